Background: an optimization exercise with open tools, aiming at small area. Do not read the settings as production practice.
RTL that was checked went through simulation tests only; none was proved equivalent to the original.
Runs are listed by start time; runs that overlapped did not see each other's results, and the first one shown may already differ from the original design.
The series may have gaps, and a smaller design here may also do less where the tests do not look.
Only the layout flow was run in runs 9, 11 and 15; the RTL was not checked for function there.

==> flow/design.v <==
module PE #(parameter data_width=8)
  (
    input  logic                      i_clk , i_rst,
    input  logic [data_width-1:0]     i_Left , i_Top,
    output logic [data_width-1:0]     o_right, o_down,
    output logic [(2*data_width):0]   o_Cell_Value
  );
  logic [(2*data_width)-1:0] mul;
  always @(posedge i_clk or posedge i_rst) 
    begin
      if(i_rst)
        begin
          o_right         <= 0;
          o_down          <= 0;
          o_Cell_Value    <= 0;
        end
      else 
        begin
          o_Cell_Value <= o_Cell_Value + mul;   
          o_right      <= i_Left;               
          o_down       <= i_Top;                
        end
    end
  assign mul = i_Left * i_Top;            
endmodule
module Systolic_Array #(parameter data_width=8) (
  input  logic                      i_clk     , i_rst,
  input  logic [data_width-1:0]     i_Cell_A1 , i_Cell_A4,i_Cell_A7,
  input  logic [data_width-1:0]     i_Cell_B1 , i_Cell_B2,i_Cell_B3,
  output logic [(data_width*2):0]   o_cell_1  , o_cell_2 , o_cell_3 , o_cell_4 , o_cell_5, o_cell_6 , o_cell_7, o_cell_8, o_cell_9
);
  logic [data_width-1:0] A12 , A23 , A45 , A56 , A78 , A89;
  logic [data_width-1:0] B14 , B47 , B25 , B58 , B36 , B69;
  PE PE1(i_clk,i_rst,i_Cell_A1,i_Cell_B1,A12,B14,o_cell_1);
  PE PE2(i_clk,i_rst,A12,i_Cell_B2,A23,B25,o_cell_2);
  PE PE3(i_clk,i_rst,A23,i_Cell_B3,,B36,o_cell_3);
  PE PE4(i_clk,i_rst,i_Cell_A4,B14,A45,B47,o_cell_4);
  PE PE5(i_clk,i_rst,A45,B25,A56,B58,o_cell_5);
  PE PE6(i_clk,i_rst,A56,B36,,B69,o_cell_6);
  PE PE7(i_clk,i_rst,i_Cell_A7,B47,A78,,o_cell_7);
  PE PE8(i_clk,i_rst,A78,B58,A89,,o_cell_8);
  PE PE9(i_clk,i_rst,A89,B69,,,o_cell_9);
endmodule
==> flow/run.sh <==
#!/bin/bash
# synth_recipe.tcl (not shown) runs the flow's synth.tcl, then flattens the netlist and writes it again
# the make line also repeats each setting of config.mk as NAME=value (left out here)
make -C /OpenROAD-flow-scripts/flow DESIGN_CONFIG=/design/flow/config.mk WORK_HOME=/design/flow/orfs CLKGATE_MAP_FILE= SYNTH_SCRIPT=/design/flow/synth_recipe.tcl finish
==> flow/config.mk <==
export PLATFORM = sky130hd
export DESIGN_NAME = Systolic_Array
export DESIGN_NICKNAME = Systolic_Array
export VERILOG_FILES = /design/flow/design.v
export SDC_FILE = /design/flow/constraint.sdc
export NUM_CORES = 4
export LEC_CHECK = 0
export CAP_MARGIN = 20
export CORE_MARGIN = 2
export CORE_UTILIZATION = 40
export SLEW_MARGIN = 20
==> flow/constraint.sdc <==
create_clock -name core_clock -period 5.2 [get_ports {i_clk}]
set_input_delay 1.0400 -clock core_clock [delete_from_list [all_inputs] [get_ports {i_clk}]]
set_output_delay 1.0400 -clock core_clock [all_outputs]
set_load 0.01 [all_outputs]
==> results of run 1 <==
==> cells in the final DEF, fill, tap and decap left out, types with 6 or more instances in the layout <==
master	instances
clkbuf_1	6
clkbuf_16	37
o21a_1	19
a31oi_1	7
o31a_1	6
ha_1	342
clkdlybuf4s50_1	202
nand2_1	293
nor3_1	15
inv_1	888
and3_1	6
buf_4	191
nand2b_1	12
a21o_1	23
nor2_1	71
o21ai_1	11
o21bai_1	8
dfrtp_1	249
and2_1	322
fa_1	450
xnor2_1	82
o211ai_1	7
a21oi_1	76
o21ai_0	33
nand4_1	9
a211oi_1	6
xor2_1	22
nor2b_1	21
nand3_1	20
==> timing repair <==
action                                  in CTS  in global routing
endpoints found under the setup margin       0                  2
resized for setup                            0                  3
endpoints found under the hold margin        0                  0
buffers inserted                             0                  0
hold buffers                                 0                  0
==> logic make-up (layout without fill, tap and decap cells) <==
logic type      count (synthesis)  in the layout  share of synthesized area
buf+inv                       916           1347                      0.116
mux                             4              4                    0.00135
xor+xnor                      104            104                     0.0307
simple gates                  796            796                      0.138
fa+ha+maj                     792            792                      0.448
compound gates                247            247                     0.0571
flops                         249            249                      0.210
other cells                     0              1                          0
==> metal layers <==
metal  vias to the layer above  GRT usage  routed length (um)
li1                      10100          -                   -
met2                       284      0.333               34100
met3                        86     0.0439                3760
met1                     10400      0.254               31400
met4                         4     0.0425                1390
met5                         -          0                  22
==> stage by stage <==
stage                     setup TNS, ps  cells  utilization
after global routing                  0   4498        0.485
after detailed placement          -7120   4436        0.469
after CTS                             0   4498        0.485
final                                 0   4499        0.485
after global placement            -6790   4436        0.469
after floorplan                       0   3108            -
==> state kept, by name (all words and copies together) (netlist names), 17 cells and up <==
register          cells
PE3.o_Cell_Value     17
PE1.o_Cell_Value     17
PE2.o_Cell_Value     17
PE6.o_Cell_Value     17
PE8.o_Cell_Value     17
PE9.o_Cell_Value     17
PE7.o_Cell_Value     17
PE4.o_Cell_Value     17
PE5.o_Cell_Value     17
==> final cells by class <==
| class | instances | area [um^2] |
|---|---|---|
| clock buffer | 48 | 1020 |
| clock inverter | 14 | 184 |
| timing repair buffer | 396 | 3520 |
| multi-input combinational | 1943 | 20000 |
| inverter | 889 | 3340 |
| antenna | 1 | 2.50 |
| fill | 6965 | 37700 |
| sequential | 249 | 6230 |
| tap | 959 | 1200 |
==> worst min path at each step <==
| stage | endpoint | slack (ps) | cells after the start |
|---|---|---|---|
| finish | PE4.o_Cell_Value[0] | 510 | 1 |
| floorplan | PE2.o_right[5] | 350 | 0 |
| CTS | PE4.o_Cell_Value[0] | 520 | 1 |
| detailed placement | PE4.o_Cell_Value[0] | 500 | 1 |
| global route | PE3.o_Cell_Value[0] | 540 | 1 |
| global placement | PE5.o_Cell_Value[0] | 490 | 1 |
==> Yosys cell counts, types with 3 or more instances <==
| cell type | instances | area, um^2 |
|---|---|---|
| a2111oi_0 | 3 | 26.3 |
| a211oi_1 | 6 | 45.0 |
| a21boi_1 | 3 | 22.5 |
| a21o_1 | 23 | 173 |
| a21oi_1 | 76 | 380 |
| a221oi_1 | 4 | 35.0 |
| a31oi_1 | 7 | 43.8 |
| a31oi_4 | 5 | 106 |
| a41oi_1 | 4 | 35.0 |
| and2_1 | 322 | 2010 |
| and3_1 | 6 | 37.5 |
| clkbuf_1 | 27 | 101 |
| dfrtp_1 | 249 | 6230 |
| fa_1 | 450 | 9010 |
| ha_1 | 342 | 4280 |
| inv_1 | 889 | 3340 |
| mux2i_1 | 4 | 40.0 |
| nand2_1 | 293 | 1100 |
| nand2b_1 | 12 | 75.1 |
| nand3_1 | 20 | 100 |
| nand3b_1 | 4 | 30.0 |
| nand4_1 | 9 | 56.3 |
| nor2_1 | 71 | 267 |
| nor2b_1 | 21 | 131 |
| nor3_1 | 15 | 75.1 |
| nor3b_1 | 4 | 30.0 |
| nor4_1 | 4 | 25.0 |
| o2111ai_1 | 3 | 26.3 |
| o211ai_1 | 7 | 52.6 |
| o21a_1 | 19 | 143 |
| o21ai_0 | 33 | 165 |
| o21ai_1 | 11 | 55.1 |
| o21bai_1 | 8 | 60.1 |
| o221ai_1 | 3 | 26.3 |
| o311ai_1 | 4 | 35.0 |
| o31a_1 | 6 | 52.6 |
| o31ai_1 | 4 | 30.0 |
| o41ai_1 | 3 | 26.3 |
| or4_4 | 5 | 56.3 |
| xnor2_1 | 82 | 718 |
| xor2_1 | 22 | 193 |
==> summary.txt, run 1 <==
Root Buffer=clkbuf_16; fin nets=around 4.4k; final setup fails=0; RSZ-0062 raised after global routing=no; drt via density=around 4.6; Total GRT Usage=0.195; initial antenna violation count=4; CP startpoint=i_Cell_B3[2]; fmax=between 150 and 200 MHz; die area=between 70000 and 80000 um^2; CP Capture Type=flop; drc violations=0; worst-path maximum fanout=7; Worst setup SP type=input pin; DP Wirelength=between 50000 and 60000 um; Slowest-stage cell, CP=clkdlybuf4s50_1; Setup Skew=between 20 and 25 ps; fin. max-slew vios=0; pin count of the biggest net entering global routing=a little over 90; Required @ worst endpoint=5610 ps; drt wl/cell=about 16 um; Max transition margin=0.514; Synth Flop Type=dfrtp_1; Starting Density=0.406; Synth Warn #=1; share of cells above drive strength 1=0.0760; final hold viol count=0; Rows=99; Port Buffer Count=202; height of the die=roughly 280 um; Num Clock Sinks=approximately 250; crit-path cells=clkdlybuf4s50_1 -> nand2_1 -> fa_1 -> fa_1 -> inv_1 -> fa_1 -> inv_1 -> fa_1 -> inv_1 -> ha_1 -> o21a_1 -> o31a_1 -> or4_4 -> a31oi_4 -> o31ai_1 -> xor2_1; crit-path max cell delay=between 600 and 700 ps; Mapped Avg Cell Area=roughly 9.6 um^2; vias in the first global route=between 20k and 25k; Buf/Inv on CP=4; Max Root-Sink Buffers=3; origin of the worst min-delay path=PE4.o_Cell_Value[0]; Final Cycle Share=0.969; I/O pins=around 200; worst hold slack=around 500 ps; final WL=approximately 71000 um; Synth cell types=a little over 60; first-pass GRT wire length=~120000 um; max-cap viol count=0; pre-CTS setup slack=-421 ps; # H-tree levels=2; crit path DAT=roughly 5500 ps; CP dominant cell by count=fa_1; placed cell areas=roughly 34000 um^2; R2R setup slack=about 500 ps; FF+latch count, synth=roughly 250; min setup slack post-route=around 160 ps; Worst Reg-to-Reg Cells=15; worst slew pin tran=just over 700 ps; routed vias=20.9k; status=finished clean; Syn Nets=between 3k and 4k; crit path capture=PE3.o_Cell_Value[15]; Mapped Area=29700 um^2; EDFF count, synth=0; Hold Path Class=flop to flop; CTS clk-pin slew, worst paths=around 60 ps; post-route ant nets=0; Clk Latency, worst-skew pair=approximately 560 ps; Area Growth Syn to Fin=19.7%; CTS tree=yes; Seq/Total Area, Yosys=0.210; CTS buffer count=35; GR Overflow Total=0; CP Class=input pin to flop; Top Family by Delay on Critical Path=adder cells; post-synthesis instance total=between 3k and 4k; Starting DRT DRC Count=slightly above 700; Critical R2R Capture=PE8.o_Cell_Value[13]; Crit path depth=16; router iterations before antenna repair=5; GP Congestion=around 0.85; DIE WIDTH=~280 um; ys async rst share=1.00; design area=roughly 36000 um^2; reg2reg start=PE7.o_right[6]; core box area=~73000 um^2; minimum clock period=5040 ps
Power of run 1 is not shown: the default activity estimate is doubtful for this run.
==> run 2: changes to the inputs <==
==> flow/design.v (replaced) <==
module SA_FA (input A, B, CIN, output SUM, COUT);
  assign SUM  = A ^ B ^ CIN;
  assign COUT = (A & B) | (A & CIN) | (B & CIN);
endmodule
module SA_HA (input A, B, output SUM, COUT);
  assign SUM  = A ^ B;
  assign COUT = A & B;
endmodule
module SA_NOR2 (input A, B, output Y);
  assign Y = ~(A | B);
endmodule
module SA_NAND2 (input A, B, output Y);
  assign Y = ~(A & B);
endmodule
module SA_AOI21 (input A1, A2, B1, output Y);
  assign Y = ~((A1 & A2) | B1);
endmodule
module SA_OAI21 (input A1, A2, B1, output Y);
  assign Y = ~((A1 | A2) & B1);
endmodule
module SA_XOR2 (input A, B, output X);
  assign X = A ^ B;
endmodule
module SA_XNOR2 (input A, B, output Y);
  assign Y = ~(A ^ B);
endmodule
module SA_NOR2B (input A, B_N, output Y);
  assign Y = ~(A | ~B_N);
endmodule
module SA_INV (input A, output Y);
  assign Y = ~A;
endmodule
module PE (
    input  logic        i_clk, i_rst,
    input  logic [7:0]  i_Left_n, i_Top_n,
    output logic [7:0]  o_right_n, o_down_n,
    output logic [16:0] o_Cell_Value
  );
  wire [7:0] an = i_Left_n;
  wire [7:0] bn = i_Top_n;
  wire [16:0] acc = o_Cell_Value;
  wire pp1;
  SA_NOR2 u2 (.A(an[0]), .B(bn[0]), .Y(pp1));
  wire pp3;
  SA_NOR2 u4 (.A(an[0]), .B(bn[1]), .Y(pp3));
  wire pp5;
  SA_NOR2 u6 (.A(an[0]), .B(bn[2]), .Y(pp5));
  wire pp7;
  SA_NOR2 u8 (.A(an[0]), .B(bn[3]), .Y(pp7));
  wire pp9;
  SA_NOR2 u10 (.A(an[0]), .B(bn[4]), .Y(pp9));
  wire pp11;
  SA_NOR2 u12 (.A(an[0]), .B(bn[5]), .Y(pp11));
  wire pp13;
  SA_NOR2 u14 (.A(an[0]), .B(bn[6]), .Y(pp13));
  wire pp15;
  SA_NOR2 u16 (.A(an[0]), .B(bn[7]), .Y(pp15));
  wire pp17;
  SA_NOR2 u18 (.A(an[1]), .B(bn[0]), .Y(pp17));
  wire pp19;
  SA_NOR2 u20 (.A(an[1]), .B(bn[1]), .Y(pp19));
  wire pp21;
  SA_NOR2 u22 (.A(an[1]), .B(bn[2]), .Y(pp21));
  wire pp23;
  SA_NOR2 u24 (.A(an[1]), .B(bn[3]), .Y(pp23));
  wire pp25;
  SA_NOR2 u26 (.A(an[1]), .B(bn[4]), .Y(pp25));
  wire pp27;
  SA_NOR2 u28 (.A(an[1]), .B(bn[5]), .Y(pp27));
  wire pp29;
  SA_NOR2 u30 (.A(an[1]), .B(bn[6]), .Y(pp29));
  wire pp31;
  SA_NOR2 u32 (.A(an[1]), .B(bn[7]), .Y(pp31));
  wire pp33;
  SA_NOR2 u34 (.A(an[2]), .B(bn[0]), .Y(pp33));
  wire pp35;
  SA_NOR2 u36 (.A(an[2]), .B(bn[1]), .Y(pp35));
  wire pp37;
  SA_NOR2 u38 (.A(an[2]), .B(bn[2]), .Y(pp37));
  wire pp39;
  SA_NOR2 u40 (.A(an[2]), .B(bn[3]), .Y(pp39));
  wire pp41;
  SA_NOR2 u42 (.A(an[2]), .B(bn[4]), .Y(pp41));
  wire pp43;
  SA_NOR2 u44 (.A(an[2]), .B(bn[5]), .Y(pp43));
  wire pp45;
  SA_NOR2 u46 (.A(an[2]), .B(bn[6]), .Y(pp45));
  wire pp47;
  SA_NOR2 u48 (.A(an[2]), .B(bn[7]), .Y(pp47));
  wire pp49;
  SA_NOR2 u50 (.A(an[3]), .B(bn[0]), .Y(pp49));
  wire pp51;
  SA_NOR2 u52 (.A(an[3]), .B(bn[1]), .Y(pp51));
  wire pp53;
  SA_NOR2 u54 (.A(an[3]), .B(bn[2]), .Y(pp53));
  wire pp55;
  SA_NOR2 u56 (.A(an[3]), .B(bn[3]), .Y(pp55));
  wire pp57;
  SA_NOR2 u58 (.A(an[3]), .B(bn[4]), .Y(pp57));
  wire pp59;
  SA_NOR2 u60 (.A(an[3]), .B(bn[5]), .Y(pp59));
  wire pp61;
  SA_NOR2 u62 (.A(an[3]), .B(bn[6]), .Y(pp61));
  wire pp63;
  SA_NOR2 u64 (.A(an[3]), .B(bn[7]), .Y(pp63));
  wire pp65;
  SA_NOR2 u66 (.A(an[4]), .B(bn[0]), .Y(pp65));
  wire pp67;
  SA_NOR2 u68 (.A(an[4]), .B(bn[1]), .Y(pp67));
  wire pp69;
  SA_NOR2 u70 (.A(an[4]), .B(bn[2]), .Y(pp69));
  wire pp71;
  SA_NOR2 u72 (.A(an[4]), .B(bn[3]), .Y(pp71));
  wire pp73;
  SA_NOR2 u74 (.A(an[4]), .B(bn[4]), .Y(pp73));
  wire pp75;
  SA_NOR2 u76 (.A(an[4]), .B(bn[5]), .Y(pp75));
  wire pp77;
  SA_NOR2 u78 (.A(an[4]), .B(bn[6]), .Y(pp77));
  wire pp79;
  SA_NOR2 u80 (.A(an[4]), .B(bn[7]), .Y(pp79));
  wire pp81;
  SA_NOR2 u82 (.A(an[5]), .B(bn[0]), .Y(pp81));
  wire pp83;
  SA_NOR2 u84 (.A(an[5]), .B(bn[1]), .Y(pp83));
  wire pp85;
  SA_NOR2 u86 (.A(an[5]), .B(bn[2]), .Y(pp85));
  wire pp87;
  SA_NOR2 u88 (.A(an[5]), .B(bn[3]), .Y(pp87));
  wire pp89;
  SA_NOR2 u90 (.A(an[5]), .B(bn[4]), .Y(pp89));
  wire pp91;
  SA_NOR2 u92 (.A(an[5]), .B(bn[5]), .Y(pp91));
  wire pp93;
  SA_NOR2 u94 (.A(an[5]), .B(bn[6]), .Y(pp93));
  wire pp95;
  SA_NOR2 u96 (.A(an[5]), .B(bn[7]), .Y(pp95));
  wire pp97;
  SA_NOR2 u98 (.A(an[6]), .B(bn[0]), .Y(pp97));
  wire pp99;
  SA_NOR2 u100 (.A(an[6]), .B(bn[1]), .Y(pp99));
  wire pp101;
  SA_NOR2 u102 (.A(an[6]), .B(bn[2]), .Y(pp101));
  wire pp103;
  SA_NOR2 u104 (.A(an[6]), .B(bn[3]), .Y(pp103));
  wire pp105;
  SA_NOR2 u106 (.A(an[6]), .B(bn[4]), .Y(pp105));
  wire pp107;
  SA_NOR2 u108 (.A(an[6]), .B(bn[5]), .Y(pp107));
  wire pp109;
  SA_NOR2 u110 (.A(an[6]), .B(bn[6]), .Y(pp109));
  wire pp111;
  SA_NOR2 u112 (.A(an[6]), .B(bn[7]), .Y(pp111));
  wire pp113;
  SA_NOR2 u114 (.A(an[7]), .B(bn[0]), .Y(pp113));
  wire pp115;
  SA_NOR2 u116 (.A(an[7]), .B(bn[1]), .Y(pp115));
  wire pp117;
  SA_NOR2 u118 (.A(an[7]), .B(bn[2]), .Y(pp117));
  wire pp119;
  SA_NOR2 u120 (.A(an[7]), .B(bn[3]), .Y(pp119));
  wire pp121;
  SA_NOR2 u122 (.A(an[7]), .B(bn[4]), .Y(pp121));
  wire pp123;
  SA_NOR2 u124 (.A(an[7]), .B(bn[5]), .Y(pp123));
  wire pp125;
  SA_NOR2 u126 (.A(an[7]), .B(bn[6]), .Y(pp125));
  wire pp127;
  SA_NOR2 u128 (.A(an[7]), .B(bn[7]), .Y(pp127));
  wire s129;
  wire c130;
  SA_HA u131 (.A(acc[0]), .B(pp1), .SUM(s129), .COUT(c130));
  wire s132;
  wire c133;
  SA_FA u134 (.A(acc[1]), .B(pp3), .CIN(pp17), .SUM(s132), .COUT(c133));
  wire s135;
  wire c136;
  SA_HA u137 (.A(c130), .B(s132), .SUM(s135), .COUT(c136));
  wire s138;
  wire c139;
  SA_FA u140 (.A(acc[2]), .B(pp5), .CIN(pp19), .SUM(s138), .COUT(c139));
  wire s141;
  wire c142;
  SA_FA u143 (.A(pp33), .B(c133), .CIN(s138), .SUM(s141), .COUT(c142));
  wire s144;
  wire c145;
  SA_HA u146 (.A(c136), .B(s141), .SUM(s144), .COUT(c145));
  wire s147;
  wire c148;
  SA_FA u149 (.A(acc[3]), .B(pp7), .CIN(pp21), .SUM(s147), .COUT(c148));
  wire s150;
  wire c151;
  SA_FA u152 (.A(pp35), .B(pp49), .CIN(c139), .SUM(s150), .COUT(c151));
  wire s153;
  wire c154;
  SA_FA u155 (.A(s147), .B(c142), .CIN(s150), .SUM(s153), .COUT(c154));
  wire s156;
  wire c157;
  SA_HA u158 (.A(c145), .B(s153), .SUM(s156), .COUT(c157));
  wire s159;
  wire c160;
  SA_FA u161 (.A(acc[4]), .B(pp9), .CIN(pp23), .SUM(s159), .COUT(c160));
  wire s162;
  wire c163;
  SA_FA u164 (.A(pp37), .B(pp51), .CIN(pp65), .SUM(s162), .COUT(c163));
  wire s165;
  wire c166;
  SA_FA u167 (.A(c148), .B(s159), .CIN(s162), .SUM(s165), .COUT(c166));
  wire s168;
  wire c169;
  SA_HA u170 (.A(c151), .B(s165), .SUM(s168), .COUT(c169));
  wire s171;
  wire k172;
  wire p173;
  wire g174;
  SA_HA u175 (.A(c154), .B(s168), .SUM(p173), .COUT(g174));
  SA_AOI21 u176 (.A1(p173), .A2(c157), .B1(g174), .Y(k172));
  SA_XOR2 u177 (.A(p173), .B(c157), .X(s171));
  wire s178;
  wire c179;
  SA_FA u180 (.A(acc[5]), .B(pp11), .CIN(pp25), .SUM(s178), .COUT(c179));
  wire s181;
  wire c182;
  SA_FA u183 (.A(pp39), .B(pp53), .CIN(pp67), .SUM(s181), .COUT(c182));
  wire s184;
  wire c185;
  SA_FA u186 (.A(pp81), .B(c160), .CIN(c163), .SUM(s184), .COUT(c185));
  wire s187;
  wire c188;
  SA_FA u189 (.A(s178), .B(s181), .CIN(c166), .SUM(s187), .COUT(c188));
  wire s190;
  wire c191;
  SA_HA u192 (.A(s184), .B(c169), .SUM(s190), .COUT(c191));
  wire s193;
  wire k194;
  wire kl195;
  wire ng196;
  wire p197;
  SA_NOR2 u198 (.A(s187), .B(s190), .Y(kl195));
  SA_NAND2 u199 (.A(s187), .B(s190), .Y(ng196));
  SA_NOR2B u200 (.A(kl195), .B_N(ng196), .Y(p197));
  SA_AOI21 u201 (.A1(ng196), .A2(k172), .B1(kl195), .Y(k194));
  SA_XNOR2 u202 (.A(p197), .B(k172), .Y(s193));
  wire s203;
  wire c204;
  SA_FA u205 (.A(acc[6]), .B(pp13), .CIN(pp27), .SUM(s203), .COUT(c204));
  wire s206;
  wire c207;
  SA_FA u208 (.A(pp41), .B(pp55), .CIN(pp69), .SUM(s206), .COUT(c207));
  wire s209;
  wire c210;
  SA_FA u211 (.A(pp83), .B(pp97), .CIN(c179), .SUM(s209), .COUT(c210));
  wire s212;
  wire c213;
  SA_FA u214 (.A(c182), .B(s203), .CIN(s206), .SUM(s212), .COUT(c213));
  wire s215;
  wire c216;
  SA_FA u217 (.A(c185), .B(s209), .CIN(s212), .SUM(s215), .COUT(c216));
  wire s218;
  wire c219;
  SA_HA u220 (.A(c191), .B(c188), .SUM(s218), .COUT(c219));
  wire s221;
  wire k222;
  wire p223;
  wire g224;
  SA_HA u225 (.A(s215), .B(s218), .SUM(p223), .COUT(g224));
  SA_AOI21 u226 (.A1(p223), .A2(k194), .B1(g224), .Y(k222));
  SA_XOR2 u227 (.A(p223), .B(k194), .X(s221));
  wire s228;
  wire c229;
  SA_FA u230 (.A(acc[7]), .B(pp15), .CIN(pp29), .SUM(s228), .COUT(c229));
  wire s231;
  wire c232;
  SA_FA u233 (.A(pp43), .B(pp57), .CIN(pp71), .SUM(s231), .COUT(c232));
  wire s234;
  wire c235;
  SA_FA u236 (.A(pp85), .B(pp99), .CIN(pp113), .SUM(s234), .COUT(c235));
  wire s237;
  wire c238;
  SA_FA u239 (.A(c204), .B(c207), .CIN(s228), .SUM(s237), .COUT(c238));
  wire s240;
  wire c241;
  SA_FA u242 (.A(s231), .B(s234), .CIN(c210), .SUM(s240), .COUT(c241));
  wire s243;
  wire c244;
  SA_FA u245 (.A(c213), .B(s237), .CIN(s240), .SUM(s243), .COUT(c244));
  wire s246;
  wire c247;
  SA_HA u248 (.A(c216), .B(c219), .SUM(s246), .COUT(c247));
  wire s249;
  wire k250;
  wire kl251;
  wire ng252;
  wire p253;
  SA_NOR2 u254 (.A(s243), .B(s246), .Y(kl251));
  SA_NAND2 u255 (.A(s243), .B(s246), .Y(ng252));
  SA_NOR2B u256 (.A(kl251), .B_N(ng252), .Y(p253));
  SA_AOI21 u257 (.A1(ng252), .A2(k222), .B1(kl251), .Y(k250));
  SA_XNOR2 u258 (.A(p253), .B(k222), .Y(s249));
  wire s259;
  wire c260;
  SA_FA u261 (.A(acc[8]), .B(pp31), .CIN(pp45), .SUM(s259), .COUT(c260));
  wire s262;
  wire c263;
  SA_FA u264 (.A(pp59), .B(pp73), .CIN(pp87), .SUM(s262), .COUT(c263));
  wire s265;
  wire c266;
  SA_FA u267 (.A(pp101), .B(pp115), .CIN(c229), .SUM(s265), .COUT(c266));
  wire s268;
  wire c269;
  SA_FA u270 (.A(c232), .B(c235), .CIN(s259), .SUM(s268), .COUT(c269));
  wire s271;
  wire c272;
  SA_FA u273 (.A(s262), .B(c238), .CIN(s265), .SUM(s271), .COUT(c272));
  wire s274;
  wire c275;
  SA_FA u276 (.A(s268), .B(c241), .CIN(s271), .SUM(s274), .COUT(c275));
  wire s277;
  wire c278;
  SA_HA u279 (.A(c247), .B(c244), .SUM(s277), .COUT(c278));
  wire s280;
  wire k281;
  wire p282;
  wire g283;
  SA_HA u284 (.A(s274), .B(s277), .SUM(p282), .COUT(g283));
  SA_AOI21 u285 (.A1(p282), .A2(k250), .B1(g283), .Y(k281));
  SA_XOR2 u286 (.A(p282), .B(k250), .X(s280));
  wire s287;
  wire c288;
  SA_FA u289 (.A(acc[9]), .B(pp47), .CIN(pp61), .SUM(s287), .COUT(c288));
  wire s290;
  wire c291;
  SA_FA u292 (.A(pp75), .B(pp89), .CIN(pp103), .SUM(s290), .COUT(c291));
  wire s293;
  wire c294;
  SA_FA u295 (.A(pp117), .B(c260), .CIN(c263), .SUM(s293), .COUT(c294));
  wire s296;
  wire c297;
  SA_FA u298 (.A(s287), .B(s290), .CIN(c266), .SUM(s296), .COUT(c297));
  wire s299;
  wire c300;
  SA_FA u301 (.A(c269), .B(s293), .CIN(c272), .SUM(s299), .COUT(c300));
  wire s302;
  wire c303;
  SA_FA u304 (.A(s296), .B(c275), .CIN(s299), .SUM(s302), .COUT(c303));
  wire s305;
  wire k306;
  wire kl307;
  wire ng308;
  wire p309;
  SA_NOR2 u310 (.A(c278), .B(s302), .Y(kl307));
  SA_NAND2 u311 (.A(c278), .B(s302), .Y(ng308));
  SA_NOR2B u312 (.A(kl307), .B_N(ng308), .Y(p309));
  SA_AOI21 u313 (.A1(ng308), .A2(k281), .B1(kl307), .Y(k306));
  SA_XNOR2 u314 (.A(p309), .B(k281), .Y(s305));
  wire s315;
  wire c316;
  SA_FA u317 (.A(acc[10]), .B(pp63), .CIN(pp77), .SUM(s315), .COUT(c316));
  wire s318;
  wire c319;
  SA_FA u320 (.A(pp91), .B(pp105), .CIN(pp119), .SUM(s318), .COUT(c319));
  wire s321;
  wire c322;
  SA_FA u323 (.A(c288), .B(c291), .CIN(s315), .SUM(s321), .COUT(c322));
  wire s324;
  wire c325;
  SA_FA u326 (.A(s318), .B(c294), .CIN(s321), .SUM(s324), .COUT(c325));
  wire s327;
  wire c328;
  SA_FA u329 (.A(c297), .B(s324), .CIN(c300), .SUM(s327), .COUT(c328));
  wire s330;
  wire k331;
  wire p332;
  wire g333;
  SA_HA u334 (.A(c303), .B(s327), .SUM(p332), .COUT(g333));
  SA_AOI21 u335 (.A1(p332), .A2(k306), .B1(g333), .Y(k331));
  SA_XOR2 u336 (.A(p332), .B(k306), .X(s330));
  wire s337;
  wire c338;
  SA_FA u339 (.A(acc[11]), .B(pp79), .CIN(pp93), .SUM(s337), .COUT(c338));
  wire s340;
  wire c341;
  SA_FA u342 (.A(pp107), .B(pp121), .CIN(c316), .SUM(s340), .COUT(c341));
  wire s343;
  wire c344;
  SA_FA u345 (.A(c319), .B(s337), .CIN(c322), .SUM(s343), .COUT(c344));
  wire s346;
  wire c347;
  SA_FA u348 (.A(s340), .B(c325), .CIN(s343), .SUM(s346), .COUT(c347));
  wire s349;
  wire k350;
  wire kl351;
  wire ng352;
  wire p353;
  SA_NOR2 u354 (.A(c328), .B(s346), .Y(kl351));
  SA_NAND2 u355 (.A(c328), .B(s346), .Y(ng352));
  SA_NOR2B u356 (.A(kl351), .B_N(ng352), .Y(p353));
  SA_AOI21 u357 (.A1(ng352), .A2(k331), .B1(kl351), .Y(k350));
  SA_XNOR2 u358 (.A(p353), .B(k331), .Y(s349));
  wire s359;
  wire c360;
  SA_FA u361 (.A(acc[12]), .B(pp95), .CIN(pp109), .SUM(s359), .COUT(c360));
  wire s362;
  wire c363;
  SA_FA u364 (.A(pp123), .B(c338), .CIN(s359), .SUM(s362), .COUT(c363));
  wire s365;
  wire c366;
  SA_FA u367 (.A(c341), .B(s362), .CIN(c344), .SUM(s365), .COUT(c366));
  wire s368;
  wire k369;
  wire p370;
  wire g371;
  SA_HA u372 (.A(c347), .B(s365), .SUM(p370), .COUT(g371));
  SA_AOI21 u373 (.A1(p370), .A2(k350), .B1(g371), .Y(k369));
  SA_XOR2 u374 (.A(p370), .B(k350), .X(s368));
  wire s375;
  wire c376;
  SA_FA u377 (.A(acc[13]), .B(pp111), .CIN(pp125), .SUM(s375), .COUT(c376));
  wire s378;
  wire c379;
  SA_FA u380 (.A(c360), .B(s375), .CIN(c363), .SUM(s378), .COUT(c379));
  wire s381;
  wire k382;
  wire kl383;
  wire ng384;
  wire p385;
  SA_NOR2 u386 (.A(c366), .B(s378), .Y(kl383));
  SA_NAND2 u387 (.A(c366), .B(s378), .Y(ng384));
  SA_NOR2B u388 (.A(kl383), .B_N(ng384), .Y(p385));
  SA_AOI21 u389 (.A1(ng384), .A2(k369), .B1(kl383), .Y(k382));
  SA_XNOR2 u390 (.A(p385), .B(k369), .Y(s381));
  wire s391;
  wire c392;
  SA_FA u393 (.A(acc[14]), .B(pp127), .CIN(c376), .SUM(s391), .COUT(c392));
  wire s394;
  wire k395;
  wire p396;
  wire g397;
  SA_HA u398 (.A(c379), .B(s391), .SUM(p396), .COUT(g397));
  SA_AOI21 u399 (.A1(p396), .A2(k382), .B1(g397), .Y(k395));
  SA_XOR2 u400 (.A(p396), .B(k382), .X(s394));
  wire s401;
  wire k402;
  wire kl403;
  wire ng404;
  wire p405;
  SA_NOR2 u406 (.A(acc[15]), .B(c392), .Y(kl403));
  SA_NAND2 u407 (.A(acc[15]), .B(c392), .Y(ng404));
  SA_NOR2B u408 (.A(kl403), .B_N(ng404), .Y(p405));
  SA_AOI21 u409 (.A1(ng404), .A2(k395), .B1(kl403), .Y(k402));
  SA_XNOR2 u410 (.A(p405), .B(k395), .Y(s401));
  wire s411;
  SA_XOR2 u412 (.A(acc[16]), .B(k402), .X(s411));
  wire [16:0] nxt = {s411, s401, s394, s381, s368, s349, s330, s305, s280, s249, s221, s193, s171, s156, s144, s135, s129};
  always @(posedge i_clk or posedge i_rst)
    if (i_rst) begin
      o_right_n    <= 8'hff;
      o_down_n     <= 8'hff;
      o_Cell_Value <= 17'd0;
    end else begin
      o_right_n    <= i_Left_n;
      o_down_n     <= i_Top_n;
      o_Cell_Value <= nxt;
    end
endmodule
module Systolic_Array #(parameter data_width=8) (
  input  logic                      i_clk     , i_rst,
  input  logic [data_width-1:0]     i_Cell_A1 , i_Cell_A4,i_Cell_A7,
  input  logic [data_width-1:0]     i_Cell_B1 , i_Cell_B2,i_Cell_B3,
  output logic [(data_width*2):0]   o_cell_1  , o_cell_2 , o_cell_3 , o_cell_4 , o_cell_5, o_cell_6 , o_cell_7, o_cell_8, o_cell_9
);
  wire [7:0] A1n, A4n, A7n, B1n, B2n, B3n;
  genvar k;
  for (k = 0; k < 8; k = k + 1) begin : inv
    SA_INV ia1 (.A(i_Cell_A1[k]), .Y(A1n[k]));
    SA_INV ia4 (.A(i_Cell_A4[k]), .Y(A4n[k]));
    SA_INV ia7 (.A(i_Cell_A7[k]), .Y(A7n[k]));
    SA_INV ib1 (.A(i_Cell_B1[k]), .Y(B1n[k]));
    SA_INV ib2 (.A(i_Cell_B2[k]), .Y(B2n[k]));
    SA_INV ib3 (.A(i_Cell_B3[k]), .Y(B3n[k]));
  end
  wire [7:0] A12, A23, A45, A56, A78, A89;
  wire [7:0] B14, B47, B25, B58, B36, B69;
  PE PE1 (i_clk, i_rst, A1n, B1n, A12, B14, o_cell_1);
  PE PE2 (i_clk, i_rst, A12, B2n, A23, B25, o_cell_2);
  PE PE3 (i_clk, i_rst, A23, B3n,    , B36, o_cell_3);
  PE PE4 (i_clk, i_rst, A4n, B14, A45, B47, o_cell_4);
  PE PE5 (i_clk, i_rst, A45, B25, A56, B58, o_cell_5);
  PE PE6 (i_clk, i_rst, A56, B36,    , B69, o_cell_6);
  PE PE7 (i_clk, i_rst, A7n, B47, A78,    , o_cell_7);
  PE PE8 (i_clk, i_rst, A78, B58, A89,    , o_cell_8);
  PE PE9 (i_clk, i_rst, A89, B69,    ,    , o_cell_9);
endmodule
==> flow/flow/run.sh (new file) <==
#!/bin/bash
# Layout flow: the standard ORFS flow, with two changes:
#  - synthesis maps the design's SA_* gate modules one-to-one onto library cells
#    (flow/gatemap.tcl, run as ORFS's SYNTH_CANONICALIZE_TCL hook);
#  - ports are buffered with sky130_fd_sc_hd__buf_1.
# Each ORFS step writes its full log under orfs/logs/; make's own output goes to flow_make.log.
set -euo pipefail
W=$(pwd)
bash standard.sh \
  "SYNTH_CANONICALIZE_TCL=$W/flow/gatemap.tcl" \
  "BUFFER_PORTS_ARGS=-buffer_cell sky130_fd_sc_hd__buf_1" \
  finish > "$W/flow_make.log" 2>&1
==> flow/flow/gatemap.tcl (new file) <==
# Map the design's gate modules (SA_*) one-to-one onto library cells of the same function.
foreach {m c} {
  SA_FA    sky130_fd_sc_hd__fa_1
  SA_HA    sky130_fd_sc_hd__ha_1
  SA_NOR2  sky130_fd_sc_hd__nor2_1
  SA_NAND2 sky130_fd_sc_hd__nand2_1
  SA_AOI21 sky130_fd_sc_hd__a21oi_1
  SA_OAI21 sky130_fd_sc_hd__o21ai_0
  SA_XOR2  sky130_fd_sc_hd__xor2_1
  SA_XNOR2 sky130_fd_sc_hd__xnor2_1
  SA_NOR2B sky130_fd_sc_hd__nor2b_1
  SA_INV   sky130_fd_sc_hd__inv_1
} {
  chtype -map $m $c
  delete $m
}
hierarchy -check -top $::env(DESIGN_NAME)
==> flow/standard.sh (new file) <==
#!/bin/bash
# synth_recipe.tcl (not shown) runs the flow's synth.tcl, then flattens the netlist and writes it again
# the make line also repeats each setting of config.mk as NAME=value (left out here)
make -C /OpenROAD-flow-scripts/flow DESIGN_CONFIG=/design/flow/config.mk WORK_HOME=/design/flow/orfs CLKGATE_MAP_FILE= SYNTH_SCRIPT=/design/flow/synth_recipe.tcl "${@:-finish}"
--- a/flow/config.mk
+++ b/flow/config.mk
@@ -9,3 +9,3 @@
 export CORE_MARGIN = 2
-export CORE_UTILIZATION = 40
+export CORE_UTILIZATION = 55
 export SLEW_MARGIN = 20
removed: flow/run.sh
==> run 2 against run 1 <==
Compared with the run above: first-iteration DRC count decreased by 13%; still clean; non-clock buffer count decreased by 47; cell count shrank 38%; wire length down 28%; register-to-register slack worse by 140 ps; synthesized cell count down 40%; worst setup slack better by 190 ps; via count shrank 29%; global-route usage increased by 7.0 points; design area decreased by 28%; count of clock-buffer cells in the layout decreased by 11; critical path depth increased by 2.
==> summary.txt, run 2 <==
Compound-Gate Fraction of Synth Area=0.0247 (-0.0324); # H-tree levels=1 (-1); CTS clk-pin slew, worst paths=60 ps (about the same); drt wl/cell=18.3 um (+16%); status=finished clean; Synth area leader=fa_1; I/O pins=203 (unchanged); initial antenna violation count=0 (-4); footprint of the multi-input gates=15400 um^2 (-23%); mux cell area share after synthesis=0 (-0.00135); post-synthesis instance total=1855 (-40%); Max Root-Sink Buffers=3 (unchanged); most common cell after layout, fill and taps aside=nor2_1; final setup fails=0 (unchanged); # hold bufs at CTS=0 (unchanged); total area of sequential cells=6350 um^2 (+1.9%); busiest grt layer=met2; drc violations=0 (unchanged); Synth Flop Type=dfrtp_1; Setup Skew=22.5 ps (-2.22 ps); ys async rst share=1.00 (unchanged); Synth Warn #=2 (+1); vias in the first global route=17.0k (-25%); synth top area cells=fa_1 42%, dfrtp_1 17%, dfstp_2 12%; pin count of the biggest net entering global routing=131 (+44%); Max transition margin=0.529 (+0.0145); Fill cells=3233 (-54%); Total GRT Usage=0.266 (+0.0704); first-pass GRT wire length=86300 um (-28%); CTS buffer count=30 (-14%); Area Growth Syn to Fin=17.0%; die area=41400 um^2 (-46%); CTS tree=yes; FF+latch count, synth=249 (unchanged); CP Class=flop to flop; Hold Path Class=flop to flop; fmax=206 MHz (+4.0%); global-route met1 utilization=0.364 (+0.110); CP Capture Type=flop; height of the die=203 um (-26%); max-cap viol count=0 (unchanged); worst slew pin tran=707 ps (-20.2 ps); Global Route met3 Usage=0.0404 (-0.00351); pre-CTS setup slack=-185 ps (+236 ps); Rows=73 (-26%); Mapped Avg Cell Area=11.8 um^2 (+23%); minimum clock period=4840 ps (-193 ps); share of the synthesized area in the top cell type=0.420 (+0.116); routed vias=14.8k (-29%); Worst setup SP type=flop; global-route met2 utilization=0.447 (+0.115); RSZ-0062 raised after global routing=no; fin nets=2880 (-34%); drt via density=5.32 (+15%); post-route ant nets=0 (unchanged); Seq/Total Area, Yosys=0.290 (+0.0804); final WL=50900 um (-28%); core box area=39500 um^2 (-46%); GP Congestion=0.910 (+6.9%); xor and xnor area share after synthesis=0.0468 (+0.0161); fin. max-slew vios=0 (unchanged); commonest non-fill, non-tap cells in the layout=630 x nor2_1, 459 x fa_1, 202 x buf_1; share of cells above drive strength 1=0.136 (+0.0603); GR Overflow Total=0 (unchanged); Num Clock Sinks=249 (unchanged); post-synthesis simple-gate area fraction=0.133 (-0.00488); Port Buffer Count=202 (unchanged); EDFF count, synth=0 (unchanged); worst-path maximum fanout=9 (+2); Root Buffer=clkbuf_16; adder-cell share of the synthesized area=0.497 (+0.0495); Final Cycle Share=0.931 (-0.0372); Syn Nets=2499 (-37%); Mapped Area=21900 um^2 (-26%); DP Wirelength=40800 um (-31%); Required @ worst endpoint=5660 ps (+50 ps); Starting Density=0.555 (+0.149); crit path DAT=5300 ps (-150 ps); cell with the most instances after synthesis=nor2_1; Clk Latency, worst-skew pair=580 ps (+20 ps); router iterations before antenna repair=5 (unchanged); Synth cell types=11 (-82%); min setup slack post-route=357 ps (+193 ps); final hold viol count=0 (unchanged); DIE WIDTH=203 um (-26%); Cells after DPL=2729 (-38%); non-filler cells, final=2785 (-38%); n_diodes=0 (-1); largest family of logic cells by synthesized area=adder cells; Starting DRT DRC Count=631 (-13%); top cells by count, synth=630 x nor2_1, 459 x fa_1, 153 x dfrtp_1, 135 x ha_1, 108 x a21oi_1
-- run 2: repair_timing --
action	in CTS	in global routing
resized for setup	0	12
setup buffers	0	0
setup endpoints to repair	0	5
-- run 2: through the flow --
step,utilization,setup TNS [ps],area (um^2),hold WS [ps]
after floorplan,-,0,21900,396
after global placement,0.619,-222,24400,413
after detailed placement,0.619,-1070,24400,410
after CTS,0.648,0,25600,405
after global routing,0.649,0,25600,417
final,0.649,0,25600,403
-- run 2: final timing paths --
check / start / to / slack [ps] / cells past startpoint
setup reg to reg: PE4.o_right_n[0] / PE5.o_Cell_Value[16] / 360 / 18
hold reg to reg: PE2.o_down_n[2] / PE5.o_down_n[2] / 400 / 0
max in group asynchronous: i_rst / PE2.o_Cell_Value[13] / 3960 / 3
setup / recovery: PE4.o_right_n[0] / PE5.o_Cell_Value[16] / 360 / 18
hold / removal: PE2.o_down_n[2] / PE5.o_down_n[2] / 400 / 0
min in group asynchronous: i_rst / PE9.o_Cell_Value[7] / 630 / 3
-- run 2: routing by layer --
layer | share of wire | wire [um] | vias up
li1 | - | - | 6594
met1 | 0.41 | 20900 | 7656
met2 | 0.50 | 25600 | 461
met3 | 0.062 | 3140 | 92
met4 | 0.025 | 1250 | 0
met5 | 0 | 0 | -
-- run 2: layout make-up --
| cell class | count | area share |
|---|---|---|
| multi-input combinational | 1557 | 0.601 |
| sequential | 249 | 0.248 |
| timing repair buffer | 349 | 0.0737 |
| clock buffer | 37 | 0.0320 |
| tap | 525 | 0.0257 |
| clock inverter | 19 | 0.0120 |
| inverter | 49 | 0.00733 |
-- run 2: cell families (layout without fill, tap and decap cells) --
family | after synthesis | count (layout)
XOR/XNOR | 117 | 117
AND/OR/NAND/NOR | 738 | 738
buffers and inverters | 49 | 454
flip-flops | 249 | 249
adder cells (fa/ha/maj) | 594 | 594
AO/OA/AOI/OAI | 108 | 108
-- run 2: critical path: stages, from the launching register on --
cell and delay [ps]:
dfstp_2 650, nor2_1 100, fa_1 470, fa_1 420, fa_1 420, ha_1 330
a21oi_1 230, a21oi_1 160, a21oi_2 230, a21oi_2 110, a21oi_2 200, a21oi_1 130
a21oi_1 250, a21oi_1 140, a21oi_1 240, a21oi_1 140, a21oi_1 230, a21oi_1 110
xor2_1 150
Power of run 2 is not shown: the default activity estimate is doubtful for this run.
==> run 3: changes to the inputs <==
--- a/flow/config.mk
+++ b/flow/config.mk
@@ -9,3 +9,5 @@
 export CORE_MARGIN = 2
-export CORE_UTILIZATION = 55
+export CORE_UTILIZATION = 65
+export CTS_BUF_LIST = sky130_fd_sc_hd__clkbuf_4
+export GPL_TIMING_DRIVEN = 0
 export SLEW_MARGIN = 20
==> run 3 against run 2 <==
Compared with the run above: still clean; utilization increased by 8.4 points; design area is 4.5% lower; flip-flop and latch count unchanged; largest cell class unchanged; highest routed layer unchanged.
==> summary.txt, run 3 <==
status=finished clean; most common cell after layout, fill and taps aside=nor2_1; crit-path cells=buf_1 -> inv_1 -> nor2_1 -> fa_1 -> fa_1 -> fa_1 -> ha_1 -> a21oi_1 -> a21oi_1 -> a21oi_1 -> a21oi_1 -> a21oi_2 -> a21oi_1 -> a21oi_1 -> a21oi_1 -> a21oi_1 -> a21oi_2 -> a21oi_2 -> a21oi_1 -> xor2_1; CP Capture Type=flop; Worst setup SP type=input pin; CTS clk-pin slew, worst paths=70 ps (about the same); minimum clock period=4920 ps (+81.0 ps); Hold Path Class=input pin to async pin; Max transition margin=0.697 (+0.168); R2R setup slack=330 ps (-30 ps); pre-CTS setup slack=-622 ps (-437 ps); crit-path max cell delay=490 ps (-160 ps); Mapped Avg Cell Area=11.8 um^2 (unchanged); height of the die=187 um (-7.9%); Num Clock Sinks=249 (unchanged); DIE WIDTH=187 um (-7.9%); Max Root-Sink Buffers=3 (unchanged); Port Buffer Count=202 (unchanged); Synth Flop Type=dfrtp_1; Synth Warn #=2 (unchanged); # hold bufs at CTS=0 (unchanged); worst-path maximum fanout=9 (unchanged); die area=35200 um^2 (-15%); GP Congestion=0.904 (-0.72%); share of the synthesized area in the top cell type=0.420 (unchanged); fin. max-slew vios=0 (unchanged); reg2reg start=PE4.o_down_n[2]; GR Overflow Total=0 (unchanged); ys async rst share=1.00 (unchanged); fin nets=2785 (-3.3%); final WL=48600 um (-4.5%); Final Cycle Share=0.947 (+0.0156); Synth area leader=fa_1; fmax=203 MHz (-1.6%); crit path DAT=5570 ps (+270 ps); I/O pins=203 (unchanged); initial antenna violation count=2 (+2); Area Growth Syn to Fin=11.7%; vias in the first global route=17.0k (+0.43%); Buf/Inv on CP=2 (+2); Seq/Total Area, Yosys=0.290 (unchanged); Required @ worst endpoint=5840 ps (+180 ps); Rows=67 (-8.2%); CTS tree=yes; Total GRT Usage=0.305 (+0.0388); core box area=33400 um^2 (-15%); max-cap viol count=0 (unchanged); Starting Density=0.656 (+0.101); Root Buffer=clkbuf_4; Top Family by Delay on Critical Path=compound AO/OA/AOI/OAI gates; post-synthesis instance total=1855 (unchanged); synth top area cells=fa_1 42%, dfrtp_1 17%, dfstp_2 12%; Setup Skew=41.2 ps (+18.8 ps); Mapped Area=21900 um^2 (unchanged); commonest non-fill, non-tap cells in the layout=630 x nor2_1, 459 x fa_1, 202 x buf_1; Syn Nets=2499 (unchanged); FF+latch count, synth=249 (unchanged); final setup fails=0 (unchanged); CP Class=input pin to flop; final hold viol count=0 (unchanged); min setup slack post-route=275 ps (-81.0 ps); CP dominant cell by count=a21oi_1; Critical R2R Capture=PE7.o_Cell_Value[16]; post-route ant nets=0 (unchanged); first-pass GRT wire length=84000 um (-2.7%); # H-tree levels=3 (+2); Clk Latency, worst-skew pair=780 ps (+200 ps); Starting DRT DRC Count=710 (+13%); EDFF count, synth=0 (unchanged); Synth cell types=11 (unchanged); Total Neg Setup Slack=0 ps (unchanged); CTS buffer count=72 (+140%); cell with the most instances after synthesis=nor2_1; drt wl/cell=18.3 um (+0.40%); Worst Reg-to-Reg Cells=18 (unchanged); share of cells above drive strength 1=0.118 (-0.0179); pin count of the biggest net entering global routing=38 (-71%); Slowest-stage cell, CP=fa_1; drt via density=5.55 (+4.4%); DP Wirelength=37600 um (-7.9%); drc violations=0 (unchanged); worst slew pin tran=454 ps (-253 ps); router iterations before antenna repair=5 (unchanged); top cells by count, synth=630 x nor2_1, 459 x fa_1, 153 x dfrtp_1, 135 x ha_1, 108 x a21oi_1; routed vias=14.7k (-0.70%); Fill cells=2446 (-24%)
-- run 3: cell counts after synthesis --
No cell type changed its count.
-- run 3: metal layers --
layer	global-route usage	up-vias	share of wire
met5	0	-	0
li1	-	6448	-
met2	0.493	475	0.50
met4	0.123	0	0.038
met3	0.0647	120	0.062
met1	0.410	7656	0.40
-- run 3: worst max path at each step --
stage                           startpoint                    to  cells after the start
after detailed placement      i_Cell_A4[0]  PE4.o_Cell_Value[16]                     20
after floorplan               i_Cell_A1[2]  PE1.o_Cell_Value[16]                     19
final                         i_Cell_A4[0]  PE4.o_Cell_Value[16]                     20
after global placement               i_rst   PE8.o_Cell_Value[8]                      2
after global routing       PE1.o_down_n[1]  PE4.o_Cell_Value[16]                     18
after CTS                 PE8.o_right_n[0]  PE9.o_Cell_Value[16]                     18
-- run 3: layout make-up --
cell class | count | area (um^2) | share of cell area
inverter | 49 | 191 | 0.00783
clock inverter | 19 | 126 | 0.00517
multi-input combinational | 1557 | 15400 | 0.632
tap | 448 | 561 | 0.0229
sequential | 249 | 6350 | 0.260
timing repair buffer | 212 | 933 | 0.0382
clock buffer | 111 | 833 | 0.0341
antenna | 3 | 7.51 | 0.000307
-- run 3: cells by family (layout without fill, tap and decap cells) --
logic type,Yosys count,after routing,share of synthesized area
AOI/OAI and AO/OA,108,108,0.0247
DFF,249,249,0.290
other,0,3,0
adders and majority gates,594,594,0.497
xor gates and xnor gates,117,117,0.0468
buffers and inverters,49,391,0.00840
and+or+nand+nor,738,738,0.133
-- run 3: what timing repair did --
item / CTS / global route
resized for setup: 0 / 37
setup endpoints to repair: 0 / 13
endpoints found under the hold margin: 0 / 0
buffers inserted: 0 / 2
-- run 3: through the flow --
stage	util	cell area, um^2	hold WS (ps)	instances
final	0.733	24500	283	2648
after global routing	0.733	24500	275	2648
after CTS	0.729	24300	238	2643
after detailed placement	0.700	23400	430	2513
after global placement	0.696	23200	429	2505
after floorplan	-	21900	396	1855
Power of run 3 is not shown: the default activity estimate is doubtful for this run.
==> run 4: changes to the inputs <==
--- a/flow/config.mk
+++ b/flow/config.mk
@@ -10,4 +10,3 @@
 export CORE_UTILIZATION = 65
-export CTS_BUF_LIST = sky130_fd_sc_hd__clkbuf_4
-export GPL_TIMING_DRIVEN = 0
+export CTS_BUF_LIST = sky130_fd_sc_hd__clkbuf_2 sky130_fd_sc_hd__clkbuf_4 sky130_fd_sc_hd__clkbuf_8
 export SLEW_MARGIN = 20
==> run 4 against run 3 <==
Compared with the run above: still clean; clock skew shrank 15 ps; worst setup slack gained 46 ps; via count grew 1.6%; die area is the same; non-clock buffer count grew 121; worst hold slack gained 130 ps; critical path depth shrank 2; first-iteration DRC count grew 13%; sequential share of layout area shrank 0.91 points; cell count grew 2.8%.
==> summary.txt, run 4 <==
status=finished clean; share of the synthesized area in the top cell type=0.420 (unchanged); cell with the most instances after synthesis=nor2_1; minimum clock period=4880 ps (-45.9 ps); Worst Reg-to-Reg Cells=18 (unchanged); Seq/Total Area, Yosys=0.290 (unchanged); DP Wirelength=39700 um (+5.7%); FF+latch count, synth=249 (unchanged); router iterations before antenna repair=6 (+1); most common cell after layout, fill and taps aside=nor2_1; Global Route met3 Usage=0.0645 (-0.000188); height of the die=187 um (unchanged); CTS tree=yes; synth top area cells=fa_1 42%, dfrtp_1 17%, dfstp_2 12%; # hold bufs at CTS=0 (unchanged); Critical R2R Capture=PE5.o_Cell_Value[16]; Synth area leader=fa_1; final setup fails=0 (unchanged); post-route ant nets=0 (unchanged); routed vias=14.9k (+1.6%); Num Clock Sinks=249 (unchanged); initial antenna violation count=0 (-2); first-pass GRT wire length=84800 um (+0.85%); pin count of the biggest net entering global routing=166 (+340%); commonest non-fill, non-tap cells in the layout=630 x nor2_1, 459 x fa_1, 202 x buf_1; max-cap viol count=0 (unchanged); Synth cell types=11 (unchanged); post-synthesis instance total=1855 (unchanged); worst-path maximum fanout=9 (unchanged); Starting Density=0.656 (unchanged); Max Root-Sink Buffers=3 (unchanged); GR Overflow Total=0 (unchanged); GP Congestion=0.943 (+4.4%); drt via density=5.49 (-1.1%); Area Growth Syn to Fin=15.8%; global-route met1 utilization=0.411 (+0.00101); Root Buffer=clkbuf_8; CTS buffer count=46 (-36%); share of cells above drive strength 1=0.144 (+0.0260); final hold viol count=0 (unchanged); # H-tree levels=2 (-1); Starting DRT DRC Count=802 (+13%); fin nets=2880 (+3.4%); Rows=67 (unchanged); drt wl/cell=18.1 um (-1.4%); die area=35200 um^2 (unchanged); Syn Nets=2499 (unchanged); Worst setup SP type=flop; min setup slack post-route=321 ps (+45.9 ps); CTS clk-pin slew, worst paths=60 ps (about the same); fin. max-slew vios=0 (unchanged); Port Buffer Count=202 (unchanged); Hold Path Class=flop to flop; vias in the first global route=17.2k (+0.79%); ys async rst share=1.00 (unchanged); top cells by count, synth=630 x nor2_1, 459 x fa_1, 153 x dfrtp_1, 135 x ha_1, 108 x a21oi_1; Mapped Avg Cell Area=11.8 um^2 (unchanged); Max transition margin=0.404 (-0.293); Total GRT Usage=0.307 (+0.00247); post-CTS setup buffer count=0 (unchanged); Setup Skew=26.5 ps (-14.7 ps); Hold EP=PE8.o_right_n[2]; I/O pins=203 (unchanged); worst slew pin tran=894 ps (+440 ps); Synth Flop Type=dfrtp_1; busiest grt layer=met2; n_diodes=0 (-3); global-route met2 utilization=0.512 (+0.0190); origin of the worst min-delay path=PE7.o_right_n[2]; CP Capture Type=flop; Mapped Area=21900 um^2 (unchanged); CP Class=flop to flop; Total Neg Setup Slack=0 ps (unchanged); Synth Warn #=2 (unchanged); EDFF count, synth=0 (unchanged); worst hold stages=0; CP startpoint=PE4.o_right_n[0]; drc violations=0 (unchanged); Final Cycle Share=0.938 (-0.00883); pre-CTS setup slack=-250 ps (+372 ps); DIE WIDTH=187 um (unchanged); final WL=49200 um (+1.3%); fmax=205 MHz (+0.94%); reg2reg start=PE4.o_right_n[0]; Clk Latency, worst-skew pair=600 ps (-180 ps); Required @ worst endpoint=5660 ps (-180 ps); R2R setup slack=320 ps (about the same); RSZ-0062 raised after global routing=no; fin util=0.760 (+0.0266); core box area=33400 um^2 (unchanged); crit path DAT=5340 ps (-230 ps)
==> run 4: cell counts after synthesis <==
Identical to the previous run, type by type.
==> run 4: how the worst max path moves through the flow <==
stage	endpoint
after global placement	PE4.o_Cell_Value[16]
after detailed placement	PE4.o_Cell_Value[16]
after floorplan	PE1.o_Cell_Value[16]
after CTS	PE9.o_Cell_Value[16]
final	PE5.o_Cell_Value[16]
after global routing	PE5.o_Cell_Value[16]
==> run 4: cells by family after synthesis <==
group	share of synthesized area
and+or+nand+nor	0.133
adders and majority gates	0.497
DFF	0.290
xor gates and xnor gates	0.0468
AOI/OAI and AO/OA	0.0247
buffers and inverters	0.00840
==> run 4: critical path, stage by stage (launching register included) <==
cell and delay, ps:
dfstp_2 640, nor2_1 100, fa_1 440, fa_1 440, fa_1 410, ha_1 330
a21oi_1 220, a21oi_1 140, a21oi_1 270, a21oi_1 150, a21oi_1 230, a21oi_1 130
a21oi_1 270, a21oi_1 170, a21oi_2 200, a21oi_1 120, a21oi_1 220, a21oi_1 110
xor2_1 140
==> run 4: per-layer routing <==
metal | share of wire | vias up | routed length [um]
met5 | 0 | - | 0
met4 | 0.029 | 0 | 1410
met3 | 0.072 | 106 | 3550
met2 | 0.50 | 530 | 24800
met1 | 0.40 | 7704 | 19500
li1 | - | 6598 | -
==> run 4: repair_timing <==
| item | CTS | global route |
|---|---|---|
| endpoints found under the hold margin | 0 | 0 |
| gates resized for setup | 0 | 15 |
| endpoints found under the setup margin | 0 | 7 |
==> run 4: cell type report <==
| type | count | area, um^2 |
|---|---|---|
| clock inverter | 20 | 258 |
| clock buffer | 65 | 826 |
| inverter | 49 | 188 |
| fill | 2325 | 8020 |
| multi-input combinational | 1557 | 15400 |
| sequential | 249 | 6350 |
| timing repair buffer | 333 | 1750 |
| tap | 448 | 561 |
==> run 4: per-stage QoR <==
step                      hold slack, ps  area [um^2]  cells
after global routing                 416        25300   2721
after detailed placement             409        24200   2636
final                                418        25300   2721
after global placement               411        24200   2636
after floorplan                      396        21900   1855
after CTS                            417        25300   2721
Power of run 4 is not shown: the default activity estimate is doubtful for this run.
==> run 5: changes to the inputs <==
==> flow/flow/run.sh (replaced) <==
#!/bin/bash
# Layout flow: the standard ORFS flow, with these changes:
#  - synthesis maps the design's SA_* gate modules one-to-one onto library cells
#    (flow/gatemap.tcl, run as ORFS's SYNTH_CANONICALIZE_TCL hook);
#  - ports are buffered with sky130_fd_sc_hd__buf_1;
#  - clock tree: clkbuf_8 buffers, larger sink clusters, no dummy loads.
# Each ORFS step writes its full log under orfs/logs/; make's own output goes to flow_make.log.
set -euo pipefail
W=$(pwd)
bash standard.sh \
  "SYNTH_CANONICALIZE_TCL=$W/flow/gatemap.tcl" \
  "BUFFER_PORTS_ARGS=-buffer_cell sky130_fd_sc_hd__buf_1" \
  "CTS_ARGS=-sink_clustering_enable -repair_clock_nets -buf_list sky130_fd_sc_hd__clkbuf_8 -sink_clustering_size 15 -sink_clustering_max_diameter 60 -dont_use_dummy_load" \
  finish > "$W/flow_make.log" 2>&1
--- a/flow/config.mk
+++ b/flow/config.mk
@@ -9,4 +9,4 @@
 export CORE_MARGIN = 2
-export CORE_UTILIZATION = 65
-export CTS_BUF_LIST = sky130_fd_sc_hd__clkbuf_2 sky130_fd_sc_hd__clkbuf_4 sky130_fd_sc_hd__clkbuf_8
+export CORE_UTILIZATION = 70
+export GPL_TIMING_DRIVEN = 0
 export SLEW_MARGIN = 20
==> run 5 against run 4 <==
Compared with the run above: register-to-register slack lost 30 ps; sequential share of layout area grew 1.6 points; largest cell class unchanged; still clean on timing, DRC and antenna; global-route usage grew 0.58 points.
==> summary.txt, run 5 <==
Root Buffer=clkbuf_8; Final Cycle Share=0.944 (+0.00541); core box area=30700 um^2 (-8.1%); worst slew pin tran=418 ps (-476 ps); Required @ worst endpoint=5670 ps (about the same); Synth Warn #=2 (unchanged); minimum clock period=4910 ps (+28.1 ps); share of the synthesized area in the top cell type=0.420 (unchanged); placed cell areas=23300 um^2 (-3.7%); fin nets=2742 (-4.8%); Area Growth Syn to Fin=8.99%; GP Congestion=0.888 (-5.8%); final hold viol count=0 (unchanged); Setup Skew=47.2 ps (+20.6 ps); first-pass GRT wire length=81600 um (-3.7%); Total GRT Usage=0.313 (+0.00578); Mapped Avg Cell Area=11.8 um^2 (unchanged); CTS tree=yes; # hold bufs at CTS=0 (unchanged); top cells by count, synth=630 x nor2_1, 459 x fa_1, 153 x dfrtp_1, 135 x ha_1, 108 x a21oi_1; worst hold stages=0 (unchanged); crit path DAT=5380 ps (+40 ps); status=finished clean; R2R setup slack=290 ps (-30 ps); Port Buffer Count=202 (unchanged); CP Capture Type=flop; height of the die=181 um (-3.6%); most common cell after layout, fill and taps aside=nor2_1; fin. max-slew vios=0 (unchanged); final WL=47700 um (-3.0%); initial antenna violation count=0 (unchanged); DP Wirelength=38000 um (-4.5%); Syn Nets=2499 (unchanged); # H-tree levels=1 (-1); Hold Path Class=flop to flop; Max Root-Sink Buffers=3 (unchanged); n_diodes=0 (unchanged); routed vias=14.5k (-2.9%); Starting DRT DRC Count=898 (+12%); synth top area cells=fa_1 42%, dfrtp_1 17%, dfstp_2 12%; Starting Density=0.714 (+0.0576); Fill cells=2028 (-13%); die area=32700 um^2 (-7.0%); ys async rst share=1.00 (unchanged); drt wl/cell=19.1 um (+5.9%); vias in the first global route=16.6k (-3.4%); worst-path maximum fanout=8 (-1); design area=23900 um^2 (-5.9%); Clk Latency, worst-skew pair=610 ps (about the same); cell with the most instances after synthesis=nor2_1; Mapped Area=21900 um^2 (unchanged); I/O pins=203 (unchanged); post-synthesis instance total=1855 (unchanged); Worst setup SP type=flop; final setup fails=0 (unchanged); Seq/Total Area, Yosys=0.290 (unchanged); max-cap viol count=0 (unchanged); CP Class=flop to flop; Synth Flop Type=dfrtp_1; drc violations=0 (unchanged); Rows=64 (-4.5%); router iterations before antenna repair=5 (-1); drt via density=5.82 (+6.1%); Worst Reg-to-Reg Cells=18 (unchanged); FF+latch count, synth=249 (unchanged); Max transition margin=0.721 (+0.317); pin count of the biggest net entering global routing=36 (-78%); Num Clock Sinks=249 (unchanged); commonest non-fill, non-tap cells in the layout=630 x nor2_1, 459 x fa_1, 202 x buf_1; share of cells above drive strength 1=0.0949 (-0.0494); GR Overflow Total=0 (unchanged); Synth area leader=fa_1; EDFF count, synth=0 (unchanged); DIE WIDTH=181 um (-3.6%); post-route ant nets=0 (unchanged); Synth cell types=11 (unchanged); CTS buffer count=29 (-37%); CTS clk-pin slew, worst paths=90 ps (+30 ps); fmax=204 MHz (-0.57%)
-- run 5: critical path: stages, from the launching register on --
cell and delay, ps:
dfstp_2 640, nor2_1 90, fa_1 480, fa_1 420, fa_1 420, ha_1 360, a21oi_2 230, a21oi_1 130
a21oi_1 250, a21oi_1 140, a21oi_1 230, a21oi_1 140, a21oi_2 270, a21oi_2 110, a21oi_2 190, a21oi_1 120
a21oi_1 250, a21oi_1 130, xor2_1 160
-- run 5: stage by stage --
stage / std cells / utilization / hold slack, ps / setup TNS (ps) / worst slack (ps)
detailed placement: 2461 / 0.760 / 424 / -5450 / -622
global placement: 2453 / 0.755 / 422 / -83730 / -556
floorplan: 1855 / - / 396 / 0 / 137
finish: 2492 / 0.778 / 402 / 0 / 293
global route: 2492 / 0.778 / 393 / -18.4 / -11.5
CTS: 2490 / 0.773 / 369 / 0 / 16.6
-- run 5: per-layer routing --
metal	vias up	global-route usage	routed length (um)
li1	6282	-	-
met1	7545	0.425	18600
met2	565	0.527	24500
met3	117	0.0536	3180
met4	0	0.0958	1460
met5	-	0	0
-- run 5: logic make-up after synthesis --
family	share of synthesized area
fa+ha+maj	0.497
flops	0.290
compound gates	0.0247
xor+xnor	0.0468
buf+inv	0.00840
simple gates	0.133
-- run 5: what timing repair did --
item	CTS	global route
endpoints found under the setup margin	0	16
gates resized for setup	0	63
setup buffers	0	2
-- run 5: area by class of cell --
cell class                 instances  area (um^2)  area share
clock buffer                      29          399      0.0167
multi-input combinational       1557        15500       0.649
timing repair buffer             212          941      0.0395
inverter                          49          191     0.00803
tap                              396          495      0.0208
sequential                       249         6350       0.266
-- run 5: path summary, 6_finish.rpt --
check	start	to
min in group asynchronous	i_rst	PE3.o_Cell_Value[6]
max in group asynchronous	i_rst	PE7.o_right_n[0]
worst min register to register	PE4.o_right_n[3]	PE5.o_right_n[3]
worst max register to register	PE6.o_down_n[2]	PE9.o_Cell_Value[16]
worst max-delay path	PE6.o_down_n[2]	PE9.o_Cell_Value[16]
worst min-delay path	PE4.o_right_n[3]	PE5.o_right_n[3]
Power of run 5 is not shown: the default activity estimate is doubtful for this run.
==> run 6: changes to the inputs <==
==> flow/flow/run.sh (replaced) <==
#!/bin/bash
# Layout flow: the standard ORFS flow, with these changes:
#  - synthesis maps the design's SA_* gate modules one-to-one onto library cells
#    (flow/gatemap.tcl, run as ORFS's SYNTH_CANONICALIZE_TCL hook);
#  - ports are buffered with sky130_fd_sc_hd__buf_1;
#  - clock tree: clkbuf_4 buffers, larger sink clusters, no dummy loads.
# Each ORFS step writes its full log under orfs/logs/; make's own output goes to flow_make.log.
set -euo pipefail
W=$(pwd)
bash standard.sh \
  "SYNTH_CANONICALIZE_TCL=$W/flow/gatemap.tcl" \
  "BUFFER_PORTS_ARGS=-buffer_cell sky130_fd_sc_hd__buf_1" \
  "CTS_ARGS=-sink_clustering_enable -repair_clock_nets -buf_list sky130_fd_sc_hd__clkbuf_4 -sink_clustering_size 10 -sink_clustering_max_diameter 50 -dont_use_dummy_load" \
  finish > "$W/flow_make.log" 2>&1
==> run 6 against run 5 <==
Compared with the run above: utilization decreased by 0.20 points; highest routed layer unchanged; die area unchanged; non-clock buffer count increased by 10; register-to-register slack improved by 30 ps; worst setup slack got worse by 47 ps; via count increased by 0.49%; design area decreased by 0.26%; sequential share of layout area increased by 0.070 points; first-iteration DRC count decreased by 0.33%; area after synthesis unchanged.
==> summary.txt, run 6 <==
status=finished clean; vias in the first global route=16.7k (+0.71%); EDFF count, synth=0 (unchanged); fin. max-slew vios=0 (unchanged); GP Congestion=0.888 (unchanged); ys async rst share=1.00 (unchanged); most common cell after layout, fill and taps aside=nor2_1; Critical R2R Capture=PE5.o_Cell_Value[16]; post-synthesis simple-gate area fraction=0.133 (unchanged); router iterations before antenna repair=6 (+1); post-route ant nets=0 (unchanged); Port Buffer Count=202 (unchanged); top cells by count, synth=630 x nor2_1, 459 x fa_1, 153 x dfrtp_1, 135 x ha_1, 108 x a21oi_1; final setup fails=0 (unchanged); FF+latch count, synth=249 (unchanged); I/O pins=203 (unchanged); Worst Reg-to-Reg Cells=18 (unchanged); Synth cell types=11 (unchanged); height of the die=181 um (unchanged); min setup slack post-route=246 ps (-47.1 ps); # H-tree levels=2 (+1); fin nets=2761 (+0.69%); GR Overflow Total=0 (unchanged); Starting Density=0.714 (unchanged); Rows=64 (unchanged); DIE WIDTH=181 um (unchanged); CTS clk-pin slew, worst paths=90 ps (about the same); adder-cell share of the synthesized area=0.497 (unchanged); pin count of the biggest net entering global routing=36 (unchanged); Setup Skew=64.6 ps (+17.4 ps); CTS tree=yes; R2R setup slack=320 ps (+30 ps); crit path DAT=5480 ps (+100 ps); Compound-Gate Fraction of Synth Area=0.0247 (unchanged); CP startpoint=i_Cell_B1[2]; Root Buffer=clkbuf_4; Syn Nets=2499 (unchanged); cell with the most instances after synthesis=nor2_1; mux cell area share after synthesis=0 (unchanged); Worst setup SP type=input pin; Total GRT Usage=0.315 (+0.00178); Area Growth Syn to Fin=8.70%; drt wl/cell=19.1 um (-0.25%); Num Clock Sinks=249 (unchanged); drt via density=5.80 (-0.31%); die area=32700 um^2 (unchanged); Required @ worst endpoint=5730 ps (+60 ps); Hold Path Class=input pin to async pin; minimum clock period=4950 ps (+47.1 ps); # hold bufs at CTS=0 (unchanged); worst-path maximum fanout=9 (+1); reg2reg start=PE2.o_down_n[2]; Mapped Area=21900 um^2 (unchanged); commonest non-fill, non-tap cells in the layout=630 x nor2_1, 459 x fa_1, 202 x buf_1; Synth Flop Type=dfrtp_1; share of the synthesized area in the top cell type=0.420 (unchanged); Max transition margin=0.712 (-0.00897); DP Wirelength=38000 um (unchanged); core box area=30700 um^2 (unchanged); Mapped Avg Cell Area=11.8 um^2 (unchanged); Starting DRT DRC Count=895 (-0.33%); worst slew pin tran=431 ps (+13.9 ps); CP Class=input pin to flop; share of cells above drive strength 1=0.0965 (+0.00151); Seq/Total Area, Yosys=0.290 (unchanged); final WL=48000 um (+0.55%); CP Capture Type=flop; pre-CTS setup slack=-622 ps (unchanged); Clk Latency, worst-skew pair=680 ps (+70 ps); Max Root-Sink Buffers=3 (unchanged); routed vias=14.6k (+0.49%); Synth area leader=fa_1; Final Cycle Share=0.953 (+0.00907); Fill cells=2054 (+1.3%); synth top area cells=fa_1 42%, dfrtp_1 17%, dfstp_2 12%; first-pass GRT wire length=81700 um (+0.13%); CTS buffer count=38 (+31%); largest family of logic cells by synthesized area=adder cells; post-synthesis instance total=1855 (unchanged); xor and xnor area share after synthesis=0.0468 (unchanged); crit path capture=PE1.o_Cell_Value[16]; drc violations=0 (unchanged); RSZ-0062 raised after global routing=no; Synth Warn #=2 (unchanged); fmax=202 MHz (-0.95%); final hold viol count=0 (unchanged); initial antenna violation count=1 (+1); max-cap viol count=0 (unchanged)
-- run 6: cell counts after synthesis --
No cell type changed its count.
-- run 6: cell families (layout without fill, tap and decap cells) --
family                     after synthesis  in the layout
and+or+nand+nor                        738            738
adders and majority gates              594            594
DFF                                    249            249
xor gates and xnor gates               117            117
AOI/OAI and AO/OA                      108            108
buffers and inverters                   49            309
other                                    0              1
-- run 6: cell type report --
| class | count | area (um^2) | area share |
|---|---|---|---|
| sequential | 249 | 6350 | 0.267 |
| inverter | 49 | 191 | 0.00805 |
| antenna | 1 | 2.50 | 0.000105 |
| multi-input combinational | 1557 | 15400 | 0.649 |
| clock buffer | 38 | 285 | 0.0120 |
| tap | 396 | 495 | 0.0208 |
| timing repair buffer | 222 | 1020 | 0.0427 |
-- run 6: worst min-delay path by stage --
stage	startpoint	to	slack, ps	depth (start not counted)
2_1_floorplan	PE1.o_down_n[0]	PE4.o_down_n[0]	400	0
3_3_place_gp	PE3.o_down_n[0]	PE6.o_down_n[0]	420	0
3_5_place_dp	PE3.o_down_n[0]	PE6.o_down_n[0]	420	0
4_1_cts	i_rst	PE3.o_Cell_Value[8]	330	2
5_1_grt	i_rst	PE3.o_Cell_Value[5]	360	2
6_report	i_rst	PE3.o_Cell_Value[8]	370	2
-- run 6: per-stage QoR --
stage / area [um^2] / setup TNS (ps) / util / hold WS, ps / instances
floorplan: 21900 / 0 / - / 396 / 1855
global placement: 23100 / -83730 / 0.755 / 422 / 2453
detailed placement: 23300 / -5450 / 0.760 / 424 / 2461
CTS: 23600 / 0 / 0.769 / 334 / 2499
global route: 23800 / 0 / 0.776 / 361 / 2512
finish: 23800 / 0 / 0.776 / 365 / 2512
-- run 6: repair_timing --
item	in CTS	in global routing
endpoints found under the hold margin	0	0
setup buffers	0	12
gates resized for setup	0	49
setup endpoints to repair	0	14
-- run 6: routing by layer --
layer	track usage	share of wire	vias up
li1	-	-	6336
met1	0.422	0.39	7589
met2	0.532	0.51	543
met3	0.0570	0.065	112
met4	0.0984	0.030	0
met5	0	0	-
-- run 6: critical path, cell delays in order --
cell	delay [ps]
buf_1	80
inv_2	170
nor2_1	100
fa_1	570
fa_1	450
ha_1	210
ha_1	180
ha_1	200
ha_1	190
ha_1	290
ha_1	310
a21oi_1	240
a21oi_1	150
a21oi_1	270
a21oi_1	140
a21oi_1	240
a21oi_1	150
a21oi_1	230
a21oi_1	110
xor2_1	150
Power of run 6 is not shown: the default activity estimate is doubtful for this run.
==> run 7: changes to the inputs <==
==> flow/flow/run.sh (replaced) <==
#!/bin/bash
# Layout flow: the standard ORFS flow (standard.sh), with these changes:
#  - synthesis maps the design's SA_* gate modules one-to-one onto library cells
#    (flow/gatemap.tcl, run as ORFS's SYNTH_CANONICALIZE_TCL hook);
#  - ports are buffered with sky130_fd_sc_hd__buf_1;
#  - clock tree: clkbuf_4 buffers, sink clusters of up to CLUSTER sinks, no dummy loads;
#  - the largest buffers and inverters are added to the platform's don't-use list, so that
#    repair builds the reset tree from smaller buffers.
# Each ORFS step writes its full log under orfs/logs/; make's own output goes to flow_make.log.
set -euo pipefail
W=$(pwd)
CLUSTER=10
DIAMETER=50
PLAT_DU=$(make -s -C "$FLOW_HOME" DESIGN_CONFIG="$W/config.mk" WORK_HOME="$W/orfs" print-DONT_USE_CELLS | sed -n 's/^DONT_USE_CELLS: //p')
EXTRA_DU="sky130_fd_sc_hd__buf_8 sky130_fd_sc_hd__buf_12 sky130_fd_sc_hd__buf_16 sky130_fd_sc_hd__bufbuf_8 sky130_fd_sc_hd__bufbuf_16 sky130_fd_sc_hd__bufinv_8 sky130_fd_sc_hd__bufinv_16 sky130_fd_sc_hd__inv_12 sky130_fd_sc_hd__inv_16 sky130_fd_sc_hd__clkinv_16 sky130_fd_sc_hd__clkbuf_16"
bash standard.sh \
  "SYNTH_CANONICALIZE_TCL=$W/flow/gatemap.tcl" \
  "BUFFER_PORTS_ARGS=-buffer_cell sky130_fd_sc_hd__buf_1" \
  "CTS_ARGS=-sink_clustering_enable -repair_clock_nets -buf_list sky130_fd_sc_hd__clkbuf_4 -sink_clustering_size $CLUSTER -sink_clustering_max_diameter $DIAMETER -dont_use_dummy_load" \
  "DONT_USE_CELLS=$PLAT_DU $EXTRA_DU" \
  finish > "$W/flow_make.log" 2>&1
--- a/flow/config.mk
+++ b/flow/config.mk
@@ -9,3 +9,3 @@
 export CORE_MARGIN = 2
-export CORE_UTILIZATION = 70
+export CORE_UTILIZATION = 78
 export GPL_TIMING_DRIVEN = 0
==> run 7 against run 6 <==
Compared with the run above: largest cell class unchanged; cell count shrank 0.68%; sequential share of layout area grew 0.13 points; die area shrank 10%; via count grew 4.2%; utilization grew 7.9 points; synthesized cell count is the same.
==> summary.txt, run 7 <==
status=finished clean; Area Growth Syn to Fin=8.17%; Synth cell types=11 (unchanged); top cells by count, synth=630 x nor2_1, 459 x fa_1, 153 x dfrtp_1, 135 x ha_1, 108 x a21oi_1; Rows=61 (-4.7%); Final Cycle Share=0.960 (+0.00691); Clk Latency, worst-skew pair=680 ps (about the same); Seq/Total Area, Yosys=0.290 (unchanged); worst slew pin tran=663 ps (+232 ps); drt via density=6.09 (+4.9%); I/O pins=203 (unchanged); final hold viol count=0 (unchanged); cell with the most instances after synthesis=nor2_1; Worst Reg-to-Reg Cells=18 (unchanged); die area=29400 um^2 (-10%); worst hold slack=417 ps (+52.3 ps); vias in the first global route=17.0k (+1.9%); post-route ant nets=0 (unchanged); # hold bufs at CTS=0 (unchanged); initial antenna violation count=2 (+1); origin of the worst min-delay path=PE2.o_down_n[0]; R2R setup slack=210 ps (-110 ps); max-cap viol count=0 (unchanged); Synth area leader=fa_1; fin nets=2762 (+0.036%); Starting Density=0.790 (+0.0763); minimum clock period=4990 ps (+35.9 ps); Hold Path Class=flop to flop; Total GRT Usage=0.358 (+0.0438); CP Capture Type=flop; FF+latch count, synth=249 (unchanged); synth top area cells=fa_1 42%, dfrtp_1 17%, dfstp_2 12%; router iterations before antenna repair=6 (unchanged); Mapped Avg Cell Area=11.8 um^2 (unchanged); final WL=49600 um (+3.3%); Fill cells=1481 (-28%); CP Class=flop to flop; commonest non-fill, non-tap cells in the layout=630 x nor2_1, 459 x fa_1, 202 x buf_1; Syn Nets=2499 (unchanged); final setup fails=0 (unchanged); total area of sequential cells=6350 um^2 (unchanged); Required @ worst endpoint=5780 ps (+50 ps); core box area=27700 um^2 (-9.7%); post-synthesis instance total=1855 (unchanged); CTS buffer count=38 (unchanged); fmax=200 MHz (-0.72%); Mapped Area=21900 um^2 (unchanged); first-pass GRT wire length=81400 um (-0.40%); worst hold stages=0; drt wl/cell=19.9 um (+4.0%); Root Buffer=clkbuf_4; global-route met1 utilization=0.464 (+0.0414); ys async rst share=1.00 (unchanged); Hold EP=PE5.o_down_n[0]; # H-tree levels=2 (unchanged); Worst setup SP type=flop; Setup Skew=58.0 ps (-6.59 ps); CTS tree=yes; Synth Warn #=2 (unchanged); Global Route met3 Usage=0.0647 (+0.00761); global-route met2 utilization=0.606 (+0.0749); crit path DAT=5570 ps (+90 ps); most common cell after layout, fill and taps aside=nor2_1; share of the synthesized area in the top cell type=0.420 (unchanged); GR Overflow Total=0 (unchanged); EDFF count, synth=0 (unchanged); Starting DRT DRC Count=1082 (+21%); height of the die=172 um (-5.1%); footprint of the multi-input gates=15500 um^2 (about the same); CTS clk-pin slew, worst paths=110 ps (+20 ps); routed vias=15.2k (+4.2%); Num Clock Sinks=249 (unchanged); Port Buffer Count=202 (unchanged); reg2reg start=PE3.o_down_n[3]; DIE WIDTH=172 um (-5.1%); Synth Flop Type=dfrtp_1; drc violations=0 (unchanged); busiest grt layer=met2; share of cells above drive strength 1=0.0992 (+0.00279); GP Congestion=0.954 (+7.3%); fin. max-slew vios=0 (unchanged); Critical R2R Capture=PE6.o_Cell_Value[16]; Max Root-Sink Buffers=3 (unchanged); pin count of the biggest net entering global routing=38 (+5.6%); Max transition margin=0.557 (-0.155); DP Wirelength=38400 um (+1.1%); worst-path maximum fanout=9 (unchanged)
## run 7: cell count changes in the layout (fill, tap and decap cells not counted)
cell | previous run | this run
buf_2 | 0 | 14
buf_4 | 12 | 0
a21oi_1 | 82 | 78
a21oi_2 | 26 | 30
inv_1 | 25 | 24
buf_12 | 7 | 0
inv_2 | 22 | 23
buf_6 | 0 | 7
buf_16 | 1 | 0
## run 7: worst max-delay path by stage
stage                          from                   end  slack (ps)
finish              PE3.o_down_n[3]  PE6.o_Cell_Value[16]         210
global route        PE3.o_down_n[2]  PE6.o_Cell_Value[16]         -70
CTS                    i_Cell_A4[0]  PE4.o_Cell_Value[16]          20
detailed placement     i_Cell_A4[0]  PE4.o_Cell_Value[16]        -700
global placement              i_rst  PE7.o_Cell_Value[11]        -460
floorplan              i_Cell_A1[2]  PE1.o_Cell_Value[16]         140
## run 7: worst max-delay path: stages, from the launching register on
cell	delay, ps
dfstp_2	670
nor2_1	120
fa_1	460
fa_1	510
ha_1	200
ha_1	180
ha_1	200
ha_1	190
ha_1	310
ha_1	330
a21oi_1	100
a21oi_1	290
a21oi_2	130
a21oi_1	290
a21oi_1	160
a21oi_1	270
a21oi_1	150
a21oi_1	200
xor2_1	160
## run 7: cell type report
| type | instances | area share |
|---|---|---|
| flip-flops and latches | 249 | 0.268 |
| inverters | 49 | 0.00809 |
| clock buffers | 38 | 0.0121 |
| repair buffers | 223 | 0.0383 |
| diodes | 1 | 0.000106 |
| multi-input cells | 1557 | 0.653 |
| well taps | 378 | 0.0200 |
## run 7: cell families (layout without fill, tap and decap cells)
family	after synthesis	count (layout)	share of synthesized area
AOI/OAI and AO/OA	108	108	0.0247
other	0	1	0
and+or+nand+nor	738	738	0.133
adders and majority gates	594	594	0.497
xor gates and xnor gates	117	117	0.0468
DFF	249	249	0.290
buffers and inverters	49	310	0.00840
## run 7: repair_timing
action	in CTS	in global routing
gates resized for setup	0	54
setup buffers	0	14
setup endpoints to repair	0	14
## run 7: per-layer routing
| layer | part of all wire | vias to the layer above |
|---|---|---|
| met3 | 0.076 | 194 |
| met5 | 0 | - |
| met2 | 0.51 | 777 |
| met1 | 0.36 | 7878 |
| li1 | - | 6338 |
| met4 | 0.046 | 0 |
## run 7: per-stage QoR
step | area, um^2 | util | worst slack, ps | instances | TNS [ps]
finish | 23700 | 0.854 | 210 | 2495 | 0
global route | 23700 | 0.854 | -72.5 | 2495 | -150
CTS | 23500 | 0.848 | 18.3 | 2480 | 0
detailed placement | 23200 | 0.837 | -697 | 2442 | -5800
global placement | 23100 | 0.834 | -464 | 2435 | -69810
floorplan | 21900 | - | 137 | 1855 | 0
Power of run 7 is not shown: the default activity estimate is doubtful for this run.
==> run 8: changes to the inputs <==
--- a/flow/config.mk
+++ b/flow/config.mk
@@ -9,3 +9,3 @@
 export CORE_MARGIN = 2
-export CORE_UTILIZATION = 78
+export CORE_UTILIZATION = 85
 export GPL_TIMING_DRIVEN = 0
==> run 8 against run 7 <==
Compared with the run above: the run now fails in global routing; synthesized cell count did not move; area after synthesis did not move.
==> summary.txt, run 8 <==
status=did not finish; Failed at=global routing; Run Error=[ERROR GRT-0228] Horizontal edge usage exceeds the maximum allowed. (11, 15) usage=65535 limit=3200; Syn Nets=2499 (unchanged); FF+latch count, synth=249 (unchanged); Synth area leader=fa_1; worst ep type=register input; Synth Flop Type=dfrtp_1; GRT worst endpoint=PE6.o_Cell_Value[16]$_DFF_PP0_/D; Synth cell types=11 (unchanged); share of the synthesized area in the top cell type=0.420 (unchanged); top cells by count, synth=630 x nor2_1, 459 x fa_1, 153 x dfrtp_1, 135 x ha_1, 108 x a21oi_1; pin count of the biggest net entering global routing=39; # H-tree levels=2 (unchanged); initial antenna violation count=10; height of the die=164 um (-4.1%); placed cell areas=23100 um^2 (-0.26%); Mapped Area=21900 um^2 (unchanged); EDFF count, synth=0 (unchanged); I/O pins=203 (unchanged); Rows=58 (-4.9%); ys async rst share=1.00 (unchanged); DIE WIDTH=164 um (-4.1%); Synth Warn #=2 (unchanged); Mapped Avg Cell Area=11.8 um^2 (unchanged); Max Root-Sink Buffers=3 (unchanged); Seq/Total Area, Yosys=0.290 (unchanged); Starting Density=0.867 (+0.0767); CTS buffer count=36 (-5.3%); synth top area cells=fa_1 42%, dfrtp_1 17%, dfstp_2 12%; pre-CTS setup slack=-728 ps (-30.5 ps); Root Buffer=clkbuf_4; Num Clock Sinks=249 (unchanged); cell with the most instances after synthesis=nor2_1; GP Congestion=0.931 (-2.4%); Port Buffer Count=202 (unchanged); post-synthesis instance total=1855 (unchanged); DP Wirelength=44700 um (+16%)
run 8: worst max path at each step:
| stage | startpoint | end | cells past startpoint |
|---|---|---|---|
| after floorplan | i_Cell_A1[2] | PE1.o_Cell_Value[16] | 19 |
| after global placement | i_rst | PE8.o_Cell_Value[6] | 2 |
| after detailed placement | i_Cell_B2[1] | PE2.o_Cell_Value[16] | 20 |
| after CTS | i_Cell_B1[1] | PE1.o_Cell_Value[16] | 20 |
run 8: logic make-up after synthesis:
kind of cell,synth area share
compound gates,0.0247
xor+xnor,0.0468
fa+ha+maj,0.497
buf+inv,0.00840
flops,0.290
simple gates,0.133
run 8: metrics by stage:
step           instances  hold slack (ps)   util
2_1_floorplan       1855              396      -
3_3_place_gp        2387              423  0.913
3_5_place_dp        2394              427  0.916
4_1_cts             2433              323  0.930
run 8: timing repair:
item	in CTS
setup endpoints to repair	7
hold buffers	0
resized for setup	17
setup buffers	3
gates cloned	0
==> run 9: changes to the inputs <==
==> flow/design.v (replaced) <==
module SA_FA (input A, B, CIN, output SUM, COUT);
  assign SUM  = A ^ B ^ CIN;
  assign COUT = (A & B) | (A & CIN) | (B & CIN);
endmodule
module SA_HA (input A, B, output SUM, COUT);
  assign SUM  = A ^ B;
  assign COUT = A & B;
endmodule
module SA_NOR2 (input A, B, output Y);
  assign Y = ~(A | B);
endmodule
module SA_NAND2 (input A, B, output Y);
  assign Y = ~(A & B);
endmodule
module SA_AOI21 (input A1, A2, B1, output Y);
  assign Y = ~((A1 & A2) | B1);
endmodule
module SA_OAI21 (input A1, A2, B1, output Y);
  assign Y = ~((A1 | A2) & B1);
endmodule
module SA_XOR2 (input A, B, output X);
  assign X = A ^ B;
endmodule
module SA_XNOR2 (input A, B, output Y);
  assign Y = ~(A ^ B);
endmodule
module SA_NOR2B (input A, B_N, output Y);
  assign Y = ~(A | ~B_N);
endmodule
module SA_INV (input A, output Y);
  assign Y = ~A;
endmodule
module PE (
    input  logic        i_clk, i_rst,
    input  logic [7:0]  i_Left_n, i_Top_n,
    output logic [7:0]  o_right_n, o_down_n,
    output logic [16:0] o_Cell_Value
  );
  wire [7:0] an = i_Left_n;
  wire [7:0] bn = i_Top_n;
  wire [16:0] acc = o_Cell_Value;
  wire pp1;
  SA_NOR2 u2 (.A(an[0]), .B(bn[0]), .Y(pp1));
  wire pp3;
  SA_NOR2 u4 (.A(an[0]), .B(bn[1]), .Y(pp3));
  wire pp5;
  SA_NOR2 u6 (.A(an[0]), .B(bn[2]), .Y(pp5));
  wire pp7;
  SA_NOR2 u8 (.A(an[0]), .B(bn[3]), .Y(pp7));
  wire pp9;
  SA_NOR2 u10 (.A(an[0]), .B(bn[4]), .Y(pp9));
  wire pp11;
  SA_NOR2 u12 (.A(an[0]), .B(bn[5]), .Y(pp11));
  wire pp13;
  SA_NOR2 u14 (.A(an[0]), .B(bn[6]), .Y(pp13));
  wire pp15;
  SA_NOR2 u16 (.A(an[0]), .B(bn[7]), .Y(pp15));
  wire pp17;
  SA_NOR2 u18 (.A(an[1]), .B(bn[0]), .Y(pp17));
  wire pp19;
  SA_NOR2 u20 (.A(an[1]), .B(bn[1]), .Y(pp19));
  wire pp21;
  SA_NOR2 u22 (.A(an[1]), .B(bn[2]), .Y(pp21));
  wire pp23;
  SA_NOR2 u24 (.A(an[1]), .B(bn[3]), .Y(pp23));
  wire pp25;
  SA_NOR2 u26 (.A(an[1]), .B(bn[4]), .Y(pp25));
  wire pp27;
  SA_NOR2 u28 (.A(an[1]), .B(bn[5]), .Y(pp27));
  wire pp29;
  SA_NOR2 u30 (.A(an[1]), .B(bn[6]), .Y(pp29));
  wire pp31;
  SA_NOR2 u32 (.A(an[1]), .B(bn[7]), .Y(pp31));
  wire pp33;
  SA_NOR2 u34 (.A(an[2]), .B(bn[0]), .Y(pp33));
  wire pp35;
  SA_NOR2 u36 (.A(an[2]), .B(bn[1]), .Y(pp35));
  wire pp37;
  SA_NOR2 u38 (.A(an[2]), .B(bn[2]), .Y(pp37));
  wire pp39;
  SA_NOR2 u40 (.A(an[2]), .B(bn[3]), .Y(pp39));
  wire pp41;
  SA_NOR2 u42 (.A(an[2]), .B(bn[4]), .Y(pp41));
  wire pp43;
  SA_NOR2 u44 (.A(an[2]), .B(bn[5]), .Y(pp43));
  wire pp45;
  SA_NOR2 u46 (.A(an[2]), .B(bn[6]), .Y(pp45));
  wire pp47;
  SA_NOR2 u48 (.A(an[2]), .B(bn[7]), .Y(pp47));
  wire pp49;
  SA_NOR2 u50 (.A(an[3]), .B(bn[0]), .Y(pp49));
  wire pp51;
  SA_NOR2 u52 (.A(an[3]), .B(bn[1]), .Y(pp51));
  wire pp53;
  SA_NOR2 u54 (.A(an[3]), .B(bn[2]), .Y(pp53));
  wire pp55;
  SA_NOR2 u56 (.A(an[3]), .B(bn[3]), .Y(pp55));
  wire pp57;
  SA_NOR2 u58 (.A(an[3]), .B(bn[4]), .Y(pp57));
  wire pp59;
  SA_NOR2 u60 (.A(an[3]), .B(bn[5]), .Y(pp59));
  wire pp61;
  SA_NOR2 u62 (.A(an[3]), .B(bn[6]), .Y(pp61));
  wire pp63;
  SA_NOR2 u64 (.A(an[3]), .B(bn[7]), .Y(pp63));
  wire pp65;
  SA_NOR2 u66 (.A(an[4]), .B(bn[0]), .Y(pp65));
  wire pp67;
  SA_NOR2 u68 (.A(an[4]), .B(bn[1]), .Y(pp67));
  wire pp69;
  SA_NOR2 u70 (.A(an[4]), .B(bn[2]), .Y(pp69));
  wire pp71;
  SA_NOR2 u72 (.A(an[4]), .B(bn[3]), .Y(pp71));
  wire pp73;
  SA_NOR2 u74 (.A(an[4]), .B(bn[4]), .Y(pp73));
  wire pp75;
  SA_NOR2 u76 (.A(an[4]), .B(bn[5]), .Y(pp75));
  wire pp77;
  SA_NOR2 u78 (.A(an[4]), .B(bn[6]), .Y(pp77));
  wire pp79;
  SA_NOR2 u80 (.A(an[4]), .B(bn[7]), .Y(pp79));
  wire pp81;
  SA_NOR2 u82 (.A(an[5]), .B(bn[0]), .Y(pp81));
  wire pp83;
  SA_NOR2 u84 (.A(an[5]), .B(bn[1]), .Y(pp83));
  wire pp85;
  SA_NOR2 u86 (.A(an[5]), .B(bn[2]), .Y(pp85));
  wire pp87;
  SA_NOR2 u88 (.A(an[5]), .B(bn[3]), .Y(pp87));
  wire pp89;
  SA_NOR2 u90 (.A(an[5]), .B(bn[4]), .Y(pp89));
  wire pp91;
  SA_NOR2 u92 (.A(an[5]), .B(bn[5]), .Y(pp91));
  wire pp93;
  SA_NOR2 u94 (.A(an[5]), .B(bn[6]), .Y(pp93));
  wire pp95;
  SA_NOR2 u96 (.A(an[5]), .B(bn[7]), .Y(pp95));
  wire pp97;
  SA_NOR2 u98 (.A(an[6]), .B(bn[0]), .Y(pp97));
  wire pp99;
  SA_NOR2 u100 (.A(an[6]), .B(bn[1]), .Y(pp99));
  wire pp101;
  SA_NOR2 u102 (.A(an[6]), .B(bn[2]), .Y(pp101));
  wire pp103;
  SA_NOR2 u104 (.A(an[6]), .B(bn[3]), .Y(pp103));
  wire pp105;
  SA_NOR2 u106 (.A(an[6]), .B(bn[4]), .Y(pp105));
  wire pp107;
  SA_NOR2 u108 (.A(an[6]), .B(bn[5]), .Y(pp107));
  wire pp109;
  SA_NOR2 u110 (.A(an[6]), .B(bn[6]), .Y(pp109));
  wire pp111;
  SA_NOR2 u112 (.A(an[6]), .B(bn[7]), .Y(pp111));
  wire pp113;
  SA_NOR2 u114 (.A(an[7]), .B(bn[0]), .Y(pp113));
  wire pp115;
  SA_NOR2 u116 (.A(an[7]), .B(bn[1]), .Y(pp115));
  wire pp117;
  SA_NOR2 u118 (.A(an[7]), .B(bn[2]), .Y(pp117));
  wire pp119;
  SA_NOR2 u120 (.A(an[7]), .B(bn[3]), .Y(pp119));
  wire pp121;
  SA_NOR2 u122 (.A(an[7]), .B(bn[4]), .Y(pp121));
  wire pp123;
  SA_NOR2 u124 (.A(an[7]), .B(bn[5]), .Y(pp123));
  wire pp125;
  SA_NOR2 u126 (.A(an[7]), .B(bn[6]), .Y(pp125));
  wire pp127;
  SA_NOR2 u128 (.A(an[7]), .B(bn[7]), .Y(pp127));
  wire s129;
  wire c130;
  SA_HA u131 (.A(acc[0]), .B(pp1), .SUM(s129), .COUT(c130));
  wire s132;
  wire c133;
  SA_FA u134 (.A(acc[1]), .B(pp3), .CIN(pp17), .SUM(s132), .COUT(c133));
  wire s135;
  wire c136;
  SA_HA u137 (.A(c130), .B(s132), .SUM(s135), .COUT(c136));
  wire s138;
  wire c139;
  SA_FA u140 (.A(acc[2]), .B(pp5), .CIN(pp19), .SUM(s138), .COUT(c139));
  wire s141;
  wire c142;
  SA_FA u143 (.A(pp33), .B(c133), .CIN(s138), .SUM(s141), .COUT(c142));
  wire s144;
  wire c145;
  SA_HA u146 (.A(c136), .B(s141), .SUM(s144), .COUT(c145));
  wire s147;
  wire c148;
  SA_FA u149 (.A(acc[3]), .B(pp7), .CIN(pp21), .SUM(s147), .COUT(c148));
  wire s150;
  wire c151;
  SA_FA u152 (.A(pp35), .B(pp49), .CIN(c139), .SUM(s150), .COUT(c151));
  wire s153;
  wire c154;
  SA_FA u155 (.A(s147), .B(s150), .CIN(c142), .SUM(s153), .COUT(c154));
  wire s156;
  wire c157;
  SA_HA u158 (.A(c145), .B(s153), .SUM(s156), .COUT(c157));
  wire s159;
  wire c160;
  SA_FA u161 (.A(acc[4]), .B(pp9), .CIN(pp23), .SUM(s159), .COUT(c160));
  wire s162;
  wire c163;
  SA_FA u164 (.A(pp37), .B(pp51), .CIN(pp65), .SUM(s162), .COUT(c163));
  wire s165;
  wire c166;
  SA_FA u167 (.A(c148), .B(s159), .CIN(s162), .SUM(s165), .COUT(c166));
  wire s168;
  wire c169;
  SA_FA u170 (.A(c151), .B(s165), .CIN(c154), .SUM(s168), .COUT(c169));
  wire s171;
  wire c172;
  SA_HA u173 (.A(c157), .B(s168), .SUM(s171), .COUT(c172));
  wire s174;
  wire c175;
  SA_FA u176 (.A(acc[5]), .B(pp11), .CIN(pp25), .SUM(s174), .COUT(c175));
  wire s177;
  wire c178;
  SA_FA u179 (.A(pp39), .B(pp53), .CIN(pp67), .SUM(s177), .COUT(c178));
  wire s180;
  wire c181;
  SA_FA u182 (.A(pp81), .B(c160), .CIN(c163), .SUM(s180), .COUT(c181));
  wire s183;
  wire c184;
  SA_FA u185 (.A(s174), .B(s177), .CIN(s180), .SUM(s183), .COUT(c184));
  wire s186;
  wire c187;
  SA_FA u188 (.A(c166), .B(s183), .CIN(c169), .SUM(s186), .COUT(c187));
  wire s189;
  wire c190;
  SA_HA u191 (.A(c172), .B(s186), .SUM(s189), .COUT(c190));
  wire s192;
  wire c193;
  SA_FA u194 (.A(acc[6]), .B(pp13), .CIN(pp27), .SUM(s192), .COUT(c193));
  wire s195;
  wire c196;
  SA_FA u197 (.A(pp41), .B(pp55), .CIN(pp69), .SUM(s195), .COUT(c196));
  wire s198;
  wire c199;
  SA_FA u200 (.A(pp83), .B(pp97), .CIN(c175), .SUM(s198), .COUT(c199));
  wire s201;
  wire c202;
  SA_FA u203 (.A(c178), .B(s192), .CIN(s195), .SUM(s201), .COUT(c202));
  wire s204;
  wire c205;
  SA_FA u206 (.A(c181), .B(s198), .CIN(s201), .SUM(s204), .COUT(c205));
  wire s207;
  wire c208;
  SA_HA u209 (.A(c184), .B(s204), .SUM(s207), .COUT(c208));
  wire s210;
  wire k211;
  wire p212;
  wire g213;
  SA_HA u214 (.A(c187), .B(s207), .SUM(p212), .COUT(g213));
  SA_AOI21 u215 (.A1(p212), .A2(c190), .B1(g213), .Y(k211));
  SA_XOR2 u216 (.A(p212), .B(c190), .X(s210));
  wire s217;
  wire c218;
  SA_FA u219 (.A(acc[7]), .B(pp15), .CIN(pp29), .SUM(s217), .COUT(c218));
  wire s220;
  wire c221;
  SA_FA u222 (.A(pp43), .B(pp57), .CIN(pp71), .SUM(s220), .COUT(c221));
  wire s223;
  wire c224;
  SA_FA u225 (.A(pp85), .B(pp99), .CIN(pp113), .SUM(s223), .COUT(c224));
  wire s226;
  wire c227;
  SA_FA u228 (.A(c193), .B(c196), .CIN(s217), .SUM(s226), .COUT(c227));
  wire s229;
  wire c230;
  SA_FA u231 (.A(s220), .B(s223), .CIN(c199), .SUM(s229), .COUT(c230));
  wire s232;
  wire c233;
  SA_FA u234 (.A(c202), .B(s226), .CIN(s229), .SUM(s232), .COUT(c233));
  wire s235;
  wire c236;
  SA_HA u237 (.A(c205), .B(c208), .SUM(s235), .COUT(c236));
  wire s238;
  wire k239;
  wire ng240;
  wire np241;
  SA_NAND2 u242 (.A(s232), .B(s235), .Y(ng240));
  SA_XNOR2 u243 (.A(s232), .B(s235), .Y(np241));
  SA_OAI21 u244 (.A1(np241), .A2(k211), .B1(ng240), .Y(k239));
  SA_XOR2 u245 (.A(np241), .B(k211), .X(s238));
  wire s246;
  wire c247;
  SA_FA u248 (.A(acc[8]), .B(pp31), .CIN(pp45), .SUM(s246), .COUT(c247));
  wire s249;
  wire c250;
  SA_FA u251 (.A(pp59), .B(pp73), .CIN(pp87), .SUM(s249), .COUT(c250));
  wire s252;
  wire c253;
  SA_FA u254 (.A(pp101), .B(pp115), .CIN(c218), .SUM(s252), .COUT(c253));
  wire s255;
  wire c256;
  SA_FA u257 (.A(c221), .B(c224), .CIN(s246), .SUM(s255), .COUT(c256));
  wire s258;
  wire c259;
  SA_FA u260 (.A(s249), .B(s252), .CIN(c227), .SUM(s258), .COUT(c259));
  wire s261;
  wire c262;
  SA_FA u263 (.A(s255), .B(c230), .CIN(s258), .SUM(s261), .COUT(c262));
  wire s264;
  wire c265;
  SA_HA u266 (.A(c233), .B(c236), .SUM(s264), .COUT(c265));
  wire s267;
  wire k268;
  wire p269;
  wire g270;
  SA_HA u271 (.A(s261), .B(s264), .SUM(p269), .COUT(g270));
  SA_AOI21 u272 (.A1(p269), .A2(k239), .B1(g270), .Y(k268));
  SA_XOR2 u273 (.A(p269), .B(k239), .X(s267));
  wire s274;
  wire c275;
  SA_FA u276 (.A(acc[9]), .B(pp47), .CIN(pp61), .SUM(s274), .COUT(c275));
  wire s277;
  wire c278;
  SA_FA u279 (.A(pp75), .B(pp89), .CIN(pp103), .SUM(s277), .COUT(c278));
  wire s280;
  wire c281;
  SA_FA u282 (.A(pp117), .B(c247), .CIN(c250), .SUM(s280), .COUT(c281));
  wire s283;
  wire c284;
  SA_FA u285 (.A(s274), .B(s277), .CIN(c253), .SUM(s283), .COUT(c284));
  wire s286;
  wire c287;
  SA_FA u288 (.A(s280), .B(c256), .CIN(s283), .SUM(s286), .COUT(c287));
  wire s289;
  wire c290;
  SA_FA u291 (.A(c259), .B(s286), .CIN(c262), .SUM(s289), .COUT(c290));
  wire s292;
  wire k293;
  wire ng294;
  wire np295;
  SA_NAND2 u296 (.A(c265), .B(s289), .Y(ng294));
  SA_XNOR2 u297 (.A(c265), .B(s289), .Y(np295));
  SA_OAI21 u298 (.A1(np295), .A2(k268), .B1(ng294), .Y(k293));
  SA_XOR2 u299 (.A(np295), .B(k268), .X(s292));
  wire s300;
  wire c301;
  SA_FA u302 (.A(acc[10]), .B(pp63), .CIN(pp77), .SUM(s300), .COUT(c301));
  wire s303;
  wire c304;
  SA_FA u305 (.A(pp91), .B(pp105), .CIN(pp119), .SUM(s303), .COUT(c304));
  wire s306;
  wire c307;
  SA_FA u308 (.A(c275), .B(c278), .CIN(s300), .SUM(s306), .COUT(c307));
  wire s309;
  wire c310;
  SA_FA u311 (.A(s303), .B(c281), .CIN(s306), .SUM(s309), .COUT(c310));
  wire s312;
  wire c313;
  SA_FA u314 (.A(c284), .B(s309), .CIN(c287), .SUM(s312), .COUT(c313));
  wire s315;
  wire k316;
  wire p317;
  wire g318;
  SA_HA u319 (.A(c290), .B(s312), .SUM(p317), .COUT(g318));
  SA_AOI21 u320 (.A1(p317), .A2(k293), .B1(g318), .Y(k316));
  SA_XOR2 u321 (.A(p317), .B(k293), .X(s315));
  wire s322;
  wire c323;
  SA_FA u324 (.A(acc[11]), .B(pp79), .CIN(pp93), .SUM(s322), .COUT(c323));
  wire s325;
  wire c326;
  SA_FA u327 (.A(pp107), .B(pp121), .CIN(c301), .SUM(s325), .COUT(c326));
  wire s328;
  wire c329;
  SA_FA u330 (.A(c304), .B(s322), .CIN(s325), .SUM(s328), .COUT(c329));
  wire s331;
  wire c332;
  SA_FA u333 (.A(c307), .B(s328), .CIN(c310), .SUM(s331), .COUT(c332));
  wire s334;
  wire k335;
  wire ng336;
  wire np337;
  SA_NAND2 u338 (.A(c313), .B(s331), .Y(ng336));
  SA_XNOR2 u339 (.A(c313), .B(s331), .Y(np337));
  SA_OAI21 u340 (.A1(np337), .A2(k316), .B1(ng336), .Y(k335));
  SA_XOR2 u341 (.A(np337), .B(k316), .X(s334));
  wire s342;
  wire c343;
  SA_FA u344 (.A(acc[12]), .B(pp95), .CIN(pp109), .SUM(s342), .COUT(c343));
  wire s345;
  wire c346;
  SA_FA u347 (.A(pp123), .B(c323), .CIN(s342), .SUM(s345), .COUT(c346));
  wire s348;
  wire c349;
  SA_FA u350 (.A(c326), .B(s345), .CIN(c329), .SUM(s348), .COUT(c349));
  wire s351;
  wire k352;
  wire p353;
  wire g354;
  SA_HA u355 (.A(c332), .B(s348), .SUM(p353), .COUT(g354));
  SA_AOI21 u356 (.A1(p353), .A2(k335), .B1(g354), .Y(k352));
  SA_XOR2 u357 (.A(p353), .B(k335), .X(s351));
  wire s358;
  wire c359;
  SA_FA u360 (.A(acc[13]), .B(pp111), .CIN(pp125), .SUM(s358), .COUT(c359));
  wire s361;
  wire c362;
  SA_FA u363 (.A(c343), .B(s358), .CIN(c346), .SUM(s361), .COUT(c362));
  wire s364;
  wire k365;
  wire ng366;
  wire np367;
  SA_NAND2 u368 (.A(c349), .B(s361), .Y(ng366));
  SA_XNOR2 u369 (.A(c349), .B(s361), .Y(np367));
  SA_OAI21 u370 (.A1(np367), .A2(k352), .B1(ng366), .Y(k365));
  SA_XOR2 u371 (.A(np367), .B(k352), .X(s364));
  wire s372;
  wire c373;
  SA_FA u374 (.A(acc[14]), .B(pp127), .CIN(c359), .SUM(s372), .COUT(c373));
  wire s375;
  wire k376;
  wire p377;
  wire g378;
  SA_HA u379 (.A(c362), .B(s372), .SUM(p377), .COUT(g378));
  SA_AOI21 u380 (.A1(p377), .A2(k365), .B1(g378), .Y(k376));
  SA_XOR2 u381 (.A(p377), .B(k365), .X(s375));
  wire s382;
  wire k383;
  wire ng384;
  wire np385;
  SA_NAND2 u386 (.A(acc[15]), .B(c373), .Y(ng384));
  SA_XNOR2 u387 (.A(acc[15]), .B(c373), .Y(np385));
  SA_OAI21 u388 (.A1(np385), .A2(k376), .B1(ng384), .Y(k383));
  SA_XOR2 u389 (.A(np385), .B(k376), .X(s382));
  wire s390;
  SA_XOR2 u391 (.A(acc[16]), .B(k383), .X(s390));
  wire [16:0] nxt = {s390, s382, s375, s364, s351, s334, s315, s292, s267, s238, s210, s189, s171, s156, s144, s135, s129};
  always @(posedge i_clk or posedge i_rst)
    if (i_rst) begin
      o_right_n    <= 8'hff;
      o_down_n     <= 8'hff;
      o_Cell_Value <= 17'd0;
    end else begin
      o_right_n    <= i_Left_n;
      o_down_n     <= i_Top_n;
      o_Cell_Value <= nxt;
    end
endmodule
module Systolic_Array #(parameter data_width=8) (
  input  logic                      i_clk     , i_rst,
  input  logic [data_width-1:0]     i_Cell_A1 , i_Cell_A4,i_Cell_A7,
  input  logic [data_width-1:0]     i_Cell_B1 , i_Cell_B2,i_Cell_B3,
  output logic [(data_width*2):0]   o_cell_1  , o_cell_2 , o_cell_3 , o_cell_4 , o_cell_5, o_cell_6 , o_cell_7, o_cell_8, o_cell_9
);
  wire [7:0] A1n, A4n, A7n, B1n, B2n, B3n;
  genvar k;
  for (k = 0; k < 8; k = k + 1) begin : inv
    SA_INV ia1 (.A(i_Cell_A1[k]), .Y(A1n[k]));
    SA_INV ia4 (.A(i_Cell_A4[k]), .Y(A4n[k]));
    SA_INV ia7 (.A(i_Cell_A7[k]), .Y(A7n[k]));
    SA_INV ib1 (.A(i_Cell_B1[k]), .Y(B1n[k]));
    SA_INV ib2 (.A(i_Cell_B2[k]), .Y(B2n[k]));
    SA_INV ib3 (.A(i_Cell_B3[k]), .Y(B3n[k]));
  end
  wire [7:0] A12, A23, A45, A56, A78, A89;
  wire [7:0] B14, B47, B25, B58, B36, B69;
  PE PE1 (i_clk, i_rst, A1n, B1n, A12, B14, o_cell_1);
  PE PE2 (i_clk, i_rst, A12, B2n, A23, B25, o_cell_2);
  PE PE3 (i_clk, i_rst, A23, B3n,    , B36, o_cell_3);
  PE PE4 (i_clk, i_rst, A4n, B14, A45, B47, o_cell_4);
  PE PE5 (i_clk, i_rst, A45, B25, A56, B58, o_cell_5);
  PE PE6 (i_clk, i_rst, A56, B36,    , B69, o_cell_6);
  PE PE7 (i_clk, i_rst, A7n, B47, A78,    , o_cell_7);
  PE PE8 (i_clk, i_rst, A78, B58, A89,    , o_cell_8);
  PE PE9 (i_clk, i_rst, A89, B69,    ,    , o_cell_9);
endmodule
--- a/flow/flow/run.sh
+++ b/flow/flow/run.sh
@@ -11,3 +11,3 @@
 W=$(pwd)
-CLUSTER=10
+CLUSTER=9
 DIAMETER=50
--- a/flow/flow/gatemap.tcl
+++ b/flow/flow/gatemap.tcl
@@ -7,3 +7,3 @@
   SA_AOI21 sky130_fd_sc_hd__a21oi_1
-  SA_OAI21 sky130_fd_sc_hd__o21ai_0
+  SA_OAI21 sky130_fd_sc_hd__o21ai_1
   SA_XOR2  sky130_fd_sc_hd__xor2_1
--- a/flow/config.mk
+++ b/flow/config.mk
@@ -9,3 +9,3 @@
 export CORE_MARGIN = 2
-export CORE_UTILIZATION = 85
+export CORE_UTILIZATION = 78
 export GPL_TIMING_DRIVEN = 0
==> run 9 against run 8 <==
Compared with the run above: now clean on timing, DRC and antenna; area after synthesis shrank 0.82%; synthesized cell count fell by 5.3%.
==> summary.txt, run 9 <==
CP Class=input pin to flop; commonest non-fill, non-tap cells in the layout=575 x nor2_1, 477 x fa_1, 202 x buf_1; crit path DAT=between 5000 and 6000 ps; Area Growth Syn to Fin=9.25%; Crit path depth=20; GR Overflow Total=0; non-filler cells, final=between 2k and 2.5k; Starting Density=0.788 (-0.0788); EDFF count, synth=0 (unchanged); # H-tree levels=2 (unchanged); Final Cycle Share=0.973; router iterations before antenna repair=7; final hold viol count=0; CTS tree=yes; CP Capture Type=flop; FF+latch count, synth=249 (unchanged); pre-CTS setup slack=-639 ps (+89.2 ps); Num Clock Sinks=249 (unchanged); synth top area cells=fa_1 44%, dfrtp_1 18%, dfstp_2 12%; Clk Latency, worst-skew pair=just under 700 ps; ys async rst share=1.00 (unchanged); Starting DRT DRC Count=about 1.1k; cell with the most instances after synthesis=nor2_1; Mapped Avg Cell Area=12.4 um^2 (+4.8%); fin nets=2691; drc violations=0; max-cap viol count=0; Hold Path Class=flop to flop; total area of sequential cells=6350 um^2; fin. max-slew vios=0; Worst Reg-to-Reg Cells=18; Max Root-Sink Buffers=3 (unchanged); share of cells above drive strength 1=0.123; Cells after DPL=2344 (-2.1%); worst slew pin tran=about 640 ps; DP Wirelength=38200 um (-14%); Top Family by Delay on Critical Path=adder cells; crit-path max cell delay=between 400 and 500 ps; GP Congestion=0.930 (-0.13%); vias in the first global route=roughly 17k; placed cell areas=23100 um^2 (about the same); worst hold stages=0; Synth Warn #=2 (unchanged); pin count of the biggest net entering global routing=35; post-route ant nets=0; status=finished clean; CTS clk-pin slew, worst paths=approximately 110 ps; fin util=0.861; footprint of the multi-input gates=~15000 um^2; # hold bufs at CTS=0 (unchanged); Worst setup SP type=input pin; fmax=roughly 200 MHz; height of the die=171 um (+3.9%); Rows=61 (+5.2%); drt wl/cell=between 20 and 25 um; Synth cell types=11 (unchanged); minimum clock period=between 5000 and 6000 ps; core box area=~28000 um^2; Max transition margin=0.574; final WL=roughly 50000 um; drt via density=approximately 6.1; routed vias=~15k; Mapped Area=21700 um^2 (-0.82%); most common cell after layout, fill and taps aside=nor2_1; I/O pins=203 (unchanged); Fill cells=around 1.4k; Seq/Total Area, Yosys=0.293 (+0.00241); post-synthesis instance total=1756 (-5.3%); crit-path cells=buf_1 -> inv_1 -> nor2_1 -> fa_1 -> fa_1 -> fa_1 -> fa_1 -> fa_1 -> ha_1 -> a21oi_2 -> o21ai_1 -> a21oi_2 -> o21ai_2 -> a21oi_2 -> o21ai_2 -> a21oi_2 -> o21ai_1 -> a21oi_2 -> o21ai_1 -> xor2_1; die area=between 20000 and 30000 um^2; Required @ worst endpoint=5750 ps; share of the synthesized area in the top cell type=0.440 (+0.0201); Total GRT Usage=0.363; initial antenna violation count=1; worst-path maximum fanout=9; final setup fails=0; Syn Nets=2409 (-3.6%); Port Buffer Count=202 (unchanged); Synth Flop Type=dfrtp_1; Slowest-stage cell, CP=fa_1; Root Buffer=clkbuf_4; min setup slack post-route=approximately 140 ps; design area=~24000 um^2; top cells by count, synth=576 x nor2_1, 477 x fa_1, 153 x dfrtp_1, 126 x ha_1, 99 x xor2_1; Setup Skew=approximately 63 ps; Buf/Inv on CP=2; first-pass GRT wire length=80700 um; DIE WIDTH=171 um (+3.9%); Synth area leader=fa_1; CTS buffer count=38 (+5.6%)
## run 9: cell type report
type / count / share of cell area
multi-input combinational: 1458 / 0.650
sequential: 249 / 0.268
timing repair buffer: 242 / 0.0426
tap: 378 / 0.0199
clock buffer: 38 / 0.0120
inverter: 49 / 0.00792
antenna: 1 / 0.000106
## run 9: path summary, 6_finish.rpt
| check | start | endpoint | slack, ps |
|---|---|---|---|
| setup / recovery | i_Cell_B3[0] | PE3.o_Cell_Value[16] | 140 |
| hold / removal | PE3.o_down_n[1] | PE6.o_down_n[1] | 410 |
| max in group asynchronous | i_rst | PE3.o_down_n[4] | 3110 |
| setup reg to reg | PE5.o_right_n[1] | PE6.o_Cell_Value[16] | 150 |
| hold reg to reg | PE3.o_down_n[1] | PE6.o_down_n[1] | 410 |
| min in group asynchronous | i_rst | PE4.o_Cell_Value[10] | 430 |
## run 9: logic make-up (layout without fill, tap and decap cells)
group | count (synthesis) | after routing | share of synthesized area
AO/OA/AOI/OAI | 90 | 90 | 0.0208
XOR/XNOR | 144 | 144 | 0.0581
adder cells (fa/ha/maj) | 603 | 603 | 0.513
buffers and inverters | 49 | 329 | 0.00847
flip-flops | 249 | 249 | 0.293
other | 0 | 1 | 0
AND/OR/NAND/NOR | 621 | 621 | 0.107
## run 9: worst reg2reg max path, cell delays in order, from the launching register on
cell     delay [ps]
dfstp_2         640
nor2_1           90
fa_1            380
fa_1            470
fa_1            430
fa_1            400
fa_1            370
ha_1            340
a21oi_2         180
o21ai_1         120
a21oi_2         200
o21ai_1         130
a21oi_2         220
o21ai_1         140
a21oi_2         240
o21ai_2         100
a21oi_2         200
o21ai_1         110
xor2_1          160
## run 9: timing repair
action	in CTS	in global routing
gates resized for setup	12	35
cloned	0	0
setup endpoints to repair	7	18
pin swaps	0	2
setup buffers	4	28
## run 9: routing by layer
layer  GRT usage  routed length [um]  vias to the layer above
met5           0                   0                        -
met4       0.164                1940                        0
met3      0.0817                4310                      167
met2       0.602               25700                      820
met1       0.466               17900                     7601
li1            -                   -                     6031
## run 9: per-stage QoR
step,hold slack [ps],TNS [ps]
4_1_cts,398,0
3_3_place_gp,426,-74300
3_5_place_dp,421,-7970
5_1_grt,418,-31.6
2_1_floorplan,396,0
6_report,408,0
Power of run 9 is not shown: the default activity estimate is doubtful for this run.
==> run 10: changes to the inputs <==
--- a/flow/design.v
+++ b/flow/design.v
@@ -210,225 +210,234 @@
   wire c169;
-  SA_FA u170 (.A(c151), .B(s165), .CIN(c154), .SUM(s168), .COUT(c169));
+  SA_HA u170 (.A(c151), .B(s165), .SUM(s168), .COUT(c169));
   wire s171;
-  wire c172;
-  SA_HA u173 (.A(c157), .B(s168), .SUM(s171), .COUT(c172));
-  wire s174;
-  wire c175;
-  SA_FA u176 (.A(acc[5]), .B(pp11), .CIN(pp25), .SUM(s174), .COUT(c175));
-  wire s177;
-  wire c178;
-  SA_FA u179 (.A(pp39), .B(pp53), .CIN(pp67), .SUM(s177), .COUT(c178));
-  wire s180;
-  wire c181;
-  SA_FA u182 (.A(pp81), .B(c160), .CIN(c163), .SUM(s180), .COUT(c181));
-  wire s183;
-  wire c184;
-  SA_FA u185 (.A(s174), .B(s177), .CIN(s180), .SUM(s183), .COUT(c184));
-  wire s186;
-  wire c187;
-  SA_FA u188 (.A(c166), .B(s183), .CIN(c169), .SUM(s186), .COUT(c187));
-  wire s189;
-  wire c190;
-  SA_HA u191 (.A(c172), .B(s186), .SUM(s189), .COUT(c190));
-  wire s192;
-  wire c193;
-  SA_FA u194 (.A(acc[6]), .B(pp13), .CIN(pp27), .SUM(s192), .COUT(c193));
-  wire s195;
-  wire c196;
-  SA_FA u197 (.A(pp41), .B(pp55), .CIN(pp69), .SUM(s195), .COUT(c196));
-  wire s198;
-  wire c199;
-  SA_FA u200 (.A(pp83), .B(pp97), .CIN(c175), .SUM(s198), .COUT(c199));
+  wire k172;
+  wire p173;
+  wire g174;
+  SA_HA u175 (.A(c154), .B(s168), .SUM(p173), .COUT(g174));
+  SA_AOI21 u176 (.A1(p173), .A2(c157), .B1(g174), .Y(k172));
+  SA_XOR2 u177 (.A(p173), .B(c157), .X(s171));
+  wire s178;
+  wire c179;
+  SA_FA u180 (.A(acc[5]), .B(pp11), .CIN(pp25), .SUM(s178), .COUT(c179));
+  wire s181;
+  wire c182;
+  SA_FA u183 (.A(pp39), .B(pp53), .CIN(pp67), .SUM(s181), .COUT(c182));
+  wire s184;
+  wire c185;
+  SA_FA u186 (.A(pp81), .B(c160), .CIN(c163), .SUM(s184), .COUT(c185));
+  wire s187;
+  wire c188;
+  SA_FA u189 (.A(s178), .B(s181), .CIN(s184), .SUM(s187), .COUT(c188));
+  wire s190;
+  wire c191;
+  SA_HA u192 (.A(c166), .B(c169), .SUM(s190), .COUT(c191));
+  wire s193;
+  wire k194;
+  wire ng195;
+  wire np196;
+  SA_NAND2 u197 (.A(s187), .B(s190), .Y(ng195));
+  SA_XNOR2 u198 (.A(s187), .B(s190), .Y(np196));
+  SA_OAI21 u199 (.A1(np196), .A2(k172), .B1(ng195), .Y(k194));
+  SA_XOR2 u200 (.A(np196), .B(k172), .X(s193));
   wire s201;
   wire c202;
-  SA_FA u203 (.A(c178), .B(s192), .CIN(s195), .SUM(s201), .COUT(c202));
+  SA_FA u203 (.A(acc[6]), .B(pp13), .CIN(pp27), .SUM(s201), .COUT(c202));
   wire s204;
   wire c205;
-  SA_FA u206 (.A(c181), .B(s198), .CIN(s201), .SUM(s204), .COUT(c205));
+  SA_FA u206 (.A(pp41), .B(pp55), .CIN(pp69), .SUM(s204), .COUT(c205));
   wire s207;
   wire c208;
-  SA_HA u209 (.A(c184), .B(s204), .SUM(s207), .COUT(c208));
+  SA_FA u209 (.A(pp83), .B(pp97), .CIN(c179), .SUM(s207), .COUT(c208));
   wire s210;
-  wire k211;
-  wire p212;
-  wire g213;
-  SA_HA u214 (.A(c187), .B(s207), .SUM(p212), .COUT(g213));
-  SA_AOI21 u215 (.A1(p212), .A2(c190), .B1(g213), .Y(k211));
-  SA_XOR2 u216 (.A(p212), .B(c190), .X(s210));
-  wire s217;
-  wire c218;
-  SA_FA u219 (.A(acc[7]), .B(pp15), .CIN(pp29), .SUM(s217), .COUT(c218));
-  wire s220;
-  wire c221;
-  SA_FA u222 (.A(pp43), .B(pp57), .CIN(pp71), .SUM(s220), .COUT(c221));
-  wire s223;
-  wire c224;
-  SA_FA u225 (.A(pp85), .B(pp99), .CIN(pp113), .SUM(s223), .COUT(c224));
+  wire c211;
+  SA_FA u212 (.A(c182), .B(s201), .CIN(s204), .SUM(s210), .COUT(c211));
+  wire s213;
+  wire c214;
+  SA_FA u215 (.A(c185), .B(s207), .CIN(s210), .SUM(s213), .COUT(c214));
+  wire s216;
+  wire c217;
+  SA_HA u218 (.A(c188), .B(c191), .SUM(s216), .COUT(c217));
+  wire s219;
+  wire k220;
+  wire p221;
+  wire g222;
+  SA_HA u223 (.A(s213), .B(s216), .SUM(p221), .COUT(g222));
+  SA_AOI21 u224 (.A1(p221), .A2(k194), .B1(g222), .Y(k220));
+  SA_XOR2 u225 (.A(p221), .B(k194), .X(s219));
   wire s226;
   wire c227;
-  SA_FA u228 (.A(c193), .B(c196), .CIN(s217), .SUM(s226), .COUT(c227));
+  SA_FA u228 (.A(acc[7]), .B(pp15), .CIN(pp29), .SUM(s226), .COUT(c227));
   wire s229;
   wire c230;
-  SA_FA u231 (.A(s220), .B(s223), .CIN(c199), .SUM(s229), .COUT(c230));
+  SA_FA u231 (.A(pp43), .B(pp57), .CIN(pp71), .SUM(s229), .COUT(c230));
   wire s232;
   wire c233;
-  SA_FA u234 (.A(c202), .B(s226), .CIN(s229), .SUM(s232), .COUT(c233));
+  SA_FA u234 (.A(pp85), .B(pp99), .CIN(pp113), .SUM(s232), .COUT(c233));
   wire s235;
   wire c236;
-  SA_HA u237 (.A(c205), .B(c208), .SUM(s235), .COUT(c236));
+  SA_FA u237 (.A(c202), .B(c205), .CIN(s226), .SUM(s235), .COUT(c236));
   wire s238;
-  wire k239;
-  wire ng240;
-  wire np241;
-  SA_NAND2 u242 (.A(s232), .B(s235), .Y(ng240));
-  SA_XNOR2 u243 (.A(s232), .B(s235), .Y(np241));
-  SA_OAI21 u244 (.A1(np241), .A2(k211), .B1(ng240), .Y(k239));
-  SA_XOR2 u245 (.A(np241), .B(k211), .X(s238));
-  wire s246;
-  wire c247;
-  SA_FA u248 (.A(acc[8]), .B(pp31), .CIN(pp45), .SUM(s246), .COUT(c247));
-  wire s249;
-  wire c250;
-  SA_FA u251 (.A(pp59), .B(pp73), .CIN(pp87), .SUM(s249), .COUT(c250));
-  wire s252;
-  wire c253;
-  SA_FA u254 (.A(pp101), .B(pp115), .CIN(c218), .SUM(s252), .COUT(c253));
+  wire c239;
+  SA_FA u240 (.A(s229), .B(s232), .CIN(c208), .SUM(s238), .COUT(c239));
+  wire s241;
+  wire c242;
+  SA_FA u243 (.A(c211), .B(s235), .CIN(s238), .SUM(s241), .COUT(c242));
+  wire s244;
+  wire c245;
+  SA_HA u246 (.A(c214), .B(c217), .SUM(s244), .COUT(c245));
+  wire s247;
+  wire k248;
+  wire ng249;
+  wire np250;
+  SA_NAND2 u251 (.A(s241), .B(s244), .Y(ng249));
+  SA_XNOR2 u252 (.A(s241), .B(s244), .Y(np250));
+  SA_OAI21 u253 (.A1(np250), .A2(k220), .B1(ng249), .Y(k248));
+  SA_XOR2 u254 (.A(np250), .B(k220), .X(s247));
   wire s255;
   wire c256;
-  SA_FA u257 (.A(c221), .B(c224), .CIN(s246), .SUM(s255), .COUT(c256));
+  SA_FA u257 (.A(acc[8]), .B(pp31), .CIN(pp45), .SUM(s255), .COUT(c256));
   wire s258;
   wire c259;
-  SA_FA u260 (.A(s249), .B(s252), .CIN(c227), .SUM(s258), .COUT(c259));
+  SA_FA u260 (.A(pp59), .B(pp73), .CIN(pp87), .SUM(s258), .COUT(c259));
   wire s261;
   wire c262;
-  SA_FA u263 (.A(s255), .B(c230), .CIN(s258), .SUM(s261), .COUT(c262));
+  SA_FA u263 (.A(pp101), .B(pp115), .CIN(c227), .SUM(s261), .COUT(c262));
   wire s264;
   wire c265;
-  SA_HA u266 (.A(c233), .B(c236), .SUM(s264), .COUT(c265));
+  SA_FA u266 (.A(c230), .B(c233), .CIN(s255), .SUM(s264), .COUT(c265));
   wire s267;
-  wire k268;
-  wire p269;
-  wire g270;
-  SA_HA u271 (.A(s261), .B(s264), .SUM(p269), .COUT(g270));
-  SA_AOI21 u272 (.A1(p269), .A2(k239), .B1(g270), .Y(k268));
-  SA_XOR2 u273 (.A(p269), .B(k239), .X(s267));
-  wire s274;
-  wire c275;
-  SA_FA u276 (.A(acc[9]), .B(pp47), .CIN(pp61), .SUM(s274), .COUT(c275));
-  wire s277;
-  wire c278;
-  SA_FA u279 (.A(pp75), .B(pp89), .CIN(pp103), .SUM(s277), .COUT(c278));
-  wire s280;
-  wire c281;
-  SA_FA u282 (.A(pp117), .B(c247), .CIN(c250), .SUM(s280), .COUT(c281));
+  wire c268;
+  SA_FA u269 (.A(s258), .B(s261), .CIN(c236), .SUM(s267), .COUT(c268));
+  wire s270;
+  wire c271;
+  SA_FA u272 (.A(s264), .B(c239), .CIN(s267), .SUM(s270), .COUT(c271));
+  wire s273;
+  wire c274;
+  SA_HA u275 (.A(c242), .B(c245), .SUM(s273), .COUT(c274));
+  wire s276;
+  wire k277;
+  wire p278;
+  wire g279;
+  SA_HA u280 (.A(s270), .B(s273), .SUM(p278), .COUT(g279));
+  SA_AOI21 u281 (.A1(p278), .A2(k248), .B1(g279), .Y(k277));
+  SA_XOR2 u282 (.A(p278), .B(k248), .X(s276));
   wire s283;
   wire c284;
-  SA_FA u285 (.A(s274), .B(s277), .CIN(c253), .SUM(s283), .COUT(c284));
+  SA_FA u285 (.A(acc[9]), .B(pp47), .CIN(pp61), .SUM(s283), .COUT(c284));
   wire s286;
   wire c287;
-  SA_FA u288 (.A(s280), .B(c256), .CIN(s283), .SUM(s286), .COUT(c287));
+  SA_FA u288 (.A(pp75), .B(pp89), .CIN(pp103), .SUM(s286), .COUT(c287));
   wire s289;
   wire c290;
-  SA_FA u291 (.A(c259), .B(s286), .CIN(c262), .SUM(s289), .COUT(c290));
+  SA_FA u291 (.A(pp117), .B(c256), .CIN(c259), .SUM(s289), .COUT(c290));
   wire s292;
-  wire k293;
-  wire ng294;
-  wire np295;
-  SA_NAND2 u296 (.A(c265), .B(s289), .Y(ng294));
-  SA_XNOR2 u297 (.A(c265), .B(s289), .Y(np295));
-  SA_OAI21 u298 (.A1(np295), .A2(k268), .B1(ng294), .Y(k293));
-  SA_XOR2 u299 (.A(np295), .B(k268), .X(s292));
-  wire s300;
-  wire c301;
-  SA_FA u302 (.A(acc[10]), .B(pp63), .CIN(pp77), .SUM(s300), .COUT(c301));
-  wire s303;
-  wire c304;
-  SA_FA u305 (.A(pp91), .B(pp105), .CIN(pp119), .SUM(s303), .COUT(c304));
-  wire s306;
-  wire c307;
-  SA_FA u308 (.A(c275), .B(c278), .CIN(s300), .SUM(s306), .COUT(c307));
+  wire c293;
+  SA_FA u294 (.A(s283), .B(s286), .CIN(c262), .SUM(s292), .COUT(c293));
+  wire s295;
+  wire c296;
+  SA_FA u297 (.A(s289), .B(c265), .CIN(s292), .SUM(s295), .COUT(c296));
+  wire s298;
+  wire c299;
+  SA_FA u300 (.A(c268), .B(s295), .CIN(c271), .SUM(s298), .COUT(c299));
+  wire s301;
+  wire k302;
+  wire ng303;
+  wire np304;
+  SA_NAND2 u305 (.A(c274), .B(s298), .Y(ng303));
+  SA_XNOR2 u306 (.A(c274), .B(s298), .Y(np304));
+  SA_OAI21 u307 (.A1(np304), .A2(k277), .B1(ng303), .Y(k302));
+  SA_XOR2 u308 (.A(np304), .B(k277), .X(s301));
   wire s309;
   wire c310;
-  SA_FA u311 (.A(s303), .B(c281), .CIN(s306), .SUM(s309), .COUT(c310));
+  SA_FA u311 (.A(acc[10]), .B(pp63), .CIN(pp77), .SUM(s309), .COUT(c310));
   wire s312;
   wire c313;
-  SA_FA u314 (.A(c284), .B(s309), .CIN(c287), .SUM(s312), .COUT(c313));
+  SA_FA u314 (.A(pp91), .B(pp105), .CIN(pp119), .SUM(s312), .COUT(c313));
   wire s315;
-  wire k316;
-  wire p317;
-  wire g318;
-  SA_HA u319 (.A(c290), .B(s312), .SUM(p317), .COUT(g318));
-  SA_AOI21 u320 (.A1(p317), .A2(k293), .B1(g318), .Y(k316));
-  SA_XOR2 u321 (.A(p317), .B(k293), .X(s315));
-  wire s322;
-  wire c323;
-  SA_FA u324 (.A(acc[11]), .B(pp79), .CIN(pp93), .SUM(s322), .COUT(c323));
-  wire s325;
-  wire c326;
-  SA_FA u327 (.A(pp107), .B(pp121), .CIN(c301), .SUM(s325), .COUT(c326));
-  wire s328;
-  wire c329;
-  SA_FA u330 (.A(c304), .B(s322), .CIN(s325), .SUM(s328), .COUT(c329));
+  wire c316;
+  SA_FA u317 (.A(c284), .B(c287), .CIN(s309), .SUM(s315), .COUT(c316));
+  wire s318;
+  wire c319;
+  SA_FA u320 (.A(s312), .B(c290), .CIN(s315), .SUM(s318), .COUT(c319));
+  wire s321;
+  wire c322;
+  SA_FA u323 (.A(c293), .B(s318), .CIN(c296), .SUM(s321), .COUT(c322));
+  wire s324;
+  wire k325;
+  wire p326;
+  wire g327;
+  SA_HA u328 (.A(c299), .B(s321), .SUM(p326), .COUT(g327));
+  SA_AOI21 u329 (.A1(p326), .A2(k302), .B1(g327), .Y(k325));
+  SA_XOR2 u330 (.A(p326), .B(k302), .X(s324));
   wire s331;
   wire c332;
-  SA_FA u333 (.A(c307), .B(s328), .CIN(c310), .SUM(s331), .COUT(c332));
+  SA_FA u333 (.A(acc[11]), .B(pp79), .CIN(pp93), .SUM(s331), .COUT(c332));
   wire s334;
-  wire k335;
-  wire ng336;
-  wire np337;
-  SA_NAND2 u338 (.A(c313), .B(s331), .Y(ng336));
-  SA_XNOR2 u339 (.A(c313), .B(s331), .Y(np337));
-  SA_OAI21 u340 (.A1(np337), .A2(k316), .B1(ng336), .Y(k335));
-  SA_XOR2 u341 (.A(np337), .B(k316), .X(s334));
-  wire s342;
-  wire c343;
-  SA_FA u344 (.A(acc[12]), .B(pp95), .CIN(pp109), .SUM(s342), .COUT(c343));
-  wire s345;
-  wire c346;
-  SA_FA u347 (.A(pp123), .B(c323), .CIN(s342), .SUM(s345), .COUT(c346));
-  wire s348;
-  wire c349;
-  SA_FA u350 (.A(c326), .B(s345), .CIN(c329), .SUM(s348), .COUT(c349));
+  wire c335;
+  SA_FA u336 (.A(pp107), .B(pp121), .CIN(c310), .SUM(s334), .COUT(c335));
+  wire s337;
+  wire c338;
+  SA_FA u339 (.A(c313), .B(s331), .CIN(s334), .SUM(s337), .COUT(c338));
+  wire s340;
+  wire c341;
+  SA_FA u342 (.A(c316), .B(s337), .CIN(c319), .SUM(s340), .COUT(c341));
+  wire s343;
+  wire k344;
+  wire ng345;
+  wire np346;
+  SA_NAND2 u347 (.A(c322), .B(s340), .Y(ng345));
+  SA_XNOR2 u348 (.A(c322), .B(s340), .Y(np346));
+  SA_OAI21 u349 (.A1(np346), .A2(k325), .B1(ng345), .Y(k344));
+  SA_XOR2 u350 (.A(np346), .B(k325), .X(s343));
   wire s351;
-  wire k352;
-  wire p353;
-  wire g354;
-  SA_HA u355 (.A(c332), .B(s348), .SUM(p353), .COUT(g354));
-  SA_AOI21 u356 (.A1(p353), .A2(k335), .B1(g354), .Y(k352));
-  SA_XOR2 u357 (.A(p353), .B(k335), .X(s351));
-  wire s358;
-  wire c359;
-  SA_FA u360 (.A(acc[13]), .B(pp111), .CIN(pp125), .SUM(s358), .COUT(c359));
-  wire s361;
-  wire c362;
-  SA_FA u363 (.A(c343), .B(s358), .CIN(c346), .SUM(s361), .COUT(c362));
-  wire s364;
-  wire k365;
-  wire ng366;
-  wire np367;
-  SA_NAND2 u368 (.A(c349), .B(s361), .Y(ng366));
-  SA_XNOR2 u369 (.A(c349), .B(s361), .Y(np367));
-  SA_OAI21 u370 (.A1(np367), .A2(k352), .B1(ng366), .Y(k365));
-  SA_XOR2 u371 (.A(np367), .B(k352), .X(s364));
-  wire s372;
-  wire c373;
-  SA_FA u374 (.A(acc[14]), .B(pp127), .CIN(c359), .SUM(s372), .COUT(c373));
-  wire s375;
-  wire k376;
-  wire p377;
-  wire g378;
-  SA_HA u379 (.A(c362), .B(s372), .SUM(p377), .COUT(g378));
-  SA_AOI21 u380 (.A1(p377), .A2(k365), .B1(g378), .Y(k376));
-  SA_XOR2 u381 (.A(p377), .B(k365), .X(s375));
-  wire s382;
-  wire k383;
-  wire ng384;
-  wire np385;
-  SA_NAND2 u386 (.A(acc[15]), .B(c373), .Y(ng384));
-  SA_XNOR2 u387 (.A(acc[15]), .B(c373), .Y(np385));
-  SA_OAI21 u388 (.A1(np385), .A2(k376), .B1(ng384), .Y(k383));
-  SA_XOR2 u389 (.A(np385), .B(k376), .X(s382));
-  wire s390;
-  SA_XOR2 u391 (.A(acc[16]), .B(k383), .X(s390));
-  wire [16:0] nxt = {s390, s382, s375, s364, s351, s334, s315, s292, s267, s238, s210, s189, s171, s156, s144, s135, s129};
+  wire c352;
+  SA_FA u353 (.A(acc[12]), .B(pp95), .CIN(pp109), .SUM(s351), .COUT(c352));
+  wire s354;
+  wire c355;
+  SA_FA u356 (.A(pp123), .B(c332), .CIN(s351), .SUM(s354), .COUT(c355));
+  wire s357;
+  wire c358;
+  SA_FA u359 (.A(c335), .B(s354), .CIN(c338), .SUM(s357), .COUT(c358));
+  wire s360;
+  wire k361;
+  wire p362;
+  wire g363;
+  SA_HA u364 (.A(c341), .B(s357), .SUM(p362), .COUT(g363));
+  SA_AOI21 u365 (.A1(p362), .A2(k344), .B1(g363), .Y(k361));
+  SA_XOR2 u366 (.A(p362), .B(k344), .X(s360));
+  wire s367;
+  wire c368;
+  SA_FA u369 (.A(acc[13]), .B(pp111), .CIN(pp125), .SUM(s367), .COUT(c368));
+  wire s370;
+  wire c371;
+  SA_FA u372 (.A(c352), .B(s367), .CIN(c355), .SUM(s370), .COUT(c371));
+  wire s373;
+  wire k374;
+  wire ng375;
+  wire np376;
+  SA_NAND2 u377 (.A(c358), .B(s370), .Y(ng375));
+  SA_XNOR2 u378 (.A(c358), .B(s370), .Y(np376));
+  SA_OAI21 u379 (.A1(np376), .A2(k361), .B1(ng375), .Y(k374));
+  SA_XOR2 u380 (.A(np376), .B(k361), .X(s373));
+  wire s381;
+  wire c382;
+  SA_FA u383 (.A(acc[14]), .B(pp127), .CIN(c368), .SUM(s381), .COUT(c382));
+  wire s384;
+  wire k385;
+  wire p386;
+  wire g387;
+  SA_HA u388 (.A(c371), .B(s381), .SUM(p386), .COUT(g387));
+  SA_AOI21 u389 (.A1(p386), .A2(k374), .B1(g387), .Y(k385));
+  SA_XOR2 u390 (.A(p386), .B(k374), .X(s384));
+  wire s391;
+  wire k392;
+  wire ng393;
+  wire np394;
+  SA_NAND2 u395 (.A(acc[15]), .B(c382), .Y(ng393));
+  SA_XNOR2 u396 (.A(acc[15]), .B(c382), .Y(np394));
+  SA_OAI21 u397 (.A1(np394), .A2(k385), .B1(ng393), .Y(k392));
+  SA_XOR2 u398 (.A(np394), .B(k385), .X(s391));
+  wire s399;
+  SA_XOR2 u400 (.A(acc[16]), .B(k392), .X(s399));
+  wire [16:0] nxt = {s399, s391, s384, s373, s360, s343, s324, s301, s276, s247, s219, s193, s171, s156, s144, s135, s129};
   always @(posedge i_clk or posedge i_rst)
==> run 10 against run 9 <==
Compared with the run above: still clean on timing, DRC and antenna; first-iteration DRC count fell by 11%; non-clock buffer count shrank 27; count of clock-buffer cells in the layout unchanged; synthesized cell count increased by 2.6%; global-route usage about the same; worst setup slack better by 85 ps; sequential share of layout area grew 0.22 points; largest cell class unchanged.
==> summary.txt, run 10 <==
status=finished clean; share of the synthesized area in the top cell type=0.421 (-0.0188); initial antenna violation count=1 (unchanged); Critical R2R Capture=PE5.o_Cell_Value[16]; fin nets=2700 (+0.33%); # hold bufs at CTS=0 (unchanged); pin count of the biggest net entering global routing=36 (+2.9%); Starting Density=0.790 (+0.00190); Root Buffer=clkbuf_4; reg2reg start=PE4.o_right_n[0]; post-route ant nets=0 (unchanged); Area Growth Syn to Fin=7.78%; adder-cell share of the synthesized area=0.499 (-0.0140); router iterations before antenna repair=6 (-1); Fill cells=1517 (+8.0%); final hold viol count=0 (unchanged); Synth area leader=fa_1; GP Congestion=0.924 (-0.62%); Setup Skew=39.0 ps (-23.8 ps); vias in the first global route=16.8k (+0.53%); R2R setup slack=270 ps (+120 ps); Syn Nets=2445 (+1.5%); Required @ worst endpoint=5750 ps (about the same); core box area=27600 um^2 (+0.28%); Synth Flop Type=dfrtp_1; Synth cell types=11 (unchanged); Starting DRT DRC Count=1020 (-11%); die area=29300 um^2 (+0.51%); first-pass GRT wire length=81300 um (+0.74%); crit path DAT=5520 ps (-90 ps); routed vias=14.7k (+0.38%); worst slew pin tran=462 ps (-176 ps); CP Capture Type=flop; Total GRT Usage=0.363 (about the same); non-filler cells, final=2433 (+0.75%); Synth Warn #=2 (unchanged); Hold Path Class=input pin to async pin; largest family of logic cells by synthesized area=adder cells; post-synthesis instance total=1801 (+2.6%); Compound-Gate Fraction of Synth Area=0.0248 (+0.00402); final setup fails=0 (unchanged); CTS buffer count=38 (unchanged); Max transition margin=0.692 (+0.118); post-synthesis simple-gate area fraction=0.108 (+0.000994); most common cell after layout, fill and taps aside=nor2_1; CTS clk-pin slew, worst paths=110 ps (about the same); top cells by count, synth=576 x nor2_1, 459 x fa_1, 153 x dfrtp_1, 135 x ha_1, 117 x xor2_1; xor and xnor area share after synthesis=0.0687 (+0.0105); # H-tree levels=2 (unchanged); minimum clock period=4970 ps (-85.0 ps); Max Root-Sink Buffers=3 (unchanged); total area of sequential cells=6350 um^2 (unchanged); fmax=201 MHz (+1.7%); I/O pins=203 (unchanged); max-cap viol count=0 (unchanged); drt wl/cell=20.3 um (-1.6%); Worst setup SP type=input pin; commonest non-fill, non-tap cells in the layout=576 x nor2_1, 459 x fa_1, 202 x buf_1; Rows=61 (unchanged); Mapped Avg Cell Area=12.1 um^2 (-2.0%); Final Cycle Share=0.956 (-0.0164); Mapped Area=21800 um^2 (+0.52%); worst-path maximum fanout=9 (unchanged); DIE WIDTH=171 um (+0.25%); EDFF count, synth=0 (unchanged); CTS tree=yes; Num Clock Sinks=249 (unchanged); crit path capture=PE1.o_Cell_Value[16]; height of the die=171 um (+0.25%); CP Class=input pin to flop; fin. max-slew vios=0 (unchanged); CP startpoint=i_Cell_B1[6]; Port Buffer Count=202 (unchanged); FF+latch count, synth=249 (unchanged); share of cells above drive strength 1=0.0920 (-0.0308); Seq/Total Area, Yosys=0.291 (-0.00151); drc violations=0 (unchanged); ys async rst share=1.00 (unchanged); synth top area cells=fa_1 42%, dfrtp_1 18%, dfstp_2 12%; GR Overflow Total=0 (unchanged); mux cell area share after synthesis=0 (unchanged); cell with the most instances after synthesis=nor2_1; final WL=49400 um (-0.84%); Worst Reg-to-Reg Cells=18 (unchanged); footprint of the multi-input gates=15300 um^2 (-0.41%); DP Wirelength=38800 um (+1.6%); drt via density=6.03 (-0.37%); Cells after DPL=2389 (+1.9%); Clk Latency, worst-skew pair=670 ps (-20 ps)
## run 10: cell types whose count changed after synthesis, sizes merged
| cell | previous run | this run |
|---|---|---|
| xor2 | 99 | 117 |
| a21oi | 45 | 54 |
| nand2 | 45 | 54 |
| o21ai | 45 | 54 |
| xnor2 | 45 | 54 |
| fa | 477 | 459 |
| ha | 126 | 135 |
## run 10: metal layers
| metal | vias to the layer above | GRT usage | routed length, um |
|---|---|---|---|
| met4 | 0 | 0.168 | 2200 |
| met2 | 698 | 0.598 | 25400 |
| met1 | 7631 | 0.473 | 18200 |
| met5 | - | 0 | 0 |
| li1 | 6154 | - | - |
| met3 | 191 | 0.0757 | 3640 |
## run 10: layout make-up
class                           count  area share
Multi-Input combinational cell   1503       0.652
Antenna cell                        1    0.000106
Clock buffer                       38      0.0121
Tap cell                          378      0.0201
Sequential cell                   249       0.270
Inverter                           49     0.00814
Timing Repair Buffer              215      0.0371
## run 10: cells by family (layout without fill, tap and decap cells)
kind of cell,count (synthesis),in the layout
adders and majority gates,594,594
DFF,249,249
xor gates and xnor gates,171,171
other,0,1
AOI/OAI and AO/OA,108,108
and+or+nand+nor,630,630
buffers and inverters,49,302
## run 10: how the worst min path moves through the flow
| stage | from | to | slack [ps] | cells after the start |
|---|---|---|---|---|
| 6_report | i_rst | PE3.o_Cell_Value[7] | 340 | 2 |
| 5_1_grt | i_rst | PE3.o_Cell_Value[7] | 360 | 2 |
| 4_1_cts | i_rst | PE3.o_Cell_Value[7] | 330 | 2 |
| 3_5_place_dp | PE1.o_down_n[7] | PE4.o_down_n[7] | 430 | 0 |
| 3_3_place_gp | PE1.o_down_n[0] | PE4.o_down_n[0] | 430 | 0 |
| 2_1_floorplan | PE1.o_down_n[0] | PE4.o_down_n[0] | 400 | 0 |
## run 10: what timing repair did
action | in CTS | in global routing
setup buffers | 0 | 5
resized for setup | 0 | 41
hold endpoints to repair | 0 | 0
setup endpoints to repair | 0 | 15
## run 10: worst max-delay path, cell delays in order
cell and delay (ps):
buf_1 70, inv_1 260, nor2_1 110, fa_1 440, fa_1 480, fa_1 490
fa_1 400, fa_1 500, xnor2_1 250, o21ai_1 140, a21oi_1 270, o21ai_1 140
a21oi_1 280, o21ai_1 140, a21oi_1 240, o21ai_1 120, xor2_1 150
## run 10: through the flow
stage,hold WS (ps),TNS [ps],worst slack [ps],utilization,instance area (um^2)
floorplan,396,0,186,-,21800
global placement,427,-71590,-481,0.834,23100
detailed placement,429,-5840,-569,0.838,23100
CTS,334,0,127,0.848,23400
global route,359,-34.7,-18.9,0.851,23500
finish,344,0,227,0.851,23500
Power of run 10 is not shown: the default activity estimate is doubtful for this run.
==> run 11: changes to the inputs <==
==> flow/design.v (replaced) <==
module SA_FA (input A, B, CIN, output SUM, COUT);
  assign SUM  = A ^ B ^ CIN;
  assign COUT = (A & B) | (A & CIN) | (B & CIN);
endmodule
module SA_HA (input A, B, output SUM, COUT);
  assign SUM  = A ^ B;
  assign COUT = A & B;
endmodule
module SA_NOR2 (input A, B, output Y);
  assign Y = ~(A | B);
endmodule
module SA_NAND2 (input A, B, output Y);
  assign Y = ~(A & B);
endmodule
module SA_AOI21 (input A1, A2, B1, output Y);
  assign Y = ~((A1 & A2) | B1);
endmodule
module SA_OAI21 (input A1, A2, B1, output Y);
  assign Y = ~((A1 | A2) & B1);
endmodule
module SA_XOR2 (input A, B, output X);
  assign X = A ^ B;
endmodule
module SA_XNOR2 (input A, B, output Y);
  assign Y = ~(A ^ B);
endmodule
module SA_NOR2B (input A, B_N, output Y);
  assign Y = ~(A | ~B_N);
endmodule
module SA_INV (input A, output Y);
  assign Y = ~A;
endmodule
module PE (
    input  logic        i_clk, i_rst,
    input  logic [7:0]  i_Left_n, i_Top_n,
    output logic [7:0]  o_right_n, o_down_n,
    output logic [16:0] o_Cell_Value
  );
  wire [7:0] an = i_Left_n;
  wire [7:0] bn = i_Top_n;
  wire [16:0] acc = o_Cell_Value;
  wire pp1;
  SA_NOR2 u2 (.A(an[0]), .B(bn[0]), .Y(pp1));
  wire pp3;
  SA_NOR2 u4 (.A(an[0]), .B(bn[1]), .Y(pp3));
  wire pp5;
  SA_NOR2 u6 (.A(an[0]), .B(bn[2]), .Y(pp5));
  wire pp7;
  SA_NOR2 u8 (.A(an[0]), .B(bn[3]), .Y(pp7));
  wire pp9;
  SA_NOR2 u10 (.A(an[0]), .B(bn[4]), .Y(pp9));
  wire pp11;
  SA_NOR2 u12 (.A(an[0]), .B(bn[5]), .Y(pp11));
  wire pp13;
  SA_NOR2 u14 (.A(an[0]), .B(bn[6]), .Y(pp13));
  wire pp15;
  SA_NOR2 u16 (.A(an[0]), .B(bn[7]), .Y(pp15));
  wire pp17;
  SA_NOR2 u18 (.A(an[1]), .B(bn[0]), .Y(pp17));
  wire pp19;
  SA_NOR2 u20 (.A(an[1]), .B(bn[1]), .Y(pp19));
  wire pp21;
  SA_NOR2 u22 (.A(an[1]), .B(bn[2]), .Y(pp21));
  wire pp23;
  SA_NOR2 u24 (.A(an[1]), .B(bn[3]), .Y(pp23));
  wire pp25;
  SA_NOR2 u26 (.A(an[1]), .B(bn[4]), .Y(pp25));
  wire pp27;
  SA_NOR2 u28 (.A(an[1]), .B(bn[5]), .Y(pp27));
  wire pp29;
  SA_NOR2 u30 (.A(an[1]), .B(bn[6]), .Y(pp29));
  wire pp31;
  SA_NOR2 u32 (.A(an[1]), .B(bn[7]), .Y(pp31));
  wire pp33;
  SA_NOR2 u34 (.A(an[2]), .B(bn[0]), .Y(pp33));
  wire pp35;
  SA_NOR2 u36 (.A(an[2]), .B(bn[1]), .Y(pp35));
  wire pp37;
  SA_NOR2 u38 (.A(an[2]), .B(bn[2]), .Y(pp37));
  wire pp39;
  SA_NOR2 u40 (.A(an[2]), .B(bn[3]), .Y(pp39));
  wire pp41;
  SA_NOR2 u42 (.A(an[2]), .B(bn[4]), .Y(pp41));
  wire pp43;
  SA_NOR2 u44 (.A(an[2]), .B(bn[5]), .Y(pp43));
  wire pp45;
  SA_NOR2 u46 (.A(an[2]), .B(bn[6]), .Y(pp45));
  wire pp47;
  SA_NOR2 u48 (.A(an[2]), .B(bn[7]), .Y(pp47));
  wire pp49;
  SA_NOR2 u50 (.A(an[3]), .B(bn[0]), .Y(pp49));
  wire pp51;
  SA_NOR2 u52 (.A(an[3]), .B(bn[1]), .Y(pp51));
  wire pp53;
  SA_NOR2 u54 (.A(an[3]), .B(bn[2]), .Y(pp53));
  wire pp55;
  SA_NOR2 u56 (.A(an[3]), .B(bn[3]), .Y(pp55));
  wire pp57;
  SA_NOR2 u58 (.A(an[3]), .B(bn[4]), .Y(pp57));
  wire pp59;
  SA_NOR2 u60 (.A(an[3]), .B(bn[5]), .Y(pp59));
  wire pp61;
  SA_NOR2 u62 (.A(an[3]), .B(bn[6]), .Y(pp61));
  wire pp63;
  SA_NOR2 u64 (.A(an[3]), .B(bn[7]), .Y(pp63));
  wire pp65;
  SA_NOR2 u66 (.A(an[4]), .B(bn[0]), .Y(pp65));
  wire pp67;
  SA_NOR2 u68 (.A(an[4]), .B(bn[1]), .Y(pp67));
  wire pp69;
  SA_NOR2 u70 (.A(an[4]), .B(bn[2]), .Y(pp69));
  wire pp71;
  SA_NOR2 u72 (.A(an[4]), .B(bn[3]), .Y(pp71));
  wire pp73;
  SA_NOR2 u74 (.A(an[4]), .B(bn[4]), .Y(pp73));
  wire pp75;
  SA_NOR2 u76 (.A(an[4]), .B(bn[5]), .Y(pp75));
  wire pp77;
  SA_NOR2 u78 (.A(an[4]), .B(bn[6]), .Y(pp77));
  wire pp79;
  SA_NOR2 u80 (.A(an[4]), .B(bn[7]), .Y(pp79));
  wire pp81;
  SA_NOR2 u82 (.A(an[5]), .B(bn[0]), .Y(pp81));
  wire pp83;
  SA_NOR2 u84 (.A(an[5]), .B(bn[1]), .Y(pp83));
  wire pp85;
  SA_NOR2 u86 (.A(an[5]), .B(bn[2]), .Y(pp85));
  wire pp87;
  SA_NOR2 u88 (.A(an[5]), .B(bn[3]), .Y(pp87));
  wire pp89;
  SA_NOR2 u90 (.A(an[5]), .B(bn[4]), .Y(pp89));
  wire pp91;
  SA_NOR2 u92 (.A(an[5]), .B(bn[5]), .Y(pp91));
  wire pp93;
  SA_NOR2 u94 (.A(an[5]), .B(bn[6]), .Y(pp93));
  wire pp95;
  SA_NOR2 u96 (.A(an[5]), .B(bn[7]), .Y(pp95));
  wire pp97;
  SA_NOR2 u98 (.A(an[6]), .B(bn[0]), .Y(pp97));
  wire pp99;
  SA_NOR2 u100 (.A(an[6]), .B(bn[1]), .Y(pp99));
  wire pp101;
  SA_NOR2 u102 (.A(an[6]), .B(bn[2]), .Y(pp101));
  wire pp103;
  SA_NOR2 u104 (.A(an[6]), .B(bn[3]), .Y(pp103));
  wire pp105;
  SA_NOR2 u106 (.A(an[6]), .B(bn[4]), .Y(pp105));
  wire pp107;
  SA_NOR2 u108 (.A(an[6]), .B(bn[5]), .Y(pp107));
  wire pp109;
  SA_NOR2 u110 (.A(an[6]), .B(bn[6]), .Y(pp109));
  wire pp111;
  SA_NOR2 u112 (.A(an[6]), .B(bn[7]), .Y(pp111));
  wire pp113;
  SA_NOR2 u114 (.A(an[7]), .B(bn[0]), .Y(pp113));
  wire pp115;
  SA_NOR2 u116 (.A(an[7]), .B(bn[1]), .Y(pp115));
  wire pp117;
  SA_NOR2 u118 (.A(an[7]), .B(bn[2]), .Y(pp117));
  wire pp119;
  SA_NOR2 u120 (.A(an[7]), .B(bn[3]), .Y(pp119));
  wire pp121;
  SA_NOR2 u122 (.A(an[7]), .B(bn[4]), .Y(pp121));
  wire pp123;
  SA_NOR2 u124 (.A(an[7]), .B(bn[5]), .Y(pp123));
  wire pp125;
  SA_NOR2 u126 (.A(an[7]), .B(bn[6]), .Y(pp125));
  wire pp127;
  SA_NOR2 u128 (.A(an[7]), .B(bn[7]), .Y(pp127));
  wire s129;
  wire c130;
  SA_HA u131 (.A(acc[0]), .B(pp1), .SUM(s129), .COUT(c130));
  wire s132;
  wire c133;
  SA_FA u134 (.A(acc[1]), .B(pp3), .CIN(pp17), .SUM(s132), .COUT(c133));
  wire s135;
  wire c136;
  SA_HA u137 (.A(c130), .B(s132), .SUM(s135), .COUT(c136));
  wire s138;
  wire c139;
  SA_FA u140 (.A(acc[2]), .B(pp5), .CIN(pp19), .SUM(s138), .COUT(c139));
  wire s141;
  wire c142;
  SA_FA u143 (.A(pp33), .B(c133), .CIN(s138), .SUM(s141), .COUT(c142));
  wire s144;
  wire c145;
  SA_HA u146 (.A(c136), .B(s141), .SUM(s144), .COUT(c145));
  wire s147;
  wire c148;
  SA_FA u149 (.A(acc[3]), .B(pp7), .CIN(pp21), .SUM(s147), .COUT(c148));
  wire s150;
  wire c151;
  SA_FA u152 (.A(pp35), .B(pp49), .CIN(c139), .SUM(s150), .COUT(c151));
  wire s153;
  wire c154;
  SA_HA u155 (.A(s147), .B(s150), .SUM(s153), .COUT(c154));
  wire s156;
  wire k157;
  wire p158;
  wire g159;
  SA_HA u160 (.A(c142), .B(s153), .SUM(p158), .COUT(g159));
  SA_AOI21 u161 (.A1(p158), .A2(c145), .B1(g159), .Y(k157));
  SA_XOR2 u162 (.A(p158), .B(c145), .X(s156));
  wire s163;
  wire c164;
  SA_FA u165 (.A(acc[4]), .B(pp9), .CIN(pp23), .SUM(s163), .COUT(c164));
  wire s166;
  wire c167;
  SA_FA u168 (.A(pp37), .B(pp51), .CIN(pp65), .SUM(s166), .COUT(c167));
  wire s169;
  wire c170;
  SA_FA u171 (.A(c148), .B(s163), .CIN(s166), .SUM(s169), .COUT(c170));
  wire s172;
  wire c173;
  SA_HA u174 (.A(c151), .B(s169), .SUM(s172), .COUT(c173));
  wire s175;
  wire k176;
  wire ng177;
  wire np178;
  SA_NAND2 u179 (.A(c154), .B(s172), .Y(ng177));
  SA_XNOR2 u180 (.A(c154), .B(s172), .Y(np178));
  SA_OAI21 u181 (.A1(np178), .A2(k157), .B1(ng177), .Y(k176));
  SA_XOR2 u182 (.A(np178), .B(k157), .X(s175));
  wire s183;
  wire c184;
  SA_FA u185 (.A(acc[5]), .B(pp11), .CIN(pp25), .SUM(s183), .COUT(c184));
  wire s186;
  wire c187;
  SA_FA u188 (.A(pp39), .B(pp53), .CIN(pp67), .SUM(s186), .COUT(c187));
  wire s189;
  wire c190;
  SA_FA u191 (.A(pp81), .B(c164), .CIN(c167), .SUM(s189), .COUT(c190));
  wire s192;
  wire c193;
  SA_FA u194 (.A(s183), .B(s186), .CIN(s189), .SUM(s192), .COUT(c193));
  wire s195;
  wire c196;
  SA_HA u197 (.A(c170), .B(c173), .SUM(s195), .COUT(c196));
  wire s198;
  wire k199;
  wire p200;
  wire g201;
  SA_HA u202 (.A(s192), .B(s195), .SUM(p200), .COUT(g201));
  SA_AOI21 u203 (.A1(p200), .A2(k176), .B1(g201), .Y(k199));
  SA_XOR2 u204 (.A(p200), .B(k176), .X(s198));
  wire s205;
  wire c206;
  SA_FA u207 (.A(acc[6]), .B(pp13), .CIN(pp27), .SUM(s205), .COUT(c206));
  wire s208;
  wire c209;
  SA_FA u210 (.A(pp41), .B(pp55), .CIN(pp69), .SUM(s208), .COUT(c209));
  wire s211;
  wire c212;
  SA_FA u213 (.A(pp83), .B(pp97), .CIN(c184), .SUM(s211), .COUT(c212));
  wire s214;
  wire c215;
  SA_FA u216 (.A(c187), .B(s205), .CIN(s208), .SUM(s214), .COUT(c215));
  wire s217;
  wire c218;
  SA_FA u219 (.A(c190), .B(s211), .CIN(s214), .SUM(s217), .COUT(c218));
  wire s220;
  wire c221;
  SA_HA u222 (.A(c193), .B(c196), .SUM(s220), .COUT(c221));
  wire s223;
  wire k224;
  wire ng225;
  wire np226;
  SA_NAND2 u227 (.A(s217), .B(s220), .Y(ng225));
  SA_XNOR2 u228 (.A(s217), .B(s220), .Y(np226));
  SA_OAI21 u229 (.A1(np226), .A2(k199), .B1(ng225), .Y(k224));
  SA_XOR2 u230 (.A(np226), .B(k199), .X(s223));
  wire s231;
  wire c232;
  SA_FA u233 (.A(acc[7]), .B(pp15), .CIN(pp29), .SUM(s231), .COUT(c232));
  wire s234;
  wire c235;
  SA_FA u236 (.A(pp43), .B(pp57), .CIN(pp71), .SUM(s234), .COUT(c235));
  wire s237;
  wire c238;
  SA_FA u239 (.A(pp85), .B(pp99), .CIN(pp113), .SUM(s237), .COUT(c238));
  wire s240;
  wire c241;
  SA_FA u242 (.A(c206), .B(c209), .CIN(s231), .SUM(s240), .COUT(c241));
  wire s243;
  wire c244;
  SA_FA u245 (.A(s234), .B(s237), .CIN(c212), .SUM(s243), .COUT(c244));
  wire s246;
  wire c247;
  SA_FA u248 (.A(c215), .B(s240), .CIN(s243), .SUM(s246), .COUT(c247));
  wire s249;
  wire c250;
  SA_HA u251 (.A(c218), .B(c221), .SUM(s249), .COUT(c250));
  wire s252;
  wire k253;
  wire p254;
  wire g255;
  SA_HA u256 (.A(s246), .B(s249), .SUM(p254), .COUT(g255));
  SA_AOI21 u257 (.A1(p254), .A2(k224), .B1(g255), .Y(k253));
  SA_XOR2 u258 (.A(p254), .B(k224), .X(s252));
  wire s259;
  wire c260;
  SA_FA u261 (.A(acc[8]), .B(pp31), .CIN(pp45), .SUM(s259), .COUT(c260));
  wire s262;
  wire c263;
  SA_FA u264 (.A(pp59), .B(pp73), .CIN(pp87), .SUM(s262), .COUT(c263));
  wire s265;
  wire c266;
  SA_FA u267 (.A(pp101), .B(pp115), .CIN(c232), .SUM(s265), .COUT(c266));
  wire s268;
  wire c269;
  SA_FA u270 (.A(c235), .B(c238), .CIN(s259), .SUM(s268), .COUT(c269));
  wire s271;
  wire c272;
  SA_FA u273 (.A(s262), .B(s265), .CIN(c241), .SUM(s271), .COUT(c272));
  wire s274;
  wire c275;
  SA_FA u276 (.A(s268), .B(c244), .CIN(s271), .SUM(s274), .COUT(c275));
  wire s277;
  wire c278;
  SA_HA u279 (.A(c247), .B(c250), .SUM(s277), .COUT(c278));
  wire s280;
  wire k281;
  wire ng282;
  wire np283;
  SA_NAND2 u284 (.A(s274), .B(s277), .Y(ng282));
  SA_XNOR2 u285 (.A(s274), .B(s277), .Y(np283));
  SA_OAI21 u286 (.A1(np283), .A2(k253), .B1(ng282), .Y(k281));
  SA_XOR2 u287 (.A(np283), .B(k253), .X(s280));
  wire s288;
  wire c289;
  SA_FA u290 (.A(acc[9]), .B(pp47), .CIN(pp61), .SUM(s288), .COUT(c289));
  wire s291;
  wire c292;
  SA_FA u293 (.A(pp75), .B(pp89), .CIN(pp103), .SUM(s291), .COUT(c292));
  wire s294;
  wire c295;
  SA_FA u296 (.A(pp117), .B(c260), .CIN(c263), .SUM(s294), .COUT(c295));
  wire s297;
  wire c298;
  SA_FA u299 (.A(s288), .B(s291), .CIN(c266), .SUM(s297), .COUT(c298));
  wire s300;
  wire c301;
  SA_FA u302 (.A(s294), .B(c269), .CIN(s297), .SUM(s300), .COUT(c301));
  wire s303;
  wire c304;
  SA_FA u305 (.A(c272), .B(s300), .CIN(c275), .SUM(s303), .COUT(c304));
  wire s306;
  wire k307;
  wire p308;
  wire g309;
  SA_HA u310 (.A(c278), .B(s303), .SUM(p308), .COUT(g309));
  SA_AOI21 u311 (.A1(p308), .A2(k281), .B1(g309), .Y(k307));
  SA_XOR2 u312 (.A(p308), .B(k281), .X(s306));
  wire s313;
  wire c314;
  SA_FA u315 (.A(acc[10]), .B(pp63), .CIN(pp77), .SUM(s313), .COUT(c314));
  wire s316;
  wire c317;
  SA_FA u318 (.A(pp91), .B(pp105), .CIN(pp119), .SUM(s316), .COUT(c317));
  wire s319;
  wire c320;
  SA_FA u321 (.A(c289), .B(c292), .CIN(s313), .SUM(s319), .COUT(c320));
  wire s322;
  wire c323;
  SA_FA u324 (.A(s316), .B(c295), .CIN(s319), .SUM(s322), .COUT(c323));
  wire s325;
  wire c326;
  SA_FA u327 (.A(c298), .B(s322), .CIN(c301), .SUM(s325), .COUT(c326));
  wire s328;
  wire k329;
  wire ng330;
  wire np331;
  SA_NAND2 u332 (.A(c304), .B(s325), .Y(ng330));
  SA_XNOR2 u333 (.A(c304), .B(s325), .Y(np331));
  SA_OAI21 u334 (.A1(np331), .A2(k307), .B1(ng330), .Y(k329));
  SA_XOR2 u335 (.A(np331), .B(k307), .X(s328));
  wire s336;
  wire c337;
  SA_FA u338 (.A(acc[11]), .B(pp79), .CIN(pp93), .SUM(s336), .COUT(c337));
  wire s339;
  wire c340;
  SA_FA u341 (.A(pp107), .B(pp121), .CIN(c314), .SUM(s339), .COUT(c340));
  wire s342;
  wire c343;
  SA_FA u344 (.A(c317), .B(s336), .CIN(s339), .SUM(s342), .COUT(c343));
  wire s345;
  wire c346;
  SA_FA u347 (.A(c320), .B(s342), .CIN(c323), .SUM(s345), .COUT(c346));
  wire s348;
  wire k349;
  wire p350;
  wire g351;
  SA_HA u352 (.A(c326), .B(s345), .SUM(p350), .COUT(g351));
  SA_AOI21 u353 (.A1(p350), .A2(k329), .B1(g351), .Y(k349));
  SA_XOR2 u354 (.A(p350), .B(k329), .X(s348));
  wire s355;
  wire c356;
  SA_FA u357 (.A(acc[12]), .B(pp95), .CIN(pp109), .SUM(s355), .COUT(c356));
  wire s358;
  wire c359;
  SA_FA u360 (.A(pp123), .B(c337), .CIN(s355), .SUM(s358), .COUT(c359));
  wire s361;
  wire c362;
  SA_FA u363 (.A(c340), .B(s358), .CIN(c343), .SUM(s361), .COUT(c362));
  wire s364;
  wire k365;
  wire ng366;
  wire np367;
  SA_NAND2 u368 (.A(c346), .B(s361), .Y(ng366));
  SA_XNOR2 u369 (.A(c346), .B(s361), .Y(np367));
  SA_OAI21 u370 (.A1(np367), .A2(k349), .B1(ng366), .Y(k365));
  SA_XOR2 u371 (.A(np367), .B(k349), .X(s364));
  wire s372;
  wire c373;
  SA_FA u374 (.A(acc[13]), .B(pp111), .CIN(pp125), .SUM(s372), .COUT(c373));
  wire s375;
  wire c376;
  SA_FA u377 (.A(c356), .B(s372), .CIN(c359), .SUM(s375), .COUT(c376));
  wire s378;
  wire k379;
  wire p380;
  wire g381;
  SA_HA u382 (.A(c362), .B(s375), .SUM(p380), .COUT(g381));
  SA_AOI21 u383 (.A1(p380), .A2(k365), .B1(g381), .Y(k379));
  SA_XOR2 u384 (.A(p380), .B(k365), .X(s378));
  wire s385;
  wire c386;
  SA_FA u387 (.A(acc[14]), .B(pp127), .CIN(c373), .SUM(s385), .COUT(c386));
  wire s388;
  wire k389;
  wire ng390;
  wire np391;
  SA_NAND2 u392 (.A(c376), .B(s385), .Y(ng390));
  SA_XNOR2 u393 (.A(c376), .B(s385), .Y(np391));
  SA_OAI21 u394 (.A1(np391), .A2(k379), .B1(ng390), .Y(k389));
  SA_XOR2 u395 (.A(np391), .B(k379), .X(s388));
  wire s396;
  wire k397;
  wire p398;
  wire g399;
  SA_HA u400 (.A(acc[15]), .B(c386), .SUM(p398), .COUT(g399));
  SA_AOI21 u401 (.A1(p398), .A2(k389), .B1(g399), .Y(k397));
  SA_XOR2 u402 (.A(p398), .B(k389), .X(s396));
  wire s403;
  SA_XNOR2 u404 (.A(acc[16]), .B(k397), .Y(s403));
  wire [16:0] nxt = {s403, s396, s388, s378, s364, s348, s328, s306, s280, s252, s223, s198, s175, s156, s144, s135, s129};
  always @(posedge i_clk or posedge i_rst)
    if (i_rst) begin
      o_right_n    <= 8'hff;
      o_down_n     <= 8'hff;
      o_Cell_Value <= 17'd0;
    end else begin
      o_right_n    <= i_Left_n;
      o_down_n     <= i_Top_n;
      o_Cell_Value <= nxt;
    end
endmodule
module Systolic_Array #(parameter data_width=8) (
  input  logic                      i_clk     , i_rst,
  input  logic [data_width-1:0]     i_Cell_A1 , i_Cell_A4,i_Cell_A7,
  input  logic [data_width-1:0]     i_Cell_B1 , i_Cell_B2,i_Cell_B3,
  output logic [(data_width*2):0]   o_cell_1  , o_cell_2 , o_cell_3 , o_cell_4 , o_cell_5, o_cell_6 , o_cell_7, o_cell_8, o_cell_9
);
  wire [7:0] A1n, A4n, A7n, B1n, B2n, B3n;
  genvar k;
  for (k = 0; k < 8; k = k + 1) begin : inv
    SA_INV ia1 (.A(i_Cell_A1[k]), .Y(A1n[k]));
    SA_INV ia4 (.A(i_Cell_A4[k]), .Y(A4n[k]));
    SA_INV ia7 (.A(i_Cell_A7[k]), .Y(A7n[k]));
    SA_INV ib1 (.A(i_Cell_B1[k]), .Y(B1n[k]));
    SA_INV ib2 (.A(i_Cell_B2[k]), .Y(B2n[k]));
    SA_INV ib3 (.A(i_Cell_B3[k]), .Y(B3n[k]));
  end
  wire [7:0] A12, A23, A45, A56, A78, A89;
  wire [7:0] B14, B47, B25, B58, B36, B69;
  PE PE1 (i_clk, i_rst, A1n, B1n, A12, B14, o_cell_1);
  PE PE2 (i_clk, i_rst, A12, B2n, A23, B25, o_cell_2);
  PE PE3 (i_clk, i_rst, A23, B3n,    , B36, o_cell_3);
  PE PE4 (i_clk, i_rst, A4n, B14, A45, B47, o_cell_4);
  PE PE5 (i_clk, i_rst, A45, B25, A56, B58, o_cell_5);
  PE PE6 (i_clk, i_rst, A56, B36,    , B69, o_cell_6);
  PE PE7 (i_clk, i_rst, A7n, B47, A78,    , o_cell_7);
  PE PE8 (i_clk, i_rst, A78, B58, A89,    , o_cell_8);
  PE PE9 (i_clk, i_rst, A89, B69,    ,    , o_cell_9);
endmodule
==> run 11 against run 10 <==
Compared with the run above: wire length is 1.2% lower; flip-flop and latch count unchanged; worst hold slack better by 45 ps; die area is 0.25% higher; worst setup slack got worse by 34 ps.
==> summary.txt, run 11 <==
fin. max-slew vios=0 (unchanged); DP Wirelength=38900 um (about the same); initial antenna violation count=1 (unchanged); Required @ worst endpoint=5710 ps (-40 ps); Area Growth Syn to Fin=7.87% (about the same); GR Overflow Total=0 (unchanged); Total GRT Usage=0.358 (-0.00530); Mapped Area=21900 um^2 (+0.26%); Seq/Total Area, Yosys=0.290 (-0.000749); minimum clock period=5010 ps (+33.6 ps); fmax=200 MHz (-0.67%); share of cells above drive strength 1=0.0857 (-0.00627); pre-CTS setup slack=-611 ps (-42.3 ps); die area=29400 um^2 (+0.25%); cell with the most instances after synthesis=nor2_1; Hold Path Class=input pin to async pin; most common cell after layout, fill and taps aside=nor2_1; Worst setup SP type=flop; DIE WIDTH=171 um (+0.13%); GP Congestion=0.917 (-0.78%); Synth Flop Type=dfrtp_1; CTS clk-pin slew, worst paths=100 ps (about the same); Clk Latency, worst-skew pair=680 ps (about the same); Root Buffer=clkbuf_4; EDFF count, synth=0 (unchanged); final WL=48800 um (-1.2%); post-route ant nets=0 (unchanged); Final Cycle Share=0.963 (+0.00646); final setup fails=0 (unchanged); # hold bufs at CTS=0 (unchanged); final hold viol count=0 (unchanged); Synth Warn #=2 (unchanged); drt wl/cell=19.9 um (-2.1%); post-synthesis instance total=1819 (+1.0%); Max transition margin=0.651 (-0.0404); FF+latch count, synth=249 (unchanged); Starting Density=0.789 (about the same); height of the die=171 um (+0.13%); Synth area leader=fa_1; core box area=27700 um^2 (+0.28%); reg2reg start=PE7.o_right_n[0]; vias in the first global route=16.7k (-0.53%); synth top area cells=fa_1 41%, dfrtp_1 18%, dfstp_2 12%; Max Root-Sink Buffers=3 (unchanged); Mapped Avg Cell Area=12.0 um^2 (-0.73%); # H-tree levels=2 (unchanged); CP Class=flop to flop; Critical R2R Capture=PE8.o_Cell_Value[16]; Num Clock Sinks=249 (unchanged); commonest non-fill, non-tap cells in the layout=576 x nor2_1, 450 x fa_1, 202 x buf_1; drc violations=0 (unchanged); worst slew pin tran=522 ps (+60.4 ps); CP Capture Type=flop; Synth cell types=11 (unchanged); I/O pins=203 (unchanged); pin count of the biggest net entering global routing=38 (+5.6%); Starting DRT DRC Count=891 (-13%); CTS tree=yes; max-cap viol count=0 (unchanged); Rows=61 (unchanged); worst-path maximum fanout=9 (unchanged); routed vias=14.8k (+0.78%); status=finished clean; Setup Skew=65.2 ps (+26.2 ps); top cells by count, synth=576 x nor2_1, 450 x fa_1, 153 x dfrtp_1, 144 x ha_1, 117 x xor2_1; first-pass GRT wire length=80800 um (-0.63%); ys async rst share=1.00 (unchanged); router iterations before antenna repair=6 (unchanged); R2R setup slack=190 ps (-80 ps); share of the synthesized area in the top cell type=0.412 (-0.00932); crit path DAT=5510 ps (about the same); Worst Reg-to-Reg Cells=15 (-3); Port Buffer Count=202 (unchanged); drt via density=6.02 (-0.12%); min setup slack post-route=194 ps (-33.6 ps); Syn Nets=2463 (+0.74%); fin nets=2722 (+0.81%); CTS buffer count=39 (+2.6%)
run 11: cell types whose count changed in the layout (fill, tap and decap cells not counted), moves of 3 or more:
cell     before  now
a21oi_1      39   47
inv_1        22   38
xnor2_1      54   63
buf_2         5    8
fa_1        459  450
ha_1        135  144
inv_2        25   10
run 11: cell type report:
cell class | count | area (um^2)
sequential | 249 | 6350
inverter | 49 | 188
tap | 378 | 473
fill | 1503 | 4110
clock buffer | 39 | 293
multi-input combinational | 1521 | 15400
timing repair buffer | 218 | 888
antenna | 1 | 2.50
run 11: kinds of logic (layout without fill, tap and decap cells):
family,after synthesis,after routing,share of synthesized area
compound gates,117,117,0.0268
xor+xnor,180,180,0.0721
fa+ha+maj,594,594,0.494
buf+inv,49,306,0.00841
flops,249,249,0.290
other cells,0,1,0
simple gates,630,630,0.108
run 11: repair_timing:
| action | 4_1_cts | 5_1_grt |
|---|---|---|
| gates resized for setup | 0 | 26 |
| setup endpoints to repair | 0 | 12 |
| setup buffers | 0 | 8 |
| hold endpoints to repair | 0 | 0 |
run 11: metrics by stage:
stage | cells | area (um^2) | hold WS, ps | TNS, ps | utilization
3_3_place_gp | 2399 | 23100 | 428 | -72900 | 0.834
3_5_place_dp | 2407 | 23200 | 426 | -5210 | 0.837
2_1_floorplan | 1819 | 21900 | 396 | 0 | -
4_1_cts | 2446 | 23500 | 378 | 0 | 0.848
5_1_grt | 2455 | 23600 | 413 | -68.8 | 0.852
6_report | 2455 | 23600 | 389 | 0 | 0.852
run 11: routing by layer:
| metal | routed length (um) | global-route usage |
|---|---|---|
| met5 | 0 | 0 |
| met4 | 2080 | 0.147 |
| met3 | 3890 | 0.0775 |
| met2 | 25100 | 0.604 |
| met1 | 17700 | 0.457 |
run 11: worst max-delay path by stage:
| stage | startpoint | endpoint | slack, ps | cells after the start |
|---|---|---|---|---|
| final | PE7.o_right_n[0] | PE8.o_Cell_Value[16] | 190 | 15 |
| after global placement | i_rst | PE4.o_Cell_Value[14] | -490 | 2 |
| after detailed placement | i_Cell_B2[2] | PE2.o_Cell_Value[16] | -610 | 21 |
| after CTS | i_Cell_B2[2] | PE2.o_Cell_Value[16] | 80 | 21 |
| after global routing | i_Cell_B3[3] | PE3.o_Cell_Value[16] | -60 | 20 |
| after floorplan | i_Cell_A1[0] | PE1.o_Cell_Value[16] | 140 | 16 |
run 11: worst max-delay path: stages, from the launching register on:
cell and delay (ps):
dfstp_2 640, nor2_1 100, fa_1 420, fa_1 410
fa_1 520, fa_1 450, fa_1 480, ha_1 330
a21oi_1 110, o21ai_1 340, a21oi_2 120, o21ai_1 240
a21oi_1 150, o21ai_1 320, a21oi_1 140, xnor2_1 140
Power of run 11 is not shown: the default activity estimate is doubtful for this run.
==> run 12: changes to the inputs <==
==> flow/design.v: back to that of run 10 <==
--- a/flow/config.mk
+++ b/flow/config.mk
@@ -9,3 +9,3 @@
 export CORE_MARGIN = 2
-export CORE_UTILIZATION = 78
+export CORE_UTILIZATION = 81
 export GPL_TIMING_DRIVEN = 0
==> run 12 against run 11 <==
Compared with the run above: still clean; non-clock buffer count decreased by 9; area after synthesis decreased by 0.26%; via count is 1.1% higher; flip-flop and latch count stayed put; count of clock-buffer cells in the layout is 1 lower; wire length rose by 2.9%; synthesized cell count decreased by 0.99%.
==> summary.txt, run 12 <==
Top Family by Delay on Critical Path=adder cells; share of the synthesized area in the top cell type=0.421 (+0.00932); EDFF count, synth=0 (unchanged); worst-path maximum fanout=9 (unchanged); post-route ant nets=0 (unchanged); fin nets=2694 (-1.0%); max-cap viol count=0 (unchanged); CP dominant cell by count=o21ai_1; Mapped Avg Cell Area=12.1 um^2 (+0.74%); fmax=202 MHz (+0.99%); crit-path max cell delay=570 ps (-70 ps); die area=28300 um^2 (-3.9%); drt via density=6.26 (+3.9%); reg2reg start=PE3.o_down_n[2]; Synth area leader=fa_1; GP Congestion=0.919 (+0.27%); met2 wire len=26000 um (+3.4%); ys async rst share=1.00 (unchanged); routed length on met3=3990 um (+2.5%); Synth cell types=11 (unchanged); Buf/Inv on CP=2 (+2); post-CTS setup buffer count=0 (unchanged); CP startpoint=i_Cell_A7[2]; Mapped Area=21800 um^2 (-0.26%); router iterations before antenna repair=6 (unchanged); Clk Latency, worst-skew pair=680 ps (about the same); CTS tree=yes; Total GRT Usage=0.387 (+0.0291); GR Overflow Total=0 (unchanged); Seq/Total Area, Yosys=0.291 (+0.000749); wl on met1=17900 um (+1.1%); share of cells above drive strength 1=0.0913 (+0.00557); cell with the most instances after synthesis=nor2_1; Area Growth Syn to Fin=7.47%; DIE WIDTH=168 um (-1.9%); # H-tree levels=2 (unchanged); pin count of the biggest net entering global routing=38 (unchanged); height of the die=168 um (-1.9%); Setup Skew=63.1 ps (-2.07 ps); Num Clock Sinks=249 (unchanged); top cells by count, synth=576 x nor2_1, 459 x fa_1, 153 x dfrtp_1, 135 x ha_1, 117 x xor2_1; Rows=60 (-1.6%); Final Cycle Share=0.953 (-0.00939); initial antenna violation count=1 (unchanged); Starting Density=0.816 (+0.0268); I/O pins=203 (unchanged); CP Capture Type=flop; crit-path cells=buf_1 -> inv_1 -> nor2_1 -> fa_1 -> fa_1 -> ha_1 -> ha_1 -> ha_1 -> ha_1 -> a21oi_2 -> o21ai_1 -> a21oi_1 -> o21ai_1 -> a21oi_2 -> o21ai_1 -> a21oi_2 -> o21ai_1 -> a21oi_2 -> o21ai_1 -> xor2_1; Required @ worst endpoint=5780 ps (+70 ps); worst hold slack=372 ps (-17.3 ps); first-pass GRT wire length=84700 um (+4.8%); commonest non-fill, non-tap cells in the layout=576 x nor2_1, 459 x fa_1, 202 x buf_1; drt wl/cell=21.0 um (+5.7%); DP Wirelength=39500 um (+1.7%); worst slew pin tran=445 ps (-76.9 ps); routed vias=15.0k (+1.1%); Root Buffer=clkbuf_4; CTS buffer count=38 (-2.6%); mux cell area share after synthesis=0 (unchanged); Synth Flop Type=dfrtp_1; CP Class=input pin to flop; Hold Path Class=input pin to async pin; Slowest-stage cell, CP=fa_1; Syn Nets=2445 (-0.73%); synth top area cells=fa_1 42%, dfrtp_1 18%, dfstp_2 12%; minimum clock period=4960 ps (-48.8 ps); crit path DAT=5530 ps (+20 ps); FF+latch count, synth=249 (unchanged); Worst setup SP type=input pin; Port Buffer Count=202 (unchanged); core box area=26700 um^2 (-3.5%); vias in the first global route=17.3k (+3.3%); adder-cell share of the synthesized area=0.499 (+0.00437); final WL=50200 um (+2.9%); largest family of logic cells by synthesized area=adder cells; min setup slack post-route=243 ps (+48.8 ps); Synth Warn #=2 (unchanged); post-synthesis simple-gate area fraction=0.108 (+0.000279); placed cell areas=23100 um^2 (-0.49%); design area=23400 um^2 (-0.62%); pre-CTS setup slack=-626 ps (-14.4 ps); final hold viol count=0 (unchanged); most common cell after layout, fill and taps aside=nor2_1; Max Root-Sink Buffers=3 (unchanged); top sig layer=met4; status=finished clean; Max transition margin=0.703 (+0.0514); post-synthesis instance total=1801 (-0.99%); Starting DRT DRC Count=1136 (+27%); CTS clk-pin slew, worst paths=110 ps (about the same); final setup fails=0 (unchanged); xor and xnor area share after synthesis=0.0687 (-0.00343); drc violations=0 (unchanged); Compound-Gate Fraction of Synth Area=0.0248 (-0.00200); fin. max-slew vios=0 (unchanged)
## run 12: changes by cell type after synthesis
cell     delta
a21oi_1     -9
fa_1        +9
ha_1        -9
xnor2_1     -9
## run 12: repair_timing
action	CTS	global route
hold buffers	0	0
gates resized for setup	0	45
setup endpoints to repair	0	16
## run 12: worst paths after layout
check / to / cells after the start / slack [ps]
setup / recovery: PE7.o_Cell_Value[16] / 20 / 240
hold / removal: PE3.o_Cell_Value[6] / 2 / 370
setup reg to reg: PE6.o_Cell_Value[16] / 18 / 250
hold reg to reg: PE4.o_down_n[0] / 0 / 390
max in group asynchronous: PE4.o_down_n[3] / 4 / 3750
min in group core_clock: PE4.o_down_n[0] / 0 / 390
## run 12: final cells by class
class / count / area [um^2]
clock buffers: 38 / 285
repair buffers: 209 / 837
flip-flops and latches: 249 / 6350
inverters: 49 / 188
fillers: 1301 / 3280
diodes: 1 / 2.50
well taps: 341 / 427
multi-input cells: 1503 / 15400
## run 12: per-layer routing
layer | vias up | global-route usage
met3 | 215 | 0.0689
li1 | 6128 | -
met1 | 7790 | 0.509
met4 | 0 | 0.171
met2 | 821 | 0.649
met5 | - | 0
## run 12: kinds of logic after synthesis
family	after synthesis
simple gates	630
fa+ha+maj	594
flops	249
xor+xnor	171
compound gates	108
buf+inv	49
## run 12: per-stage QoR
step                       util  setup TNS [ps]  std cells
after floorplan               -               0       1801
after global placement    0.861          -69140       2344
after detailed placement  0.864           -5890       2351
after CTS                 0.874               0       2389
after global routing      0.877           -10.6       2390
final                     0.877               0       2390
Power of run 12 is not shown: the default activity estimate is doubtful for this run.
==> run 13: changes to the inputs <==
--- a/flow/design.v
+++ b/flow/design.v
@@ -258,186 +258,180 @@
   wire c217;
-  SA_HA u218 (.A(c188), .B(c191), .SUM(s216), .COUT(c217));
+  SA_FA u218 (.A(c188), .B(c191), .CIN(s213), .SUM(s216), .COUT(c217));
   wire s219;
   wire k220;
-  wire p221;
-  wire g222;
-  SA_HA u223 (.A(s213), .B(s216), .SUM(p221), .COUT(g222));
-  SA_AOI21 u224 (.A1(p221), .A2(k194), .B1(g222), .Y(k220));
-  SA_XOR2 u225 (.A(p221), .B(k194), .X(s219));
+  SA_XOR2 u221 (.A(s216), .B(k194), .X(s219));
+  SA_NAND2 u222 (.A(s216), .B(k194), .Y(k220));
+  wire s223;
+  wire c224;
+  SA_FA u225 (.A(acc[7]), .B(pp15), .CIN(pp29), .SUM(s223), .COUT(c224));
   wire s226;
   wire c227;
-  SA_FA u228 (.A(acc[7]), .B(pp15), .CIN(pp29), .SUM(s226), .COUT(c227));
+  SA_FA u228 (.A(pp43), .B(pp57), .CIN(pp71), .SUM(s226), .COUT(c227));
   wire s229;
   wire c230;
-  SA_FA u231 (.A(pp43), .B(pp57), .CIN(pp71), .SUM(s229), .COUT(c230));
+  SA_FA u231 (.A(pp85), .B(pp99), .CIN(pp113), .SUM(s229), .COUT(c230));
   wire s232;
   wire c233;
-  SA_FA u234 (.A(pp85), .B(pp99), .CIN(pp113), .SUM(s232), .COUT(c233));
+  SA_FA u234 (.A(c202), .B(c205), .CIN(s223), .SUM(s232), .COUT(c233));
   wire s235;
   wire c236;
-  SA_FA u237 (.A(c202), .B(c205), .CIN(s226), .SUM(s235), .COUT(c236));
+  SA_FA u237 (.A(s226), .B(s229), .CIN(c208), .SUM(s235), .COUT(c236));
   wire s238;
   wire c239;
-  SA_FA u240 (.A(s229), .B(s232), .CIN(c208), .SUM(s238), .COUT(c239));
+  SA_FA u240 (.A(c211), .B(s232), .CIN(s235), .SUM(s238), .COUT(c239));
   wire s241;
   wire c242;
-  SA_FA u243 (.A(c211), .B(s235), .CIN(s238), .SUM(s241), .COUT(c242));
+  SA_HA u243 (.A(c214), .B(s238), .SUM(s241), .COUT(c242));
   wire s244;
-  wire c245;
-  SA_HA u246 (.A(c214), .B(c217), .SUM(s244), .COUT(c245));
-  wire s247;
-  wire k248;
-  wire ng249;
-  wire np250;
-  SA_NAND2 u251 (.A(s241), .B(s244), .Y(ng249));
-  SA_XNOR2 u252 (.A(s241), .B(s244), .Y(np250));
-  SA_OAI21 u253 (.A1(np250), .A2(k220), .B1(ng249), .Y(k248));
-  SA_XOR2 u254 (.A(np250), .B(k220), .X(s247));
+  wire k245;
+  wire ng246;
+  wire np247;
+  SA_NAND2 u248 (.A(c217), .B(s241), .Y(ng246));
+  SA_XNOR2 u249 (.A(c217), .B(s241), .Y(np247));
+  SA_OAI21 u250 (.A1(np247), .A2(k220), .B1(ng246), .Y(k245));
+  SA_XOR2 u251 (.A(np247), .B(k220), .X(s244));
+  wire s252;
+  wire c253;
+  SA_FA u254 (.A(acc[8]), .B(pp31), .CIN(pp45), .SUM(s252), .COUT(c253));
   wire s255;
   wire c256;
-  SA_FA u257 (.A(acc[8]), .B(pp31), .CIN(pp45), .SUM(s255), .COUT(c256));
+  SA_FA u257 (.A(pp59), .B(pp73), .CIN(pp87), .SUM(s255), .COUT(c256));
   wire s258;
   wire c259;
-  SA_FA u260 (.A(pp59), .B(pp73), .CIN(pp87), .SUM(s258), .COUT(c259));
+  SA_FA u260 (.A(pp101), .B(pp115), .CIN(c224), .SUM(s258), .COUT(c259));
   wire s261;
   wire c262;
-  SA_FA u263 (.A(pp101), .B(pp115), .CIN(c227), .SUM(s261), .COUT(c262));
+  SA_FA u263 (.A(c227), .B(c230), .CIN(s252), .SUM(s261), .COUT(c262));
   wire s264;
   wire c265;
-  SA_FA u266 (.A(c230), .B(c233), .CIN(s255), .SUM(s264), .COUT(c265));
+  SA_FA u266 (.A(s255), .B(s258), .CIN(c233), .SUM(s264), .COUT(c265));
   wire s267;
   wire c268;
-  SA_FA u269 (.A(s258), .B(s261), .CIN(c236), .SUM(s267), .COUT(c268));
+  SA_FA u269 (.A(s261), .B(c236), .CIN(s264), .SUM(s267), .COUT(c268));
   wire s270;
   wire c271;
-  SA_FA u272 (.A(s264), .B(c239), .CIN(s267), .SUM(s270), .COUT(c271));
+  SA_FA u272 (.A(c239), .B(s267), .CIN(c242), .SUM(s270), .COUT(c271));
   wire s273;
-  wire c274;
-  SA_HA u275 (.A(c242), .B(c245), .SUM(s273), .COUT(c274));
-  wire s276;
-  wire k277;
-  wire p278;
-  wire g279;
-  SA_HA u280 (.A(s270), .B(s273), .SUM(p278), .COUT(g279));
-  SA_AOI21 u281 (.A1(p278), .A2(k248), .B1(g279), .Y(k277));
-  SA_XOR2 u282 (.A(p278), .B(k248), .X(s276));
+  wire k274;
+  SA_XOR2 u275 (.A(s270), .B(k245), .X(s273));
+  SA_NAND2 u276 (.A(s270), .B(k245), .Y(k274));
+  wire s277;
+  wire c278;
+  SA_FA u279 (.A(acc[9]), .B(pp47), .CIN(pp61), .SUM(s277), .COUT(c278));
+  wire s280;
+  wire c281;
+  SA_FA u282 (.A(pp75), .B(pp89), .CIN(pp103), .SUM(s280), .COUT(c281));
   wire s283;
   wire c284;
-  SA_FA u285 (.A(acc[9]), .B(pp47), .CIN(pp61), .SUM(s283), .COUT(c284));
+  SA_FA u285 (.A(pp117), .B(c253), .CIN(c256), .SUM(s283), .COUT(c284));
   wire s286;
   wire c287;
-  SA_FA u288 (.A(pp75), .B(pp89), .CIN(pp103), .SUM(s286), .COUT(c287));
+  SA_FA u288 (.A(s277), .B(s280), .CIN(c259), .SUM(s286), .COUT(c287));
   wire s289;
   wire c290;
-  SA_FA u291 (.A(pp117), .B(c256), .CIN(c259), .SUM(s289), .COUT(c290));
+  SA_FA u291 (.A(s283), .B(c262), .CIN(s286), .SUM(s289), .COUT(c290));
   wire s292;
   wire c293;
-  SA_FA u294 (.A(s283), .B(s286), .CIN(c262), .SUM(s292), .COUT(c293));
+  SA_FA u294 (.A(c265), .B(s289), .CIN(c268), .SUM(s292), .COUT(c293));
   wire s295;
-  wire c296;
-  SA_FA u297 (.A(s289), .B(c265), .CIN(s292), .SUM(s295), .COUT(c296));
-  wire s298;
-  wire c299;
-  SA_FA u300 (.A(c268), .B(s295), .CIN(c271), .SUM(s298), .COUT(c299));
-  wire s301;
-  wire k302;
-  wire ng303;
-  wire np304;
-  SA_NAND2 u305 (.A(c274), .B(s298), .Y(ng303));
-  SA_XNOR2 u306 (.A(c274), .B(s298), .Y(np304));
-  SA_OAI21 u307 (.A1(np304), .A2(k277), .B1(ng303), .Y(k302));
-  SA_XOR2 u308 (.A(np304), .B(k277), .X(s301));
+  wire k296;
+  wire ng297;
+  wire np298;
+  SA_NAND2 u299 (.A(c271), .B(s292), .Y(ng297));
+  SA_XNOR2 u300 (.A(c271), .B(s292), .Y(np298));
+  SA_OAI21 u301 (.A1(np298), .A2(k274), .B1(ng297), .Y(k296));
+  SA_XOR2 u302 (.A(np298), .B(k274), .X(s295));
+  wire s303;
+  wire c304;
+  SA_FA u305 (.A(acc[10]), .B(pp63), .CIN(pp77), .SUM(s303), .COUT(c304));
+  wire s306;
+  wire c307;
+  SA_FA u308 (.A(pp91), .B(pp105), .CIN(pp119), .SUM(s306), .COUT(c307));
   wire s309;
   wire c310;
-  SA_FA u311 (.A(acc[10]), .B(pp63), .CIN(pp77), .SUM(s309), .COUT(c310));
+  SA_FA u311 (.A(c278), .B(c281), .CIN(s303), .SUM(s309), .COUT(c310));
   wire s312;
   wire c313;
-  SA_FA u314 (.A(pp91), .B(pp105), .CIN(pp119), .SUM(s312), .COUT(c313));
+  SA_FA u314 (.A(s306), .B(c284), .CIN(s309), .SUM(s312), .COUT(c313));
   wire s315;
   wire c316;
-  SA_FA u317 (.A(c284), .B(c287), .CIN(s309), .SUM(s315), .COUT(c316));
+  SA_FA u317 (.A(c287), .B(s312), .CIN(c290), .SUM(s315), .COUT(c316));
   wire s318;
-  wire c319;
-  SA_FA u320 (.A(s312), .B(c290), .CIN(s315), .SUM(s318), .COUT(c319));
-  wire s321;
-  wire c322;
-  SA_FA u323 (.A(c293), .B(s318), .CIN(c296), .SUM(s321), .COUT(c322));
-  wire s324;
-  wire k325;
-  wire p326;
-  wire g327;
-  SA_HA u328 (.A(c299), .B(s321), .SUM(p326), .COUT(g327));
-  SA_AOI21 u329 (.A1(p326), .A2(k302), .B1(g327), .Y(k325));
-  SA_XOR2 u330 (.A(p326), .B(k302), .X(s324));
+  wire k319;
+  wire p320;
+  wire g321;
+  SA_HA u322 (.A(c293), .B(s315), .SUM(p320), .COUT(g321));
+  SA_AOI21 u323 (.A1(p320), .A2(k296), .B1(g321), .Y(k319));
+  SA_XOR2 u324 (.A(p320), .B(k296), .X(s318));
+  wire s325;
+  wire c326;
+  SA_FA u327 (.A(acc[11]), .B(pp79), .CIN(pp93), .SUM(s325), .COUT(c326));
+  wire s328;
+  wire c329;
+  SA_FA u330 (.A(pp107), .B(pp121), .CIN(c304), .SUM(s328), .COUT(c329));
   wire s331;
   wire c332;
-  SA_FA u333 (.A(acc[11]), .B(pp79), .CIN(pp93), .SUM(s331), .COUT(c332));
+  SA_FA u333 (.A(c307), .B(s325), .CIN(s328), .SUM(s331), .COUT(c332));
   wire s334;
   wire c335;
-  SA_FA u336 (.A(pp107), .B(pp121), .CIN(c310), .SUM(s334), .COUT(c335));
+  SA_FA u336 (.A(c310), .B(s331), .CIN(c313), .SUM(s334), .COUT(c335));
   wire s337;
-  wire c338;
-  SA_FA u339 (.A(c313), .B(s331), .CIN(s334), .SUM(s337), .COUT(c338));
-  wire s340;
-  wire c341;
-  SA_FA u342 (.A(c316), .B(s337), .CIN(c319), .SUM(s340), .COUT(c341));
-  wire s343;
-  wire k344;
-  wire ng345;
-  wire np346;
-  SA_NAND2 u347 (.A(c322), .B(s340), .Y(ng345));
-  SA_XNOR2 u348 (.A(c322), .B(s340), .Y(np346));
-  SA_OAI21 u349 (.A1(np346), .A2(k325), .B1(ng345), .Y(k344));
-  SA_XOR2 u350 (.A(np346), .B(k325), .X(s343));
+  wire k338;
+  wire ng339;
+  wire np340;
+  SA_NAND2 u341 (.A(c316), .B(s334), .Y(ng339));
+  SA_XNOR2 u342 (.A(c316), .B(s334), .Y(np340));
+  SA_OAI21 u343 (.A1(np340), .A2(k319), .B1(ng339), .Y(k338));
+  SA_XOR2 u344 (.A(np340), .B(k319), .X(s337));
+  wire s345;
+  wire c346;
+  SA_FA u347 (.A(acc[12]), .B(pp95), .CIN(pp109), .SUM(s345), .COUT(c346));
+  wire s348;
+  wire c349;
+  SA_FA u350 (.A(pp123), .B(c326), .CIN(s345), .SUM(s348), .COUT(c349));
   wire s351;
   wire c352;
-  SA_FA u353 (.A(acc[12]), .B(pp95), .CIN(pp109), .SUM(s351), .COUT(c352));
+  SA_FA u353 (.A(c329), .B(s348), .CIN(c332), .SUM(s351), .COUT(c352));
   wire s354;
-  wire c355;
-  SA_FA u356 (.A(pp123), .B(c332), .CIN(s351), .SUM(s354), .COUT(c355));
-  wire s357;
-  wire c358;
-  SA_FA u359 (.A(c335), .B(s354), .CIN(c338), .SUM(s357), .COUT(c358));
-  wire s360;
-  wire k361;
-  wire p362;
-  wire g363;
-  SA_HA u364 (.A(c341), .B(s357), .SUM(p362), .COUT(g363));
-  SA_AOI21 u365 (.A1(p362), .A2(k344), .B1(g363), .Y(k361));
-  SA_XOR2 u366 (.A(p362), .B(k344), .X(s360));
+  wire k355;
+  wire p356;
+  wire g357;
+  SA_HA u358 (.A(c335), .B(s351), .SUM(p356), .COUT(g357));
+  SA_AOI21 u359 (.A1(p356), .A2(k338), .B1(g357), .Y(k355));
+  SA_XOR2 u360 (.A(p356), .B(k338), .X(s354));
+  wire s361;
+  wire c362;
+  SA_FA u363 (.A(acc[13]), .B(pp111), .CIN(pp125), .SUM(s361), .COUT(c362));
+  wire s364;
+  wire c365;
+  SA_FA u366 (.A(c346), .B(s361), .CIN(c349), .SUM(s364), .COUT(c365));
   wire s367;
-  wire c368;
-  SA_FA u369 (.A(acc[13]), .B(pp111), .CIN(pp125), .SUM(s367), .COUT(c368));
-  wire s370;
-  wire c371;
-  SA_FA u372 (.A(c352), .B(s367), .CIN(c355), .SUM(s370), .COUT(c371));
-  wire s373;
-  wire k374;
-  wire ng375;
-  wire np376;
-  SA_NAND2 u377 (.A(c358), .B(s370), .Y(ng375));
-  SA_XNOR2 u378 (.A(c358), .B(s370), .Y(np376));
-  SA_OAI21 u379 (.A1(np376), .A2(k361), .B1(ng375), .Y(k374));
-  SA_XOR2 u380 (.A(np376), .B(k361), .X(s373));
-  wire s381;
-  wire c382;
-  SA_FA u383 (.A(acc[14]), .B(pp127), .CIN(c368), .SUM(s381), .COUT(c382));
-  wire s384;
-  wire k385;
-  wire p386;
-  wire g387;
-  SA_HA u388 (.A(c371), .B(s381), .SUM(p386), .COUT(g387));
-  SA_AOI21 u389 (.A1(p386), .A2(k374), .B1(g387), .Y(k385));
-  SA_XOR2 u390 (.A(p386), .B(k374), .X(s384));
-  wire s391;
-  wire k392;
-  wire ng393;
-  wire np394;
-  SA_NAND2 u395 (.A(acc[15]), .B(c382), .Y(ng393));
-  SA_XNOR2 u396 (.A(acc[15]), .B(c382), .Y(np394));
-  SA_OAI21 u397 (.A1(np394), .A2(k385), .B1(ng393), .Y(k392));
-  SA_XOR2 u398 (.A(np394), .B(k385), .X(s391));
-  wire s399;
-  SA_XOR2 u400 (.A(acc[16]), .B(k392), .X(s399));
-  wire [16:0] nxt = {s399, s391, s384, s373, s360, s343, s324, s301, s276, s247, s219, s193, s171, s156, s144, s135, s129};
+  wire k368;
+  wire ng369;
+  wire np370;
+  SA_NAND2 u371 (.A(c352), .B(s364), .Y(ng369));
+  SA_XNOR2 u372 (.A(c352), .B(s364), .Y(np370));
+  SA_OAI21 u373 (.A1(np370), .A2(k355), .B1(ng369), .Y(k368));
+  SA_XOR2 u374 (.A(np370), .B(k355), .X(s367));
+  wire s375;
+  wire c376;
+  SA_FA u377 (.A(acc[14]), .B(pp127), .CIN(c362), .SUM(s375), .COUT(c376));
+  wire s378;
+  wire k379;
+  wire p380;
+  wire g381;
+  SA_HA u382 (.A(c365), .B(s375), .SUM(p380), .COUT(g381));
+  SA_AOI21 u383 (.A1(p380), .A2(k368), .B1(g381), .Y(k379));
+  SA_XOR2 u384 (.A(p380), .B(k368), .X(s378));
+  wire s385;
+  wire k386;
+  wire ng387;
+  wire np388;
+  SA_NAND2 u389 (.A(acc[15]), .B(c376), .Y(ng387));
+  SA_XNOR2 u390 (.A(acc[15]), .B(c376), .Y(np388));
+  SA_OAI21 u391 (.A1(np388), .A2(k379), .B1(ng387), .Y(k386));
+  SA_XOR2 u392 (.A(np388), .B(k379), .X(s385));
+  wire s393;
+  SA_XOR2 u394 (.A(acc[16]), .B(k386), .X(s393));
+  wire [16:0] nxt = {s393, s385, s378, s367, s354, s337, s318, s295, s273, s244, s219, s193, s171, s156, s144, s135, s129};
   always @(posedge i_clk or posedge i_rst)
--- a/flow/flow/run.sh
+++ b/flow/flow/run.sh
@@ -11,3 +11,3 @@
 W=$(pwd)
-CLUSTER=9
+CLUSTER=8
 DIAMETER=50
--- a/flow/config.mk
+++ b/flow/config.mk
@@ -9,3 +9,3 @@
 export CORE_MARGIN = 2
-export CORE_UTILIZATION = 81
+export CORE_UTILIZATION = 80
 export GPL_TIMING_DRIVEN = 0
==> run 13 against run 12 <==
Compared with the run above: wire length is 0.64% lower; design area is 0.16% lower; largest cell class unchanged; sequential share of layout area hardly changed; clock skew is 46 ps higher; still clean on timing, DRC and antenna; global-route usage is 0.62 points lower.
==> summary.txt, run 13 <==
Worst Reg-to-Reg Cells=16 (-2); Synth area leader=fa_1; CP Capture Type=flop; final hold viol count=0 (unchanged); DP Wirelength=38800 um (-1.9%); status=finished clean; Buf/Inv on CP=0 (-2); die area=28500 um^2 (+0.71%); Total GRT Usage=0.380 (-0.00620); # H-tree levels=2 (unchanged); first-pass GRT wire length=83200 um (-1.7%); FF+latch count, synth=249 (unchanged); CTS clk-pin slew, worst paths=100 ps (about the same); Starting Density=0.810 (-0.00649); Max Root-Sink Buffers=3 (unchanged); GR Overflow Total=0 (unchanged); Seq/Total Area, Yosys=0.293 (+0.00151); # hold bufs at CTS=0 (unchanged); Crit path depth=16 (-20%); fin nets=2672 (-0.82%); worst-path maximum fanout=8 (-1); EDFF count, synth=0 (unchanged); crit-path cells=nor2_1 -> fa_1 -> fa_1 -> fa_1 -> fa_1 -> ha_1 -> fa_1 -> xnor2_1 -> o21ai_1 -> a21oi_1 -> o21ai_2 -> a21oi_2 -> o21ai_1 -> a21oi_1 -> o21ai_1 -> xor2_1; CP dominant cell by count=fa_1; Required @ worst endpoint=5730 ps (-50 ps); core box area=26800 um^2 (+0.28%); worst hold stages=0; post-route ant nets=0 (unchanged); Port Buffer Count=202 (unchanged); CTS tree=yes; synth top area cells=fa_1 44%, dfrtp_1 18%, dfstp_2 12%; share of the synthesized area in the top cell type=0.440 (+0.0188); fin util=0.873 (-0.00386); GP Congestion=0.919 (about the same); initial antenna violation count=1 (unchanged); commonest non-fill, non-tap cells in the layout=576 x nor2_1, 477 x fa_1, 202 x buf_1; Synth cell types=11 (unchanged); drc violations=0 (unchanged); Max transition margin=0.518 (-0.184); Syn Nets=2409 (-1.5%); CP Class=flop to flop; origin of the worst min-delay path=PE1.o_down_n[0]; crit-path max cell delay=660 ps (+90 ps); reg2reg start=PE5.o_down_n[5]; Top Family by Delay on Critical Path=adder cells; Hold Path Class=flop to flop; max-cap viol count=0 (unchanged); Setup Skew=109 ps (+46.3 ps); top cells by count, synth=576 x nor2_1, 477 x fa_1, 153 x dfrtp_1, 117 x xor2_1, 99 x ha_1; Mapped Avg Cell Area=12.2 um^2 (+0.49%); Rows=60 (unchanged); drt wl/cell=20.9 um (-0.47%); final setup fails=0 (unchanged); drt via density=6.18 (-1.3%); R2R setup slack=140 ps (-110 ps); fin. max-slew vios=0 (unchanged); router iterations before antenna repair=6 (unchanged); share of cells above drive strength 1=0.0944 (+0.00311); crit path capture=PE8.o_Cell_Value[16]; height of the die=169 um (+0.35%); Clk Latency, worst-skew pair=710 ps (+30 ps); Mapped Area=21700 um^2 (-0.52%); final WL=49900 um (-0.64%); Synth Flop Type=dfrtp_1; routed vias=14.7k (-1.4%); ys async rst share=1.00 (unchanged); pin count of the biggest net entering global routing=38 (unchanged); CP startpoint=PE5.o_down_n[5]; crit path DAT=5580 ps (+50 ps); most common cell after layout, fill and taps aside=nor2_1; Starting DRT DRC Count=1218 (+7.2%); post-synthesis instance total=1783 (-1.0%); I/O pins=203 (unchanged); cell with the most instances after synthesis=nor2_1; Area Growth Syn to Fin=7.86%; Num Clock Sinks=249 (unchanged); Critical R2R Capture=PE8.o_Cell_Value[16]; DIE WIDTH=169 um (+0.35%); Root Buffer=clkbuf_4; vias in the first global route=17.0k (-1.5%); CTS buffer count=40 (+5.3%); worst slew pin tran=721 ps (+276 ps); fmax=198 MHz (-1.9%); Slowest-stage cell, CP=dfstp_2; Synth Warn #=2 (unchanged); Final Cycle Share=0.972 (+0.0189); minimum clock period=5060 ps (+98.3 ps); Worst setup SP type=flop
[run 13: cell types whose count changed after synthesis]
cell | before | now
a21oi_1 | 54 | 36
fa_1 | 459 | 477
ha_1 | 135 | 99
nand2_1 | 54 | 72
[run 13: layout make-up]
class | count | area [um^2]
inverters | 49 | 191
repair buffers | 221 | 905
multi-input cells | 1485 | 15200
clock buffers | 40 | 300
fillers | 1334 | 3390
flip-flops and latches | 249 | 6350
diodes | 1 | 2.50
well taps | 341 | 427
[run 13: worst min-delay path by stage]
stage                  endpoint
6_report        PE4.o_down_n[0]
5_1_grt         PE4.o_down_n[0]
4_1_cts         PE4.o_down_n[0]
3_5_place_dp   PE8.o_right_n[2]
3_3_place_gp    PE6.o_down_n[0]
2_1_floorplan   PE4.o_down_n[0]
[run 13: logic make-up (layout without fill, tap and decap cells)]
| kind of cell | Yosys count | count (layout) | synth area share |
|---|---|---|---|
| adders and majority gates | 576 | 576 | 0.497 |
| DFF | 249 | 249 | 0.293 |
| other | 0 | 1 | 0 |
| AOI/OAI and AO/OA | 90 | 90 | 0.0208 |
| xor gates and xnor gates | 171 | 171 | 0.0690 |
| and+or+nand+nor | 648 | 648 | 0.112 |
| buffers and inverters | 49 | 310 | 0.00847 |
[run 13: repair_timing]
action                                  CTS  global route
gates resized for setup                   0            37
setup buffers                             0            12
endpoints found under the setup margin    0            13
[run 13: through the flow]
step,worst slack (ps),TNS [ps],area (um^2),cells,hold slack (ps)
global route,-22.7,-43.7,23400,2386,392
global placement,-456,-68060,22900,2326,426
floorplan,102,0,21700,1783,396
finish,144,0,23400,2386,374
detailed placement,-577,-5250,23000,2333,427
CTS,94.5,0,23300,2373,381
[run 13: layer usage]
| layer | up-vias | part of all wire | wire, um | track usage |
|---|---|---|---|---|
| li1 | 6044 | - | - | - |
| met1 | 7713 | 0.36 | 18100 | 0.496 |
| met2 | 778 | 0.51 | 25500 | 0.633 |
| met3 | 205 | 0.077 | 3830 | 0.0744 |
| met4 | 0 | 0.049 | 2440 | 0.178 |
| met5 | - | 0 | 0 | 0 |
Power of run 13 is not shown: the default activity estimate is doubtful for this run.
==> run 14: changes to the inputs <==
--- a/flow/flow/run.sh
+++ b/flow/flow/run.sh
@@ -11,3 +11,3 @@
 W=$(pwd)
-CLUSTER=8
+CLUSTER=9
 DIAMETER=50
--- a/flow/config.mk
+++ b/flow/config.mk
@@ -9,3 +9,3 @@
 export CORE_MARGIN = 2
-export CORE_UTILIZATION = 80
+export CORE_UTILIZATION = 78
 export GPL_TIMING_DRIVEN = 0
==> run 14 against run 13 <==
Compared with the run above: first-iteration DRC count decreased by 18%; worst hold slack improved by 48 ps; non-clock buffer count decreased by 10; via count decreased by 2.6%; wire length decreased by 4.8%; global-route usage decreased by 2.1 points; worst setup slack improved by 27 ps; design area decreased by 0.28%; area after synthesis unchanged; fmax increased by 0.54%; synthesized cell count unchanged; critical path type unchanged; largest cell class unchanged; highest routed layer unchanged.
==> summary.txt, run 14 <==
crit path DAT=5560 ps (-20 ps); fin. max-slew vios=0 (unchanged); Slowest-stage cell, CP=dfstp_2; cell with the most instances after synthesis=nor2_1; CTS clk-pin slew, worst paths=100 ps (about the same); DIE WIDTH=171 um (+1.2%); top cells by count, synth=576 x nor2_1, 477 x fa_1, 153 x dfrtp_1, 117 x xor2_1, 99 x ha_1; Synth area leader=fa_1; CP Capture Type=flop; CP Class=flop to flop; Starting DRT DRC Count=997 (-18%); Required @ worst endpoint=5730 ps (about the same); synth top area cells=fa_1 44%, dfrtp_1 18%, dfstp_2 12%; final setup fails=0 (unchanged); Max Root-Sink Buffers=3 (unchanged); Mapped Area=21700 um^2 (unchanged); ys async rst share=1.00 (unchanged); drt wl/cell=19.7 um (-5.8%); GP Congestion=0.911 (-0.86%); status=finished clean; Synth Flop Type=dfrtp_1; Worst setup SP type=flop; fmax=199 MHz (+0.54%); placed cell areas=23000 um^2 (+0.20%); routed vias=14.4k (-2.6%); GR Overflow Total=0 (unchanged); router iterations before antenna repair=5 (-1); post-route ant nets=0 (unchanged); Total GRT Usage=0.359 (-0.0210); Mapped Avg Cell Area=12.2 um^2 (unchanged); Clk Latency, worst-skew pair=680 ps (-30 ps); footprint of the multi-input gates=15200 um^2 (-0.30%); Synth Warn #=2 (unchanged); CP dominant cell by count=fa_1; Area Growth Syn to Fin=7.56%; minimum clock period=5030 ps (-27.0 ps); drt via density=5.95 (-3.6%); share of the synthesized area in the top cell type=0.440 (unchanged); core box area=27600 um^2 (+2.8%); Synth cell types=11 (unchanged); final WL=47500 um (-4.8%); design area=23300 um^2 (-0.28%); I/O pins=203 (unchanged); post-synthesis instance total=1783 (unchanged); CTS tree=yes; commonest non-fill, non-tap cells in the layout=576 x nor2_1, 477 x fa_1, 202 x buf_1; Max transition margin=0.500 (-0.0186); Port Buffer Count=202 (unchanged); Fill cells=1475 (+11%); # H-tree levels=2 (unchanged); share of cells above drive strength 1=0.0817 (-0.0127); EDFF count, synth=0 (unchanged); Setup Skew=43.6 ps (-65.9 ps); Buf/Inv on CP=0 (unchanged); pre-CTS setup slack=-573 ps (+4.68 ps); Seq/Total Area, Yosys=0.293 (unchanged); Num Clock Sinks=249 (unchanged); crit-path cells=nor2_1 -> fa_1 -> fa_1 -> fa_1 -> fa_1 -> ha_1 -> fa_1 -> xnor2_1 -> o21ai_1 -> a21oi_1 -> o21ai_1 -> a21oi_1 -> o21ai_1 -> a21oi_1 -> o21ai_1 -> xor2_1; Rows=61 (+1.7%); fin nets=2660 (-0.45%); Syn Nets=2409 (unchanged); height of the die=171 um (+1.2%); worst slew pin tran=749 ps (+27.9 ps); first-pass GRT wire length=80500 um (-3.3%); worst-path maximum fanout=9 (+1); most common cell after layout, fill and taps aside=nor2_1; Top Family by Delay on Critical Path=adder cells; die area=29200 um^2 (+2.5%); max-cap viol count=0 (unchanged); CTS buffer count=38 (-5.0%); Final Cycle Share=0.967 (-0.00520); FF+latch count, synth=249 (unchanged); drc violations=0 (unchanged); crit-path max cell delay=650 ps (about the same); initial antenna violation count=2 (+1); pin count of the biggest net entering global routing=36 (-5.3%); min setup slack post-route=171 ps (+27.0 ps); final hold viol count=0 (unchanged); vias in the first global route=16.6k (-2.3%); Root Buffer=clkbuf_4; total area of sequential cells=6350 um^2 (unchanged); Hold Path Class=flop to flop; DP Wirelength=37600 um (-2.9%); R2R setup slack=170 ps (+30 ps); Starting Density=0.788 (-0.0221)
==> run 14: cell type report <==
class | count | share of cell area
sequential | 249 | 0.272
clock buffer | 38 | 0.0122
multi-input combinational | 1485 | 0.651
antenna | 2 | 0.000214
tap | 378 | 0.0203
timing repair buffer | 211 | 0.0363
inverter | 49 | 0.00836
==> run 14: layer usage <==
layer	up-vias	track usage	wire, um
met5	-	0	0
met4	0	0.145	2020
met2	693	0.598	24200
li1	6045	-	-
met3	175	0.0685	3550
met1	7450	0.478	17700
==> run 14: cells by family after synthesis <==
family / Yosys count / share of synthesized area
buffers and inverters: 49 / 0.00847
xor gates and xnor gates: 171 / 0.0690
AOI/OAI and AO/OA: 90 / 0.0208
DFF: 249 / 0.293
and+or+nand+nor: 648 / 0.112
adders and majority gates: 576 / 0.497
==> run 14: per-stage QoR <==
step	std cells	TNS, ps	hold WS (ps)	util
after floorplan	1783	0	396	-
after global placement	2363	-77200	423	0.833
after detailed placement	2370	-5320	424	0.835
after CTS	2408	0	419	0.846
after global routing	2412	-1.99	435	0.847
final	2412	0	422	0.847
==> run 14: worst paths after layout <==
kind / startpoint / to / cells past startpoint
max: PE7.o_right_n[0] / PE8.o_Cell_Value[16] / 16
min: PE7.o_right_n[4] / PE8.o_right_n[4] / 0
max reg2reg: PE7.o_right_n[0] / PE8.o_Cell_Value[16] / 16
min reg2reg: PE7.o_right_n[4] / PE8.o_right_n[4] / 0
max in group asynchronous: i_rst / PE4.o_down_n[3] / 5
min in group asynchronous: i_rst / PE3.o_Cell_Value[7] / 2
==> run 14: worst register-to-register path: cells and delay by family, from the launching register on <==
kind | cells | cell delay [ps]
AOI/OAI and AO/OA | 7 | 1340
xor gates and xnor gates | 2 | 440
DFF | 1 | 650
and+or+nand+nor | 1 | 100
adders and majority gates | 6 | 2380
==> run 14: what timing repair did <==
action / CTS / global route
buffers inserted: 0 / 2
gates resized for setup: 0 / 22
setup endpoints to repair: 0 / 7
hold buffers: 0 / 0
Power of run 14 is not shown: the default activity estimate is doubtful for this run.
==> run 15: changes to the inputs <==
--- a/flow/design.v
+++ b/flow/design.v
@@ -210,55 +210,55 @@
   wire c169;
-  SA_HA u170 (.A(c151), .B(s165), .SUM(s168), .COUT(c169));
+  SA_FA u170 (.A(c151), .B(s165), .CIN(c154), .SUM(s168), .COUT(c169));
   wire s171;
   wire k172;
-  wire p173;
-  wire g174;
-  SA_HA u175 (.A(c154), .B(s168), .SUM(p173), .COUT(g174));
-  SA_AOI21 u176 (.A1(p173), .A2(c157), .B1(g174), .Y(k172));
-  SA_XOR2 u177 (.A(p173), .B(c157), .X(s171));
+  SA_XOR2 u173 (.A(s168), .B(c157), .X(s171));
+  SA_NAND2 u174 (.A(s168), .B(c157), .Y(k172));
+  wire s175;
+  wire c176;
+  SA_FA u177 (.A(acc[5]), .B(pp11), .CIN(pp25), .SUM(s175), .COUT(c176));
   wire s178;
   wire c179;
-  SA_FA u180 (.A(acc[5]), .B(pp11), .CIN(pp25), .SUM(s178), .COUT(c179));
+  SA_FA u180 (.A(pp39), .B(pp53), .CIN(pp67), .SUM(s178), .COUT(c179));
   wire s181;
   wire c182;
-  SA_FA u183 (.A(pp39), .B(pp53), .CIN(pp67), .SUM(s181), .COUT(c182));
+  SA_FA u183 (.A(pp81), .B(c160), .CIN(c163), .SUM(s181), .COUT(c182));
   wire s184;
   wire c185;
-  SA_FA u186 (.A(pp81), .B(c160), .CIN(c163), .SUM(s184), .COUT(c185));
+  SA_FA u186 (.A(s175), .B(s178), .CIN(s181), .SUM(s184), .COUT(c185));
   wire s187;
   wire c188;
-  SA_FA u189 (.A(s178), .B(s181), .CIN(s184), .SUM(s187), .COUT(c188));
+  SA_HA u189 (.A(c166), .B(s184), .SUM(s187), .COUT(c188));
   wire s190;
-  wire c191;
-  SA_HA u192 (.A(c166), .B(c169), .SUM(s190), .COUT(c191));
-  wire s193;
-  wire k194;
-  wire ng195;
-  wire np196;
-  SA_NAND2 u197 (.A(s187), .B(s190), .Y(ng195));
-  SA_XNOR2 u198 (.A(s187), .B(s190), .Y(np196));
-  SA_OAI21 u199 (.A1(np196), .A2(k172), .B1(ng195), .Y(k194));
-  SA_XOR2 u200 (.A(np196), .B(k172), .X(s193));
+  wire k191;
+  wire ng192;
+  wire np193;
+  SA_NAND2 u194 (.A(c169), .B(s187), .Y(ng192));
+  SA_XNOR2 u195 (.A(c169), .B(s187), .Y(np193));
+  SA_OAI21 u196 (.A1(np193), .A2(k172), .B1(ng192), .Y(k191));
+  SA_XOR2 u197 (.A(np193), .B(k172), .X(s190));
+  wire s198;
+  wire c199;
+  SA_FA u200 (.A(acc[6]), .B(pp13), .CIN(pp27), .SUM(s198), .COUT(c199));
   wire s201;
   wire c202;
-  SA_FA u203 (.A(acc[6]), .B(pp13), .CIN(pp27), .SUM(s201), .COUT(c202));
+  SA_FA u203 (.A(pp41), .B(pp55), .CIN(pp69), .SUM(s201), .COUT(c202));
   wire s204;
   wire c205;
-  SA_FA u206 (.A(pp41), .B(pp55), .CIN(pp69), .SUM(s204), .COUT(c205));
+  SA_FA u206 (.A(pp83), .B(pp97), .CIN(c176), .SUM(s204), .COUT(c205));
   wire s207;
   wire c208;
-  SA_FA u209 (.A(pp83), .B(pp97), .CIN(c179), .SUM(s207), .COUT(c208));
+  SA_FA u209 (.A(c179), .B(s198), .CIN(s201), .SUM(s207), .COUT(c208));
   wire s210;
   wire c211;
-  SA_FA u212 (.A(c182), .B(s201), .CIN(s204), .SUM(s210), .COUT(c211));
+  SA_FA u212 (.A(c182), .B(s204), .CIN(s207), .SUM(s210), .COUT(c211));
   wire s213;
   wire c214;
-  SA_FA u215 (.A(c185), .B(s207), .CIN(s210), .SUM(s213), .COUT(c214));
+  SA_HA u215 (.A(c185), .B(s210), .SUM(s213), .COUT(c214));
   wire s216;
-  wire c217;
-  SA_FA u218 (.A(c188), .B(c191), .CIN(s213), .SUM(s216), .COUT(c217));
-  wire s219;
-  wire k220;
-  SA_XOR2 u221 (.A(s216), .B(k194), .X(s219));
-  SA_NAND2 u222 (.A(s216), .B(k194), .Y(k220));
+  wire k217;
+  wire p218;
+  wire g219;
+  SA_HA u220 (.A(c188), .B(s213), .SUM(p218), .COUT(g219));
+  SA_AOI21 u221 (.A1(p218), .A2(k191), .B1(g219), .Y(k217));
+  SA_XOR2 u222 (.A(p218), .B(k191), .X(s216));
   wire s223;
@@ -274,12 +274,12 @@
   wire c233;
-  SA_FA u234 (.A(c202), .B(c205), .CIN(s223), .SUM(s232), .COUT(c233));
+  SA_FA u234 (.A(c199), .B(c202), .CIN(s223), .SUM(s232), .COUT(c233));
   wire s235;
   wire c236;
-  SA_FA u237 (.A(s226), .B(s229), .CIN(c208), .SUM(s235), .COUT(c236));
+  SA_FA u237 (.A(s226), .B(s229), .CIN(c205), .SUM(s235), .COUT(c236));
   wire s238;
   wire c239;
-  SA_FA u240 (.A(c211), .B(s232), .CIN(s235), .SUM(s238), .COUT(c239));
+  SA_FA u240 (.A(c208), .B(s232), .CIN(s235), .SUM(s238), .COUT(c239));
   wire s241;
   wire c242;
-  SA_HA u243 (.A(c214), .B(s238), .SUM(s241), .COUT(c242));
+  SA_HA u243 (.A(c211), .B(c214), .SUM(s241), .COUT(c242));
   wire s244;
@@ -288,6 +288,6 @@
   wire np247;
-  SA_NAND2 u248 (.A(c217), .B(s241), .Y(ng246));
-  SA_XNOR2 u249 (.A(c217), .B(s241), .Y(np247));
-  SA_OAI21 u250 (.A1(np247), .A2(k220), .B1(ng246), .Y(k245));
-  SA_XOR2 u251 (.A(np247), .B(k220), .X(s244));
+  SA_NAND2 u248 (.A(s238), .B(s241), .Y(ng246));
+  SA_XNOR2 u249 (.A(s238), .B(s241), .Y(np247));
+  SA_OAI21 u250 (.A1(np247), .A2(k217), .B1(ng246), .Y(k245));
+  SA_XOR2 u251 (.A(np247), .B(k217), .X(s244));
   wire s252;
@@ -312,3 +312,3 @@
   wire c271;
-  SA_FA u272 (.A(c239), .B(s267), .CIN(c242), .SUM(s270), .COUT(c271));
+  SA_FA u272 (.A(c239), .B(c242), .CIN(s267), .SUM(s270), .COUT(c271));
   wire s273;
@@ -435,3 +435,3 @@
   SA_XOR2 u394 (.A(acc[16]), .B(k386), .X(s393));
-  wire [16:0] nxt = {s393, s385, s378, s367, s354, s337, s318, s295, s273, s244, s219, s193, s171, s156, s144, s135, s129};
+  wire [16:0] nxt = {s393, s385, s378, s367, s354, s337, s318, s295, s273, s244, s216, s190, s171, s156, s144, s135, s129};
   always @(posedge i_clk or posedge i_rst)
==> run 15 against run 14 <==
Compared with the run above: still clean; cell count is 0.50% higher; synthesized cell count stayed put; non-clock buffer count is 13 higher; clock skew is 53 ps higher; worst hold slack worse by 65 ps; worst setup slack better by 21 ps; wire length is 1.8% higher; critical path type unchanged; critical endpoint is now PE9.o_Cell_Value[16].
==> summary.txt, run 15 <==
status=finished clean; Rows=61 (unchanged); initial antenna violation count=1 (-1); DP Wirelength=37800 um (+0.28%); final hold viol count=0 (unchanged); pin count of the biggest net entering global routing=39 (+8.3%); drt wl/cell=19.9 um (+1.3%); Syn Nets=2409 (unchanged); Num Clock Sinks=249 (unchanged); post-route ant nets=0 (unchanged); GP Congestion=0.894 (-1.9%); fin nets=2673 (+0.49%); GR Overflow Total=0 (unchanged); max-cap viol count=0 (unchanged); cell with the most instances after synthesis=nor2_1; Max transition margin=0.711 (+0.212); I/O pins=203 (unchanged); Setup Skew=96.5 ps (+52.9 ps); vias in the first global route=16.3k (-1.7%); fin. max-slew vios=0 (unchanged); Mapped Avg Cell Area=12.2 um^2 (unchanged); Max Root-Sink Buffers=3 (unchanged); # H-tree levels=2 (unchanged); Area Growth Syn to Fin=8.13%; Required @ worst endpoint=5740 ps (about the same); CP Class=flop to flop; final setup fails=0 (unchanged); Total Neg Setup Slack=0 ps (unchanged); commonest non-fill, non-tap cells in the layout=576 x nor2_1, 477 x fa_1, 202 x buf_1; die area=29200 um^2 (unchanged); router iterations before antenna repair=7 (+2); height of the die=171 um (unchanged); Clk Latency, worst-skew pair=700 ps (+20 ps); first-pass GRT wire length=79500 um (-1.2%); FF+latch count, synth=249 (unchanged); DIE WIDTH=171 um (unchanged); core box area=27600 um^2 (unchanged); routed vias=14.6k (+1.3%); Starting DRT DRC Count=1084 (+8.7%); Root Buffer=clkbuf_4; EDFF count, synth=0 (unchanged); final WL=48300 um (+1.8%); ys async rst share=1.00 (unchanged); minimum clock period=5010 ps (-21.0 ps); top cells by count, synth=576 x nor2_1, 477 x fa_1, 153 x dfrtp_1, 117 x xor2_1, 99 x ha_1; crit path DAT=5540 ps (-20 ps); Starting Density=0.788 (unchanged); Port Buffer Count=202 (unchanged); Synth area leader=fa_1; Total GRT Usage=0.357 (-0.00290); CTS tree=yes; Final Cycle Share=0.963 (-0.00405); post-synthesis instance total=1783 (unchanged); Hold Path Class=input pin to async pin; Seq/Total Area, Yosys=0.293 (unchanged); Mapped Area=21700 um^2 (unchanged); Worst setup SP type=flop; synth top area cells=fa_1 44%, dfrtp_1 18%, dfstp_2 12%; share of the synthesized area in the top cell type=0.440 (unchanged); Synth Warn #=2 (unchanged); Synth cell types=11 (unchanged); drc violations=0 (unchanged); CTS clk-pin slew, worst paths=100 ps (about the same); worst slew pin tran=432 ps (-317 ps); most common cell after layout, fill and taps aside=nor2_1; CP Capture Type=flop; drt via density=6.00 (+0.80%); CTS buffer count=38 (unchanged); Synth Flop Type=dfrtp_1; worst-path maximum fanout=8 (-1); share of cells above drive strength 1=0.0973 (+0.0156); fmax=200 MHz (+0.42%)
-- run 15: cell count changes in the layout (fill, tap and decap cells not counted), moves of 2 or more --
cell / previous run / this run
a21oi_1: 31 / 23
a21oi_2: 5 / 13
buf_2: 2 / 14
clkinvlp_4: 3 / 1
inv_1: 31 / 27
inv_2: 15 / 21
o21ai_1: 54 / 48
o21ai_2: 0 / 6
xnor2_1: 54 / 52
xnor2_2: 0 / 2
-- run 15: cells by family (layout without fill, tap and decap cells) --
family | Yosys count | in the layout | synth area share
flops | 249 | 249 | 0.293
simple gates | 648 | 648 | 0.112
buf+inv | 49 | 311 | 0.00847
fa+ha+maj | 576 | 576 | 0.497
other cells | 0 | 1 | 0
xor+xnor | 171 | 171 | 0.0690
compound gates | 90 | 90 | 0.0208
-- run 15: worst max-delay path, stage by stage (launching register included) --
cell and delay [ps]:
dfstp_2 630, nor2_1 90, fa_1 420, fa_1 560, fa_1 430, ha_1 320
xnor2_1 160, o21ai_1 230, a21oi_1 150, o21ai_1 210, nand2_1 110, o21ai_1 300
a21oi_2 130, o21ai_1 260, a21oi_2 120, o21ai_2 180, a21oi_2 120, o21ai_1 200
xor2_1 220
-- run 15: metrics by stage --
step | instance area [um^2] | instances | utilization | worst slack [ps] | hold WS [ps]
after floorplan | 21700 | 1783 | - | 167 | 396
final | 23500 | 2424 | 0.852 | 192 | 356
after global placement | 22900 | 2363 | 0.833 | -432 | 425
after global routing | 23500 | 2424 | 0.852 | -23.7 | 374
after CTS | 23300 | 2408 | 0.846 | 29.4 | 330
after detailed placement | 23000 | 2370 | 0.835 | -574 | 426
-- run 15: path summary, 6_finish.rpt --
path	endpoint	cells past startpoint	slack [ps]	from
setup / recovery	PE9.o_Cell_Value[16]	18	190	PE6.o_down_n[4]
hold / removal	PE3.o_Cell_Value[5]	2	360	i_rst
setup reg to reg	PE9.o_Cell_Value[16]	18	190	PE6.o_down_n[4]
hold reg to reg	PE5.o_down_n[5]	0	380	PE2.o_down_n[5]
max in group asynchronous	PE1.o_down_n[7]	5	3390	i_rst
min in group core_clock	PE5.o_down_n[5]	0	380	PE2.o_down_n[5]
-- run 15: cell type report --
type | count | area (um^2)
fillers | 1452 | 4080
multi-input cells | 1485 | 15300
repair buffers | 224 | 915
flip-flops and latches | 249 | 6350
inverters | 49 | 188
well taps | 378 | 473
clock buffers | 38 | 285
diodes | 1 | 2.50
-- run 15: timing repair --
item	in CTS	in global routing
setup buffers	0	15
resized for setup	0	42
setup endpoints to repair	0	13
hold buffers	0	0
-- run 15: per-layer routing --
metal  track usage  share of wire  vias to the layer above
li1              -              -                     6065
met1         0.466           0.36                     7580
met2         0.591           0.51                      750
met3        0.0761          0.084                      155
met4         0.151          0.043                        0
met5             0              0                        -
Power of run 15 is not shown: the default activity estimate is doubtful for this run.
==> run 16: changes to the inputs <==
--- a/flow/design.v
+++ b/flow/design.v
@@ -255,183 +255,180 @@
   wire c214;
-  SA_HA u215 (.A(c185), .B(s210), .SUM(s213), .COUT(c214));
+  SA_FA u215 (.A(c185), .B(s210), .CIN(c188), .SUM(s213), .COUT(c214));
   wire s216;
   wire k217;
-  wire p218;
-  wire g219;
-  SA_HA u220 (.A(c188), .B(s213), .SUM(p218), .COUT(g219));
-  SA_AOI21 u221 (.A1(p218), .A2(k191), .B1(g219), .Y(k217));
-  SA_XOR2 u222 (.A(p218), .B(k191), .X(s216));
+  SA_XOR2 u218 (.A(s213), .B(k191), .X(s216));
+  SA_NAND2 u219 (.A(s213), .B(k191), .Y(k217));
+  wire s220;
+  wire c221;
+  SA_FA u222 (.A(acc[7]), .B(pp15), .CIN(pp29), .SUM(s220), .COUT(c221));
   wire s223;
   wire c224;
-  SA_FA u225 (.A(acc[7]), .B(pp15), .CIN(pp29), .SUM(s223), .COUT(c224));
+  SA_FA u225 (.A(pp43), .B(pp57), .CIN(pp71), .SUM(s223), .COUT(c224));
   wire s226;
   wire c227;
-  SA_FA u228 (.A(pp43), .B(pp57), .CIN(pp71), .SUM(s226), .COUT(c227));
+  SA_FA u228 (.A(pp85), .B(pp99), .CIN(pp113), .SUM(s226), .COUT(c227));
   wire s229;
   wire c230;
-  SA_FA u231 (.A(pp85), .B(pp99), .CIN(pp113), .SUM(s229), .COUT(c230));
+  SA_FA u231 (.A(c199), .B(c202), .CIN(s220), .SUM(s229), .COUT(c230));
   wire s232;
   wire c233;
-  SA_FA u234 (.A(c199), .B(c202), .CIN(s223), .SUM(s232), .COUT(c233));
+  SA_FA u234 (.A(s223), .B(s226), .CIN(c205), .SUM(s232), .COUT(c233));
   wire s235;
   wire c236;
-  SA_FA u237 (.A(s226), .B(s229), .CIN(c205), .SUM(s235), .COUT(c236));
+  SA_FA u237 (.A(c208), .B(s229), .CIN(s232), .SUM(s235), .COUT(c236));
   wire s238;
   wire c239;
-  SA_FA u240 (.A(c208), .B(s232), .CIN(s235), .SUM(s238), .COUT(c239));
+  SA_HA u240 (.A(c211), .B(s235), .SUM(s238), .COUT(c239));
   wire s241;
-  wire c242;
-  SA_HA u243 (.A(c211), .B(c214), .SUM(s241), .COUT(c242));
-  wire s244;
-  wire k245;
-  wire ng246;
-  wire np247;
-  SA_NAND2 u248 (.A(s238), .B(s241), .Y(ng246));
-  SA_XNOR2 u249 (.A(s238), .B(s241), .Y(np247));
-  SA_OAI21 u250 (.A1(np247), .A2(k217), .B1(ng246), .Y(k245));
-  SA_XOR2 u251 (.A(np247), .B(k217), .X(s244));
+  wire k242;
+  wire ng243;
+  wire np244;
+  SA_NAND2 u245 (.A(c214), .B(s238), .Y(ng243));
+  SA_XNOR2 u246 (.A(c214), .B(s238), .Y(np244));
+  SA_OAI21 u247 (.A1(np244), .A2(k217), .B1(ng243), .Y(k242));
+  SA_XOR2 u248 (.A(np244), .B(k217), .X(s241));
+  wire s249;
+  wire c250;
+  SA_FA u251 (.A(acc[8]), .B(pp31), .CIN(pp45), .SUM(s249), .COUT(c250));
   wire s252;
   wire c253;
-  SA_FA u254 (.A(acc[8]), .B(pp31), .CIN(pp45), .SUM(s252), .COUT(c253));
+  SA_FA u254 (.A(pp59), .B(pp73), .CIN(pp87), .SUM(s252), .COUT(c253));
   wire s255;
   wire c256;
-  SA_FA u257 (.A(pp59), .B(pp73), .CIN(pp87), .SUM(s255), .COUT(c256));
+  SA_FA u257 (.A(pp101), .B(pp115), .CIN(c221), .SUM(s255), .COUT(c256));
   wire s258;
   wire c259;
-  SA_FA u260 (.A(pp101), .B(pp115), .CIN(c224), .SUM(s258), .COUT(c259));
+  SA_FA u260 (.A(c224), .B(c227), .CIN(s249), .SUM(s258), .COUT(c259));
   wire s261;
   wire c262;
-  SA_FA u263 (.A(c227), .B(c230), .CIN(s252), .SUM(s261), .COUT(c262));
+  SA_FA u263 (.A(s252), .B(s255), .CIN(c230), .SUM(s261), .COUT(c262));
   wire s264;
   wire c265;
-  SA_FA u266 (.A(s255), .B(s258), .CIN(c233), .SUM(s264), .COUT(c265));
+  SA_FA u266 (.A(s258), .B(c233), .CIN(s261), .SUM(s264), .COUT(c265));
   wire s267;
   wire c268;
-  SA_FA u269 (.A(s261), .B(c236), .CIN(s264), .SUM(s267), .COUT(c268));
+  SA_FA u269 (.A(c236), .B(s264), .CIN(c239), .SUM(s267), .COUT(c268));
   wire s270;
-  wire c271;
-  SA_FA u272 (.A(c239), .B(c242), .CIN(s267), .SUM(s270), .COUT(c271));
-  wire s273;
-  wire k274;
-  SA_XOR2 u275 (.A(s270), .B(k245), .X(s273));
-  SA_NAND2 u276 (.A(s270), .B(k245), .Y(k274));
+  wire k271;
+  SA_XOR2 u272 (.A(s267), .B(k242), .X(s270));
+  SA_NAND2 u273 (.A(s267), .B(k242), .Y(k271));
+  wire s274;
+  wire c275;
+  SA_FA u276 (.A(acc[9]), .B(pp47), .CIN(pp61), .SUM(s274), .COUT(c275));
   wire s277;
   wire c278;
-  SA_FA u279 (.A(acc[9]), .B(pp47), .CIN(pp61), .SUM(s277), .COUT(c278));
+  SA_FA u279 (.A(pp75), .B(pp89), .CIN(pp103), .SUM(s277), .COUT(c278));
   wire s280;
   wire c281;
-  SA_FA u282 (.A(pp75), .B(pp89), .CIN(pp103), .SUM(s280), .COUT(c281));
+  SA_FA u282 (.A(pp117), .B(c250), .CIN(c253), .SUM(s280), .COUT(c281));
   wire s283;
   wire c284;
-  SA_FA u285 (.A(pp117), .B(c253), .CIN(c256), .SUM(s283), .COUT(c284));
+  SA_FA u285 (.A(s274), .B(s277), .CIN(c256), .SUM(s283), .COUT(c284));
   wire s286;
   wire c287;
-  SA_FA u288 (.A(s277), .B(s280), .CIN(c259), .SUM(s286), .COUT(c287));
+  SA_FA u288 (.A(s280), .B(c259), .CIN(s283), .SUM(s286), .COUT(c287));
   wire s289;
   wire c290;
-  SA_FA u291 (.A(s283), .B(c262), .CIN(s286), .SUM(s289), .COUT(c290));
+  SA_FA u291 (.A(c262), .B(s286), .CIN(c265), .SUM(s289), .COUT(c290));
   wire s292;
-  wire c293;
-  SA_FA u294 (.A(c265), .B(s289), .CIN(c268), .SUM(s292), .COUT(c293));
-  wire s295;
-  wire k296;
-  wire ng297;
-  wire np298;
-  SA_NAND2 u299 (.A(c271), .B(s292), .Y(ng297));
-  SA_XNOR2 u300 (.A(c271), .B(s292), .Y(np298));
-  SA_OAI21 u301 (.A1(np298), .A2(k274), .B1(ng297), .Y(k296));
-  SA_XOR2 u302 (.A(np298), .B(k274), .X(s295));
+  wire k293;
+  wire ng294;
+  wire np295;
+  SA_NAND2 u296 (.A(c268), .B(s289), .Y(ng294));
+  SA_XNOR2 u297 (.A(c268), .B(s289), .Y(np295));
+  SA_OAI21 u298 (.A1(np295), .A2(k271), .B1(ng294), .Y(k293));
+  SA_XOR2 u299 (.A(np295), .B(k271), .X(s292));
+  wire s300;
+  wire c301;
+  SA_FA u302 (.A(acc[10]), .B(pp63), .CIN(pp77), .SUM(s300), .COUT(c301));
   wire s303;
   wire c304;
-  SA_FA u305 (.A(acc[10]), .B(pp63), .CIN(pp77), .SUM(s303), .COUT(c304));
+  SA_FA u305 (.A(pp91), .B(pp105), .CIN(pp119), .SUM(s303), .COUT(c304));
   wire s306;
   wire c307;
-  SA_FA u308 (.A(pp91), .B(pp105), .CIN(pp119), .SUM(s306), .COUT(c307));
+  SA_FA u308 (.A(c275), .B(c278), .CIN(s300), .SUM(s306), .COUT(c307));
   wire s309;
   wire c310;
-  SA_FA u311 (.A(c278), .B(c281), .CIN(s303), .SUM(s309), .COUT(c310));
+  SA_FA u311 (.A(s303), .B(c281), .CIN(s306), .SUM(s309), .COUT(c310));
   wire s312;
   wire c313;
-  SA_FA u314 (.A(s306), .B(c284), .CIN(s309), .SUM(s312), .COUT(c313));
+  SA_FA u314 (.A(c284), .B(s309), .CIN(c287), .SUM(s312), .COUT(c313));
   wire s315;
-  wire c316;
-  SA_FA u317 (.A(c287), .B(s312), .CIN(c290), .SUM(s315), .COUT(c316));
-  wire s318;
-  wire k319;
-  wire p320;
-  wire g321;
-  SA_HA u322 (.A(c293), .B(s315), .SUM(p320), .COUT(g321));
-  SA_AOI21 u323 (.A1(p320), .A2(k296), .B1(g321), .Y(k319));
-  SA_XOR2 u324 (.A(p320), .B(k296), .X(s318));
+  wire k316;
+  wire p317;
+  wire g318;
+  SA_HA u319 (.A(c290), .B(s312), .SUM(p317), .COUT(g318));
+  SA_AOI21 u320 (.A1(p317), .A2(k293), .B1(g318), .Y(k316));
+  SA_XOR2 u321 (.A(p317), .B(k293), .X(s315));
+  wire s322;
+  wire c323;
+  SA_FA u324 (.A(acc[11]), .B(pp79), .CIN(pp93), .SUM(s322), .COUT(c323));
   wire s325;
   wire c326;
-  SA_FA u327 (.A(acc[11]), .B(pp79), .CIN(pp93), .SUM(s325), .COUT(c326));
+  SA_FA u327 (.A(pp107), .B(pp121), .CIN(c301), .SUM(s325), .COUT(c326));
   wire s328;
   wire c329;
-  SA_FA u330 (.A(pp107), .B(pp121), .CIN(c304), .SUM(s328), .COUT(c329));
+  SA_FA u330 (.A(c304), .B(s322), .CIN(s325), .SUM(s328), .COUT(c329));
   wire s331;
   wire c332;
-  SA_FA u333 (.A(c307), .B(s325), .CIN(s328), .SUM(s331), .COUT(c332));
+  SA_FA u333 (.A(c307), .B(s328), .CIN(c310), .SUM(s331), .COUT(c332));
   wire s334;
-  wire c335;
-  SA_FA u336 (.A(c310), .B(s331), .CIN(c313), .SUM(s334), .COUT(c335));
-  wire s337;
-  wire k338;
-  wire ng339;
-  wire np340;
-  SA_NAND2 u341 (.A(c316), .B(s334), .Y(ng339));
-  SA_XNOR2 u342 (.A(c316), .B(s334), .Y(np340));
-  SA_OAI21 u343 (.A1(np340), .A2(k319), .B1(ng339), .Y(k338));
-  SA_XOR2 u344 (.A(np340), .B(k319), .X(s337));
+  wire k335;
+  wire ng336;
+  wire np337;
+  SA_NAND2 u338 (.A(c313), .B(s331), .Y(ng336));
+  SA_XNOR2 u339 (.A(c313), .B(s331), .Y(np337));
+  SA_OAI21 u340 (.A1(np337), .A2(k316), .B1(ng336), .Y(k335));
+  SA_XOR2 u341 (.A(np337), .B(k316), .X(s334));
+  wire s342;
+  wire c343;
+  SA_FA u344 (.A(acc[12]), .B(pp95), .CIN(pp109), .SUM(s342), .COUT(c343));
   wire s345;
   wire c346;
-  SA_FA u347 (.A(acc[12]), .B(pp95), .CIN(pp109), .SUM(s345), .COUT(c346));
+  SA_FA u347 (.A(pp123), .B(c323), .CIN(s342), .SUM(s345), .COUT(c346));
   wire s348;
   wire c349;
-  SA_FA u350 (.A(pp123), .B(c326), .CIN(s345), .SUM(s348), .COUT(c349));
+  SA_FA u350 (.A(c326), .B(s345), .CIN(c329), .SUM(s348), .COUT(c349));
   wire s351;
-  wire c352;
-  SA_FA u353 (.A(c329), .B(s348), .CIN(c332), .SUM(s351), .COUT(c352));
-  wire s354;
-  wire k355;
-  wire p356;
-  wire g357;
-  SA_HA u358 (.A(c335), .B(s351), .SUM(p356), .COUT(g357));
-  SA_AOI21 u359 (.A1(p356), .A2(k338), .B1(g357), .Y(k355));
-  SA_XOR2 u360 (.A(p356), .B(k338), .X(s354));
+  wire k352;
+  wire p353;
+  wire g354;
+  SA_HA u355 (.A(c332), .B(s348), .SUM(p353), .COUT(g354));
+  SA_AOI21 u356 (.A1(p353), .A2(k335), .B1(g354), .Y(k352));
+  SA_XOR2 u357 (.A(p353), .B(k335), .X(s351));
+  wire s358;
+  wire c359;
+  SA_FA u360 (.A(acc[13]), .B(pp111), .CIN(pp125), .SUM(s358), .COUT(c359));
   wire s361;
   wire c362;
-  SA_FA u363 (.A(acc[13]), .B(pp111), .CIN(pp125), .SUM(s361), .COUT(c362));
+  SA_FA u363 (.A(c343), .B(s358), .CIN(c346), .SUM(s361), .COUT(c362));
   wire s364;
-  wire c365;
-  SA_FA u366 (.A(c346), .B(s361), .CIN(c349), .SUM(s364), .COUT(c365));
-  wire s367;
-  wire k368;
-  wire ng369;
-  wire np370;
-  SA_NAND2 u371 (.A(c352), .B(s364), .Y(ng369));
-  SA_XNOR2 u372 (.A(c352), .B(s364), .Y(np370));
-  SA_OAI21 u373 (.A1(np370), .A2(k355), .B1(ng369), .Y(k368));
-  SA_XOR2 u374 (.A(np370), .B(k355), .X(s367));
+  wire k365;
+  wire ng366;
+  wire np367;
+  SA_NAND2 u368 (.A(c349), .B(s361), .Y(ng366));
+  SA_XNOR2 u369 (.A(c349), .B(s361), .Y(np367));
+  SA_OAI21 u370 (.A1(np367), .A2(k352), .B1(ng366), .Y(k365));
+  SA_XOR2 u371 (.A(np367), .B(k352), .X(s364));
+  wire s372;
+  wire c373;
+  SA_FA u374 (.A(acc[14]), .B(pp127), .CIN(c359), .SUM(s372), .COUT(c373));
   wire s375;
-  wire c376;
-  SA_FA u377 (.A(acc[14]), .B(pp127), .CIN(c362), .SUM(s375), .COUT(c376));
-  wire s378;
-  wire k379;
-  wire p380;
-  wire g381;
-  SA_HA u382 (.A(c365), .B(s375), .SUM(p380), .COUT(g381));
-  SA_AOI21 u383 (.A1(p380), .A2(k368), .B1(g381), .Y(k379));
-  SA_XOR2 u384 (.A(p380), .B(k368), .X(s378));
-  wire s385;
-  wire k386;
-  wire ng387;
-  wire np388;
-  SA_NAND2 u389 (.A(acc[15]), .B(c376), .Y(ng387));
-  SA_XNOR2 u390 (.A(acc[15]), .B(c376), .Y(np388));
-  SA_OAI21 u391 (.A1(np388), .A2(k379), .B1(ng387), .Y(k386));
-  SA_XOR2 u392 (.A(np388), .B(k379), .X(s385));
-  wire s393;
-  SA_XOR2 u394 (.A(acc[16]), .B(k386), .X(s393));
-  wire [16:0] nxt = {s393, s385, s378, s367, s354, s337, s318, s295, s273, s244, s216, s190, s171, s156, s144, s135, s129};
+  wire k376;
+  wire p377;
+  wire g378;
+  SA_HA u379 (.A(c362), .B(s372), .SUM(p377), .COUT(g378));
+  SA_AOI21 u380 (.A1(p377), .A2(k365), .B1(g378), .Y(k376));
+  SA_XOR2 u381 (.A(p377), .B(k365), .X(s375));
+  wire s382;
+  wire k383;
+  wire ng384;
+  wire np385;
+  SA_NAND2 u386 (.A(acc[15]), .B(c373), .Y(ng384));
+  SA_XNOR2 u387 (.A(acc[15]), .B(c373), .Y(np385));
+  SA_OAI21 u388 (.A1(np385), .A2(k376), .B1(ng384), .Y(k383));
+  SA_XOR2 u389 (.A(np385), .B(k376), .X(s382));
+  wire s390;
+  SA_XOR2 u391 (.A(acc[16]), .B(k383), .X(s390));
+  wire [16:0] nxt = {s390, s382, s375, s364, s351, s334, s315, s292, s270, s241, s216, s190, s171, s156, s144, s135, s129};
   always @(posedge i_clk or posedge i_rst)
==> run 16 against run 15 <==
Compared with the run above: via count is 0.16% lower; critical path type is now input pin to flop; area after synthesis shrank 0.26%; synthesized cell count shrank 0.50%; global-route usage rose by 1.1 points; die area down 0.25%; worst setup slack got worse by 37 ps; first-iteration DRC count increased by 1.7%; highest routed layer unchanged; still clean; design area fell by 0.60%; largest cell class unchanged.
==> summary.txt, run 16 <==
CTS buffer count=39 (+2.6%); Synth Flop Type=dfrtp_1; # hold bufs at CTS=0 (unchanged); most common cell after layout, fill and taps aside=nor2_1; status=finished clean; Port Buffer Count=202 (unchanged); crit path DAT=5530 ps (about the same); CTS tree=yes; Root Buffer=clkbuf_4; Synth cell types=11 (unchanged); Syn Nets=2391 (-0.75%); GR Overflow Total=0 (unchanged); fin. max-slew vios=0 (unchanged); commonest non-fill, non-tap cells in the layout=576 x nor2_1, 486 x fa_1, 202 x buf_1; DP Wirelength=38700 um (+2.4%); max-cap viol count=0 (unchanged); post-route ant nets=0 (unchanged); Area Growth Syn to Fin=7.76%; FF+latch count, synth=249 (unchanged); initial antenna violation count=1 (unchanged); Mapped Avg Cell Area=12.2 um^2 (+0.25%); Hold Path Class=input pin to async pin; Seq/Total Area, Yosys=0.293 (+0.000761); fin nets=2641 (-1.2%); CP startpoint=i_Cell_B3[5]; drt wl/cell=20.5 um (+2.9%); Fill cells=1385 (-4.6%); pin count of the biggest net entering global routing=39 (unchanged); Clk Latency, worst-skew pair=680 ps (-20 ps); ys async rst share=1.00 (unchanged); worst-path maximum fanout=9 (+1); height of the die=171 um (-0.13%); Worst Reg-to-Reg Cells=16 (-2); share of the synthesized area in the top cell type=0.449 (+0.00947); worst slew pin tran=574 ps (+142 ps); DIE WIDTH=171 um (-0.13%); Max Root-Sink Buffers=3 (unchanged); vias in the first global route=16.9k (+3.6%); cell with the most instances after synthesis=nor2_1; CP Capture Type=flop; final setup fails=0 (unchanged); reg2reg start=PE8.o_right_n[1]; EDFF count, synth=0 (unchanged); CTS clk-pin slew, worst paths=100 ps (about the same); non-filler cells, final=2395 (-1.2%); Worst setup SP type=input pin; Synth Warn #=2 (unchanged); Cells after DPL=2355 (-0.63%); GP Congestion=0.939 (+5.0%); Starting DRT DRC Count=1102 (+1.7%); minimum clock period=5040 ps (+36.6 ps); R2R setup slack=170 ps (-20 ps); core box area=27100 um^2 (-1.6%); synth top area cells=fa_1 45%, dfrtp_1 18%, dfstp_2 12%; router iterations before antenna repair=5 (-2); Required @ worst endpoint=5680 ps (-60 ps); # H-tree levels=2 (unchanged); worst hold slack=401 ps (+44.8 ps); I/O pins=203 (unchanged); final WL=49100 um (+1.7%); first-pass GRT wire length=82000 um (+3.1%); drt via density=6.07 (+1.1%); share of cells above drive strength 1=0.0945 (-0.00285); Total GRT Usage=0.368 (+0.0111); post-synthesis instance total=1774 (-0.50%); Critical R2R Capture=PE9.o_Cell_Value[16]; Rows=60 (-1.6%); Num Clock Sinks=249 (unchanged); fmax=198 MHz (-0.73%); die area=29100 um^2 (-0.25%); Starting Density=0.799 (+0.0111); Final Cycle Share=0.970 (+0.00704); drc violations=0 (unchanged); final hold viol count=0 (unchanged); design area=23300 um^2 (-0.60%); Setup Skew=66.2 ps (-30.3 ps); routed vias=14.5k (-0.16%); Synth area leader=fa_1; top cells by count, synth=576 x nor2_1, 486 x fa_1, 153 x dfrtp_1, 117 x xor2_1, 96 x dfstp_2; CP Class=input pin to flop; placed cell areas=23000 um^2 (-0.28%); Max transition margin=0.617 (-0.0948); min setup slack post-route=156 ps (-36.6 ps); pre-CTS setup slack=-567 ps (+6.78 ps); Mapped Area=21600 um^2 (-0.26%)
==> run 16: changes by cell type after synthesis, sizes merged <==
cell   previous run  this run
fa              477       486
ha               99        81
a21oi            36        27
nand2            72        81
==> run 16: kinds of logic after synthesis <==
group | after synthesis | synth area share
and+or+nand+nor | 657 | 0.114
AOI/OAI and AO/OA | 81 | 0.0187
DFF | 249 | 0.293
xor gates and xnor gates | 171 | 0.0692
buffers and inverters | 49 | 0.00850
adders and majority gates | 567 | 0.496
==> run 16: cell type report <==
class                   count  area [um^2]  area share
diodes                      1         2.50    0.000107
clock buffers              39          293      0.0126
inverters                  49          188     0.00805
multi-input cells        1476        15200       0.651
flip-flops and latches    249         6350       0.272
well taps                 372          465      0.0200
repair buffers            209          837      0.0359
==> run 16: repair_timing <==
item	in CTS	in global routing
buffers inserted	0	0
gates resized for setup	0	48
setup endpoints to repair	0	14
==> run 16: stage by stage <==
| stage | utilization | setup TNS [ps] |
|---|---|---|
| final | 0.861 | 0 |
| after global placement | 0.844 | -69960 |
| after global routing | 0.861 | -89.2 |
| after detailed placement | 0.847 | -5160 |
| after CTS | 0.858 | 0 |
| after floorplan | - | 0 |
==> run 16: worst max path at each step <==
stage / to / slack [ps]
final: PE3.o_Cell_Value[16] / 160
after global routing: PE4.o_Cell_Value[16] / -50
after CTS: PE8.o_Cell_Value[16] / 40
after detailed placement: PE3.o_Cell_Value[16] / -570
after global placement: PE4.o_Cell_Value[14] / -460
after floorplan: PE1.o_Cell_Value[16] / 100
==> run 16: critical path: stages <==
cell	delay, ps
buf_1	90
inv_2	170
nor2_1	90
fa_1	410
fa_1	400
fa_1	520
fa_1	440
ha_1	220
fa_1	430
xnor2_2	230
o21ai_2	110
a21oi_1	250
o21ai_1	130
a21oi_1	320
o21ai_2	120
a21oi_1	260
o21ai_1	120
xor2_1	170
==> run 16: layer usage <==
layer  vias up  part of all wire  GRT usage
met5         -                 0          0
met4         0             0.050      0.178
met3       202             0.076     0.0694
met2       769              0.51      0.602
met1      7576              0.37      0.486
li1       5980                 -          -
Power of run 16 is not shown: the default activity estimate is doubtful for this run.
==> run 17: changes to the inputs <==
--- a/flow/flow/run.sh
+++ b/flow/flow/run.sh
@@ -5,3 +5,3 @@
 #  - ports are buffered with sky130_fd_sc_hd__buf_1;
-#  - clock tree: clkbuf_4 buffers, sink clusters of up to CLUSTER sinks, no dummy loads;
+#  - clock tree: clkbuf_8 buffers, sink clusters of up to CLUSTER sinks, no dummy loads;
 #  - the largest buffers and inverters are added to the platform's don't-use list, so that
@@ -11,3 +11,3 @@
 W=$(pwd)
-CLUSTER=9
+CLUSTER=17
 DIAMETER=50
@@ -18,3 +18,3 @@
   "BUFFER_PORTS_ARGS=-buffer_cell sky130_fd_sc_hd__buf_1" \
-  "CTS_ARGS=-sink_clustering_enable -repair_clock_nets -buf_list sky130_fd_sc_hd__clkbuf_4 -sink_clustering_size $CLUSTER -sink_clustering_max_diameter $DIAMETER -dont_use_dummy_load" \
+  "CTS_ARGS=-sink_clustering_enable -repair_clock_nets -buf_list sky130_fd_sc_hd__clkbuf_8 -sink_clustering_size $CLUSTER -sink_clustering_max_diameter $DIAMETER -dont_use_dummy_load" \
   "DONT_USE_CELLS=$PLAT_DU $EXTRA_DU" \
==> run 17 against run 16 <==
Compared with the run above: count of clock-buffer cells in the layout down 5; global-route usage up 0.33 points; highest routed layer unchanged; register-to-register slack better by 90 ps; wire length up 2.9%.
==> summary.txt, run 17 <==
share of cells above drive strength 1=0.101 (+0.00702); router iterations before antenna repair=5 (unchanged); Hold EP=PE5.o_right_n[7]; final hold viol count=0 (unchanged); Num Clock Sinks=249 (unchanged); Starting DRT DRC Count=1124 (+2.0%); worst slew pin tran=565 ps (-8.52 ps); post-synthesis instance total=1774 (unchanged); CP Capture Type=flop; DIE WIDTH=171 um (unchanged); status=finished clean; Critical R2R Capture=PE6.o_Cell_Value[16]; cell with the most instances after synthesis=nor2_1; Seq/Total Area, Yosys=0.293 (unchanged); Mapped Area=21600 um^2 (unchanged); worst-path maximum fanout=9 (unchanged); GP Congestion=0.939 (unchanged); post-route ant nets=0 (unchanged); Cells after DPL=2355 (unchanged); crit path DAT=5480 ps (-50 ps); worst hold stages=0; Root Buffer=clkbuf_8; ys async rst share=1.00 (unchanged); crit-path max cell delay=540 ps (+20 ps); Worst setup SP type=input pin; pin count of the biggest net entering global routing=39 (unchanged); design area=23600 um^2 (+0.98%); crit-path cells=buf_1 -> inv_2 -> nor2_1 -> fa_1 -> fa_1 -> fa_1 -> fa_1 -> ha_1 -> fa_1 -> xnor2_2 -> o21ai_1 -> a21oi_1 -> o21ai_1 -> a21oi_1 -> o21ai_1 -> a21oi_1 -> o21ai_1 -> xor2_1; reg2reg start=PE3.o_down_n[5]; top cells by count, synth=576 x nor2_1, 486 x fa_1, 153 x dfrtp_1, 117 x xor2_1, 96 x dfstp_2; placed cell areas=23000 um^2 (unchanged); height of the die=171 um (unchanged); Setup Skew=54.0 ps (-12.3 ps); Starting Density=0.799 (unchanged); drt wl/cell=21.1 um (+3.0%); R2R setup slack=260 ps (+90 ps); footprint of the multi-input gates=15200 um^2 (+0.24%); minimum clock period=5070 ps (+25.6 ps); FF+latch count, synth=249 (unchanged); Synth cell types=11 (unchanged); I/O pins=203 (unchanged); CP Class=input pin to flop; CTS clk-pin slew, worst paths=100 ps (about the same); Fill cells=1320 (-4.7%); core box area=27100 um^2 (unchanged); Mapped Avg Cell Area=12.2 um^2 (unchanged); fmax=197 MHz (-0.50%); Worst Reg-to-Reg Cells=16 (unchanged); Area Growth Syn to Fin=8.81%; commonest non-fill, non-tap cells in the layout=575 x nor2_1, 486 x fa_1, 202 x buf_1; Required @ worst endpoint=5610 ps (-70 ps); drc violations=0 (unchanged); Final Cycle Share=0.975 (+0.00492); GR Overflow Total=0 (unchanged); routed vias=14.6k (+0.76%); max-cap viol count=0 (unchanged); Max Root-Sink Buffers=3 (unchanged); Synth Flop Type=dfrtp_1; fin. max-slew vios=0 (unchanged); Max transition margin=0.622 (+0.00569); CP dominant cell by count=fa_1; Synth Warn #=2 (unchanged); CTS tree=yes; fin nets=2639 (-0.076%); Hold Path Class=flop to flop; drt via density=6.12 (+0.88%); total area of sequential cells=6350 um^2 (unchanged); final WL=50600 um (+2.9%); non-filler cells, final=2392 (-0.13%); most common cell after layout, fill and taps aside=nor2_1; EDFF count, synth=0 (unchanged); first-pass GRT wire length=82700 um (+0.78%); final setup fails=0 (unchanged); origin of the worst min-delay path=PE4.o_right_n[7]; initial antenna violation count=0 (-1); Total GRT Usage=0.371 (+0.00332); # H-tree levels=2 (unchanged); Rows=60 (unchanged); Port Buffer Count=202 (unchanged); Syn Nets=2391 (unchanged); synth top area cells=fa_1 45%, dfrtp_1 18%, dfstp_2 12%; Synth area leader=fa_1; vias in the first global route=17.0k (+0.54%); Clk Latency, worst-skew pair=550 ps (-130 ps); n_diodes=0 (-1); Slowest-stage cell, CP=fa_1; die area=29100 um^2 (unchanged); DP Wirelength=38700 um (unchanged); share of the synthesized area in the top cell type=0.449 (unchanged); CTS buffer count=34 (-13%)
-- run 17: changes by cell type in the layout (fill, tap and decap cells not counted), moves of 3 or more --
cell      change
clkbuf_8     +34
inv_1         -7
o21ai_1       -4
clkbuf_4     -39
a21oi_2       +3
o21ai_2       +4
a21oi_1       -3
inv_2         +6
buf_2         +3
-- run 17: kinds of logic after synthesis --
kind of cell / count (synthesis) / share of synthesized area
and+or+nand+nor: 657 / 0.114
adders and majority gates: 567 / 0.496
DFF: 249 / 0.293
xor gates and xnor gates: 171 / 0.0692
AOI/OAI and AO/OA: 81 / 0.0187
buffers and inverters: 49 / 0.00850
-- run 17: cell type report --
cell class / instances / share of cell area
Clock buffer: 34 / 0.0199
Sequential cell: 249 / 0.270
Timing Repair Buffer: 212 / 0.0362
Multi-Input combinational cell: 1476 / 0.646
Tap cell: 372 / 0.0198
Inverter: 49 / 0.00813
-- run 17: metrics by stage --
stage	utilization	setup TNS, ps	setup slack, ps	hold WS, ps
floorplan	-	0	102	396
global placement	0.844	-69960	-463	426
detailed placement	0.847	-5160	-567	426
CTS	0.864	0	13.8	408
global route	0.869	-49.2	-19.9	411
finish	0.869	0	130	411
-- run 17: how the worst max path moves through the flow --
stage,from,endpoint,depth (start not counted)
after floorplan,i_Cell_A1[0],PE1.o_Cell_Value[16],17
after global placement,i_rst,PE4.o_Cell_Value[14],2
after detailed placement,i_Cell_B3[5],PE3.o_Cell_Value[16],18
after CTS,i_Cell_B3[2],PE3.o_Cell_Value[16],20
after global routing,i_Cell_A7[0],PE7.o_Cell_Value[16],18
final,i_Cell_A7[0],PE7.o_Cell_Value[16],18
-- run 17: worst max-delay path, delay by kind of cell --
family          cells  cell delay, ps
buf+inv             2             250
fa+ha+maj           6            2420
xor+xnor            2             410
simple gates        1             110
compound gates      7            1250
-- run 17: timing repair --
item | 4_1_cts | 5_1_grt
buffers inserted | 0 | 3
resized for setup | 2 | 62
endpoints found under the setup margin | 2 | 15
hold buffers | 0 | 0
hold endpoints to repair | 0 | 0
-- run 17: layer usage --
metal / vias up / GRT usage / wire (um)
li1: 5965 / - / -
met2: 798 / 0.613 / 25900
met3: 214 / 0.0743 / 3880
met5: - / 0 / 0
met1: 7660 / 0.484 / 18300
met4: 0 / 0.174 / 2500
Power of run 17 is not shown: the default activity estimate is doubtful for this run.
==> run 18: changes to the inputs <==
==> flow/flow/run.sh (replaced) <==
#!/bin/bash
# Layout flow: the standard ORFS flow (standard.sh), with these changes:
#  - synthesis maps the design's SA_* gate modules one-to-one onto library cells
#    (flow/gatemap.tcl, run as ORFS's SYNTH_CANONICALIZE_TCL hook);
#  - ports are buffered with sky130_fd_sc_hd__buf_1;
#  - clock tree: clkbuf_4 buffers, sink clusters of up to CLUSTER sinks, no dummy loads;
#  - the largest buffers and inverters are added to the platform's don't-use list, so that
#    repair builds the reset tree from smaller buffers.
# Each ORFS step writes its full log under orfs/logs/; make's own output goes to flow_make.log.
set -euo pipefail
W=$(pwd)
CLUSTER=8
DIAMETER=40
PLAT_DU=$(make -s -C "$FLOW_HOME" DESIGN_CONFIG="$W/config.mk" WORK_HOME="$W/orfs" print-DONT_USE_CELLS | sed -n 's/^DONT_USE_CELLS: //p')
EXTRA_DU="sky130_fd_sc_hd__buf_6 sky130_fd_sc_hd__buf_8 sky130_fd_sc_hd__buf_12 sky130_fd_sc_hd__buf_16 sky130_fd_sc_hd__bufbuf_8 sky130_fd_sc_hd__bufbuf_16 sky130_fd_sc_hd__bufinv_8 sky130_fd_sc_hd__bufinv_16 sky130_fd_sc_hd__inv_12 sky130_fd_sc_hd__inv_16 sky130_fd_sc_hd__clkinv_16 sky130_fd_sc_hd__clkbuf_16"
bash standard.sh \
  "SYNTH_CANONICALIZE_TCL=$W/flow/gatemap.tcl" \
  "BUFFER_PORTS_ARGS=-buffer_cell sky130_fd_sc_hd__buf_1" \
  "CTS_ARGS=-sink_clustering_enable -repair_clock_nets -buf_list sky130_fd_sc_hd__clkbuf_4 -sink_clustering_size $CLUSTER -sink_clustering_max_diameter $DIAMETER -dont_use_dummy_load" \
  "DONT_USE_CELLS=$PLAT_DU $EXTRA_DU" \
  finish > "$W/flow_make.log" 2>&1
==> run 18 against run 17 <==
Compared with the run above: fmax increased by 0.40%; critical path depth increased by 1; worst hold slack got worse by 9.6 ps; utilization decreased by 0.74 points; non-clock buffer count decreased by 2; area after synthesis unchanged; sequential share of layout area increased by 0.23 points; worst setup slack improved by 20 ps; critical path type unchanged; largest cell class unchanged.
==> summary.txt, run 18 <==
status=finished clean; Starting Density=0.799 (unchanged); drt wl/cell=20.5 um (-3.2%); # H-tree levels=2 (unchanged); synth top area cells=fa_1 45%, dfrtp_1 18%, dfstp_2 12%; CP Capture Type=flop; CTS tree=yes; DP Wirelength=38500 um (-0.49%); height of the die=171 um (unchanged); placed cell areas=22900 um^2 (-0.11%); max-cap viol count=0 (unchanged); FF+latch count, synth=249 (unchanged); Synth Warn #=2 (unchanged); Root Buffer=clkbuf_4; Max transition margin=0.611 (-0.0118); share of the synthesized area in the top cell type=0.449 (unchanged); Mapped Area=21600 um^2 (unchanged); first-pass GRT wire length=82100 um (-0.73%); pin count of the biggest net entering global routing=39 (unchanged); DIE WIDTH=171 um (unchanged); Setup Skew=70.3 ps (+16.3 ps); Rows=60 (unchanged); Port Buffer Count=202 (unchanged); Area Growth Syn to Fin=7.89%; CTS buffer count=45 (+32%); top cells by count, synth=576 x nor2_1, 486 x fa_1, 153 x dfrtp_1, 117 x xor2_1, 96 x dfstp_2; most common cell after layout, fill and taps aside=nor2_1; minimum clock period=5050 ps (-20.0 ps); share of cells above drive strength 1=0.0946 (-0.00686); vias in the first global route=16.9k (-0.79%); EDFF count, synth=0 (unchanged); fin. max-slew vios=0 (unchanged); Synth area leader=fa_1; drc violations=0 (unchanged); Worst setup SP type=input pin; router iterations before antenna repair=7 (+2); final WL=49100 um (-2.8%); Starting DRT DRC Count=1088 (-3.2%); Synth cell types=11 (unchanged); worst slew pin tran=583 ps (+17.6 ps); worst hold slack=401 ps (-9.61 ps); worst-path maximum fanout=9 (unchanged); CTS clk-pin slew, worst paths=90 ps (about the same); Total Neg Setup Slack=0 ps (unchanged); I/O pins=203 (unchanged); final setup fails=0 (unchanged); GR Overflow Total=0 (unchanged); post-synthesis instance total=1774 (unchanged); die area=29100 um^2 (unchanged); Final Cycle Share=0.971 (-0.00385); fmax=198 MHz (+0.40%); Max Root-Sink Buffers=3 (unchanged); total area of sequential cells=6350 um^2 (unchanged); Synth Flop Type=dfrtp_1; CP Class=input pin to flop; Total GRT Usage=0.368 (-0.00258); drt via density=6.06 (-1.0%); Hold Path Class=flop to flop; cell with the most instances after synthesis=nor2_1; Mapped Avg Cell Area=12.2 um^2 (unchanged); design area=23400 um^2 (-0.85%); crit path DAT=5570 ps (+90 ps); post-route ant nets=0 (unchanged); Required @ worst endpoint=5720 ps (+110 ps); GP Congestion=0.939 (unchanged); fin nets=2648 (+0.34%); Syn Nets=2391 (unchanged); core box area=27100 um^2 (unchanged); initial antenna violation count=1 (+1); Fill cells=1372 (+3.9%); Seq/Total Area, Yosys=0.293 (unchanged); commonest non-fill, non-tap cells in the layout=576 x nor2_1, 486 x fa_1, 202 x buf_1; Num Clock Sinks=249 (unchanged); ys async rst share=1.00 (unchanged); Clk Latency, worst-skew pair=690 ps (+140 ps); routed vias=14.5k (-0.61%); final hold viol count=0 (unchanged); footprint of the multi-input gates=15200 um^2 (-0.21%)
-- run 18: worst max-delay path, cell delays in order --
cell and delay, ps:
buf_1 70, inv_1 270, nor2_1 120, fa_1 420, fa_1 510, fa_1 440
ha_1 220, fa_1 410, xnor2_1 270, o21ai_1 150, nand2_1 150, o21ai_2 90
a21oi_1 260, o21ai_1 130, a21oi_1 330, o21ai_2 120, a21oi_1 260, o21ai_1 120
xor2_1 170
-- run 18: path summary, 6_finish.rpt --
kind,startpoint,endpoint,slack (ps),cells after the start
min in group asynchronous,i_rst,PE3.o_Cell_Value[5],410,2
max,i_Cell_B3[0],PE3.o_Cell_Value[16],150,19
max in group asynchronous,i_rst,PE2.o_down_n[6],3420,4
max reg2reg,PE2.o_right_n[1],PE3.o_Cell_Value[16],170,16
min,PE2.o_down_n[6],PE5.o_down_n[6],400,0
min reg2reg,PE2.o_down_n[6],PE5.o_down_n[6],400,0
-- run 18: timing repair --
action                                  in CTS  in global routing
buffers inserted                             0                  1
endpoints found under the setup margin       0                 11
hold buffers                                 0                  0
gates resized for setup                      0                 42
-- run 18: cells by family after synthesis --
| kind of cell | after synthesis | share of synthesized area |
|---|---|---|
| adder cells (fa/ha/maj) | 567 | 0.496 |
| flip-flops | 249 | 0.293 |
| AO/OA/AOI/OAI | 81 | 0.0187 |
| XOR/XNOR | 171 | 0.0692 |
| buffers and inverters | 49 | 0.00850 |
| AND/OR/NAND/NOR | 657 | 0.114 |
-- run 18: metal layers --
metal / vias to the layer above / share of wire / track usage
met1: 7569 / 0.36 / 0.487
li1: 6000 / - / -
met3: 220 / 0.077 / 0.0752
met2: 759 / 0.51 / 0.597
met4: 0 / 0.053 / 0.181
met5: - / 0 / 0
-- run 18: per-stage QoR --
| stage | instances | setup slack [ps] | util |
|---|---|---|---|
| after global routing | 2402 | -73.7 | 0.862 |
| after detailed placement | 2355 | -538 | 0.846 |
| after floorplan | 1774 | 102 | - |
| after global placement | 2348 | -463 | 0.844 |
| after CTS | 2400 | 59.1 | 0.858 |
| final | 2402 | 150 | 0.862 |
-- run 18: area by class of cell --
type,count,area share
Antenna cell,1,0.000107
Clock buffer,45,0.0145
Inverter,49,0.00804
Multi-Input combinational cell,1476,0.651
Sequential cell,249,0.272
Tap cell,372,0.0199
Timing Repair Buffer,210,0.0349
Power of run 18 is not shown: the default activity estimate is doubtful for this run.

static timing again, ports no longer ideal:
The results above use ideal ports. As a check the final layouts listed here were re-extracted and re-timed, cells and wires unchanged.
Step 1 (the two cells are an assumption about what drives the block):
set clk [get_ports {i_clk}]
set_driving_cell -lib_cell sky130_fd_sc_hd__clkbuf_16 $clk
set_driving_cell -lib_cell sky130_fd_sc_hd__buf_2 [delete_from_list [all_inputs] $clk]
Step 2 moves the port delays by t, midway between the first and last clock arrival at a register: inputs arrive t later, outputs are due t later. That takes back most of the time a late clock gives input paths.
a / b / c = ideal ports / drivers / drivers and shift; a / b = the first two.
run	t (ns)	setup slack, ns	hold WS [ns]	worst setup path after step 2	latest minus earliest clock arrival (ns)
run 1	0.605	0.163 / 0.178 / -0.427	0.510 / 0.510 / 0.510	input to register	0.030 / 0.030
run 2	0.629	0.356 / 0.356 / -0.235	0.403 / 0.403 / 0.403	input to register	0.024 / 0.024
run 3	0.802	0.275 / 0.308 / -0.494	0.283 / 0.251 / 0.418	input to register	0.052 / 0.052
run 4	0.637	0.321 / 0.321 / -0.252	0.418 / 0.418 / 0.418	input to register	0.036 / 0.036
run 5	0.641	0.293 / 0.293 / -0.302	0.402 / 0.376 / 0.402	input to register	0.049 / 0.049
run 6	0.702	0.246 / 0.276 / -0.426	0.365 / 0.336 / 0.410	input to register	0.066 / 0.067
run 7	0.700	0.210 / 0.210 / -0.443	0.417 / 0.417 / 0.417	input to register	0.060 / 0.060
run 9	0.707	0.142 / 0.155 / -0.533	0.408 / 0.408 / 0.408	input to register	0.063 / 0.063
run 10	0.707	0.227 / 0.257 / -0.450	0.344 / 0.322 / 0.416	input to register	0.058 / 0.058
run 11	0.694	0.194 / 0.194 / -0.415	0.389 / 0.360 / 0.410	input to register	0.077 / 0.076
run 12	0.698	0.243 / 0.254 / -0.432	0.372 / 0.343 / 0.392	input to register	0.063 / 0.064
run 13	0.703	0.144 / 0.144 / -0.487	0.373 / 0.373 / 0.373	input to register	0.111 / 0.111
run 14	0.699	0.171 / 0.171 / -0.475	0.422 / 0.422 / 0.422	input to register	0.068 / 0.068
run 15	0.695	0.192 / 0.192 / -0.453	0.356 / 0.331 / 0.383	input to register	0.098 / 0.098
run 16	0.692	0.156 / 0.167 / -0.521	0.401 / 0.377 / 0.402	input to register	0.067 / 0.067
run 17	0.577	0.130 / 0.156 / -0.420	0.411 / 0.411 / 0.411	input to register	0.065 / 0.065
run 18	0.704	0.150 / 0.168 / -0.533	0.401 / 0.385 / 0.401	input to register	0.071 / 0.070
With both steps, setup timing fails in every run listed, where it was met with ideal ports. For run 3, which loses most, drivers alone change the setup slack by +0.033 ns; drivers and shift together by -0.769 ns.
